Context: an optimization exercise on an open-source flow, tuned for small area. The choices shown serve that exercise and are no tape-out recipe. RTL that was checked went through simulation tests only; none was proved equivalent to the original. Runs are listed by start time; runs that overlapped did not see each other's results, and the first one shown may already differ from the original design. The series may have gaps, and a smaller design here may also do less where the tests do not look. For runs 1 and 3, only the layout was checked, not whether the RTL still works. Power figures rest on the tool's default switching activity, not on a simulated workload.

==> design.v <==
module fetch (
    clock,
    reset,
    address,
    insn,
    insn_decode,
    pc,
    stall,
    pcIn,
    jump
);
    input wire clock;  
    input wire reset;  
    input wire[0:31] insn;  
    input wire stall;  
    input wire[0:31] pcIn;  
    input wire       jump;  
    output reg[0:31] address;  
    output wire[0:31] insn_decode;  
    output reg[0:31] pc; 
    assign insn_decode = stall ? 32'h0000_0000 : insn;
    always @(posedge clock) begin
        if (reset) begin
            pc <= 32'h8002_0000;
            address <= 32'h0000_0000;
        end
        else if (stall != 1'b1) begin
            if (jump) begin
                address <= pcIn;                
                pc <= pcIn + 4;
            end
            else begin
                address <= pc;
                pc <= pc + 4;
            end            
        end
    end
endmodule
module reg_file (
    clock,
    reset,
    rsOut,
    rtOut,
    rsIn,
    rtIn,
    rdIn,
    regWriteEnable,
    writeBackData
);
    parameter REG_WIDTH = 32;
    parameter NUM_REGS = 32;
    input wire clock;
    input wire reset;
    input wire[0:4] rdIn;
    input wire[0:31] writeBackData;
    output reg[0:31] rsOut;
    output reg[0:31] rtOut;
    input wire[0:4] rsIn;
    input wire[0:4] rtIn;
    input wire regWriteEnable;
    reg[0:REG_WIDTH-1] registers[0:NUM_REGS-1];
    integer i;
    always @(posedge clock)
    begin
        if (reset) begin
            for (i = 0; i < NUM_REGS; i = i + 1) begin
                if (i == 29)
                    registers[i] <= 32'h80022000;
                else
                    registers[i] <= i;
            end
            rsOut <= 0;
            rtOut <= 0;
        end else begin
            rsOut <= registers[rsIn];
            rtOut <= registers[rtIn];
            if (regWriteEnable) begin
                registers[rdIn] <= writeBackData;
            end        
        end
    end  
endmodule
module decode (
    clock,
    reset,
    fetch_insn,
    insn_valid,
    pc,
    rsDataOut,
    rtDataOut,
    rdIn,
    pcOut,
    irOut,
    writeBackData,
    regWriteEnable,
    control,
    rdOut,
    alu_stage_rd,
    mem_stage_rd,
    alu_stage_reg_we,
    mem_stage_reg_we,
    writeback_stage_rd,
    writeback_stage_we,
    stall,
    alu_branch_taken
);
    output wire[0:31] rsDataOut;
    output wire[0:31] rtDataOut;
    wire[0:31] insn;
    input wire[0:31] fetch_insn;
    reg[0:31] stalled_insn;
    input wire [0:31] pc;
    input wire clock;
    input wire reset;
    input wire insn_valid;
    input wire[0:4] rdIn;
    input wire[0:31] writeBackData;
    input wire regWriteEnable;
    input wire[0:4] alu_stage_rd;
    input wire[0:4] mem_stage_rd;
    input wire[0:4] writeback_stage_rd;
    input wire      alu_stage_reg_we;
    input wire      mem_stage_reg_we;
    input wire      writeback_stage_we;
    input wire      alu_branch_taken;
    wire[0:31] rsData;  
    wire[0:31] rtData;
    output reg[0:31] pcOut; 
    output reg[0:31] irOut;
    output reg[0:8-1] control;    
    output reg[0:4] rdOut;    
    output reg stall; 
    wire[0:5] opcode;
    wire[0:4] rs;
    wire[0:4] rt;
    wire[0:4] rd;
    wire[0:5] funct;
    wire    should_stall_rs; 
    wire    should_stall_rt; 
    reg_file REGISTER_FILE(
        .clock (clock),
        .reset (reset),
        .rsOut (rsData),
        .rtOut (rtData),
        .rsIn (rs),
        .rtIn (rt),
        .rdIn (rdIn),
        .regWriteEnable (regWriteEnable),
        .writeBackData (writeBackData)
    );
    assign insn = stall ? stalled_insn : fetch_insn;
    assign opcode = insn[0:5];
    assign rs = insn[6:10];
    assign rt = insn[11:15];
    assign rd = insn[16:20];
    assign funct = insn[26:31];
    assign rsDataOut = (regWriteEnable == 1 && rs == rdIn) ? writeBackData : rsData;
    assign rtDataOut = (regWriteEnable == 1 && rt == rdIn) ? writeBackData : rtData;
    assign should_stall_rs = (((alu_stage_reg_we == 1 && stall == 0) && 
                           (rs == alu_stage_rd)) || 
                           ((mem_stage_reg_we == 1) && 
                           (rs == mem_stage_rd)) ||
                           ((writeback_stage_we == 1) &&
                           (rs == writeback_stage_rd)) ||
                           ((regWriteEnable == 1) &&
                           (rs == rdIn)));
    assign should_stall_rt = (((alu_stage_reg_we == 1 && stall == 0) && 
                           (rt == alu_stage_rd)) || 
                           ((mem_stage_reg_we == 1) && 
                           (rt == mem_stage_rd)) ||
                           ((writeback_stage_we == 1) &&
                           (rt == writeback_stage_rd)) ||
                           ((regWriteEnable == 1) &&
                           (rt == rdIn)));
    reg[0:8-1] ctl;
    reg[0:4]  rd_next;
    reg[0:31] ir_next;
    reg       stall_next;
    always @(*)
    begin
        ctl = 0;
	    rd_next = rd;
        if(insn_valid && insn != 32'h0000_0000) begin            
            case(opcode)
                6'b000000: begin
                    ctl[2] = 1'b1;
    	            if(funct == 6'b001000) begin
    		            ctl[0] = 0;
    	            end else begin
    		            ctl[0] = 1;
    	            end
                end  
                6'b001001: begin  
                    ctl[0] = 1'b1;
                    ctl[1] = 1'b1;
		    rd_next = rt;
                end
                6'b001010: begin  
                    ctl[0] = 1;
                    ctl[1] = 1'b1;
		    rd_next = rt;
                end
                6'b100011: begin  
                    ctl[0] = 1;
                    ctl[1] = 1'b1;
                    ctl[5] = 1'b1;                    
                    ctl[6] = 1'b1;
		    rd_next = rt;
                end
                6'b101011: begin  
                    ctl[0] = 0;
                    ctl[4] = 1'b1;
                    ctl[1] = 1'b1;
		    rd_next = rt;
                end
                6'b001111: begin  
                    ctl[0] = 1;
                    ctl[1] = 1'b1;
		    rd_next = rt;
                end
                6'b001101: begin  
                    ctl[0] = 1'b1;
                    ctl[1] = 1'b1;
    	            ctl[7] = 1'b1;
		    rd_next = rt;
                end
                6'b000010: begin  
                    ctl[0] = 0;
    	            ctl[3] = 1'b1;
                end
                6'b000011: begin
    	            ctl[0] = 1;
    	            ctl[3] = 1'b1;
    	            ctl[7] = 1'b1;
		    rd_next = 31;
    	        end
                6'b000100: begin  
                    ctl[0] = 0;
             	    ctl[3] = 1'b1;
                end
                6'b000101: begin  
                    ctl[0] = 0;
                    ctl[3] = 1'b1;
                end
                6'b000111: begin  
                    ctl[0] = 0;
                    ctl[3] = 1'b1;
                end
                6'b000110: begin  
                    ctl[0] = 0;
                    ctl[3] = 1'b1;
                end
                6'b000001: begin  
                    ctl[3] = 1'b1;
                    ctl[0] = 0;
                end
                default:
                  ;                  
            endcase  
        end  
	    if (alu_branch_taken) begin
	        ir_next = 32'h0000_0000;
	        rd_next = 0;
	        ctl[0] = 0;
	    end else begin
	        ir_next = insn;
	    end
        stall_next = 1'b0;
        if (opcode == 6'b000000 || opcode == 6'b000100 || opcode == 6'b000101 || opcode == 6'b101011) begin
	        if (should_stall_rs || should_stall_rt) begin
		        stall_next = 1'b1;
		        ir_next = 32'h0000_0000;
		        rd_next = 0;
		        ctl[0] = 0;
                if (opcode == 6'b101011) begin
                    ctl[4] = 0;
                end
	        end
        end else if (opcode == 6'b001001 || opcode == 6'b001010 || opcode == 6'b001111 || opcode == 6'b001101) begin
            if (should_stall_rt) begin
		        stall_next = 1'b1;
		        ir_next = 32'h0000_0000;
		        rd_next = 0;
		        ctl[0] = 0;
	        end
        end else if (opcode == 6'b100011 || opcode == 6'b000111 || 
            opcode == 6'b000110 || opcode == 6'b000001) begin
            if (should_stall_rs) begin
		        stall_next = 1'b1;
		        ir_next = 32'h0000_0000;
		        rd_next = 0;
		        ctl[0] = 0;
                if (opcode == 6'b100011) begin
                    ctl[5] = 1'b0;                    
                    ctl[6] = 1'b0;
                end
	        end
        end
    end
    always @(posedge clock)
    begin
        if (reset) begin
            pcOut <= 0;
            stalled_insn <= 0;
            control <= 0;
            rdOut <= 0;
            irOut <= 0;
            stall <= 0;
        end else begin
            pcOut <= pc;
	        stalled_insn <= insn;
            control <= ctl;
            rdOut <= rd_next;
            irOut <= ir_next;
            stall <= stall_next;
        end
    end
endmodule
module alu (
    clock,
    reset,
    rsData,
    rtData,
    rtDataOut,
    control,
    control_out,
    outData,
    branchTaken,
    insn,
    insn_out,
    pc,
    rdIn,
    rdOut
);
    input wire clock;
    input wire reset;
    input wire[0:31] rsData;
    input wire[0:31] rtData;
    input wire[0:8-1] control;
    input wire[0:31] insn;
    input wire[0:31] pc;
    input wire[0:4]  rdIn;
    wire[0:5] opcode;
    wire[5:0] funct;
    wire[0:5] sa;
    wire[0:15] immediate;
    wire[0:25] insn_index;
    wire[0:17] offset;
    wire[0:4]  rt;
    output reg[0:31] outData;
    output reg branchTaken;  
    output reg[0:31] insn_out;
    output reg[0:31] rtDataOut;
    output reg[0:8-1] control_out;
    output reg[0:4] rdOut;
    assign opcode = insn[0:5];
    assign rt = insn[11:15];
    assign sa = insn[21:25];
    assign funct = insn[26:31];
    assign immediate = insn[16:31];
    assign offset = insn[16:31];
    assign insn_index = insn[6:31];
    always @(posedge clock)
    begin
        if (reset) begin
            rdOut <= 0;
        end
	else if (control[1]) begin
	    rdOut <= rt;
	end
	else if(opcode == 6'b000011) begin
	    rdOut <= 31;
	end
	else begin
	    rdOut <= rdIn;
	end
    end  
    reg[0:31] out_next;
    reg       taken_next;
    always @(*)
    begin
	    out_next = outData;
	    taken_next = 0;          
	    if (control[2]) begin
	        case(funct)
	            6'b100000:
	              out_next = rsData + rtData;
	            6'b100001:
	              out_next = $signed(rsData) + $signed(rtData);
	            6'b100010:
	              out_next = $signed(rsData) - $signed(rtData);
	            6'b100011:
	              out_next = $signed(rsData) - $signed(rtData);
	            6'b101010:  
	              if ($signed(rsData) < $signed(rtData)) begin
	                  out_next = 32'h00000001;
	              end else begin
	                  out_next = 32'h00000000;
	              end
	            6'b101011:
	              if ($unsigned(rsData) < $unsigned(rtData)) begin
	                  out_next = 32'h0000001;
	              end else begin 
	                  out_next = 32'h00000000; 
	              end
	            6'b000000: begin
	              out_next = rtData << $unsigned(sa);
		      end
	            6'b000010:
	              out_next = rtData >> sa;
	            6'b000011:
	              out_next = rtData >>> sa;
	            6'b100100:
	              out_next = rsData & rtData;
	            6'b100101:
	              out_next = rsData | rtData;
	            6'b100110:
	              out_next = rsData ^ rtData;
	            6'b100111:
	              out_next = ~(rsData | rtData);
		    6'b001000: begin
			out_next = rsData;
			taken_next = 1'b1;
		      end
		    default: ;
	        endcase  
	    end else if(control[1]) begin
	        case(opcode)
	            6'b001001:
		          out_next = $signed(rsData) + $signed(immediate);
	            6'b001010:
		          if ($signed(rsData) < $signed(immediate)) begin
		              out_next = 32'h0000001;
		          end else begin
		              out_next = 32'h0000000;
		          end
	            6'b100011:
		          out_next = $signed(offset) + rsData;
	            6'b101011:
		          out_next = $signed(offset) + rsData;
	            6'b001111:
		          out_next = immediate << 16;
	            6'b001101:
		          out_next = rsData | immediate;
		    default: ;
	        endcase  
	    end else if (control[3]) begin
            case(opcode)
	            6'b000010: begin                  
		            out_next = ((pc + 4) & 32'hfc00_0000) | (insn_index << 2); 
	                taken_next = 1'b1;
                end               
	            6'b000011: begin
			out_next = ((pc + 4) & 32'hfc00_0000) | (insn_index << 2);
			taken_next = 1'b1;
		    end
	            6'b000100:
		          if (rsData == rtData) begin
		              out_next = $signed(pc) + $signed(offset << 2);
		              taken_next = 1'b1;
		          end else begin
		              taken_next = 1'b0;
		          end
	            6'b000101:
		          if  (rsData  != rtData) begin
		              out_next = $signed(pc) + $signed(offset << 2);
		              taken_next = 1'b1;
		          end else begin
		              taken_next = 1'b0;
		          end
	            6'b000111:
		          if ($signed(rsData) > 1'b0) begin
		              out_next = $signed(pc) + $signed(offset << 2);
		              taken_next = 1'b1;
		          end else begin
		              taken_next = 1'b0;
		          end
	            6'b000110:
		          if ($signed(rsData) <= 1'b0) begin
		              out_next = $signed(pc) + $signed(offset << 2);
		          end else begin
		              taken_next = 1'b0;
		          end
	            6'b000001:
		          case(rt)
		              5'b00000:
		                if ($signed(rsData) < 1'b0) begin
			                out_next = $signed(pc) + $signed(offset << 2);
			                taken_next = 1'b1;
		                end else begin
			                taken_next = 1'b0;
		                end
		              5'b00001:
		                if ($signed(rsData) >= 1'b0) begin
			                out_next = $signed(pc) + $signed(offset << 2);
			                taken_next = 1'b1;
		                end else begin
			                taken_next = 1'b0;
		                end
		              default: ;
		          endcase  
		    default: ;
	        endcase  
	    end else begin
            out_next = 32'h0000_0000;
        end        
    end
    always @(posedge clock)
    begin
        if (reset) begin
            outData <= 0;
            branchTaken <= 0;
            insn_out <= 0;
            rtDataOut <= 0;
            control_out <= 0;
        end else begin
            outData <= out_next;
            branchTaken <= taken_next;
            insn_out <= insn;
            if (opcode == 6'b000011) begin
                rtDataOut <= (pc + 8);
            end
            else begin
                rtDataOut <= rtData;
            end
	    if (insn == 0) begin
                control_out <= 0;
	    end else begin
                control_out <= control;
	    end  
        end
    end
endmodule
module mem_stage(
    clock,
    reset,
    address,
    data_in,
    mem_rdata,
    mem_data_out,
    data_out,
    control,
    control_out,
    rdIn,
    rdOut
);
    input wire clock; 
    input wire reset;
    input wire[0:31] address;
    input wire[0:31] data_in;
    input wire[0:31] mem_rdata;
    input wire[0:8-1] control;
    input wire[0:4] rdIn;
    output reg[0:31] data_out;
    output reg[0:31] mem_data_out;
    output reg[0:8-1] control_out;
    output reg[0:4] rdOut;
    always @(posedge clock)
    begin
        if (reset) begin
            rdOut <= 0;
            mem_data_out <= 0;
            data_out <= 0;
            control_out <= 0;
        end else begin
            rdOut <= rdIn;
            mem_data_out <= mem_rdata;
            if (control[7] == 1) begin
                data_out <= data_in;
            end
            else begin
                data_out <= address;
            end
            control_out <= control;
        end
    end
endmodule
module writeback_stage(
    rdIn,
    rdDataIn,
    memDataIn,
    control,                       
    rdOut,
    regWriteEnable,
    writeBackData
);
    input wire[0:4] rdIn;
    input wire[0:31] rdDataIn;
    input wire[0:31] memDataIn;
    input wire[0:8-1] control;
    output wire[0:4] rdOut;
    output wire regWriteEnable;
    output wire[0:31] writeBackData;
    assign rdOut = rdIn;
    assign writeBackData = control[5] ? memDataIn : rdDataIn;
    assign regWriteEnable = control[0];
endmodule
module pipeline(
    clock,
    reset,
    imem_addr,
    imem_rdata,
    dmem_addr,
    dmem_wdata,
    dmem_we,
    dmem_re,
    dmem_rdata,
    program_done
);
    input wire clock;
    input wire reset;
    output wire[31:0] imem_addr;
    input wire[31:0]  imem_rdata;
    output wire[31:0] dmem_addr;
    output wire[31:0] dmem_wdata;
    output wire       dmem_we;
    output wire       dmem_re;
    input wire[31:0]  dmem_rdata;
    output reg program_done;
    wire[0:31]  fetch_address;
    wire[0:31]  fetch_data_in;
    wire[0:31]  fetch_data_out;
    wire[0:31]  fetch_pc_out;
    wire        fetch_stall; 	
    reg         decode_insn_valid;
    wire[0:31]  decode_insn_in;
    wire[0:31]  decode_rs_data;
    wire[0:31]  decode_rt_data;
    wire [0:4] 	decode_rd_out;
    wire[0:31]  decode_pc_out;
    wire[0:31]  decode_ir_out;
    wire[0:31]  decode_write_back_data;
    wire        decode_reg_write_enable;
    wire[0:8-1] decode_control;
    wire        decode_stall_out;
    wire[0:31]  alu_rt_data_out;
    wire[0:31]  alu_out_data;
    wire[0:8-1] alu_control_out;
    wire        alu_branch_taken;
    wire[0:31]  alu_insn_out;
    wire [0:31] alu_insn_in;
    wire[0:4]   alu_rd_out;
    wire[0:31]  mem_stage_mem_data_out;
    wire[0:31]  mem_stage_data_out;
    wire[0:8-1] mem_stage_control_out;
    wire[0:4]   mem_stage_rd_out;
    wire[0:4]   writeback_rd_out;
    fetch fetch0(
        .clock          (clock),
        .reset          (reset),
        .address        (fetch_address),
        .insn           (fetch_data_in),
        .insn_decode    (fetch_data_out),
        .pc             (fetch_pc_out),
        .stall          (fetch_stall),
        .pcIn           (alu_out_data),
        .jump           (alu_branch_taken)
    );
    decode decode0(
        .clock          (clock),
        .reset          (reset),
        .fetch_insn     (decode_insn_in),
        .insn_valid     (decode_insn_valid),
        .pc             (fetch_address),
        .rsDataOut      (decode_rs_data),
        .rtDataOut      (decode_rt_data),
        .rdIn           (writeback_rd_out),
        .pcOut          (decode_pc_out),
        .irOut          (decode_ir_out),
        .writeBackData  (decode_write_back_data),
        .regWriteEnable (decode_reg_write_enable),
        .control        (decode_control),
        .rdOut          (decode_rd_out),
        .alu_stage_rd   (decode_rd_out),
        .mem_stage_rd   (alu_rd_out),
        .alu_stage_reg_we   (decode_control[0]),
        .mem_stage_reg_we   (alu_control_out[0]),
        .writeback_stage_rd (mem_stage_rd_out),
        .writeback_stage_we (mem_stage_control_out[0]),
        .stall          (decode_stall_out),
        .alu_branch_taken (alu_branch_taken)
    );
    alu alu0(
        .clock          (clock),
        .reset          (reset),
        .rsData         (decode_rs_data),
        .rtData         (decode_rt_data),
        .rtDataOut      (alu_rt_data_out),
        .control        (decode_control),
        .control_out    (alu_control_out),
        .outData        (alu_out_data),
        .branchTaken    (alu_branch_taken),
        .insn           (alu_insn_in),
        .insn_out       (alu_insn_out),
        .pc             (decode_pc_out),
        .rdIn           (decode_rd_out),
        .rdOut          (alu_rd_out)
    );
    mem_stage mem_stage0(
        .clock          (clock),
        .reset          (reset),
        .address        (alu_out_data),
        .data_in        (alu_rt_data_out),
        .mem_rdata      (dmem_rdata),
        .mem_data_out   (mem_stage_mem_data_out),
        .data_out       (mem_stage_data_out),
        .control        (alu_control_out),
        .control_out    (mem_stage_control_out),
        .rdIn           (alu_rd_out),
        .rdOut          (mem_stage_rd_out)
    );
    writeback_stage writeback_stage0(
        .rdIn           (mem_stage_rd_out),
        .rdDataIn       (mem_stage_data_out),
        .memDataIn      (mem_stage_mem_data_out),
        .control        (mem_stage_control_out),
        .rdOut          (writeback_rd_out),
        .regWriteEnable (decode_reg_write_enable),
        .writeBackData  (decode_write_back_data)
    );
    assign imem_addr = fetch_address;
    assign fetch_data_in = imem_rdata;
    assign dmem_addr = alu_out_data;
    assign dmem_wdata = alu_rt_data_out;
    assign dmem_we = alu_control_out[4];
    assign dmem_re = alu_control_out[6];
    assign decode_insn_in = decode_stall_out ? decode_ir_out : fetch_data_out;
    assign alu_insn_in = (decode_stall_out || alu_branch_taken) ? 32'h0000_0000 : decode_ir_out;
    assign fetch_stall = decode_stall_out;
    always @(posedge clock) begin
        if (reset) begin
            program_done <= 1'b0;
            decode_insn_valid <= 1'b0;
        end else begin
            if (alu_insn_out[26:31] == 6'b001000 && alu_out_data == 31) begin
                program_done <= 1'b1;
            end
            if (fetch_address < 32'h8002_0000) begin
	            decode_insn_valid <= 1'b0;
            end else begin 
	            decode_insn_valid <= 1'b1;
            end
        end
    end
endmodule
==> run.sh <==
#!/bin/bash
# synth_recipe.tcl (not shown) runs the flow's synth.tcl, then flattens the netlist and writes it again
# the make line also repeats each setting of config.mk as NAME=value (left out here)
make -C /OpenROAD-flow-scripts/flow DESIGN_CONFIG=/design/flow/config.mk WORK_HOME=/design/flow/orfs CLKGATE_MAP_FILE= SYNTH_SCRIPT=/design/flow/synth_recipe.tcl finish
==> config.mk <==
export PLATFORM = sky130hd
export DESIGN_NAME = pipeline
export DESIGN_NICKNAME = pipeline
export VERILOG_FILES = /design/flow/design.v
export SDC_FILE = /design/flow/constraint.sdc
export NUM_CORES = 4
export LEC_CHECK = 0
export CAP_MARGIN = 20
export CORE_MARGIN = 2
export CORE_UTILIZATION = 40
export PLACE_DENSITY = 0.6
export SLEW_MARGIN = 20
==> constraint.sdc <==
create_clock -name core_clock -period 10.0 [get_ports {clock}]
set_input_delay 2.0000 -clock core_clock [delete_from_list [all_inputs] [get_ports {clock}]]
set_output_delay 2.0000 -clock core_clock [all_outputs]
set_load 0.01 [all_outputs]
==> results of run 1 <==
area by class of cell:
class | instances | share of cell area [%]
diodes | 14 | 0.03697
clock buffers | 230 | 4.758
clock inverters | 71 | 0.7962
inverters | 147 | 0.5823
multi-input cells | 6288 | 45.19
flip-flops and latches | 1414 | 40.71
well taps | 2805 | 3.704
repair buffers | 465 | 4.228
sequential cells by signal, indices dropped and copies added (netlist names), 6 cells and up:
signal / cells
decode0.irOut: 32
decode0.REGISTER_FILE.registers: 1024
decode0.pcOut: 32
decode0.REGISTER_FILE.rtOut: 32
decode0.REGISTER_FILE.rsOut: 32
fetch0.address: 32
mem_stage0.data_out: 32
decode0.stalled_insn: 32
decode0.control: 7
fetch0.pc: 32
alu0.outData: 32
alu0.rtDataOut: 32
mem_stage0.mem_data_out: 32
alu0.insn_out: 6
metrics by stage:
step                area [sq um]  worst slack [ns]  total power, mW  hold slack (ns)
finish                     94760            0.9821            15.15           0.4449
global route               94730             1.189            15.50           0.4733
CTS                        94700             1.446            15.09           0.4444
detailed placement         89430            0.5867            9.174           0.4303
global placement           89420            0.5951            9.175           0.4319
floorplan                  84140             2.715            8.075           0.4057
power by group:
part	internal [mW]	switching (mW)	leakage, nW	total [mW]
clock network	3.40	2.59	2.55	5.99
registers	6.46	0.145	13.5	6.61
logic	0.797	1.76	15.8	2.56
total	10.7	4.50	31.8	15.2
how the worst min path moves through the flow:
stage,from,end,cells past startpoint
after floorplan,decode0.control[4]$_SDFF_PP0_,alu0.control_out[4]$_SDFF_PP0_,1
after global placement,decode0.control[4]$_SDFF_PP0_,alu0.control_out[4]$_SDFF_PP0_,1
after detailed placement,decode0.control[4]$_SDFF_PP0_,alu0.control_out[4]$_SDFF_PP0_,1
after CTS,decode0.control[7]$_SDFF_PP0_,alu0.control_out[7]$_SDFF_PP0_,1
after global routing,decode0.control[7]$_SDFF_PP0_,alu0.control_out[7]$_SDFF_PP0_,1
final,decode0.control[7]$_SDFF_PP0_,alu0.control_out[7]$_SDFF_PP0_,1
synth_stat cells, types with 57 or more instances:
| library cell | number | area, sq um |
|---|---|---|
| edfxtp_1 | 1024 | 30750 |
| o21ai_0 | 232 | 1161 |
| nor2_1 | 1523 | 5717 |
| xnor2_1 | 135 | 1182 |
| a31oi_1 | 165 | 1032 |
| nor3_1 | 90 | 450.4 |
| buf_1 | 79 | 296.5 |
| mux2i_1 | 150 | 1501 |
| a21oi_1 | 455 | 2277 |
| o211ai_1 | 74 | 555.5 |
| nand2_1 | 910 | 3416 |
| dfxtp_1 | 390 | 7807 |
| nand2b_1 | 64 | 400.4 |
| and2_1 | 289 | 1808 |
| inv_1 | 143 | 536.8 |
| a221oi_1 | 57 | 499.2 |
| clkbuf_1 | 666 | 2500 |
| ha_1 | 206 | 2577 |
| xor2_1 | 66 | 578.1 |
| a22o_1 | 76 | 665.6 |
| nor2b_1 | 115 | 719.4 |
| nand3_1 | 104 | 520.5 |
| mux4_2 | 323 | 7274 |
| nor4_1 | 74 | 462.9 |
| a311oi_1 | 146 | 1279 |
| a211oi_1 | 393 | 2950 |
per-layer routing:
metal,vias to the layer above,routed length [um],global-route usage (%)
met5,-,262,0
met2,5135,170700,52.96
met4,36,24940,19.79
li1,31487,-,-
met3,1058,48190,9.855
met1,37365,153100,47.60
cell families after synthesis:
logic type | count (synthesis) | share of synthesized area, %
flip-flops | 1414 | 45.82
XOR/XNOR | 201 | 2.092
AND/OR/NAND/NOR | 3348 | 17.53
multiplexers | 491 | 10.70
AO/OA/AOI/OAI | 2038 | 16.53
buffers and inverters | 921 | 4.167
adder cells (fa/ha/maj) | 210 | 3.158
==> results.json, run 1 <==
{
  "rsz0062_at_grt": "false",
  "core_area_sq_um": 209400,
  "ys_ff_latch": 1414,
  "r2r_slack_ns": 2.11,
  "dieArea_sq_um": 214000,
  "power.density_nw_per_um2": 159.9,
  "cts_tree": "yes",
  "worst_ep_arrival_time_ns": 9.81,
  "reg2reg_depth": 21,
  "crit_path_frequent_cell": "buf_4",
  "synth_area_sq_um": 84140,
  "die_x_um": 462.7,
  "cp_cell_sequence": "clkdlybuf4s50_1 -> mux2i_2 -> buf_4 -> xnor2_1 -> nor4_1 -> nand2_2 -> buf_4 -> buf_4 -> a21o_1 -> buf_4 -> ha_1 -> nor4_1 -> nand4_1 -> nor3_1 -> xor2_1 -> o21ai_0 -> nor3_1 -> o21ai_1 -> nor2_1 -> nand2_1 -> a31oi_1 -> o21bai_1",
  "hold_viol": 0,
  "max_freq_mhz": 110.9,
  "fillCellCount": 19784,
  "tns_ns": 0,
  "fin_util_pct": 45.26,
  "synth.avg_cell_area_sq_um": 9.758,
  "wire_per_inst_um": 34.73,
  "relSlewSlack_pct": 13.59,
  "crit_path_start": "imem_rdata[25]",
  "finalNonFillerCells": 11434,
  "antenna_found_initial": 39,
  "cts_setup_buffers": 0,
  "overflow": 0,
  "grt_pass1_vias": 70060,
  "hp-class": "reg2reg",
  "io-pin-count": 165,
  "drv_cap": 0,
  "worstSkewPairLatency_ns": 0.88,
  "drive_gt1_share_pct": 12.06,
  "outcome": "no timing/DRC/antenna violations",
  "slowest_delay_ns": 0.92,
  "ys_types": 93,
  "multi_input_area_sq_um": 42820,
  "setup-violations-final": 0,
  "cts-root-buf": "clkbuf_16",
  "synth_edf_count": 1024,
  "worst-path-stages": 22,
  "cp-end-kind": "flip-flop",
  "io_buffers": 164,
  "die_h_um": 462.7,
  "drc": 0,
  "clk_transition_reported_paths_ns": 0.06,
  "p_leak_nw": 31.84,
  "antenna_left": 0,
  "most-common-layout-cells": "nor2_1 (1,519), edfxtp_1 (1,024), nand2_1 (893)",
  "cts_buffer_depth": 3,
  "area_growth_pct": 12.61,
  "critPathBufInv": 5,
  "cts_sinks": 1414,
  "r2r-end": "alu0.outData[16]$_SDFFE_PP0P_",
  "seq_area_sq_um": 38570,
  "post_cts_resized": 0,
  "numCtsBuffers": 163,
  "syn-instance-count": 8623,
  "finClkSkew_ns": 0.03897,
  "start_util_pct": 40.19,
  "endpoint": "alu0.outData[16]$_SDFFE_PP0P_",
  "hold_buffers": 0,
  "peakVddDrop_mv": 0.1910,
  "yosysSeqAreaShare_pct": 45.82,
  "post-place-cells": 11118,
  "worst_pin_slew_ns": 1.284,
  "first_iter_violations": 12023,
  "vias": 75081,
  "ys_warn_count": 6,
  "worstPathRequired_ns": 10.79,
  "startpoint_type": "input pin",
  "r2r_start": "decode0.stall$_SDFF_PP0_",
  "grt_first_pass_wirelength_um": 549500,
  "period_minus_slack_ns": 9.018,
  "fin_crit_sh_pct": 90.18,
  "crit_path_top_delay_cell": "nor4_1",
  "dpl.hpwl_um": 274400,
  "first_pass_iters": 9,
  "wirelength_um": 397200,
  "crit_fanout": 25,
  "grt_usage_pct": 35.89,
  "final_common_cell": "nor2_1",
  "critPathKind": "in2reg",
  "critPathTopFamily": "simple AND/OR/NAND/NOR gates",
  "place.gp.congestion": 1.075,
  "slew_viol_final": 0,
  "h-tree-depth": 4,
  "grt_max_degree": 159,
  "async_flop_share_pct": 0,
  "rows": 168,
  "routed_via_density": 6.566,
  "synth_flop_cell": "edfxtp_1",
  "nNetsFinal": 8755
}
==> run 2: changes to the inputs <==
==> design.v (replaced) <==
module pipeline(
    clock,
    reset,
    imem_addr,
    imem_rdata,
    dmem_addr,
    dmem_wdata,
    dmem_we,
    dmem_re,
    dmem_rdata,
    program_done
);
    input wire clock;
    input wire reset;
    output wire[31:0] imem_addr;
    input wire[31:0]  imem_rdata;
    output wire[31:0] dmem_addr;
    output wire[31:0] dmem_wdata;
    output wire       dmem_we;
    output wire       dmem_re;
    input wire[31:0]  dmem_rdata;
    output reg program_done;
    reg [31:0] fa;           
    reg        first;        
    reg        insn_valid;   
    reg [31:0] si;           
    reg        zap;          
    reg        stall;
    reg [31:0] pc_d;         
    reg        c_we, c_rtype, c_itype, c_jtype, c_memwe, c_memrd, c_link;
    reg [4:0]  rd_d;
    reg [31:0] regs [0:31];
    reg [31:0] rvalid;       
    reg [31:0] rs_q, rt_q;
    reg [31:0] out;
    reg        taken;
    reg [5:0]  funct_x;
    reg [31:0] rtd_x;
    reg        x_we, x_memwe, x_memrd, x_link;
    reg [4:0]  rd_x;
    reg [31:0] wb_data;
    reg        wb_we;
    reg [4:0]  wb_rd;
    assign imem_addr  = fa;
    assign dmem_addr  = out;
    assign dmem_wdata = rtd_x;
    assign dmem_we    = x_memwe;
    assign dmem_re    = x_memrd;
    wire [31:0] insn = stall ? si : imem_rdata;
    wire [5:0]  op = insn[31:26];
    wire [4:0]  rs = insn[25:21];
    wire [4:0]  rt = insn[20:16];
    wire [4:0]  rd = insn[15:11];
    wire [5:0]  fn = insn[5:0];
    wire rs_wb = wb_we && rs == wb_rd;
    wire rt_wb = wb_we && rt == wb_rd;
    wire [31:0] a = rs_wb ? wb_data : rs_q;
    wire [31:0] b = rt_wb ? wb_data : rt_q;
    wire hz_rs = (c_we && !stall && rs == rd_d) || (x_we && rs == rd_x) || rs_wb;
    wire hz_rt = (c_we && !stall && rt == rd_d) || (x_we && rt == rd_x) || rt_wb;
    wire op_r     = op == 6'b000000;
    wire op_addiu = op == 6'b001001;
    wire op_slti  = op == 6'b001010;
    wire op_lw    = op == 6'b100011;
    wire op_sw    = op == 6'b101011;
    wire op_lui   = op == 6'b001111;
    wire op_ori   = op == 6'b001101;
    wire op_j     = op == 6'b000010;
    wire op_jal   = op == 6'b000011;
    wire op_beq   = op == 6'b000100;
    wire op_bne   = op == 6'b000101;
    wire op_bgtz  = op == 6'b000111;
    wire op_blez  = op == 6'b000110;
    wire op_rimm  = op == 6'b000001;
    wire dv = insn_valid && insn != 32'h0000_0000;
    wire d_itype = op_addiu | op_slti | op_lw | op_sw | op_lui | op_ori;
    wire d_jtype = op_j | op_jal | op_beq | op_bne | op_bgtz | op_blez | op_rimm;
    wire d_we = (op_r & fn != 6'b001000) | op_addiu | op_slti | op_lw | op_lui | op_ori | op_jal;
    wire stall_next = ((op_r | op_beq | op_bne | op_sw) & (hz_rs | hz_rt)) |
                      ((op_addiu | op_slti | op_lui | op_ori) & hz_rt) |
                      ((op_lw | op_bgtz | op_blez | op_rimm) & hz_rs);
    wire kill_d = taken | stall_next;
    wire [4:0] rd_next = (dv & d_itype) ? rt : (dv & op_jal) ? 5'd31 : rd;
    always @(posedge clock) begin
        si    <= insn;
        pc_d  <= fa;
        rd_d  <= rd_next;
        if (reset) begin
            zap <= 1'b1;
            stall <= 1'b0;
            c_we <= 1'b0;
            c_rtype <= 1'b0;
            c_itype <= 1'b0;
            c_jtype <= 1'b0;
            c_memwe <= 1'b0;
            c_memrd <= 1'b0;
            c_link <= 1'b0;
        end else begin
            zap <= kill_d;
            stall <= stall_next;
            c_we <= dv & d_we & ~kill_d;
            c_rtype <= dv & op_r;
            c_itype <= dv & d_itype;
            c_jtype <= dv & d_jtype;
            c_memwe <= dv & op_sw;
            c_memrd <= dv & op_lw;
            c_link <= dv & (op_ori | op_jal);
        end
    end
    genvar gi;
    generate
        for (gi = 0; gi < 32; gi = gi + 1) begin : rf
            always @(posedge clock) begin
                if (wb_we && wb_rd == gi)
                    regs[gi] <= wb_data;
            end
        end
    endgenerate
    always @(posedge clock) begin
        if (reset)
            rvalid <= 32'h0;
        else if (wb_we)
            rvalid[wb_rd] <= 1'b1;
    end
    function [31:0] init_val;
        input [4:0] r;
        init_val = (r == 5'd29) ? 32'h8002_2000 : {27'b0, r};
    endfunction
    always @(posedge clock) begin
        rs_q <= rvalid[rs] ? regs[rs] : init_val(rs);
        rt_q <= rvalid[rt] ? regs[rt] : init_val(rt);
    end
    wire kill_x = taken | zap;               
    wire [5:0]  xop = kill_x ? 6'b0 : si[31:26];
    wire [5:0]  xfn = kill_x ? 6'b0 : si[5:0];
    wire [4:0]  xsa = kill_x ? 5'b0 : si[10:6];
    wire [4:0]  xrt = si[20:16];
    wire [15:0] imm = si[15:0];
    wire x_addiu = xop == 6'b001001;
    wire x_slti  = xop == 6'b001010;
    wire x_lwsw  = xop == 6'b100011 || xop == 6'b101011;
    wire x_lui   = xop == 6'b001111;
    wire x_ori   = xop == 6'b001101;
    wire x_j     = xop == 6'b000010 || xop == 6'b000011;
    wire x_jal   = xop == 6'b000011;
    wire x_beq   = xop == 6'b000100;
    wire x_bne   = xop == 6'b000101;
    wire x_bgtz  = xop == 6'b000111;
    wire x_blez  = xop == 6'b000110;
    wire x_bgez  = xop == 6'b000001 && xrt == 5'b00001;
    wire f_add  = xfn == 6'b100000 || xfn == 6'b100001;
    wire f_sub  = xfn == 6'b100010 || xfn == 6'b100011;
    wire f_slt  = xfn == 6'b101010;
    wire f_sltu = xfn == 6'b101011;
    wire f_sll  = xfn == 6'b000000;
    wire f_srl  = xfn == 6'b000010 || xfn == 6'b000011;
    wire f_and  = xfn == 6'b100100;
    wire f_or   = xfn == 6'b100101;
    wire f_xor  = xfn == 6'b100110;
    wire f_nor  = xfn == 6'b100111;
    wire f_jr   = xfn == 6'b001000;
    wire [31:0] simm = {{16{imm[15]}}, imm};
    wire use_pc = c_jtype | x_jal;
    wire sub = c_rtype ? (f_sub | f_slt | f_sltu) : (c_itype & x_slti);
    reg [31:0] yop;
    always @(*) begin
        if (c_rtype)
            yop = b;
        else if (c_itype)
            yop = x_lwsw ? {16'b0, imm} : simm;
        else if (x_jal)
            yop = 32'd8;
        else
            yop = {simm[29:0], 2'b00};
    end
    wire [31:0] xop_a = use_pc ? pc_d : a;
    wire [32:0] sum = {1'b0, xop_a} + {1'b0, sub ? ~yop : yop} + {32'b0, sub};
    wire lt_s = (a[31] ^ yop[31]) ? a[31] : sum[31];
    wire lt_u = ~sum[32];
    function [31:0] rev32;
        input [31:0] v;
        integer k;
        for (k = 0; k < 32; k = k + 1) rev32[k] = v[31-k];
    endfunction
    wire [31:0] sh_in  = f_sll ? rev32(b) : b;
    wire [31:0] sh_r   = sh_in >> xsa;
    wire [31:0] sh_out = f_sll ? rev32(sh_r) : sh_r;
    wire [31:0] axb = a ^ b;
    wire a_eq_b = axb == 32'h0;
    wire a_zero = a == 32'h0;
    wire [5:0]  jtop = pc_d[31:26] + {5'b0, &pc_d[25:2]};
    wire [31:0] jtarget = {jtop, 26'b0} | {si[25:0], 2'b00};
    reg [31:0] out_next;
    reg        taken_next;
    always @(*) begin
        out_next = out;
        taken_next = 1'b0;
        if (c_rtype) begin
            if (f_add | f_sub)       out_next = sum[31:0];
            else if (f_slt)          out_next = {31'b0, lt_s};
            else if (f_sltu)         out_next = {31'b0, lt_u};
            else if (f_sll | f_srl)  out_next = sh_out;
            else if (f_and)          out_next = a & b;
            else if (f_or)           out_next = a | b;
            else if (f_xor)          out_next = axb;
            else if (f_nor)          out_next = ~(a | b);
            else if (f_jr) begin
                out_next = a;
                taken_next = 1'b1;
            end
        end else if (c_itype) begin
            if (x_addiu | x_lwsw)    out_next = sum[31:0];
            else if (x_slti)         out_next = {31'b0, lt_s};
            else if (x_lui)          out_next = {imm, 16'b0};
            else if (x_ori)          out_next = a | {16'b0, imm};
        end else if (c_jtype) begin
            if (x_j) begin
                out_next = jtarget;
                taken_next = 1'b1;
            end else if ((x_beq & a_eq_b) | (x_bne & ~a_eq_b) | (x_bgtz & ~a_zero) | x_bgez) begin
                out_next = sum[31:0];
                taken_next = 1'b1;
            end else if (x_blez & a_zero) begin
                out_next = sum[31:0];
            end
        end else begin
            out_next = 32'h0;
        end
    end
    always @(posedge clock) begin
        out <= out_next;
        rtd_x <= x_jal ? sum[31:0] : b;
        rd_x <= rd_d;
        if (reset) begin
            taken <= 1'b0;
            funct_x <= 6'b0;
            x_we <= 1'b0;
            x_memwe <= 1'b0;
            x_memrd <= 1'b0;
            x_link <= 1'b0;
        end else begin
            taken <= taken_next;
            funct_x <= xfn;
            x_we <= c_we & ~kill_x;
            x_memwe <= c_memwe & ~kill_x;
            x_memrd <= c_memrd & ~kill_x;
            x_link <= c_link & ~kill_x;
        end
    end
    always @(posedge clock) begin
        wb_data <= x_memrd ? dmem_rdata : (x_link ? rtd_x : out);
        wb_rd <= rd_x;
        if (reset)
            wb_we <= 1'b0;
        else
            wb_we <= x_we;
    end
    always @(posedge clock) begin
        first <= reset;
        if (reset) begin
            fa <= 32'h0;
            insn_valid <= 1'b0;
            program_done <= 1'b0;
        end else begin
            if (!stall)
                fa <= taken ? out : first ? 32'h8002_0000 : fa + 32'd4;
            insn_valid <= fa >= 32'h8002_0000;
            if (funct_x == 6'b001000 && out == 32'd31)
                program_done <= 1'b1;
        end
    end
endmodule
==> run 2 against run 1 <==
Maximum frequency grew 9.6%. Combinational power fell by 52%. Critical path type unchanged. Synthesized cell count down 34%. Clock skew grew 0.026 ns. Register-to-register slack better by 0.54 ns. Core utilization up 1.3 points. Cell count is 29% lower. Critical endpoint is now out[30]$_DFFE_PP_. Largest cell class is now registers.
==> results.json, run 2 <==
{
  "first_pass_iters": 11,
  "fin_crit_sh_pct": 82.26,
  "relSlewSlack_pct": 12.61,
  "numCtsBuffers": 145,
  "p_leak_nw": 27.26,
  "start_util_pct": 40.12,
  "synth_commonest_cells": "edfxtp_1 (1,056), nor2_1 (443), a221oi_1 (387), clkbuf_1 (373), a22o_1 (350)",
  "ys_warn_count": 2,
  "outcome": "no timing/DRC/antenna violations",
  "dpl_worst_slack_ns": 1.282,
  "synth_flop_cell": "edfxtp_1",
  "synth_edf_count": 1056,
  "max_freq_mhz": 121.6,
  "dpl_cell_area_sq_um": 71570,
  "async_flop_share_pct": 0,
  "peakVddDrop_mv": 0.1735,
  "top_register": "regs",
  "worstSkewPairLatency_ns": 0.83,
  "routed_via_density": 7.580,
  "fin_util_pct": 46.54,
  "critPathTopFamily": "compound AO/OA/AOI/OAI gates",
  "crit_fanout": 28,
  "worst_pin_slew_ns": 1.307,
  "grt_usage_pct": 40.74,
  "antenna_found_initial": 17,
  "synth_most_common_cell": "edfxtp_1",
  "finClkSkew_ns": 0.06481,
  "ys_ff_latch": 1351,
  "overflow": 0,
  "cts_sinks": 1351,
  "die_x_um": 410.1,
  "synth.avg_cell_area_sq_um": 11.64,
  "wire_per_inst_um": 43.66,
  "h-tree-depth": 4,
  "cts_buffer_depth": 3,
  "core_area_sq_um": 164400,
  "worstPathRequired_ns": 10.52,
  "final_area_sq_um": 76530,
  "switching_share_pct": 26.27,
  "cts_setup_buffers": 0,
  "hp-class": "reg2reg",
  "reg2reg_depth": 18,
  "crit_path_top_delay_cell": "o41ai_1",
  "syn-instance-count": 5668,
  "ys_types": 89,
  "cts-root-buf": "clkbuf_16",
  "power.density_nw_per_um2": 169.5,
  "hold_viol": 0,
  "grt_first_pass_wirelength_um": 475200,
  "vias": 61576,
  "dieArea_sq_um": 168200,
  "clk_transition_reported_paths_ns": 0.06,
  "slew_viol_final": 0,
  "clkPwrFrac_pct": 43.1,
  "nNetsFinal": 5978,
  "tns_ns": 0,
  "area_growth_pct": 16.00,
  "critPathBufInv": 3,
  "rsz0062_at_grt": "false",
  "postLayoutSetupSlackWorst_ns": 1.774,
  "hold_buffers": 0,
  "yosysSeqAreaShare_pct": 57.02,
  "synth_area_leaders": "edfxtp_1 (48%), dfxtp_1 (9.0%), a221oi_1 (5.1%)",
  "synth_top_cell_by_area": "edfxtp_1",
  "most-common-layout-cells": "edfxtp_1 (1,056), a221oi_1 (387), nor2_1 (351)",
  "p_comb_share_pct": 9.5,
  "worst_ep_arrival_time_ns": 8.75,
  "wirelength_um": 354700,
  "grt_max_degree": 68,
  "final_common_cell": "edfxtp_1",
  "cts_tree": "yes",
  "cp_cell_sequence": "clkdlybuf4s50_1 -> mux2i_1 -> buf_4 -> inv_2 -> xnor2_1 -> and4_1 -> nand2_2 -> mux2i_1 -> a21oi_1 -> ha_1 -> o21ai_0 -> a21boi_0 -> o41ai_1 -> a211oi_1 -> o21ai_0 -> a41oi_1 -> a31oi_1 -> xnor2_1 -> a221o_1",
  "drv_cap": 0,
  "p_sw_mw": 3.408,
  "die_h_um": 410.1,
  "netlist.area_leader.share_pct": 48.07,
  "slowest_delay_ns": 1.00,
  "drive_gt1_share_pct": 11.91,
  "io-pin-count": 165,
  "power_frac_seq_pct": 47.4,
  "internal-power_mw": 9.567,
  "grt_pass1_vias": 56733,
  "worst-path-stages": 19,
  "setup-violations-final": 0,
  "cp-end-kind": "flip-flop",
  "synth_area_sq_um": 65970,
  "period_minus_slack_ns": 8.226,
  "io_buffers": 164,
  "antenna_left": 0,
  "post_cts_resized": 0,
  "rows": 149,
  "critPathKind": "in2reg",
  "dpl.hpwl_um": 213300,
  "largest_reg_flops": 1024,
  "startpoint_type": "input pin",
  "place.gp.congestion": 1.076,
  "min_path_cells": 0,
  "first_iter_violations": 14042,
  "drc": 0
}
==> run 2: cell count changes after synthesis, sizes merged, moves of 274 or more <==
cell	before	now
a221oi	57	387
a22o	76	350
nor2	1524	444
mux4	323	28
a211oi	393	55
nand2	911	329
clkbuf	666	373
==> run 2: per-layer routing <==
metal / up-vias / track usage (%) / routed length, um
li1: 23081 / - / -
met2: 6884 / 57.12 / 140700
met4: 25 / 30.96 / 36730
met5: - / 1.264 / 410
met1: 29475 / 48.21 / 116400
met3: 2111 / 18.90 / 60500
==> run 2: power by group through the flow <==
stage / combinational (mW) / clock, mW / sequential [mW]
final: 1.24 / 5.59 / 6.15
after global routing: 1.26 / 5.79 / 6.14
after CTS: 1.16 / 5.57 / 6.14
after detailed placement: 1.15 / 0 / 6.26
after global placement: 1.16 / 0 / 6.26
after floorplan: 0.660 / 0 / 6.19
==> run 2: path summary, 6_finish.rpt <==
check | startpoint | endpoint | slack [ns]
worst min register to register | rd_d[4]$_DFF_P_ | rd_x[4]$_DFF_P_ | 0.40
worst max-delay path | imem_rdata[23] | out[30]$_DFFE_PP_ | 1.77
worst min-delay path | rd_d[4]$_DFF_P_ | rd_x[4]$_DFF_P_ | 0.40
worst max register to register | stall$_SDFF_PP0_ | out[30]$_DFFE_PP_ | 2.65
==> run 2: cells by family (layout without fill, tap and decap cells) <==
| kind of cell | after synthesis | count (layout) | synth area share (%) |
|---|---|---|---|
| compound gates | 1927 | 1927 | 21.87 |
| flops | 1351 | 1351 | 57.02 |
| simple gates | 1348 | 1348 | 9.604 |
| buf+inv | 553 | 812 | 3.217 |
| mux | 241 | 241 | 4.379 |
| xor+xnor | 142 | 142 | 1.885 |
| fa+ha+maj | 106 | 106 | 2.022 |
| other cells | 0 | 8 | 0 |
==> run 2: cell type report <==
class	instances	area, sq um
fillers	14830	87900
flip-flops and latches	1351	37630
multi-input cells	3764	27130
clock buffers	194	3953
repair buffers	423	3643
well taps	2189	2739
clock inverters	74	965.9
inverters	121	454.2
diodes	8	20.02
==> run 2: metrics by stage <==
step | total power, mW | hold slack (ns) | std cells
after floorplan | 6.851 | 0.3748 | 5668
after global placement | 7.416 | 0.3893 | 7848
after detailed placement | 7.407 | 0.3903 | 7848
after CTS | 12.86 | 0.3883 | 8116
after global routing | 13.20 | 0.3978 | 8116
final | 12.98 | 0.3951 | 8124
==> run 2: worst register-to-register path: stages, from the launching register on <==
cell and delay (ns):
dfxtp_4 0.68, mux2i_1 0.32, buf_4 0.22, inv_2 0.10, xnor2_1 0.18, and4_1 0.51
nand2_2 0.78, mux2i_1 0.66, a21oi_1 0.15, ha_1 0.34, o21ai_0 0.12, a21boi_0 0.25
o41ai_1 1.00, a211oi_1 0.31, o21ai_0 0.29, a41oi_1 0.35, a31oi_1 0.31, xnor2_1 0.11
a221o_1 0.36
==> run 3: changes to the inputs <==
--- a/design.v
+++ b/design.v
@@ -32,3 +32,2 @@
     reg [31:0] regs [0:31];
-    reg [31:0] rvalid;       
     reg [31:0] rs_q, rt_q;
@@ -109,17 +108,2 @@
     end
-    genvar gi;
-    generate
-        for (gi = 0; gi < 32; gi = gi + 1) begin : rf
-            always @(posedge clock) begin
-                if (wb_we && wb_rd == gi)
-                    regs[gi] <= wb_data;
-            end
-        end
-    endgenerate
-    always @(posedge clock) begin
-        if (reset)
-            rvalid <= 32'h0;
-        else if (wb_we)
-            rvalid[wb_rd] <= 1'b1;
-    end
     function [31:0] init_val;
@@ -128,5 +112,15 @@
     endfunction
-    always @(posedge clock) begin
-        rs_q <= rvalid[rs] ? regs[rs] : init_val(rs);
-        rt_q <= rvalid[rt] ? regs[rt] : init_val(rt);
+    genvar gi;
+    generate
+        for (gi = 0; gi < 32; gi = gi + 1) begin : rf
+            wire [31:0] wd = reset ? init_val(gi) : wb_data;
+            always @(posedge clock) begin
+                if (reset || (wb_we && wb_rd == gi))
+                    regs[gi] <= wd;
+            end
+        end
+    endgenerate
+    always @(posedge clock) begin
+        rs_q <= regs[rs];
+        rt_q <= regs[rt];
     end
--- a/config.mk
+++ b/config.mk
@@ -9,4 +9,5 @@
 export CORE_MARGIN = 2
-export CORE_UTILIZATION = 40
-export PLACE_DENSITY = 0.6
+export CORE_UTILIZATION = 55
+export CTS_BUF_LIST = sky130_fd_sc_hd__clkbuf_4 sky130_fd_sc_hd__clkbuf_8
+export PLACE_DENSITY = 0.7
 export SLEW_MARGIN = 20
==> run 3 against run 2 <==
Cell count fell by 9.5%. Count of clock-buffer cells in the layout rose by 90. Clock skew fell by 0.015 ns. Maximum frequency rose by 0.99%. Die area fell by 28%.
==> results.json, run 3 <==
{
  "outcome": "no timing/DRC/antenna violations",
  "rsz0062_at_grt": "false",
  "die_h_um": 347.2,
  "cts-root-buf": "clkbuf_8",
  "hold_buffers": 0,
  "finClkSkew_ns": 0.05000,
  "syn-instance-count": 5500,
  "crit_path_start": "imem_rdata[17]",
  "dieArea_sq_um": 120500,
  "most-common-layout-cells": "edfxtp_1 (1,056), a221oi_1 (363), a22oi_1 (355)",
  "wire_per_inst_um": 45.66,
  "cts_sinks": 1319,
  "ys_warn_count": 2,
  "relSlewSlack_pct": 7.153,
  "grt_pass1_vias": 56184,
  "worstSkewPairLatency_ns": 1.02,
  "die_x_um": 347.2,
  "synth_top_cell_by_area": "edfxtp_1",
  "async_flop_share_pct": 0,
  "startpoint_type": "input pin",
  "setup-violations-final": 0,
  "synth_most_common_cell": "edfxtp_1",
  "top_register": "regs",
  "period_minus_slack_ns": 8.146,
  "peakVddDrop_mv": 0.1737,
  "overflow": 0,
  "synth_flop_cell": "edfxtp_1",
  "min_to": "pc_d[0]$_DFF_P_",
  "largest_reg_flops": 1024,
  "synth_commonest_cells": "edfxtp_1 (1,056), a221oi_1 (363), a22oi_1 (355), clkbuf_1 (346), nand2_1 (321)",
  "dpl.hpwl_um": 194700,
  "r2r_start": "stall$_SDFF_PP0_",
  "synth_edf_count": 1056,
  "tns_ns": 0,
  "worst_ep_arrival_time_ns": 8.86,
  "netlist.area_leader.share_pct": 48.96,
  "min-delay-start": "fa[0]$_SDFFE_PP0P_",
  "cts_buffer_depth": 3,
  "nNetsFinal": 5788,
  "p_leak_nw": 26.38,
  "hp-class": "reg2reg",
  "area_growth_pct": 13.62,
  "crit_fanout": 18,
  "min_path_cells": 0,
  "dpl_worst_slack_ns": 1.108,
  "antenna_found_initial": 24,
  "vias": 61156,
  "cts_setup_buffers": 0,
  "cts_tree": "yes",
  "clk_transition_reported_paths_ns": 0.07,
  "wirelength_um": 335900,
  "r2r-end": "out[28]$_DFFE_PP_",
  "final_common_cell": "edfxtp_1",
  "drc": 0,
  "post_cts_resized": 0,
  "start_util_pct": 55.59,
  "grt_max_degree": 80,
  "first_iter_violations": 14102,
  "io-pin-count": 165,
  "worstPathRequired_ns": 10.71,
  "synth_area_leaders": "edfxtp_1 (49%), dfxtp_1 (8.1%), a221oi_1 (4.9%)",
  "synth_area_sq_um": 64770,
  "worst_pin_slew_ns": 1.389,
  "hold_viol": 0,
  "fillCellCount": 9147,
  "synth.avg_cell_area_sq_um": 11.78,
  "yosysSeqAreaShare_pct": 57.09,
  "power.density_nw_per_um2": 183.3,
  "rows": 125,
  "antenna_left": 0,
  "final_area_sq_um": 73600,
  "postLayoutSetupSlackWorst_ns": 1.854,
  "max_freq_mhz": 122.8,
  "r2r_slack_ns": 2.62,
  "fin_crit_sh_pct": 81.46,
  "routed_via_density": 8.314,
  "reg2reg_depth": 20,
  "slew_viol_final": 0,
  "grt_first_pass_wirelength_um": 451500,
  "first_pass_iters": 12,
  "drive_gt1_share_pct": 13.53,
  "dpl_cell_area_sq_um": 68780,
  "drv_cap": 0,
  "h-tree-depth": 4,
  "io_buffers": 164,
  "cp-end-kind": "flip-flop",
  "core_area_sq_um": 116500,
  "grt_usage_pct": 54.17,
  "ys_ff_latch": 1319,
  "critPathKind": "in2reg",
  "ys_types": 96,
  "place.gp.congestion": 1.111,
  "numCtsBuffers": 205
}
[run 3: changes by cell type after synthesis, moves of 32 or more]
cell,previous run,this run
a21oi_1,255,294
a22o_1,350,305
a22oi_1,282,355
dfxtp_1,295,263
nor2_1,443,283
nor2b_1,16,58
o21ai_0,211,158
o221ai_1,53,21
o32a_1,1,64
o32ai_1,43,3
[run 3: final cells by class]
type | instances | area [sq um] | area share, %
well taps | 1524 | 1907 | 2.591
clock buffers | 284 | 3546 | 4.818
clock inverters | 102 | 1077 | 1.464
multi-input cells | 3634 | 26520 | 36.04
inverters | 112 | 420.4 | 0.5712
flip-flops and latches | 1319 | 36980 | 50.25
repair buffers | 350 | 3059 | 4.157
diodes | 31 | 77.57 | 0.1054
[run 3: power by group]
| part | internal (mW) | leakage [nW] | switching, mW |
|---|---|---|---|
| combinational | 0.579 | 10.9 | 1.26 |
| sequential | 6.17 | 13.1 | 0.328 |
| clock | 2.82 | 2.42 | 2.34 |
| total | 9.57 | 26.4 | 3.93 |
[run 3: worst max path at each step]
stage	endpoint	depth (start not counted)
after floorplan	out[0]$_DFFE_PP_	20
after global placement	out[28]$_DFFE_PP_	23
after detailed placement	out[28]$_DFFE_PP_	21
after CTS	out[28]$_DFFE_PP_	21
after global routing	out[28]$_DFFE_PP_	21
final	out[28]$_DFFE_PP_	21
[run 3: cells by family after synthesis]
family,synth area share [%]
DFF,57.09
muxes,3.927
AOI/OAI and AO/OA,22.49
and+or+nand+nor,9.380
xor gates and xnor gates,1.853
adders and majority gates,1.943
buffers and inverters,3.317
[run 3: metal layers]
layer,part of all wire [%],track usage [%],routed length [um],vias up
li1,-,-,-,22479
met1,31,61.21,103200,28630
met2,39,74.43,132200,7383
met3,17,27.70,58590,2630
met4,12,48.15,41100,34
met5,0.22,2.241,743,-
[run 3: through the flow]
stage / hold WS [ns] / instances / power [mW] / utilization [%]
final: 0.3584 / 7356 / 13.49 / 63.16
after global routing: 0.3695 / 7327 / 13.67 / 63.10
after global placement: 0.3564 / 6936 / 8.275 / 59.03
after detailed placement: 0.3582 / 6936 / 8.273 / 59.03
after CTS: 0.3549 / 7322 / 13.27 / 62.99
after floorplan: 0.3734 / 5500 / 7.376 / -
[run 3: worst max-delay path: stages]
cell and delay [ns]:
clkdlybuf4s50_1 0.59, mux2i_4 0.35, inv_1 0.18, xnor2_1 0.25
and4_1 0.61, nand2_2 0.31, buf_4 0.32, mux2i_1 0.38
a21oi_1 0.15, xnor2_1 0.17, ha_1 0.31, or4_1 0.56
o21ai_0 0.37, a21oi_1 0.25, a41oi_1 0.60, o21ai_0 0.22
a2111oi_0 0.46, o21ba_2 0.24, xnor2_1 0.09, a221oi_1 0.30
nand2_1 0.10
==> run 4: changes to the inputs <==
--- a/design.v
+++ b/design.v
@@ -28,3 +28,3 @@
     reg        stall;
-    reg [31:0] pc_d;         
+    reg        sp;           
     reg        c_we, c_rtype, c_itype, c_jtype, c_memwe, c_memrd, c_link;
@@ -35,3 +35,3 @@
     reg        taken;
-    reg [5:0]  funct_x;
+    reg        jr_x;
     reg [31:0] rtd_x;
@@ -84,3 +84,3 @@
         si    <= insn;
-        pc_d  <= fa;
+        sp    <= stall;
         rd_d  <= rd_next;
@@ -157,2 +157,3 @@
     wire use_pc = c_jtype | x_jal;
+    wire [16:0] boff = {imm[15], imm} - {16'b0, ~sp};
     wire sub = c_rtype ? (f_sub | f_slt | f_sltu) : (c_itype & x_slti);
@@ -165,7 +166,7 @@
         else if (x_jal)
-            yop = 32'd8;
+            yop = sp ? 32'd8 : 32'd4;
         else
-            yop = {simm[29:0], 2'b00};
-    end
-    wire [31:0] xop_a = use_pc ? pc_d : a;
+            yop = {{13{boff[16]}}, boff, 2'b00};
+    end
+    wire [31:0] xop_a = use_pc ? fa : a;
     wire [32:0] sum = {1'b0, xop_a} + {1'b0, sub ? ~yop : yop} + {32'b0, sub};
@@ -179,4 +180,7 @@
     wire [31:0] sh_in  = f_sll ? rev32(b) : b;
-    wire [31:0] sh_r   = sh_in >> xsa;
-    wire [31:0] sh_out = f_sll ? rev32(sh_r) : sh_r;
+    wire [31:0] sh_4 = xsa[4] ? {16'b0, sh_in[31:16]} : sh_in;
+    wire [31:0] sh_3 = xsa[3] ? {8'b0, sh_4[31:8]} : sh_4;
+    wire [31:0] sh_2 = xsa[2] ? {4'b0, sh_3[31:4]} : sh_3;
+    wire [31:0] sh_1 = xsa[1] ? {2'b0, sh_2[31:2]} : sh_2;
+    wire [31:0] sh_r = xsa[0] ? {1'b0, sh_1[31:1]} : sh_1;
     wire [31:0] axb = a ^ b;
@@ -184,41 +188,38 @@
     wire a_zero = a == 32'h0;
-    wire [5:0]  jtop = pc_d[31:26] + {5'b0, &pc_d[25:2]};
+    wire [5:0]  jtop = fa[31:26] + {5'b0, sp & (&fa[25:2])};
     wire [31:0] jtarget = {jtop, 26'b0} | {si[25:0], 2'b00};
-    reg [31:0] out_next;
-    reg        taken_next;
-    always @(*) begin
-        out_next = out;
-        taken_next = 1'b0;
-        if (c_rtype) begin
-            if (f_add | f_sub)       out_next = sum[31:0];
-            else if (f_slt)          out_next = {31'b0, lt_s};
-            else if (f_sltu)         out_next = {31'b0, lt_u};
-            else if (f_sll | f_srl)  out_next = sh_out;
-            else if (f_and)          out_next = a & b;
-            else if (f_or)           out_next = a | b;
-            else if (f_xor)          out_next = axb;
-            else if (f_nor)          out_next = ~(a | b);
-            else if (f_jr) begin
-                out_next = a;
-                taken_next = 1'b1;
-            end
-        end else if (c_itype) begin
-            if (x_addiu | x_lwsw)    out_next = sum[31:0];
-            else if (x_slti)         out_next = {31'b0, lt_s};
-            else if (x_lui)          out_next = {imm, 16'b0};
-            else if (x_ori)          out_next = a | {16'b0, imm};
-        end else if (c_jtype) begin
-            if (x_j) begin
-                out_next = jtarget;
-                taken_next = 1'b1;
-            end else if ((x_beq & a_eq_b) | (x_bne & ~a_eq_b) | (x_bgtz & ~a_zero) | x_bgez) begin
-                out_next = sum[31:0];
-                taken_next = 1'b1;
-            end else if (x_blez & a_zero) begin
-                out_next = sum[31:0];
-            end
-        end else begin
-            out_next = 32'h0;
-        end
-    end
+    wire br_go  = (x_beq & a_eq_b) | (x_bne & ~a_eq_b) | (x_bgtz & ~a_zero) | x_bgez;
+    wire s_sum  = (c_rtype & (f_add | f_sub)) | (c_itype & (x_addiu | x_lwsw)) |
+                  (c_jtype & (br_go | (x_blez & a_zero)));
+    wire s_lts  = (c_rtype & f_slt) | (c_itype & x_slti);
+    wire s_ltu  = c_rtype & f_sltu;
+    wire s_sll  = c_rtype & f_sll;
+    wire s_srl  = c_rtype & f_srl;
+    wire s_and  = c_rtype & f_and;
+    wire s_or   = c_rtype & f_or;
+    wire s_xor  = c_rtype & f_xor;
+    wire s_nor  = c_rtype & f_nor;
+    wire s_a    = c_rtype & f_jr;
+    wire s_lui  = c_itype & x_lui;
+    wire s_ori  = c_itype & x_ori;
+    wire s_jt   = c_jtype & x_j;
+    wire s_zero = ~c_rtype & ~c_itype & ~c_jtype;
+    wire s_hold = ~(s_sum | s_lts | s_ltu | s_sll | s_srl | s_and | s_or | s_xor | s_nor |
+                    s_a | s_lui | s_ori | s_jt | s_zero);
+    wire [31:0] a_or_b = a | b;
+    wire [31:0] out_next =
+        ({32{s_sum}} & sum[31:0]) |
+        {31'b0, (s_lts & lt_s) | (s_ltu & lt_u)} |
+        ({32{s_sll}} & rev32(sh_r)) |
+        ({32{s_srl}} & sh_r) |
+        ({32{s_and}} & (a & b)) |
+        ({32{s_or}}  & a_or_b) |
+        ({32{s_xor}} & axb) |
+        ({32{s_nor}} & ~a_or_b) |
+        ({32{s_a}}   & a) |
+        ({32{s_lui}} & {imm, 16'b0}) |
+        ({32{s_ori}} & (a | {16'b0, imm})) |
+        ({32{s_jt}}  & jtarget) |
+        ({32{s_hold}} & out);
+    wire taken_next = (c_rtype & f_jr) | (c_jtype & (x_j | br_go));
     always @(posedge clock) begin
@@ -229,3 +230,3 @@
             taken <= 1'b0;
-            funct_x <= 6'b0;
+            jr_x <= 1'b0;
             x_we <= 1'b0;
@@ -236,3 +237,3 @@
             taken <= taken_next;
-            funct_x <= xfn;
+            jr_x <= f_jr;
             x_we <= c_we & ~kill_x;
@@ -261,3 +262,3 @@
             insn_valid <= fa >= 32'h8002_0000;
-            if (funct_x == 6'b001000 && out == 32'd31)
+            if (jr_x && out == 32'd31)
                 program_done <= 1'b1;
--- a/config.mk
+++ b/config.mk
@@ -9,5 +9,7 @@
 export CORE_MARGIN = 2
-export CORE_UTILIZATION = 55
-export CTS_BUF_LIST = sky130_fd_sc_hd__clkbuf_4 sky130_fd_sc_hd__clkbuf_8
-export PLACE_DENSITY = 0.7
+export CORE_UTILIZATION = 45
+export CTS_BUF_LIST = sky130_fd_sc_hd__clkbuf_16
+export CTS_CLUSTER_DIAMETER = 60
+export CTS_CLUSTER_SIZE = 30
+export PLACE_DENSITY = 0.6
 export SLEW_MARGIN = 20
==> run 4 against run 3 <==
Synthesized cell count down 4.5%. Maximum frequency shrank 0.13%. Clock skew rose by 0.033 ns. Critical path depth up 2. Non-clock buffer count up 41. Wire length rose by 5.1%. Cell count down 1.7%. Worst setup slack lost 0.010 ns. Register-to-register slack lost 0.02 ns. Via count decreased by 5.4%. Clock power decreased by 12%. Sequential share of layout area rose by 0.24 points.
==> results.json, run 4 <==
{
  "numCtsBuffers": 102,
  "min-delay-start": "rd_x[3]$_DFF_P_",
  "power.total_mw": 12.57,
  "finClkSkew_ns": 0.08342,
  "netlist.area_leader.share_pct": 49.19,
  "ys_types": 87,
  "synth_area_sq_um": 62520,
  "drc": 0,
  "worst_pin_slew_ns": 1.230,
  "worstSkewPairLatency_ns": 0.83,
  "core_area_sq_um": 137700,
  "r2r_start": "stall$_SDFF_PP0_",
  "hold_buffers": 0,
  "die_h_um": 376.7,
  "synth_area_leaders": "edfxtp_1 (49%), dfxtp_1 (8.3%), a221oi_1 (5.3%)",
  "largest_reg_flops": 1024,
  "first_pass_iters": 13,
  "hold_ws_ns": 0.4010,
  "cts_sinks": 1283,
  "grt_pass1_vias": 53415,
  "finalNonFillerCells": 7233,
  "worst_ep_arrival_time_ns": 8.86,
  "wirelength_um": 352900,
  "die_x_um": 376.7,
  "seq_area_sq_um": 35940,
  "post_cts_resized": 0,
  "io-pin-count": 165,
  "max_freq_mhz": 122.6,
  "final_area_sq_um": 71180,
  "async_flop_share_pct": 0,
  "post-place-cells": 7025,
  "critPathKind": "in2reg",
  "yosysSeqAreaShare_pct": 57.48,
  "dpl_cell_area_sq_um": 67320,
  "drv_cap": 0,
  "h-tree-depth": 3,
  "antenna_found_initial": 19,
  "cp-end-kind": "flip-flop",
  "synth_commonest_cells": "edfxtp_1 (1,024), a221oi_1 (379), a22oi_1 (349), clkbuf_1 (348), a22o_1 (315)",
  "wire_per_inst_um": 48.79,
  "power.density_nw_per_um2": 176.6,
  "synth_flop_cell": "edfxtp_1",
  "grt_max_degree": 69,
  "place.gp.congestion": 1.049,
  "slew_viol_final": 0,
  "vias": 57875,
  "area_growth_pct": 13.85,
  "peakVddDrop_mv": 0.1608,
  "start_util_pct": 45.41,
  "p_leak_nw": 25.54,
  "nNetsFinal": 5505,
  "clk_transition_reported_paths_ns": 0.08,
  "ys_ff_latch": 1283,
  "overflow": 0,
  "top_register": "regs",
  "fin_crit_sh_pct": 81.56,
  "drive_gt1_share_pct": 11.87,
  "dieArea_sq_um": 141900,
  "worstPathRequired_ns": 10.70,
  "cts_buffer_depth": 3,
  "fin_util_pct": 51.71,
  "crit_fanout": 23,
  "relSlewSlack_pct": 17.90,
  "synth_edf_count": 1024,
  "startpoint_type": "input pin",
  "hp-class": "reg2reg",
  "rsz0062_at_grt": "false",
  "cts-root-buf": "clkbuf_16",
  "antenna_left": 0,
  "cts_setup_buffers": 0,
  "synth_most_common_cell": "edfxtp_1",
  "synth.avg_cell_area_sq_um": 11.90,
  "cts_tree": "yes",
  "setup-violations-final": 0,
  "io_buffers": 164,
  "outcome": "no timing/DRC/antenna violations",
  "routed_via_density": 8.002,
  "first_iter_violations": 12713,
  "dpl.hpwl_um": 206500,
  "synth_top_cell_by_area": "edfxtp_1",
  "grt_first_pass_wirelength_um": 467200,
  "postLayoutSetupSlackWorst_ns": 1.844,
  "multi_input_area_sq_um": 25470,
  "rows": 136,
  "final_common_cell": "edfxtp_1",
  "crit_path_start": "imem_rdata[25]",
  "dpl_worst_slack_ns": 1.308,
  "ys_warn_count": 2,
  "period_minus_slack_ns": 8.156,
  "hold_viol": 0,
  "most-common-layout-cells": "edfxtp_1 (1,024), a221oi_1 (379), a22oi_1 (349)",
  "fillCellCount": 11922,
  "tns_ns": 0,
  "syn-instance-count": 5255,
  "grt_usage_pct": 48.32
}
-- run 4: cell types whose count changed after synthesis, sizes merged, moves of 26 or more --
cell | previous run | this run
o22ai | 37 | 6
edfxtp | 1056 | 1024
a21oi | 295 | 242
o21ai | 167 | 129
a211oi | 73 | 24
nand3 | 146 | 120
-- run 4: final cells by class --
class / count / area share, %
tap: 1794 / 3.154
multi-input combinational: 3447 / 35.78
clock buffer: 103 / 3.621
antenna: 12 / 0.04219
inverter: 112 / 0.5906
sequential: 1283 / 50.50
timing repair buffer: 391 / 4.730
clock inverter: 91 / 1.580
-- run 4: path summary, 6_finish.rpt --
kind | slack, ns | depth (start not counted) | endpoint
worst min-delay path | 0.40 | 0 | wb_rd[3]$_DFF_P_
worst max-delay path | 1.84 | 23 | out[0]$_DFF_P_
worst max register to register | 2.60 | 20 | out[0]$_DFF_P_
worst min register to register | 0.40 | 0 | wb_rd[3]$_DFF_P_
-- run 4: critical path, cell delays in order --
cell	delay, ns
clkdlybuf4s50_1	0.57
mux2i_2	0.22
buf_4	0.30
inv_1	0.06
buf_4	0.20
xnor2_1	0.14
and4_1	0.25
nand2_2	0.38
buf_12	0.30
mux2i_1	0.88
a21oi_1	0.27
ha_1	0.46
o21a_1	0.15
o21a_1	0.19
a21oi_1	0.35
a21bo_2	0.28
a2111oi_0	0.43
nand2b_1	0.37
o21bai_1	0.12
a21oi_1	0.36
o31ai_1	0.15
a211oi_1	0.26
a211o_1	0.13
-- run 4: report_power, final --
part,total [mW],internal [mW],switching [mW]
clock network,4.53,2.13,2.40
registers,6.30,5.97,0.327
logic,1.74,0.521,1.22
-- run 4: metal layers --
layer  part of all wire, %  up-vias  GRT usage (%)  routed length, um
li1                      -    21512              -                  -
met2                    41     6360          70.12             145400
met5                 0.087        -         0.9262                307
met4                    11       22          39.20              37460
met3                    15     1900          18.14              54270
met1                    33    28081          57.11             115400
-- run 4: kinds of logic after synthesis --
group,count (synthesis),synth area share [%]
xor+xnor,118,1.653
buf+inv,525,3.260
simple gates,1183,9.250
fa+ha+maj,102,2.053
mux,243,4.141
compound gates,1801,22.16
flops,1283,57.48
==> run 5: changes to the inputs <==
--- a/design.v
+++ b/design.v
@@ -171,5 +171,34 @@
     wire [31:0] xop_a = use_pc ? fa : a;
-    wire [32:0] sum = {1'b0, xop_a} + {1'b0, sub ? ~yop : yop} + {32'b0, sub};
+    wire [32:0] sum = add33(xop_a, sub ? ~yop : yop, sub);
     wire lt_s = (a[31] ^ yop[31]) ? a[31] : sum[31];
     wire lt_u = ~sum[32];
+    function [32:0] add33;
+        input [31:0] x;
+        input [31:0] y;
+        input        ci;
+        reg [31:0] p, g, pp, gg;
+        reg [32:0] c;
+        integer i, l;
+        begin
+            p = x ^ y;
+            g = x & y;
+            gg = g;
+            pp = p;
+            gg[0] = g[0] | (p[0] & ci);
+            for (l = 0; l < 5; l = l + 1)
+                for (i = (2 << l) - 1; i < 32; i = i + (2 << l)) begin
+                    gg[i] = gg[i] | (pp[i] & gg[i - (1 << l)]);
+                    pp[i] = pp[i] & pp[i - (1 << l)];
+                end
+            for (l = 3; l >= 0; l = l - 1)
+                for (i = (3 << l) - 1; i < 32; i = i + (2 << l)) begin
+                    gg[i] = gg[i] | (pp[i] & gg[i - (1 << l)]);
+                    pp[i] = pp[i] & pp[i - (1 << l)];
+                end
+            c[0] = ci;
+            for (i = 0; i < 32; i = i + 1)
+                c[i + 1] = gg[i];
+            add33 = {c[32], p ^ c[31:0]};
+        end
+    endfunction
     function [31:0] rev32;
@@ -180,7 +209,18 @@
     wire [31:0] sh_in  = f_sll ? rev32(b) : b;
-    wire [31:0] sh_4 = xsa[4] ? {16'b0, sh_in[31:16]} : sh_in;
-    wire [31:0] sh_3 = xsa[3] ? {8'b0, sh_4[31:8]} : sh_4;
-    wire [31:0] sh_2 = xsa[2] ? {4'b0, sh_3[31:4]} : sh_3;
-    wire [31:0] sh_1 = xsa[1] ? {2'b0, sh_2[31:2]} : sh_2;
-    wire [31:0] sh_r = xsa[0] ? {1'b0, sh_1[31:1]} : sh_1;
+    wire [3:0] sd0 = 4'b1 << xsa[1:0];
+    wire [3:0] sd1 = 4'b1 << xsa[3:2];
+    wire [63:0] sh_x = {32'b0, sh_in};
+    reg  [31:0] sh_1, sh_2;
+    reg  [63:0] sh_y;
+    integer si_k;
+    always @(*) begin
+        for (si_k = 0; si_k < 32; si_k = si_k + 1)
+            sh_1[si_k] = (sd0[0] & sh_x[si_k]) | (sd0[1] & sh_x[si_k + 1]) |
+                         (sd0[2] & sh_x[si_k + 2]) | (sd0[3] & sh_x[si_k + 3]);
+        sh_y = {32'b0, sh_1};
+        for (si_k = 0; si_k < 32; si_k = si_k + 1)
+            sh_2[si_k] = (sd1[0] & sh_y[si_k]) | (sd1[1] & sh_y[si_k + 4]) |
+                         (sd1[2] & sh_y[si_k + 8]) | (sd1[3] & sh_y[si_k + 12]);
+    end
+    wire [31:0] sh_r = xsa[4] ? {16'b0, sh_2[31:16]} : sh_2;
     wire [31:0] axb = a ^ b;
==> flow/run.sh (new file) <==
#!/bin/bash
# Own layout flow: the standard synthesis and layout (standard.sh), with
# clock tree synthesis told not to add dummy loads and to cluster sinks in
# larger groups, and the port buffers made with buf_1. Each call's full
# output goes to its own log file in the work folder; ORFS keeps its
# per-step logs under orfs/logs.
set -euo pipefail
bash standard.sh synth > log_1_synth.txt 2>&1
bash standard.sh \
  "CTS_ARGS=-sink_clustering_enable -repair_clock_nets -dont_use_dummy_load -buf_list sky130_fd_sc_hd__clkbuf_8 -sink_clustering_size 18 -sink_clustering_max_diameter 50" \
  "BUFFER_PORTS_ARGS=-buffer_cell sky130_fd_sc_hd__buf_1" \
  finish > log_2_layout.txt 2>&1
==> standard.sh (new file) <==
#!/bin/bash
# synth_recipe.tcl (not shown) runs the flow's synth.tcl, then flattens the netlist and writes it again
# the make line also repeats each setting of config.mk as NAME=value (left out here)
make -C /OpenROAD-flow-scripts/flow DESIGN_CONFIG=/design/flow/config.mk WORK_HOME=/design/flow/orfs CLKGATE_MAP_FILE= SYNTH_SCRIPT=/design/flow/synth_recipe.tcl "${@:-finish}"
--- a/config.mk
+++ b/config.mk
@@ -10,5 +10,2 @@
 export CORE_UTILIZATION = 45
-export CTS_BUF_LIST = sky130_fd_sc_hd__clkbuf_16
-export CTS_CLUSTER_DIAMETER = 60
-export CTS_CLUSTER_SIZE = 30
 export PLACE_DENSITY = 0.6
removed: run.sh
==> run 5 against run 4 <==
Still clean. Worst hold slack about the same. Wire length decreased by 7.3%. Sequential power decreased by 1%. Count of clock-buffer cells in the layout increased by 30. Worst setup slack improved by 0.31 ns. Maximum frequency increased by 4.0%. Area after synthesis decreased by 1.5%. Design area decreased by 5.9%. Via count decreased by 3.4%.
==> results.json, run 5 <==
{
  "antenna_found_initial": 12,
  "max_freq_mhz": 127.5,
  "dpl_worst_slack_ns": 1.489,
  "cts_buffer_depth": 3,
  "grt_first_pass_wirelength_um": 435700,
  "numCtsBuffers": 133,
  "first_pass_iters": 9,
  "cp-end-kind": "flip-flop",
  "final_area_sq_um": 66970,
  "routed_via_density": 7.956,
  "dpl_cell_area_sq_um": 64990,
  "min-delay-start": "rd_d[4]$_DFF_P_",
  "hold_viol": 0,
  "critPathTopFamily": "compound AO/OA/AOI/OAI gates",
  "worst_ep_arrival_time_ns": 8.55,
  "io-pin-count": 165,
  "fin_util_pct": 49.38,
  "cts_sinks": 1283,
  "start_util_pct": 45.42,
  "worstPathRequired_ns": 10.71,
  "drive_gt1_share_pct": 9.771,
  "fin_crit_sh_pct": 78.42,
  "vias": 55929,
  "relSlewSlack_pct": 10.82,
  "p_leak_nw": 23.16,
  "grt_pass1_vias": 51169,
  "post-place-cells": 6885,
  "worst_pin_slew_ns": 1.335,
  "worst-path-stages": 22,
  "area_growth_pct": 8.715,
  "synth_most_common_cell": "edfxtp_1",
  "crit_fanout": 16,
  "slew_viol_final": 0,
  "grt.met1_usage_pct": 54.08,
  "finalNonFillerCells": 7030,
  "clk_transition_reported_paths_ns": 0.09,
  "first_iter_violations": 12322,
  "most-common-layout-cells": "edfxtp_1 (1,024), a221oi_1 (544), a22o_1 (449)",
  "power.density_nw_per_um2": 160.0,
  "die_x_um": 374,
  "die_h_um": 374,
  "hold_buffers": 0,
  "dieArea_sq_um": 139900,
  "final_common_cell": "edfxtp_1",
  "cts_tree": "yes",
  "ys_warn_count": 2,
  "synth_flop_cell": "edfxtp_1",
  "grt_max_degree": 71,
  "wire_per_inst_um": 46.54,
  "hp-class": "reg2reg",
  "cts_setup_buffers": 0,
  "io_buffers": 164,
  "syn-instance-count": 5164,
  "min_path_cells": 0,
  "nNetsFinal": 5424,
  "overflow": 0,
  "synth_edf_count": 1024,
  "top_usage_layer": "met2",
  "r2r_start": "taken$_SDFF_PP0_",
  "worstSkewPairLatency_ns": 0.95,
  "async_flop_share_pct": 0,
  "synth_area_sq_um": 61610,
  "antenna_left": 0,
  "rsz0062_at_grt": "false",
  "yosysSeqAreaShare_pct": 58.33,
  "cts-root-buf": "clkbuf_8",
  "crit_path_top_delay_cell": "a221oi_1",
  "power.total_mw": 10.72,
  "period_minus_slack_ns": 7.842,
  "netlist.area_leader.share_pct": 49.91,
  "largest_reg_flops": 1024,
  "synth.avg_cell_area_sq_um": 11.93,
  "post_cts_resized": 0,
  "synth_top_cell_by_area": "edfxtp_1",
  "ys_types": 79,
  "met2_usage_pct": 64.48,
  "wirelength_um": 327200,
  "critPathBufInv": 0,
  "cp_cell_sequence": "or2_2 -> o21ai_0 -> nor2_1 -> nor2_1 -> a221oi_1 -> a21oi_1 -> xnor2_1 -> ha_1 -> a2111o_1 -> o22a_1 -> and3b_1 -> o2bb2ai_1 -> a211oi_1 -> o21bai_1 -> a21oi_1 -> o21ai_0 -> a21bo_2 -> fa_1 -> xor2_1 -> a21o_1 -> a221oi_1 -> o211ai_1",
  "critPathKind": "reg2reg",
  "setup-violations-final": 0,
  "h-tree-depth": 4,
  "synth_commonest_cells": "edfxtp_1 (1,024), a221oi_1 (544), a22o_1 (449), nand2_1 (356), clkbuf_1 (348)",
  "core_area_sq_um": 135600,
  "synth_area_leaders": "edfxtp_1 (50%), dfxtp_1 (8.4%), a221oi_1 (7.7%)",
  "hold_ws_ns": 0.4015,
  "drc": 0,
  "postLayoutSetupSlackWorst_ns": 2.158,
  "tns_ns": 0,
  "finClkSkew_ns": 0.1444,
  "slowest_delay_ns": 0.93,
  "peakVddDrop_mv": 0.09943,
  "rows": 135,
  "crit_path_start": "taken$_SDFF_PP0_",
  "drv_cap": 0,
  "grt_usage_pct": 45.27,
  "outcome": "no timing/DRC/antenna violations",
  "ys_ff_latch": 1283,
  "dpl.hpwl_um": 187700,
  "met3_usage_pct": 18.54,
  "top_register": "regs",
  "reg2reg_depth": 22,
  "place.gp.congestion": 1.040,
  "startpoint_type": "flip-flop"
}
run 5: cell types whose count changed after synthesis, moves of 33 or more:
cell and change:
a22oi_1 -313, o2111ai_1 +37, mux2i_1 -97, nand2_1 +50
o22a_1 +66, inv_1 +43, a22o_1 +134, o21ai_0 +33
a221oi_1 +165, o32a_1 -63
run 5: path summary, 6_finish.rpt:
kind | end | slack (ns)
hold / removal | rd_x[4]$_DFF_P_ | 0.40
setup / recovery | out[0]$_DFF_P_ | 2.16
setup reg to reg | out[0]$_DFF_P_ | 2.16
hold reg to reg | rd_x[4]$_DFF_P_ | 0.40
run 5: metal layers:
layer  part of all wire, %  routed length (um)
met5                  0.16                 528
met4                    10               33410
met3                    16               53270
met2                    41              133100
met1                    33              107000
run 5: power by group:
group | internal, mW | switching [mW]
Combinational | 0.401 | 1.09
Sequential | 5.98 | 0.268
Clock | 1.18 | 1.81
Total | 7.56 | 3.16
run 5: cell families after synthesis:
family | synth area share [%]
adders and majority gates | 2.551
buffers and inverters | 3.406
muxes | 2.214
DFF | 58.33
and+or+nand+nor | 9.540
xor gates and xnor gates | 1.407
AOI/OAI and AO/OA | 22.55
run 5: area by class of cell:
type,instances,area [sq um]
Inverter,155,581.8
Clock buffer,133,1831
Antenna cell,9,22.52
Timing Repair Buffer,338,1949
Multi-Input combinational cell,3331,24420
Sequential cell,1283,35940
Tap cell,1781,2228
Fill cell,12141,68660
==> run 6: changes to the inputs <==
--- a/flow/run.sh
+++ b/flow/run.sh
@@ -9,3 +9,3 @@
 bash standard.sh \
-  "CTS_ARGS=-sink_clustering_enable -repair_clock_nets -dont_use_dummy_load -buf_list sky130_fd_sc_hd__clkbuf_8 -sink_clustering_size 18 -sink_clustering_max_diameter 50" \
+  "CTS_ARGS=-sink_clustering_enable -repair_clock_nets -dont_use_dummy_load -buf_list sky130_fd_sc_hd__clkbuf_16 -sink_clustering_size 30 -sink_clustering_max_diameter 60" \
   "BUFFER_PORTS_ARGS=-buffer_cell sky130_fd_sc_hd__buf_1" \
--- a/config.mk
+++ b/config.mk
@@ -7,3 +7,3 @@
 export LEC_CHECK = 0
-export CAP_MARGIN = 20
+export CAP_MARGIN = 10
 export CORE_MARGIN = 2
@@ -11,2 +11,2 @@
 export PLACE_DENSITY = 0.6
-export SLEW_MARGIN = 20
+export SLEW_MARGIN = 10
==> run 6 against run 5 <==
Register-to-register slack about the same. Still clean on timing, DRC and antenna. Critical endpoint unchanged. Non-clock buffer count decreased by 3. Critical path type unchanged. Clock power rose by 23%. Design area increased by 0.93%. Via count fell by 0.42%.
==> results.json, run 6 <==
{
  "hold_buffers": 0,
  "synth_edf_count": 1024,
  "synth_top_cell_by_area": "edfxtp_1",
  "numCtsBuffers": 103,
  "hold_ws_ns": 0.4006,
  "async_flop_share_pct": 0,
  "final_common_cell": "edfxtp_1",
  "ys_ff_latch": 1283,
  "tns_ns": 0,
  "synth_most_common_cell": "edfxtp_1",
  "routed_via_density": 7.955,
  "drc": 0,
  "ys_types": 79,
  "nNetsFinal": 5391,
  "cts_tree": "yes",
  "rsz0062_at_grt": "false",
  "peakVddDrop_mv": 0.1292,
  "synth_flop_cell": "edfxtp_1",
  "p_leak_nw": 23.45,
  "h-tree-depth": 3,
  "worst_ep_arrival_time_ns": 8.41,
  "netlist.area_leader.share_pct": 49.91,
  "most-common-layout-cells": "edfxtp_1 (1,024), a221oi_1 (544), a22o_1 (449)",
  "drv_cap": 0,
  "grt_first_pass_wirelength_um": 435200,
  "hp-class": "reg2reg",
  "first_iter_violations": 12032,
  "synth_area_sq_um": 61610,
  "io-pin-count": 165,
  "area_growth_pct": 9.726,
  "synth_commonest_cells": "edfxtp_1 (1,024), a221oi_1 (544), a22o_1 (449), nand2_1 (356), clkbuf_1 (348)",
  "synth.avg_cell_area_sq_um": 11.93,
  "vias": 55692,
  "slew_viol_final": 0,
  "worstPathRequired_ns": 10.58,
  "cts_buffer_depth": 3,
  "relSlewSlack_pct": 5.780,
  "start_util_pct": 45.42,
  "hold_viol": 0,
  "clk_transition_reported_paths_ns": 0.08,
  "outcome": "no timing/DRC/antenna violations",
  "startpoint_type": "flip-flop",
  "ys_warn_count": 2,
  "overflow": 0,
  "yosysSeqAreaShare_pct": 58.33,
  "power.density_nw_per_um2": 168.7,
  "die_x_um": 374,
  "cts_setup_buffers": 0,
  "first_pass_iters": 9,
  "grt_usage_pct": 45.10,
  "cts_sinks": 1283,
  "critPathKind": "reg2reg",
  "post_cts_resized": 0,
  "wirelength_um": 326100,
  "crit_fanout": 16,
  "syn-instance-count": 5164,
  "core_area_sq_um": 135600,
  "finClkSkew_ns": 0.1195,
  "grt_max_degree": 71,
  "die_h_um": 374,
  "antenna_left": 0,
  "rows": 135,
  "max_freq_mhz": 127.7,
  "antenna_found_initial": 14,
  "worstSkewPairLatency_ns": 0.80,
  "fin_crit_sh_pct": 78.30,
  "synth_area_leaders": "edfxtp_1 (50%), dfxtp_1 (8.4%), a221oi_1 (7.7%)",
  "setup-violations-final": 0,
  "largest_reg_flops": 1024,
  "cts-root-buf": "clkbuf_16",
  "drive_gt1_share_pct": 9.122,
  "dpl.hpwl_um": 187700,
  "grt_pass1_vias": 51078,
  "cp-end-kind": "flip-flop",
  "period_minus_slack_ns": 7.830,
  "wire_per_inst_um": 46.58,
  "dieArea_sq_um": 139900,
  "io_buffers": 164,
  "worst_pin_slew_ns": 1.410,
  "place.gp.congestion": 1.040,
  "top_register": "regs"
}
run 6: metal layers:
metal  routed length, um  up-vias  track usage, %
met2              132500     6045           64.50
li1                    -    20949               -
met4               33860       20           35.52
met3               51960     1786           18.09
met5                 325        -          0.5832
met1              107500    26892           53.85
run 6: worst max-delay path, cell delays in order, from the launching register on:
cell and delay (ns):
dfxtp_1 0.72, or2_2 0.60, o21ai_0 0.25, nor2_1 0.68
nor2_1 0.39, a221oi_1 1.01, a21oi_1 0.12, xnor2_1 0.34
ha_1 0.30, nand4_1 0.13, nor2_1 0.06, a211oi_1 0.37
o2bb2ai_1 0.21, a211oi_1 0.45, o21bai_1 0.11, a21oi_1 0.27
o21ai_0 0.23, a21bo_2 0.25, fa_1 0.43, xor2_1 0.19
a21o_1 0.17, a221oi_1 0.23, o211ai_1 0.12
run 6: worst paths after layout:
path                                        end        startpoint  slack, ns  cells after the start
worst min register to register  rd_x[4]$_DFF_P_   rd_d[4]$_DFF_P_       0.40                      0
worst max-delay path             out[0]$_DFF_P_  taken$_SDFF_PP0_       2.17                     22
worst max register to register   out[0]$_DFF_P_  taken$_SDFF_PP0_       2.17                     22
worst min-delay path            rd_x[4]$_DFF_P_   rd_d[4]$_DFF_P_       0.40                      0
run 6: final cells by class:
cell class / count / area (sq um)
Antenna cell: 13 / 32.53
Clock buffer: 103 / 2577
Fill cell: 12042 / 68040
Inverter: 155 / 581.8
Multi-Input combinational cell: 3331 / 24320
Sequential cell: 1283 / 35940
Tap cell: 1781 / 2228
Timing Repair Buffer: 335 / 1916
run 6: per-stage QoR:
stage	power, mW	area [sq um]	cells	worst slack, ns	util, %
after floorplan	6.946	61610	5164	2.356	-
after global placement	7.731	64990	6885	1.601	47.91
after detailed placement	7.724	64990	6885	1.489	47.91
after CTS	11.26	67560	6988	2.240	49.81
after global routing	11.56	67570	6989	1.802	49.82
final	11.41	67600	7001	2.170	49.84
run 6: power breakdown:
group / switching [mW] / internal, mW
clock: 1.88 / 1.80
combinational: 1.08 / 0.401
sequential: 0.269 / 5.98
total: 3.23 / 8.18
run 6: cell families (layout without fill, tap and decap cells):
group | Yosys count | in the layout | share of synthesized area [%]
AOI/OAI and AO/OA | 1769 | 1769 | 22.55
DFF | 1283 | 1283 | 58.33
and+or+nand+nor | 1220 | 1220 | 9.540
buffers and inverters | 550 | 593 | 3.406
muxes | 127 | 127 | 2.214
adders and majority gates | 116 | 116 | 2.551
xor gates and xnor gates | 99 | 99 | 1.407
other | 0 | 13 | 0
==> run 7: changes to the inputs <==
--- a/design.v
+++ b/design.v
@@ -122,5 +122,19 @@
     endgenerate
+    wire [31:0] dec_rs = 32'b1 << rs;
+    wire [31:0] dec_rt = 32'b1 << rt;
+    wire [31:0] rd_rs, rd_rt;
+    genvar bk, rk;
+    generate
+        for (bk = 0; bk < 32; bk = bk + 1) begin : rdm
+            wire [31:0] col;
+            for (rk = 0; rk < 32; rk = rk + 1) begin : c
+                assign col[rk] = regs[rk][bk];
+            end
+            rf_mux32 mrs (.sel(dec_rs), .d(col), .q(rd_rs[bk]));
+            rf_mux32 mrt (.sel(dec_rt), .d(col), .q(rd_rt[bk]));
+        end
+    endgenerate
     always @(posedge clock) begin
-        rs_q <= regs[rs];
-        rt_q <= regs[rt];
+        rs_q <= rd_rs;
+        rt_q <= rd_rt;
     end
@@ -208,19 +222,4 @@
     endfunction
-    wire [31:0] sh_in  = f_sll ? rev32(b) : b;
-    wire [3:0] sd0 = 4'b1 << xsa[1:0];
-    wire [3:0] sd1 = 4'b1 << xsa[3:2];
-    wire [63:0] sh_x = {32'b0, sh_in};
-    reg  [31:0] sh_1, sh_2;
-    reg  [63:0] sh_y;
-    integer si_k;
-    always @(*) begin
-        for (si_k = 0; si_k < 32; si_k = si_k + 1)
-            sh_1[si_k] = (sd0[0] & sh_x[si_k]) | (sd0[1] & sh_x[si_k + 1]) |
-                         (sd0[2] & sh_x[si_k + 2]) | (sd0[3] & sh_x[si_k + 3]);
-        sh_y = {32'b0, sh_1};
-        for (si_k = 0; si_k < 32; si_k = si_k + 1)
-            sh_2[si_k] = (sd1[0] & sh_y[si_k]) | (sd1[1] & sh_y[si_k + 4]) |
-                         (sd1[2] & sh_y[si_k + 8]) | (sd1[3] & sh_y[si_k + 12]);
-    end
-    wire [31:0] sh_r = xsa[4] ? {16'b0, sh_2[31:16]} : sh_2;
+    wire [31:0] sh_r;
+    shift_right SHIFTER (.left (f_sll), .sa (xsa), .d (b), .q (sh_r));
     wire [31:0] axb = a ^ b;
@@ -307 +306,36 @@
 endmodule
+module rf_mux32 (
+    input  wire [31:0] sel,
+    input  wire [31:0] d,
+    output wire        q
+);
+    assign q = |(sel & d);
+endmodule
+module shift_right (
+    input  wire        left,
+    input  wire [4:0]  sa,
+    input  wire [31:0] d,
+    output wire [31:0] q
+);
+    integer k;
+    reg [31:0] din;
+    always @(*)
+        for (k = 0; k < 32; k = k + 1)
+            din[k] = left ? d[31 - k] : d[k];
+    wire [3:0] sd0 = 4'b1 << sa[1:0];
+    wire [3:0] sd1 = 4'b1 << sa[3:2];
+    wire [63:0] sh_x = {32'b0, din};
+    reg  [31:0] sh_1, sh_2;
+    reg  [63:0] sh_y;
+    integer si_k;
+    always @(*) begin
+        for (si_k = 0; si_k < 32; si_k = si_k + 1)
+            sh_1[si_k] = (sd0[0] & sh_x[si_k]) | (sd0[1] & sh_x[si_k + 1]) |
+                         (sd0[2] & sh_x[si_k + 2]) | (sd0[3] & sh_x[si_k + 3]);
+        sh_y = {32'b0, sh_1};
+        for (si_k = 0; si_k < 32; si_k = si_k + 1)
+            sh_2[si_k] = (sd1[0] & sh_y[si_k]) | (sd1[1] & sh_y[si_k + 4]) |
+                         (sd1[2] & sh_y[si_k + 8]) | (sd1[3] & sh_y[si_k + 12]);
+    end
+    assign q = sa[4] ? {16'b0, sh_2[31:16]} : sh_2;
+endmodule
--- a/config.mk
+++ b/config.mk
@@ -12 +12,2 @@
 export SLEW_MARGIN = 10
+export SYNTH_HIERARCHICAL = 1
==> run 7 against run 6 <==
Worst hold slack improved by 0.00088 ns. Core utilization rose by 0.63 points. Largest cell class unchanged. Maximum frequency fell by 4.1%. Critical path depth did not move.
==> results.json, run 7 <==
{
  "overflow": 0,
  "grt_pass1_vias": 45745,
  "worst_ep_arrival_time_ns": 8.73,
  "synth-compound-area-share_pct": 18.96,
  "synthSimpleGateAreaFrac_pct": 9.775,
  "startpoint_type": "input pin",
  "hold_buffers": 0,
  "die_x_um": 370.5,
  "outcome": "no timing/DRC/antenna violations",
  "dpl_cell_area_sq_um": 64670,
  "drv_cap": 0,
  "r2r-end": "out[0]$_DFF_P_",
  "rows": 134,
  "critPathKind": "in2reg",
  "h-tree-depth": 3,
  "ys_ff_latch": 1283,
  "hold_ws_ns": 0.4015,
  "peakVddDrop_mv": 0.1490,
  "min_path_cells": 0,
  "dpl.hpwl_um": 173000,
  "cp-end-kind": "flip-flop",
  "dieArea_sq_um": 137300,
  "crit_fanout": 11,
  "top_register": "regs",
  "worstSkewPairLatency_ns": 0.76,
  "slew_viol_final": 0,
  "min-delay-start": "rd_x[4]$_DFF_P_",
  "ys_warn_count": 9,
  "core_area_sq_um": 133500,
  "grt_first_pass_wirelength_um": 362800,
  "final_area_sq_um": 67350,
  "crit_path_frequent_cell": "mux2i_1",
  "power.total_mw": 11.25,
  "finalNonFillerCells": 6757,
  "synthAdderAreaFrac_pct": 2.633,
  "final_common_cell": "edfxtp_1",
  "synth_area_leaders": "edfxtp_1 (51%), a22oi_1 (12%), dfxtp_1 (8.6%)",
  "worst_pin_slew_ns": 1.355,
  "io_buffers": 164,
  "area_growth_pct": 11.44,
  "synth-xor-area-share_pct": 1.536,
  "async_flop_share_pct": 0,
  "largest_reg_flops": 1024,
  "critPathBufInv": 1,
  "slowest_delay_ns": 0.72,
  "drive_gt1_share_pct": 11.95,
  "first_iter_violations": 8598,
  "dpl_worst_slack_ns": 1.325,
  "start_util_pct": 45.29,
  "setup-violations-final": 0,
  "hp-class": "reg2reg",
  "finClkSkew_ns": 0.1052,
  "cp_cell_sequence": "buf_1 -> mux2i_1 -> xnor2_1 -> nor4_4 -> nand3_2 -> mux2i_1 -> mux2i_1 -> xnor2_1 -> fa_1 -> a211oi_1 -> nor3_1 -> nor4_1 -> o31ai_1 -> nand4_1 -> a31oi_1 -> a21boi_0 -> o21ai_0 -> fa_1 -> xor2_1 -> maj3_1 -> nand2_1 -> nand3_1",
  "cts_sinks": 1283,
  "synth_top_family_by_area": "compound AO/OA/AOI/OAI gates",
  "synth_flop_cell": "edfxtp_1",
  "critPathTopFamily": "simple AND/OR/NAND/NOR gates",
  "post_cts_resized": 0,
  "io-pin-count": 165,
  "period_minus_slack_ns": 8.164,
  "ys_types": 84,
  "cts_tree": "yes",
  "die_h_um": 370.5,
  "synth_top_cell_by_area": "edfxtp_1",
  "yosysSeqAreaShare_pct": 59.46,
  "grt_usage_pct": 37.78,
  "max_freq_mhz": 122.5,
  "numCtsBuffers": 106,
  "p_leak_nw": 23.38,
  "post-place-cells": 6639,
  "relSlewSlack_pct": 9.637,
  "antenna_found_initial": 18,
  "fin_util_pct": 50.47,
  "wirelength_um": 266200,
  "synth_commonest_cells": "edfxtp_1 (1,024), a22oi_1 (980), nand4_1 (280), dfxtp_1 (259), nor2_1 (257)",
  "clk_transition_reported_paths_ns": 0.07,
  "power.density_nw_per_um2": 167.1,
  "rsz0062_at_grt": "false",
  "synth_edf_count": 1024,
  "synth_most_common_cell": "edfxtp_1",
  "most-common-layout-cells": "edfxtp_1 (1,024), a22oi_1 (980), nand4_1 (280)",
  "syn-instance-count": 4702,
  "fin_crit_sh_pct": 81.64,
  "hold_viol": 0,
  "first_pass_iters": 10,
  "postLayoutSetupSlackWorst_ns": 1.836,
  "synth.avg_cell_area_sq_um": 12.85,
  "synth_mux_area_share_pct": 5.629,
  "cts_setup_buffers": 0,
  "cts-root-buf": "clkbuf_16",
  "fillCellCount": 11577,
  "wire_per_inst_um": 39.40,
  "synth_area_sq_um": 60440,
  "min_to": "wb_rd[4]$_DFF_P_",
  "nNetsFinal": 5162,
  "place.gp.congestion": 1.010,
  "worstPathRequired_ns": 10.57,
  "cts_buffer_depth": 3,
  "vias": 48923,
  "grt_max_degree": 66,
  "r2r_slack_ns": 2.21,
  "worst-path-stages": 22,
  "routed_via_density": 7.240,
  "drc": 0,
  "crit_path_top_delay_cell": "nor4_1",
  "r2r_start": "taken$_SDFF_PP0_",
  "reg2reg_depth": 20,
  "netlist.area_leader.share_pct": 50.88,
  "antenna_left": 0,
  "tns_ns": 0
}
## run 7: changes by cell type in the layout (fill, tap and decap cells not counted), moves of 55 or more
cell / previous run / this run
a22oi_1: 36 / 980
or4_1: 7 / 71
nand4_1: 175 / 280
nand2_1: 355 / 155
a22oi_2: 0 / 64
a221oi_1: 544 / 35
o22a_1: 69 / 1
a22o_1: 449 / 2
mux2i_1: 104 / 172
nor2_1: 244 / 189
o21ai_0: 153 / 69
nand3_1: 126 / 71
## run 7: worst reg2reg max path: cells and delay by family (launching register included)
kind,cells,cell delay [ns]
compound gates,6,3.29
xor+xnor,2,0.51
fa+ha+maj,3,0.86
buf+inv,1,0.26
flops,1,0.29
simple gates,8,2.54
## run 7: kinds of logic after synthesis
family / after synthesis
simple gates: 1100
buf+inv: 293
mux: 267
fa+ha+maj: 118
flops: 1283
compound gates: 1535
xor+xnor: 106
## run 7: area by class of cell
class	count	area [sq um]	area share (%)
sequential	1283	35940	53.37
multi-input combinational	3126	24120	35.81
clock buffer	106	2653	3.938
tap	1768	2212	3.284
timing repair buffer	340	1938	2.878
inverter	123	461.7	0.6855
antenna	11	27.53	0.04087
## run 7: worst max path at each step
stage                         from              to  slack [ns]
finish              imem_rdata[20]  out[0]$_DFF_P_        1.84
global placement    imem_rdata[20]  out[0]$_DFF_P_        1.44
floorplan           imem_rdata[20]  out[0]$_DFF_P_        3.02
global route        imem_rdata[20]  out[0]$_DFF_P_        1.60
detailed placement  imem_rdata[20]  out[0]$_DFF_P_        1.32
CTS                 imem_rdata[20]  out[0]$_DFF_P_        2.02
## run 7: power breakdown
| group | internal (mW) | total (mW) | switching (mW) |
|---|---|---|---|
| clock | 1.85 | 3.67 | 1.82 |
| sequential | 5.97 | 6.19 | 0.221 |
| combinational | 0.426 | 1.38 | 0.958 |
## run 7: metal layers
layer	routed length (um)	vias up	GRT usage, %
met1	93770	24471	46.97
met5	46	-	0
met2	119200	3695	57.92
met4	23570	8	27.94
li1	-	19929	-
met3	29690	820	8.407
## run 7: per-module statistics from Yosys, one instance, submodules excluded
module,flip-flops and latches,cells,times used
shift_right,0,222,1
rf_mux32,0,21,64
pipeline,1283,3136,1
==> run 8: changes to the inputs <==
--- a/flow/run.sh
+++ b/flow/run.sh
@@ -9,3 +9,3 @@
 bash standard.sh \
-  "CTS_ARGS=-sink_clustering_enable -repair_clock_nets -dont_use_dummy_load -buf_list sky130_fd_sc_hd__clkbuf_16 -sink_clustering_size 30 -sink_clustering_max_diameter 60" \
+  "CTS_ARGS=-sink_clustering_enable -repair_clock_nets -dont_use_dummy_load -buf_list sky130_fd_sc_hd__clkbuf_8 -sink_clustering_size 16 -sink_clustering_max_diameter 50" \
   "BUFFER_PORTS_ARGS=-buffer_cell sky130_fd_sc_hd__buf_1" \
==> run 8 against run 7 <==
Area after synthesis did not move. Count of clock-buffer cells in the layout increased by 28. Core utilization is 0.59 points lower. Die area unchanged. Maximum frequency is 2.7% higher. Still clean.
==> results.json, run 8 <==
{
  "cp_cell_sequence": "buf_1 -> mux2i_1 -> xnor2_1 -> nor4_4 -> nand3_2 -> mux2i_1 -> mux2i_1 -> xnor2_1 -> fa_1 -> a211oi_1 -> nor3_1 -> nor4_1 -> o31ai_1 -> nand4_1 -> a31oi_1 -> a21boi_0 -> o21ai_0 -> fa_1 -> xor2_1 -> maj3_1 -> nand2_1 -> nand3_1",
  "syn-instance-count": 4702,
  "cts_setup_buffers": 0,
  "startpoint_type": "input pin",
  "grt_first_pass_wirelength_um": 363700,
  "setup-violations-final": 0,
  "peakVddDrop_mv": 0.1353,
  "seq_area_sq_um": 35940,
  "max_freq_mhz": 125.8,
  "fillCellCount": 11721,
  "r2r_slack_ns": 2.24,
  "async_flop_share_pct": 0,
  "cts_buffer_depth": 3,
  "routed_via_density": 7.199,
  "cts-root-buf": "clkbuf_8",
  "h-tree-depth": 4,
  "place.gp.congestion": 1.010,
  "wirelength_um": 267500,
  "synth_most_common_cell": "edfxtp_1",
  "crit_path_frequent_cell": "mux2i_1",
  "drive_gt1_share_pct": 12.43,
  "met2_usage_pct": 58.13,
  "relSlewSlack_pct": 12.28,
  "io_buffers": 164,
  "finClkSkew_ns": 0.1166,
  "grt_pass1_vias": 46062,
  "synth.avg_cell_area_sq_um": 12.85,
  "worstPathRequired_ns": 10.72,
  "ys_types": 84,
  "die_x_um": 370.5,
  "critPathKind": "in2reg",
  "cp-end-kind": "flip-flop",
  "start_util_pct": 45.29,
  "cts_tree": "yes",
  "ys_ff_latch": 1283,
  "first_iter_violations": 8474,
  "min_to": "wb_rd[4]$_DFF_P_",
  "drv_cap": 0,
  "yosysSeqAreaShare_pct": 59.46,
  "synth_top_cell_by_area": "edfxtp_1",
  "synth_commonest_cells": "edfxtp_1 (1,024), a22oi_1 (980), nand4_1 (280), dfxtp_1 (259), nor2_1 (257)",
  "tns_ns": 0,
  "rsz0062_at_grt": "false",
  "synth_area_leaders": "edfxtp_1 (51%), a22oi_1 (12%), dfxtp_1 (8.6%)",
  "p_leak_nw": 23.03,
  "synth_area_sq_um": 60440,
  "worst_pin_slew_ns": 1.316,
  "hold_buffers": 0,
  "power.density_nw_per_um2": 158.3,
  "fin_crit_sh_pct": 79.48,
  "io-pin-count": 165,
  "area_growth_pct": 10.13,
  "grt.met1_usage_pct": 46.70,
  "clk_transition_reported_paths_ns": 0.08,
  "overflow": 0,
  "r2r_start": "taken$_SDFF_PP0_",
  "netlist.area_leader.share_pct": 50.88,
  "met3_usage_pct": 9.301,
  "grt_max_degree": 66,
  "hp-class": "reg2reg",
  "period_minus_slack_ns": 7.948,
  "grt_usage_pct": 38.01,
  "worstSkewPairLatency_ns": 0.93,
  "top_usage_layer": "met2",
  "dpl.hpwl_um": 173000,
  "slew_viol_final": 0,
  "numCtsBuffers": 134,
  "reg2reg_depth": 20,
  "cts_sinks": 1283,
  "core_area_sq_um": 133500,
  "multi_input_area_sq_um": 24120,
  "drc": 0,
  "crit_path_top_delay_cell": "nor4_1",
  "crit_fanout": 11,
  "synth_edf_count": 1024,
  "finalNonFillerCells": 6793,
  "rows": 134,
  "antenna_left": 0,
  "min_path_cells": 0,
  "dieArea_sq_um": 137300,
  "critPathBufInv": 1,
  "top_register": "regs",
  "hold_viol": 0,
  "largest_reg_flops": 1024,
  "first_pass_iters": 8,
  "wire_per_inst_um": 39.37,
  "outcome": "no timing/DRC/antenna violations",
  "most-common-layout-cells": "edfxtp_1 (1,024), a22oi_1 (980), nand4_1 (280)",
  "final_common_cell": "edfxtp_1",
  "post_cts_resized": 0,
  "die_h_um": 370.5,
  "nNetsFinal": 5189,
  "min-delay-start": "rd_x[4]$_DFF_P_",
  "critPathTopFamily": "simple AND/OR/NAND/NOR gates",
  "slowest_delay_ns": 0.70,
  "post-place-cells": 6639,
  "r2r-end": "out[0]$_DFF_P_",
  "vias": 48904,
  "ys_warn_count": 9,
  "synth_flop_cell": "edfxtp_1",
  "worst_ep_arrival_time_ns": 8.67,
  "antenna_found_initial": 22
}
## run 8: cell counts after synthesis
Identical to the previous run, type by type.
## run 8: area by class of cell
cell class              instances  share of cell area, %
flip-flops and latches       1283                  54.00
multi-input cells            3126                  36.23
well taps                    1768                  3.323
repair buffers                339                  2.904
clock buffers                 134                  2.771
inverters                     123                 0.6936
diodes                         20                0.07519
## run 8: where the power goes
part | total, mW | internal, mW | switching, mW
registers | 6.19 | 5.97 | 0.220
clock network | 2.96 | 1.19 | 1.77
logic | 1.39 | 0.426 | 0.960
## run 8: kinds of logic after synthesis
family                   after synthesis  synth area share [%]
flip-flops                          1283                 59.46
XOR/XNOR                             106                 1.536
adder cells (fa/ha/maj)              118                 2.633
buffers and inverters                293                 2.006
multiplexers                         267                 5.629
AND/OR/NAND/NOR                     1100                 9.775
AO/OA/AOI/OAI                       1535                 18.96
## run 8: metal layers
layer | share of wire, % | vias to the layer above
met5 | 0.022 | -
met4 | 8.9 | 6
met3 | 12 | 820
met2 | 45 | 3737
met1 | 35 | 24387
li1 | - | 19954
## run 8: worst max path at each step
stage,endpoint,start,slack (ns),depth (start not counted)
after floorplan,out[0]$_DFF_P_,imem_rdata[20],3.02,22
after global placement,out[0]$_DFF_P_,imem_rdata[20],1.44,22
after detailed placement,out[0]$_DFF_P_,imem_rdata[20],1.32,22
after CTS,out[0]$_DFF_P_,imem_rdata[20],2.21,22
after global routing,out[0]$_DFF_P_,imem_rdata[20],1.77,23
final,out[0]$_DFF_P_,imem_rdata[20],2.05,22
## run 8: Yosys stat by module, one instance, submodules excluded
module       copies in the design  flops+latches  cell area, sq um
pipeline                        1           1283             47920
shift_right                     1              0              2426
rf_mux32                       64              0             157.7
## run 8: metrics by stage
step           worst slack (ns)  area, sq um  power [mW]  hold slack, ns  utilization (%)
2_1_floorplan             3.015        60440       6.954          0.3507                -
4_1_cts                   2.209        66510       10.48          0.4042            49.84
5_1_grt                   1.771        66520       10.79          0.4108            49.85
3_3_place_gp              1.435        64670       7.619          0.4000            48.45
6_report                  2.052        66560       10.54          0.4171            49.87
3_5_place_dp              1.325        64670       7.623          0.4056            48.45
==> run 9: changes to the inputs <==
--- a/design.v
+++ b/design.v
@@ -132,4 +132,14 @@
             end
-            rf_mux32 mrs (.sel(dec_rs), .d(col), .q(rd_rs[bk]));
-            rf_mux32 mrt (.sel(dec_rt), .d(col), .q(rd_rt[bk]));
+            wire [10:0] ts_n, tt_n;
+            wire [32:0] colx = {1'b0, col};
+            wire [32:0] dsx = {1'b0, dec_rs};
+            wire [32:0] dtx = {1'b0, dec_rt};
+            for (rk = 0; rk < 11; rk = rk + 1) begin : g
+                rf_aoi3 ms (.s0(dsx[3*rk]), .d0(colx[3*rk]), .s1(dsx[3*rk+1]), .d1(colx[3*rk+1]),
+                            .s2(dsx[3*rk+2]), .d2(colx[3*rk+2]), .q_n(ts_n[rk]));
+                rf_aoi3 mt (.s0(dtx[3*rk]), .d0(colx[3*rk]), .s1(dtx[3*rk+1]), .d1(colx[3*rk+1]),
+                            .s2(dtx[3*rk+2]), .d2(colx[3*rk+2]), .q_n(tt_n[rk]));
+            end
+            assign rd_rs[bk] = ~&ts_n;
+            assign rd_rt[bk] = ~&tt_n;
         end
@@ -306,8 +316,7 @@
 endmodule
-module rf_mux32 (
-    input  wire [31:0] sel,
-    input  wire [31:0] d,
-    output wire        q
+module rf_aoi3 (
+    input  wire s0, d0, s1, d1, s2, d2,
+    output wire q_n
 );
-    assign q = |(sel & d);
+    assign q_n = ~((s0 & d0) | (s1 & d1) | (s2 & d2));
 endmodule
@@ -319,22 +328,36 @@
 );
-    integer k;
-    reg [31:0] din;
-    always @(*)
-        for (k = 0; k < 32; k = k + 1)
-            din[k] = left ? d[31 - k] : d[k];
+    wire [31:0] din;
     wire [3:0] sd0 = 4'b1 << sa[1:0];
     wire [3:0] sd1 = 4'b1 << sa[3:2];
-    wire [63:0] sh_x = {32'b0, din};
-    reg  [31:0] sh_1, sh_2;
-    reg  [63:0] sh_y;
-    integer si_k;
-    always @(*) begin
-        for (si_k = 0; si_k < 32; si_k = si_k + 1)
-            sh_1[si_k] = (sd0[0] & sh_x[si_k]) | (sd0[1] & sh_x[si_k + 1]) |
-                         (sd0[2] & sh_x[si_k + 2]) | (sd0[3] & sh_x[si_k + 3]);
-        sh_y = {32'b0, sh_1};
-        for (si_k = 0; si_k < 32; si_k = si_k + 1)
-            sh_2[si_k] = (sd1[0] & sh_y[si_k]) | (sd1[1] & sh_y[si_k + 4]) |
-                         (sd1[2] & sh_y[si_k + 8]) | (sd1[3] & sh_y[si_k + 12]);
-    end
+    wire [31:0] sh_1, sh_2;
+    genvar k;
+    generate
+        for (k = 0; k < 32; k = k + 1) begin : st
+            assign din[k] = left ? d[31 - k] : d[k];
+            if (k + 3 < 32) begin : f1
+                wire t_n;
+                rf_aoi3 u0 (.s0(sd0[0]), .d0(din[k]), .s1(sd0[1]), .d1(din[k + 1]),
+                            .s2(sd0[2]), .d2(din[k + 2]), .q_n(t_n));
+                assign sh_1[k] = ~(t_n & ~(sd0[3] & din[k + 3]));
+            end else if (k + 2 < 32) begin : p1a
+                assign sh_1[k] = (sd0[0] & din[k]) | (sd0[1] & din[k + 1]) | (sd0[2] & din[k + 2]);
+            end else if (k + 1 < 32) begin : p1b
+                assign sh_1[k] = (sd0[0] & din[k]) | (sd0[1] & din[k + 1]);
+            end else begin : p1c
+                assign sh_1[k] = sd0[0] & din[k];
+            end
+            if (k + 12 < 32) begin : f2
+                wire t_n;
+                rf_aoi3 u0 (.s0(sd1[0]), .d0(sh_1[k]), .s1(sd1[1]), .d1(sh_1[k + 4]),
+                            .s2(sd1[2]), .d2(sh_1[k + 8]), .q_n(t_n));
+                assign sh_2[k] = ~(t_n & ~(sd1[3] & sh_1[k + 12]));
+            end else if (k + 8 < 32) begin : p2a
+                assign sh_2[k] = (sd1[0] & sh_1[k]) | (sd1[1] & sh_1[k + 4]) | (sd1[2] & sh_1[k + 8]);
+            end else if (k + 4 < 32) begin : p2b
+                assign sh_2[k] = (sd1[0] & sh_1[k]) | (sd1[1] & sh_1[k + 4]);
+            end else begin : p2c
+                assign sh_2[k] = sd1[0] & sh_1[k];
+            end
+        end
+    endgenerate
     assign q = sa[4] ? {16'b0, sh_2[31:16]} : sh_2;
==> run 9 against run 8 <==
Flip-flop and latch count stayed put. Sequential share of layout area rose by 1.6 points. First-iteration DRC count up 30%. Clock skew grew 0.023 ns. Core utilization is 0.63 points higher. Die area down 3.7%. Cell count is 3.9% lower. Area after synthesis fell by 3.7%. Highest routed layer unchanged. Maximum frequency is 1.4% higher. Via count fell by 2.5%. Still clean. Largest cell class unchanged. Critical path type unchanged. Synthesized cell count down 7.5%. Sequential power fell by 0.8%.
==> results.json, run 9 <==
{
  "fin_crit_sh_pct": 78.41,
  "netlist.area_leader.share_pct": 52.84,
  "r2r_start": "stall$_SDFF_PP0_",
  "io_buffers": 164,
  "synth_area_sq_um": 58190,
  "outcome": "no timing/DRC/antenna violations",
  "post_cts_resized": 0,
  "hold_buffers": 0,
  "dieArea_sq_um": 132200,
  "wirelength_um": 251600,
  "cts_setup_buffers": 0,
  "cp-end-kind": "flip-flop",
  "synth.avg_cell_area_sq_um": 13.37,
  "max_freq_mhz": 127.5,
  "grt_usage_pct": 36.98,
  "power.density_nw_per_um2": 161.1,
  "post-place-cells": 6392,
  "cts_sinks": 1283,
  "drive_gt1_share_pct": 11.70,
  "first_pass_iters": 13,
  "area_growth_pct": 11.09,
  "fillCellCount": 11120,
  "yosysSeqAreaShare_pct": 61.75,
  "top_register": "regs",
  "synth_edf_count": 1024,
  "relSlewSlack_pct": 15.89,
  "rsz0062_at_grt": "false",
  "grt_first_pass_wirelength_um": 344900,
  "min-delay-start": "rd_d[1]$_DFF_P_",
  "reg2reg_depth": 23,
  "synth_top_cell_by_area": "edfxtp_1",
  "min_path_cells": 0,
  "ys_warn_count": 8,
  "hold_viol": 0,
  "dpl.hpwl_um": 161000,
  "nNetsFinal": 4977,
  "async_flop_share_pct": 0,
  "worst_ep_arrival_time_ns": 8.50,
  "r2r-end": "out[0]$_DFF_P_",
  "critPathKind": "in2reg",
  "setup-violations-final": 0,
  "core_area_sq_um": 128000,
  "final_common_cell": "edfxtp_1",
  "start_util_pct": 45.46,
  "worstSkewPairLatency_ns": 0.93,
  "first_iter_violations": 11009,
  "largest_reg_flops": 1024,
  "tns_ns": 0,
  "antenna_left": 0,
  "numCtsBuffers": 130,
  "min_to": "rd_x[1]$_DFF_P_",
  "cts_tree": "yes",
  "p_leak_nw": 22.51,
  "most-common-layout-cells": "edfxtp_1 (1,024), a222oi_1 (763), nor2_1 (286)",
  "vias": 47696,
  "drv_cap": 0,
  "io-pin-count": 165,
  "cts-root-buf": "clkbuf_8",
  "cts_buffer_depth": 3,
  "fin_util_pct": 50.50,
  "hp-class": "reg2reg",
  "r2r_slack_ns": 2.42,
  "drc": 0,
  "synth_commonest_cells": "edfxtp_1 (1,024), a222oi_1 (763), nor2_1 (354), dfxtp_1 (259), nand4_1 (217)",
  "finClkSkew_ns": 0.1398,
  "synth_most_common_cell": "edfxtp_1",
  "grt_max_degree": 67,
  "power.total_mw": 10.41,
  "period_minus_slack_ns": 7.841,
  "final_area_sq_um": 64650,
  "worst_pin_slew_ns": 1.262,
  "slew_viol_final": 0,
  "overflow": 0,
  "grt_pass1_vias": 44978,
  "crit_fanout": 28,
  "wire_per_inst_um": 38.55,
  "antenna_found_initial": 13,
  "die_h_um": 363.6,
  "rows": 131,
  "crit_path_start": "imem_rdata[18]",
  "place.gp.congestion": 1.046,
  "h-tree-depth": 4,
  "clk_transition_reported_paths_ns": 0.09,
  "worstPathRequired_ns": 10.66,
  "routed_via_density": 7.306,
  "peakVddDrop_mv": 0.1269,
  "ys_types": 86,
  "dpl_cell_area_sq_um": 62840,
  "startpoint_type": "input pin",
  "ys_ff_latch": 1283,
  "synth_flop_cell": "edfxtp_1",
  "finalNonFillerCells": 6528,
  "syn-instance-count": 4351,
  "die_x_um": 363.6,
  "synth_area_leaders": "edfxtp_1 (53%), a222oi_1 (13%), dfxtp_1 (8.9%)"
}
## run 9: changes by cell type in the layout (fill, tap and decap cells not counted), moves of 28 or more
cell	before	now
conb_1	0	128
mux2i_1	172	108
a22oi_2	64	0
a222oi_1	39	763
xnor2_1	83	54
nor2_1	189	286
a22oi_1	980	71
nand2_1	155	127
or4_1	71	8
nand4_1	280	217
## run 9: modules after synthesis, one instance, submodules excluded
module / flops+latches / area, sq um / cells / times used
pipeline: 1283 / 49190 / 3388 / 1
rf_aoi3: 0 / 10.01 / 1 / 753
shift_right: 0 / 1469 / 210 / 1
## run 9: how the worst max path moves through the flow
stage                endpoint  slack [ns]
6_report       out[0]$_DFF_P_        2.16
5_1_grt        out[0]$_DFF_P_        2.02
3_3_place_gp   out[0]$_DFF_P_        1.49
4_1_cts        out[0]$_DFF_P_        2.29
2_1_floorplan  out[0]$_DFF_P_        2.66
3_5_place_dp   out[0]$_DFF_P_        1.47
## run 9: kinds of logic after synthesis
logic type	after synthesis	share of synthesized area [%]
buffers and inverters	298	2.049
XOR/XNOR	103	1.550
multiplexers	171	3.150
AO/OA/AOI/OAI	1323	19.61
AND/OR/NAND/NOR	1055	9.166
adder cells (fa/ha/maj)	117	2.718
flip-flops	1283	61.75
other	1	0.006444
## run 9: final cells by class
type	instances	area [sq um]	share of cell area, %
clock buffer	130	1789	2.768
antenna	6	15.01	0.02322
timing repair buffer	345	1978	3.060
tap	1729	2163	3.346
multi-input combinational	2897	22240	34.41
sequential	1283	35940	55.60
inverter	138	518.0	0.8013
## run 9: power by group
| part | leakage (nW) | switching, mW | total (mW) | internal, mW |
|---|---|---|---|---|
| logic | 8.91 | 0.981 | 1.39 | 0.406 |
| clock network | 0.935 | 1.73 | 2.89 | 1.16 |
| registers | 12.7 | 0.171 | 6.14 | 5.97 |
| total | 22.5 | 2.88 | 10.4 | 7.53 |
## run 9: worst max-delay path, cell delays in order
cell and delay, ns:
buf_1 0.10, mux2i_1 0.41, inv_1 0.21, xnor2_1 0.16, and2_1 0.22, nand2_1 0.26, buf_4 0.49, mux2_2 0.48
inv_1 0.10, a21oi_1 0.08, xor2_1 0.19, ha_1 0.37, a211o_1 0.29, a211oi_1 0.22, o21ai_0 0.27, a31o_2 0.37
nand2_1 0.11, a31oi_1 0.21, a211o_1 0.35, fa_1 0.43, xnor2_1 0.42, maj3_1 0.26, o21ai_0 0.07, or4_1 0.40
## run 9: metrics by stage
stage / hold WS (ns) / worst slack, ns
2_1_floorplan: 0.3319 / 2.662
3_5_place_dp: 0.3832 / 1.466
4_1_cts: 0.3863 / 2.288
5_1_grt: 0.3899 / 2.022
6_report: 0.3791 / 2.159
3_3_place_gp: 0.3817 / 1.493
## run 9: per-layer routing
| layer | global-route usage, % | share of wire (%) | vias up |
|---|---|---|---|
| met1 | 47.30 | 36 | 23642 |
| met3 | 7.089 | 12 | 663 |
| met4 | 25.61 | 7.8 | 10 |
| met5 | 0.1816 | 0.026 | - |
| met2 | 56.95 | 45 | 3820 |
| li1 | - | - | 19561 |
==> run 10: changes to the inputs <==
--- a/config.mk
+++ b/config.mk
@@ -7,3 +7,3 @@
 export LEC_CHECK = 0
-export CAP_MARGIN = 10
+export CAP_MARGIN = 0
 export CORE_MARGIN = 2
@@ -11,3 +11,3 @@
 export PLACE_DENSITY = 0.6
-export SLEW_MARGIN = 10
+export SLEW_MARGIN = 0
 export SYNTH_HIERARCHICAL = 1
==> run 10 against run 9 <==
Sequential share of layout area barely moved. Highest routed layer unchanged. Still clean. Wire length barely moved. Non-clock buffer count did not move.
==> results.json, run 10 <==
{
  "outcome": "no timing/DRC/antenna violations",
  "grt_usage_pct": 36.98,
  "routed_via_density": 7.312,
  "seq_area_sq_um": 35940,
  "synth_top_cell_by_area": "edfxtp_1",
  "cts-root-buf": "clkbuf_8",
  "max_freq_mhz": 127.4,
  "slew_viol_final": 0,
  "critPathKind": "in2reg",
  "grt_first_pass_wirelength_um": 344900,
  "ys_warn_count": 8,
  "drc": 0,
  "final_common_cell": "edfxtp_1",
  "wire_per_inst_um": 38.52,
  "core_area_sq_um": 128000,
  "area_growth_pct": 11.08,
  "r2r_slack_ns": 2.41,
  "ys_types": 86,
  "worst_pin_slew_ns": 1.327,
  "largest_reg_flops": 1024,
  "crit_path_start": "imem_rdata[18]",
  "synth.avg_cell_area_sq_um": 13.37,
  "cp-end-kind": "flip-flop",
  "syn-instance-count": 4351,
  "startpoint_type": "input pin",
  "die_h_um": 363.6,
  "grt_max_degree": 67,
  "nNetsFinal": 4977,
  "grt_pass1_vias": 44978,
  "r2r_start": "stall$_SDFF_PP0_",
  "min-delay-start": "rd_d[1]$_DFF_P_",
  "async_flop_share_pct": 0,
  "start_util_pct": 45.46,
  "drv_cap": 0,
  "fillCellCount": 11121,
  "antenna_left": 0,
  "dpl_worst_slack_ns": 1.466,
  "place.gp.congestion": 1.046,
  "postLayoutSetupSlackWorst_ns": 2.149,
  "h-tree-depth": 4,
  "peakVddDrop_mv": 0.1262,
  "finalNonFillerCells": 6528,
  "fin_util_pct": 50.50,
  "most-common-layout-cells": "edfxtp_1 (1,024), a222oi_1 (763), nor2_1 (286)",
  "hold_buffers": 0,
  "cts_buffer_depth": 3,
  "reg2reg_depth": 23,
  "rsz0062_at_grt": "false",
  "hold_viol": 0,
  "power.density_nw_per_um2": 161.1,
  "netlist.area_leader.share_pct": 52.84,
  "synth_most_common_cell": "edfxtp_1",
  "worstPathRequired_ns": 10.66,
  "io_buffers": 164,
  "dpl.hpwl_um": 161000,
  "ys_ff_latch": 1283,
  "clk_transition_reported_paths_ns": 0.09,
  "p_leak_nw": 22.51,
  "worst_ep_arrival_time_ns": 8.51,
  "r2r-end": "out[0]$_DFF_P_",
  "antenna_found_initial": 13,
  "cts_tree": "yes",
  "top_register": "regs",
  "fin_crit_sh_pct": 78.51,
  "synth_commonest_cells": "edfxtp_1 (1,024), a222oi_1 (763), nor2_1 (354), dfxtp_1 (259), nand4_1 (217)",
  "hp-class": "reg2reg",
  "numCtsBuffers": 130,
  "synth_area_sq_um": 58190,
  "yosysSeqAreaShare_pct": 61.75,
  "rows": 131,
  "die_x_um": 363.6,
  "period_minus_slack_ns": 7.851,
  "cts_setup_buffers": 0,
  "finClkSkew_ns": 0.1432,
  "final_area_sq_um": 64640,
  "vias": 47735,
  "synth_flop_cell": "edfxtp_1",
  "synth_edf_count": 1024,
  "cts_sinks": 1283,
  "endpoint": "out[0]$_DFF_P_",
  "dpl_cell_area_sq_um": 62840,
  "tns_ns": 0,
  "io-pin-count": 165,
  "post-place-cells": 6392,
  "drive_gt1_share_pct": 11.66,
  "wirelength_um": 251500,
  "synth_area_leaders": "edfxtp_1 (53%), a222oi_1 (13%), dfxtp_1 (8.9%)",
  "first_iter_violations": 11033,
  "overflow": 0,
  "multi_input_area_sq_um": 22240,
  "worstSkewPairLatency_ns": 0.93,
  "first_pass_iters": 15,
  "dieArea_sq_um": 132200,
  "setup-violations-final": 0,
  "post_cts_resized": 0,
  "crit_fanout": 28,
  "relSlewSlack_pct": 11.35
}
run 10: cell counts after synthesis:
No cell type changed its count.
run 10: worst max-delay path, cell delays in order:
cell	delay (ns)
buf_1	0.10
mux2i_1	0.42
inv_1	0.22
xnor2_1	0.16
and2_1	0.22
nand2_1	0.25
buf_4	0.49
mux2_2	0.48
inv_1	0.10
a21oi_1	0.08
xor2_1	0.19
ha_1	0.37
a211o_1	0.29
a211oi_1	0.22
o21ai_0	0.27
a31o_2	0.37
nand2_1	0.11
a31oi_1	0.21
a211o_1	0.35
fa_1	0.43
xnor2_1	0.42
maj3_1	0.26
o21ai_0	0.07
or4_1	0.40
run 10: worst min-delay path by stage:
| stage | end | slack, ns | cells after the start |
|---|---|---|---|
| after detailed placement | wb_rd[2]$_DFF_P_ | 0.38 | 0 |
| after global placement | rd_x[3]$_DFF_P_ | 0.38 | 0 |
| after floorplan | sp$_DFF_P_ | 0.33 | 0 |
| after CTS | rd_x[1]$_DFF_P_ | 0.39 | 0 |
| final | rd_x[1]$_DFF_P_ | 0.38 | 0 |
| after global routing | rd_x[1]$_DFF_P_ | 0.39 | 0 |
run 10: power by group:
part           leakage (nW)  internal, mW  switching, mW  total, mW
sequential             12.7          5.97          0.171       6.14
combinational          8.91         0.406          0.981       1.39
clock                 0.935          1.16           1.73       2.89
run 10: layout make-up:
| type | instances | share of cell area [%] |
|---|---|---|
| multi-input cells | 2897 | 34.40 |
| well taps | 1729 | 3.347 |
| diodes | 6 | 0.02323 |
| flip-flops and latches | 1283 | 55.60 |
| repair buffers | 345 | 3.060 |
| clock buffers | 130 | 2.768 |
| inverters | 138 | 0.8013 |
run 10: routing by layer:
layer	track usage, %	routed length (um)	up-vias
met5	0.1816	57	-
met4	25.61	19910	8
met3	7.089	30260	682
met2	56.95	112200	3929
met1	47.30	89070	23555
li1	-	-	19561
run 10: logic make-up (layout without fill, tap and decap cells):
family,count (synthesis),after routing,synth area share (%)
compound gates,1323,1323,19.61
xor+xnor,103,103,1.550
fa+ha+maj,117,117,2.718
buf+inv,298,613,2.049
flops,1283,1283,61.75
mux,171,171,3.150
other cells,1,134,0.006444
simple gates,1055,1055,9.166
run 10: Yosys stat by module (local to each module, per instance):
module | flip-flops and latches | cells inside | times used
shift_right | 0 | 210 | 1
pipeline | 1283 | 3388 | 1
rf_aoi3 | 0 | 1 | 753
run 10: stage by stage:
stage	power, mW	hold WS [ns]
3_3_place_gp	7.572	0.3817
6_report	10.42	0.3791
5_1_grt	10.69	0.3899
3_5_place_dp	7.578	0.3832
4_1_cts	10.37	0.3863
2_1_floorplan	6.937	0.3319
==> run 11: changes to the inputs <==
--- a/config.mk
+++ b/config.mk
@@ -9,4 +9,4 @@
 export CORE_MARGIN = 2
-export CORE_UTILIZATION = 45
-export PLACE_DENSITY = 0.6
+export CORE_UTILIZATION = 55
+export PLACE_DENSITY = 0.65
 export SLEW_MARGIN = 0
==> run 11 against run 10 <==
Sequential power about the same. Still clean on timing, DRC and antenna. Largest power group unchanged. Highest routed layer unchanged. Design area shrank 1.1%. Combinational power about the same.
==> results.json, run 11 <==
{
  "outcome": "no timing/DRC/antenna violations",
  "die_x_um": 329.3,
  "tns_ns": 0,
  "synth_top_family_by_area": "compound AO/OA/AOI/OAI gates",
  "ys_warn_count": 8,
  "io-pin-count": 165,
  "crit_path_top_delay_cell": "nor4_1",
  "hold_buffers": 0,
  "largest_reg_flops": 1024,
  "setup-violations-final": 0,
  "power.total_mw": 10.28,
  "grt_first_pass_wirelength_um": 342800,
  "hold_viol": 0,
  "ys_ff_latch": 1283,
  "synth-compound-area-share_pct": 19.61,
  "critPathKind": "in2reg",
  "syn-instance-count": 4351,
  "grt_pass1_vias": 45031,
  "core_area_sq_um": 105100,
  "drc": 0,
  "cp_cell_sequence": "buf_1 -> mux2i_1 -> xnor2_1 -> nor4_1 -> nand2_1 -> mux2_2 -> a22oi_1 -> xnor2_1 -> fa_1 -> a21o_1 -> a21oi_1 -> o21ai_0 -> a31o_2 -> nand2_1 -> a31oi_1 -> a211o_1 -> fa_1 -> xnor2_1 -> maj3_1 -> o21ai_0 -> or4_1",
  "slowest_delay_ns": 0.66,
  "yosysSeqAreaShare_pct": 61.75,
  "post-place-cells": 6034,
  "synth_area_leaders": "edfxtp_1 (53%), a222oi_1 (13%), dfxtp_1 (8.9%)",
  "critPathBufInv": 1,
  "worst_ep_arrival_time_ns": 8.84,
  "hp-class": "reg2reg",
  "ys_types": 86,
  "fin_util_pct": 60.84,
  "synth_edf_count": 1024,
  "clk_transition_reported_paths_ns": 0.08,
  "io_buffers": 164,
  "nNetsFinal": 4945,
  "relSlewSlack_pct": 12.40,
  "synth_mux_area_share_pct": 3.150,
  "p_leak_nw": 22.33,
  "routed_via_density": 7.874,
  "critPathTopFamily": "compound AO/OA/AOI/OAI gates",
  "antenna_found_initial": 6,
  "area_growth_pct": 9.899,
  "cp-end-kind": "flip-flop",
  "grt_max_degree": 81,
  "peakVddDrop_mv": 0.1454,
  "synth-xor-area-share_pct": 1.550,
  "synthSimpleGateAreaFrac_pct": 9.166,
  "final_common_cell": "edfxtp_1",
  "fin_crit_sh_pct": 81.75,
  "synth_area_sq_um": 58190,
  "crit_fanout": 8,
  "dieArea_sq_um": 108400,
  "max_freq_mhz": 122.3,
  "netlist.area_leader.share_pct": 52.84,
  "overflow": 0,
  "synth_commonest_cells": "edfxtp_1 (1,024), a222oi_1 (763), nor2_1 (354), dfxtp_1 (259), nand4_1 (217)",
  "first_iter_violations": 12429,
  "drv_cap": 0,
  "drive_gt1_share_pct": 11.09,
  "worst_pin_slew_ns": 1.311,
  "dpl.hpwl_um": 158800,
  "power.density_nw_per_um2": 160.7,
  "synthAdderAreaFrac_pct": 2.718,
  "startpoint_type": "input pin",
  "period_minus_slack_ns": 8.175,
  "cts_tree": "yes",
  "vias": 48496,
  "final_area_sq_um": 63960,
  "cts_buffer_depth": 3,
  "dpl_cell_area_sq_um": 62310,
  "crit_path_frequent_cell": "xnor2_1",
  "finalNonFillerCells": 6159,
  "cts_sinks": 1283,
  "antenna_left": 0,
  "h-tree-depth": 3,
  "synth_flop_cell": "edfxtp_1",
  "cts_setup_buffers": 0,
  "die_h_um": 329.3,
  "worstPathRequired_ns": 10.67,
  "start_util_pct": 55.36,
  "worstSkewPairLatency_ns": 0.87,
  "synth_top_cell_by_area": "edfxtp_1",
  "post_cts_resized": 0,
  "numCtsBuffers": 118,
  "place.gp.congestion": 1.052,
  "cts-root-buf": "clkbuf_8",
  "finClkSkew_ns": 0.1337,
  "grt_usage_pct": 44.92,
  "rsz0062_at_grt": "false",
  "wirelength_um": 249400,
  "hold_ws_ns": 0.4025,
  "dpl_worst_slack_ns": 1.138,
  "top_register": "regs",
  "postLayoutSetupSlackWorst_ns": 1.825,
  "r2r_slack_ns": 1.94,
  "wire_per_inst_um": 40.49,
  "slew_viol_final": 0,
  "synth.avg_cell_area_sq_um": 13.37,
  "synth_most_common_cell": "edfxtp_1",
  "rows": 119,
  "most-common-layout-cells": "edfxtp_1 (1,024), a222oi_1 (763), nor2_1 (287)",
  "first_pass_iters": 13,
  "async_flop_share_pct": 0
}
-- run 11: cell types whose count changed in the layout (fill, tap and decap cells not counted), moves of 4 or more --
cell,delta
nor2_4,+4
nor2_2,-5
buf_4,-20
clkbuf_8,-12
-- run 11: logic make-up after synthesis --
group | after synthesis
AO/OA/AOI/OAI | 1323
flip-flops | 1283
AND/OR/NAND/NOR | 1055
buffers and inverters | 298
multiplexers | 171
adder cells (fa/ha/maj) | 117
XOR/XNOR | 103
other | 1
-- run 11: final timing paths --
check | start | to | depth (start not counted)
worst max-delay path | imem_rdata[16] | out[0]$_DFF_P_ | 21
worst min-delay path | rd_x[4]$_DFF_P_ | wb_rd[4]$_DFF_P_ | 0
worst max register to register | stall$_SDFF_PP0_ | out[0]$_DFF_P_ | 24
worst min register to register | rd_x[4]$_DFF_P_ | wb_rd[4]$_DFF_P_ | 0
-- run 11: cell type report --
class / instances / area, sq um
Tap cell: 1391 / 1740
Multi-Input combinational cell: 2897 / 22290
Antenna cell: 7 / 17.52
Fill cell: 8418 / 41160
Clock buffer: 118 / 1624
Timing Repair Buffer: 325 / 1828
Inverter: 138 / 518.0
Sequential cell: 1283 / 35940
-- run 11: per-layer routing --
metal	routed length, um	GRT usage, %	vias up
met3	34450	9.617	799
met2	109600	68.82	4501
met1	81670	56.36	23663
met4	23620	33.60	8
li1	-	-	19525
met5	48	0	-
-- run 11: Yosys stat by module, one instance, submodules excluded --
module | cell area, sq um | flip-flops and latches | cells | copies in the design
shift_right | 1469 | 0 | 210 | 1
pipeline | 49190 | 1283 | 3388 | 1
rf_aoi3 | 10.01 | 0 | 1 | 753
-- run 11: worst reg2reg max path, stage by stage (launching register included) --
cell	delay, ns
dfxtp_4	0.67
buf_4	0.81
mux2i_1	0.59
inv_1	0.22
xnor2_1	0.17
and2_1	0.22
nand2_1	0.24
buf_4	0.49
mux2_2	0.48
inv_1	0.10
a21oi_1	0.08
xor2_1	0.19
ha_1	0.36
a211o_1	0.29
a211oi_1	0.21
o21ai_0	0.31
a31o_2	0.39
nand2_1	0.11
a31oi_1	0.22
a211o_1	0.36
fa_1	0.44
xnor2_1	0.30
maj3_1	0.24
o21ai_0	0.07
or4_1	0.40
-- run 11: where the power goes --
group / switching [mW] / internal, mW / total, mW
sequential: 0.186 / 5.97 / 6.15
combinational: 0.999 / 0.403 / 1.40
clock: 1.68 / 1.04 / 2.72
==> run 12: changes to the inputs <==
--- a/design.v
+++ b/design.v
@@ -133,11 +133,10 @@
             wire [10:0] ts_n, tt_n;
-            wire [32:0] colx = {1'b0, col};
-            wire [32:0] dsx = {1'b0, dec_rs};
-            wire [32:0] dtx = {1'b0, dec_rt};
-            for (rk = 0; rk < 11; rk = rk + 1) begin : g
-                rf_aoi3 ms (.s0(dsx[3*rk]), .d0(colx[3*rk]), .s1(dsx[3*rk+1]), .d1(colx[3*rk+1]),
-                            .s2(dsx[3*rk+2]), .d2(colx[3*rk+2]), .q_n(ts_n[rk]));
-                rf_aoi3 mt (.s0(dtx[3*rk]), .d0(colx[3*rk]), .s1(dtx[3*rk+1]), .d1(colx[3*rk+1]),
-                            .s2(dtx[3*rk+2]), .d2(colx[3*rk+2]), .q_n(tt_n[rk]));
+            for (rk = 0; rk < 10; rk = rk + 1) begin : g
+                rf_aoi3 ms (.s0(dec_rs[3*rk]), .d0(col[3*rk]), .s1(dec_rs[3*rk+1]), .d1(col[3*rk+1]),
+                            .s2(dec_rs[3*rk+2]), .d2(col[3*rk+2]), .q_n(ts_n[rk]));
+                rf_aoi3 mt (.s0(dec_rt[3*rk]), .d0(col[3*rk]), .s1(dec_rt[3*rk+1]), .d1(col[3*rk+1]),
+                            .s2(dec_rt[3*rk+2]), .d2(col[3*rk+2]), .q_n(tt_n[rk]));
             end
+            assign ts_n[10] = ~((dec_rs[30] & col[30]) | (dec_rs[31] & col[31]));
+            assign tt_n[10] = ~((dec_rt[30] & col[30]) | (dec_rt[31] & col[31]));
             assign rd_rs[bk] = ~&ts_n;
--- a/config.mk
+++ b/config.mk
@@ -7,7 +7,7 @@
 export LEC_CHECK = 0
-export CAP_MARGIN = 0
+export CAP_MARGIN = 10
 export CORE_MARGIN = 2
-export CORE_UTILIZATION = 55
-export PLACE_DENSITY = 0.65
-export SLEW_MARGIN = 0
+export CORE_UTILIZATION = 45
+export PLACE_DENSITY = 0.6
+export SLEW_MARGIN = 10
 export SYNTH_HIERARCHICAL = 1
==> run 12 against run 11 <==
Core utilization shrank 11 points. Power grew 1.8%. Area after synthesis increased by 0.49%. Highest routed layer unchanged. Combinational power down 3%. Critical path type unchanged. Clock power increased by 7%. Worst hold slack got worse by 0.070 ns.
==> results.json, run 12 <==
{
  "outcome": "no timing/DRC/antenna violations",
  "nNetsFinal": 4932,
  "clkPwrFrac_pct": 27.8,
  "p_comb_share_pct": 13.0,
  "routed_via_density": 7.436,
  "drc": 0,
  "synth-compound-area-share_pct": 19.19,
  "crit_fanout": 18,
  "synth_top_cell_by_area": "edfxtp_1",
  "synth_mux_area_share_pct": 3.348,
  "first_pass_iters": 13,
  "antenna_found_initial": 26,
  "met3_usage_pct": 9.796,
  "setup-violations-final": 0,
  "synth_area_leaders": "edfxtp_1 (53%), a222oi_1 (12%), dfxtp_1 (8.9%)",
  "synthSimpleGateAreaFrac_pct": 9.542,
  "dieArea_sq_um": 132900,
  "slew_viol_final": 0,
  "min_to": "wb_rd[2]$_DFF_P_",
  "p_leak_nw": 22.65,
  "netlist.area_leader.share_pct": 52.58,
  "synth_area_sq_um": 58480,
  "fin_util_pct": 49.78,
  "dpl_worst_slack_ns": 1.357,
  "most-common-layout-cells": "edfxtp_1 (1,024), a222oi_1 (721), nand2_1 (347)",
  "grt_usage_pct": 37.83,
  "ys_warn_count": 8,
  "finClkSkew_ns": 0.1237,
  "startpoint_type": "input pin",
  "critPathKind": "in2reg",
  "min_path_cells": 0,
  "relSlewSlack_pct": 2.709,
  "fillCellCount": 11371,
  "ys_ff_latch": 1283,
  "drive_gt1_share_pct": 12.07,
  "postLayoutSetupSlackWorst_ns": 2.162,
  "rsz0062_at_grt": "false",
  "cts_sinks": 1283,
  "fin_crit_sh_pct": 78.38,
  "tns_ns": 0,
  "io-pin-count": 165,
  "dpl.hpwl_um": 164400,
  "overflow": 0,
  "max_freq_mhz": 127.6,
  "crit_path_top_delay_cell": "nand2_2",
  "antenna_left": 0,
  "synth_most_common_cell": "edfxtp_1",
  "period_minus_slack_ns": 7.838,
  "numCtsBuffers": 132,
  "grt_max_degree": 70,
  "synth_top_family_by_area": "compound AO/OA/AOI/OAI gates",
  "finalNonFillerCells": 6504,
  "hp-class": "reg2reg",
  "reg2reg_depth": 22,
  "slowest_delay_ns": 0.49,
  "first_iter_violations": 11445,
  "post_cts_resized": 0,
  "cp_cell_sequence": "buf_1 -> mux2i_2 -> xnor2_1 -> nor4_4 -> nand2_2 -> mux2i_2 -> mux2i_1 -> xor2_1 -> fa_1 -> a211oi_1 -> or3_1 -> nand3_1 -> a31o_2 -> a211oi_1 -> a21oi_1 -> a21boi_0 -> o21ai_0 -> fa_1 -> xnor2_1 -> maj3_1 -> o21ai_0 -> or3_1",
  "synth_edf_count": 1024,
  "rows": 132,
  "hold_buffers": 0,
  "largest_reg_flops": 1024,
  "ys_types": 87,
  "grt_first_pass_wirelength_um": 352200,
  "core_area_sq_um": 129300,
  "die_h_um": 364.5,
  "cts_buffer_depth": 3,
  "worst_pin_slew_ns": 1.459,
  "vias": 48363,
  "drv_cap": 0,
  "power_frac_seq_pct": 59.2,
  "synth_commonest_cells": "edfxtp_1 (1,024), a222oi_1 (721), nand2_1 (347), nor2_1 (263), dfxtp_1 (259)",
  "area_growth_pct": 10.07,
  "grt.met1_usage_pct": 45.18,
  "place.gp.congestion": 1.066,
  "power.density_nw_per_um2": 162.6,
  "worstPathRequired_ns": 10.74,
  "async_flop_share_pct": 0,
  "io_buffers": 164,
  "peakVddDrop_mv": 0.1315,
  "synthAdderAreaFrac_pct": 2.704,
  "cp-end-kind": "flip-flop",
  "die_x_um": 364.5,
  "start_util_pct": 45.22,
  "top_usage_layer": "met2",
  "p_sw_mw": 2.932,
  "cts_setup_buffers": 0,
  "internal-power_mw": 7.538,
  "top_register": "regs",
  "syn-instance-count": 4457,
  "switching_share_pct": 28.00,
  "synth.avg_cell_area_sq_um": 13.12,
  "yosysSeqAreaShare_pct": 61.44,
  "wirelength_um": 258900,
  "hold_ws_ns": 0.3325,
  "synth_flop_cell": "edfxtp_1",
  "synth-xor-area-share_pct": 1.528,
  "h-tree-depth": 4,
  "worst_ep_arrival_time_ns": 8.58,
  "post-place-cells": 6357,
  "seq_area_sq_um": 35940,
  "clk_transition_reported_paths_ns": 0.09,
  "grt_pass1_vias": 44643,
  "wire_per_inst_um": 39.80,
  "r2r_start": "taken$_SDFF_PP0_",
  "hold_viol": 0,
  "r2r-end": "out[0]$_DFF_P_",
  "final_common_cell": "edfxtp_1",
  "r2r_slack_ns": 2.30,
  "cts_tree": "yes",
  "multi_input_area_sq_um": 21950,
  "worstSkewPairLatency_ns": 0.94,
  "min-delay-start": "rd_x[2]$_DFF_P_",
  "cts-root-buf": "clkbuf_8",
  "met2_usage_pct": 58.79
}
==> run 12: per-module statistics from Yosys (local to each module, per instance) <==
| module | cells inside | flip-flops and latches |
|---|---|---|
| pipeline | 3558 | 1283 |
| shift_right | 210 | 0 |
| rf_aoi3 | 1 | 0 |
==> run 12: worst max path at each step <==
| stage | from | end | cells past startpoint |
|---|---|---|---|
| 2_1_floorplan | imem_rdata[16] | out[0]$_DFF_P_ | 23 |
| 3_3_place_gp | imem_rdata[16] | out[0]$_DFF_P_ | 23 |
| 3_5_place_dp | imem_rdata[16] | out[0]$_DFF_P_ | 22 |
| 4_1_cts | imem_rdata[16] | out[0]$_DFF_P_ | 22 |
| 5_1_grt | imem_rdata[16] | out[0]$_DFF_P_ | 23 |
| 6_report | imem_rdata[16] | out[0]$_DFF_P_ | 22 |
==> run 12: cell families (layout without fill, tap and decap cells) <==
group	Yosys count	in the layout
compound gates	1321	1321
xor+xnor	102	102
fa+ha+maj	117	117
buf+inv	320	611
flops	1283	1283
mux	177	177
other cells	0	14
simple gates	1137	1137
==> run 12: through the flow <==
| step | power [mW] | cell area (sq um) |
|---|---|---|
| after global routing | 10.73 | 64340 |
| final | 10.47 | 64370 |
| after CTS | 10.42 | 64320 |
| after detailed placement | 7.592 | 62500 |
| after floorplan | 6.923 | 58480 |
| after global placement | 7.592 | 62500 |
==> run 12: critical path, delay by kind of cell <==
family,cells,cell delay [ns]
buffers and inverters,1,0.11
XOR/XNOR,3,0.69
AO/OA/AOI/OAI,7,1.90
multiplexers,3,1.04
adder cells (fa/ha/maj),3,1.17
AND/OR/NAND/NOR,5,1.64
==> run 12: final cells by class <==
cell class                      count  area share (%)
Sequential cell                  1283           55.84
Timing Repair Buffer              334           2.954
Clock buffer                      132           2.822
Inverter                          145          0.8455
Multi-Input combinational cell   2854           34.10
Antenna cell                       14         0.05442
Tap cell                         1742           3.386
==> run 12: per-layer routing <==
metal  part of all wire, %  vias to the layer above
li1                      -                    19521
met1                    33                    23905
met2                    45                     4077
met3                    13                      844
met4                   9.1                       16
met5                 0.040                        -
==> run 12: power by group through the flow <==
stage	combinational [mW]	sequential (mW)	clock [mW]
2_1_floorplan	0.741	6.18	0
3_3_place_gp	1.31	6.28	0
4_1_cts	1.31	6.17	2.94
6_report	1.36	6.19	2.91
5_1_grt	1.41	6.20	3.12
3_5_place_dp	1.30	6.29	0
==> run 13: changes to the inputs <==
==> flow/run.sh (replaced) <==
#!/bin/bash
# Own layout flow: the standard synthesis and layout (standard.sh), with
# clock tree synthesis told not to add dummy loads and to cluster sinks in
# larger groups, the port buffers made with buf_1, and the resizer kept from
# buffers larger than buf_2 after synthesis (flow/dont_use.txt: the
# platform's don't-use list plus those). Each call's full output goes to its
# own log file in the work folder; ORFS keeps its per-step logs under
# orfs/logs.
set -euo pipefail
bash standard.sh synth > log_1_synth.txt 2>&1
bash standard.sh \
  "CTS_ARGS=-sink_clustering_enable -repair_clock_nets -dont_use_dummy_load -buf_list sky130_fd_sc_hd__clkbuf_4 -sink_clustering_size 8 -sink_clustering_max_diameter 50" \
  "BUFFER_PORTS_ARGS=-buffer_cell sky130_fd_sc_hd__buf_1" \
  "DONT_USE_CELLS=$(cat flow/dont_use.txt)" \
  finish > log_2_layout.txt 2>&1
==> flow/dont_use.txt (new file) <==
sky130_fd_sc_hd__probe_p_8 sky130_fd_sc_hd__probec_p_8 sky130_fd_sc_hd__lpflow_bleeder_1 sky130_fd_sc_hd__lpflow_clkbufkapwr_1 sky130_fd_sc_hd__lpflow_clkbufkapwr_16 sky130_fd_sc_hd__lpflow_clkbufkapwr_2 sky130_fd_sc_hd__lpflow_clkbufkapwr_4 sky130_fd_sc_hd__lpflow_clkbufkapwr_8 sky130_fd_sc_hd__lpflow_clkinvkapwr_1 sky130_fd_sc_hd__lpflow_clkinvkapwr_16 sky130_fd_sc_hd__lpflow_clkinvkapwr_2 sky130_fd_sc_hd__lpflow_clkinvkapwr_4 sky130_fd_sc_hd__lpflow_clkinvkapwr_8 sky130_fd_sc_hd__lpflow_decapkapwr_12 sky130_fd_sc_hd__lpflow_decapkapwr_3 sky130_fd_sc_hd__lpflow_decapkapwr_4 sky130_fd_sc_hd__lpflow_decapkapwr_6 sky130_fd_sc_hd__lpflow_decapkapwr_8 sky130_fd_sc_hd__lpflow_inputiso0n_1 sky130_fd_sc_hd__lpflow_inputiso0p_1 sky130_fd_sc_hd__lpflow_inputiso1n_1 sky130_fd_sc_hd__lpflow_inputiso1p_1 sky130_fd_sc_hd__lpflow_inputisolatch_1 sky130_fd_sc_hd__lpflow_isobufsrc_1 sky130_fd_sc_hd__lpflow_isobufsrc_16 sky130_fd_sc_hd__lpflow_isobufsrc_2 sky130_fd_sc_hd__lpflow_isobufsrc_4 sky130_fd_sc_hd__lpflow_isobufsrc_8 sky130_fd_sc_hd__lpflow_isobufsrckapwr_16 sky130_fd_sc_hd__lpflow_lsbuf_lh_hl_isowell_tap_1 sky130_fd_sc_hd__lpflow_lsbuf_lh_hl_isowell_tap_2 sky130_fd_sc_hd__lpflow_lsbuf_lh_hl_isowell_tap_4 sky130_fd_sc_hd__lpflow_lsbuf_lh_isowell_4 sky130_fd_sc_hd__lpflow_lsbuf_lh_isowell_tap_1 sky130_fd_sc_hd__lpflow_lsbuf_lh_isowell_tap_2 sky130_fd_sc_hd__lpflow_lsbuf_lh_isowell_tap_4 sky130_fd_sc_hd__buf_4 sky130_fd_sc_hd__buf_6 sky130_fd_sc_hd__buf_8 sky130_fd_sc_hd__buf_12 sky130_fd_sc_hd__buf_16 sky130_fd_sc_hd__bufbuf_8 sky130_fd_sc_hd__bufbuf_16 sky130_fd_sc_hd__bufinv_8 sky130_fd_sc_hd__bufinv_16
--- a/config.mk
+++ b/config.mk
@@ -9,4 +9,4 @@
 export CORE_MARGIN = 2
-export CORE_UTILIZATION = 45
-export PLACE_DENSITY = 0.6
+export CORE_UTILIZATION = 55
+export PLACE_DENSITY = 0.65
 export SLEW_MARGIN = 10
==> run 13 against run 12 <==
Still clean on timing, DRC and antenna. Cell count is 4.3% lower. Combinational power hardly changed. Synthesized cell count stayed put. Die area is 18% lower. First-iteration DRC count is 7.5% higher. Critical endpoint unchanged. Largest cell class unchanged. Largest power group unchanged.
==> results.json, run 13 <==
{
  "cts-root-buf": "clkbuf_4",
  "hold_viol": 0,
  "rows": 119,
  "min_to": "rd_x[2]$_DFF_P_",
  "wirelength_um": 256000,
  "dpl_worst_slack_ns": 1.343,
  "numCtsBuffers": 185,
  "hold_ws_ns": 0.4063,
  "ys_ff_latch": 1283,
  "vias": 49344,
  "rsz0062_at_grt": "false",
  "die_h_um": 330.1,
  "area_growth_pct": 7.659,
  "synth_most_common_cell": "edfxtp_1",
  "routed_via_density": 7.924,
  "grt_usage_pct": 46.04,
  "min_path_cells": 0,
  "yosysSeqAreaShare_pct": 61.44,
  "max_freq_mhz": 124.2,
  "synth_flop_cell": "edfxtp_1",
  "postLayoutSetupSlackWorst_ns": 1.948,
  "drv_cap": 0,
  "post_cts_resized": 0,
  "overflow": 0,
  "synth_top_cell_by_area": "edfxtp_1",
  "synth_edf_count": 1024,
  "synth_area_sq_um": 58480,
  "first_pass_iters": 30,
  "period_minus_slack_ns": 8.052,
  "startpoint_type": "flip-flop",
  "io-pin-count": 165,
  "slew_viol_final": 0,
  "die_x_um": 330.1,
  "finClkSkew_ns": 0.1093,
  "reg2reg_depth": 21,
  "antenna_found_initial": 20,
  "cts_tree": "yes",
  "ys_warn_count": 8,
  "drc": 0,
  "first_iter_violations": 12309,
  "final_area_sq_um": 62960,
  "worst_pin_slew_ns": 1.430,
  "crit_fanout": 31,
  "wire_per_inst_um": 41.10,
  "synth_commonest_cells": "edfxtp_1 (1,024), a222oi_1 (721), nand2_1 (347), nor2_1 (263), dfxtp_1 (259)",
  "antenna_left": 0,
  "power.total_mw": 10.15,
  "fin_util_pct": 59.73,
  "final_common_cell": "edfxtp_1",
  "grt_first_pass_wirelength_um": 350500,
  "drive_gt1_share_pct": 10.39,
  "r2r_slack_ns": 1.95,
  "cts_setup_buffers": 0,
  "finalNonFillerCells": 6227,
  "min-delay-start": "rd_d[2]$_DFF_P_",
  "async_flop_share_pct": 0,
  "place.gp.congestion": 1.123,
  "most-common-layout-cells": "edfxtp_1 (1,024), a222oi_1 (721), nand2_1 (347)",
  "io_buffers": 164,
  "ys_types": 87,
  "h-tree-depth": 4,
  "power.density_nw_per_um2": 161.2,
  "hp-class": "reg2reg",
  "worstSkewPairLatency_ns": 1.12,
  "fin_crit_sh_pct": 80.52,
  "start_util_pct": 55.48,
  "synth_area_leaders": "edfxtp_1 (53%), a222oi_1 (12%), dfxtp_1 (8.9%)",
  "fillCellCount": 8456,
  "netlist.area_leader.share_pct": 52.58,
  "grt_pass1_vias": 45920,
  "worstPathRequired_ns": 10.97,
  "nNetsFinal": 4995,
  "r2r-end": "out[0]$_DFF_P_",
  "grt_max_degree": 65,
  "dpl_cell_area_sq_um": 61500,
  "top_register": "regs",
  "cts_buffer_depth": 3,
  "outcome": "no timing/DRC/antenna violations",
  "largest_reg_flops": 1024,
  "setup-violations-final": 0,
  "critPathKind": "reg2reg",
  "post-place-cells": 6016,
  "peakVddDrop_mv": 0.1177,
  "synth.avg_cell_area_sq_um": 13.12,
  "clk_transition_reported_paths_ns": 0.09,
  "cts_sinks": 1283,
  "tns_ns": 0,
  "hold_buffers": 0,
  "core_area_sq_um": 105400,
  "dpl.hpwl_um": 174100,
  "p_leak_nw": 22.07,
  "dieArea_sq_um": 109000,
  "cp-end-kind": "flip-flop",
  "worst_ep_arrival_time_ns": 9.03,
  "relSlewSlack_pct": 4.634,
  "syn-instance-count": 4457,
  "r2r_start": "stall$_SDFF_PP0_"
}
[run 13: cell count changes in the layout (fill, tap and decap cells not counted), sizes merged]
cell    change
buf         +9
clkbuf     +54
diode      +11
[run 13: kinds of logic (layout without fill, tap and decap cells)]
| group | count (synthesis) | in the layout | share of synthesized area (%) |
|---|---|---|---|
| muxes | 177 | 177 | 3.348 |
| xor gates and xnor gates | 102 | 102 | 1.528 |
| other | 0 | 25 | 0 |
| buffers and inverters | 320 | 674 | 2.242 |
| and+or+nand+nor | 1137 | 1137 | 9.542 |
| adders and majority gates | 117 | 117 | 2.704 |
| DFF | 1283 | 1283 | 61.44 |
| AOI/OAI and AO/OA | 1321 | 1321 | 19.19 |
[run 13: area by class of cell]
cell class              count  area [sq um]  area share [%]
inverters                 145         544.3          0.8645
well taps                1391          1740           2.764
repair buffers            344          1361           2.162
multi-input cells        2854         21920           34.82
clock buffers             185          1389           2.206
diodes                     25         62.56         0.09936
flip-flops and latches   1283         35940           57.09
[run 13: modules after synthesis (local to each module, per instance)]
module       times used  cells  cell area [sq um]  flip-flops and latches
rf_aoi3             689      1              10.01                       0
pipeline              1   3558              50120                    1283
shift_right           1    210               1469                       0
[run 13: power by group]
part           total (mW)  leakage [nW]  switching (mW)  internal (mW)
Combinational        1.37          8.55           0.983          0.382
Clock                2.58         0.851            1.73          0.844
Sequential           6.21          12.7           0.237           5.97
[run 13: worst max-delay path: stages, from the launching register on]
cell and delay, ns:
dfxtp_4 0.74, buf_2 0.56, mux2i_2 0.50, xnor2_1 0.18, nor4_4 0.49, nand2_2 0.60
mux2i_1 0.51, a21oi_1 0.14, fa_1 0.47, a211oi_1 0.40, or3_1 0.22, nand3_1 0.21
a31o_2 0.33, a211oi_1 0.43, a21oi_1 0.24, a21boi_0 0.29, o21ai_0 0.17, fa_1 0.46
xnor2_1 0.30, maj3_1 0.23, o21ai_0 0.07, or3_1 0.37
[run 13: routing by layer]
layer | track usage, % | wire length, um | vias to the layer above
met5 | 0 | 69 | -
met4 | 37.30 | 25350 | 10
met3 | 14.30 | 35040 | 1010
met2 | 70.08 | 113200 | 4567
met1 | 53.98 | 82250 | 23990
li1 | - | - | 19767
[run 13: worst max-delay path by stage]
stage | cells past startpoint | start | end
floorplan | 23 | imem_rdata[16] | out[0]$_DFF_P_
global placement | 24 | imem_rdata[16] | out[0]$_DFF_P_
detailed placement | 24 | imem_rdata[16] | out[0]$_DFF_P_
CTS | 21 | stall$_SDFF_PP0_ | out[0]$_DFF_P_
global route | 21 | stall$_SDFF_PP0_ | out[0]$_DFF_P_
finish | 21 | stall$_SDFF_PP0_ | out[0]$_DFF_P_
==> run 14: changes to the inputs <==
==> flow/run.sh (replaced) <==
#!/bin/bash
# Own layout flow: the standard synthesis and layout (standard.sh), with
# clock tree synthesis told not to add dummy loads and to cluster sinks in
# larger groups, and the port buffers made with buf_1. Each call's full
# output goes to its own log file in the work folder; ORFS keeps its
# per-step logs under orfs/logs.
set -euo pipefail
bash standard.sh synth > log_1_synth.txt 2>&1
bash standard.sh \
  "CTS_ARGS=-sink_clustering_enable -repair_clock_nets -dont_use_dummy_load -buf_list sky130_fd_sc_hd__clkbuf_4 -sink_clustering_size 8 -sink_clustering_max_diameter 50" \
  "BUFFER_PORTS_ARGS=-buffer_cell sky130_fd_sc_hd__buf_1" \
  finish > log_2_layout.txt 2>&1
removed: flow/dont_use.txt
==> run 14 against run 13 <==
Critical endpoint unchanged. Synthesized cell count unchanged. First-iteration DRC count decreased by 2.3%. Flip-flop and latch count unchanged. Sequential power barely moved. Clock power is essentially flat. Combinational power barely moved. Area after synthesis did not move. Worst setup slack improved by 0.25 ns. Power shrank 0.14%. Sequential share of layout area is 0.43 points lower.
==> results.json, run 14 <==
{
  "outcome": "no timing/DRC/antenna violations",
  "io_buffers": 164,
  "grt_pass1_vias": 45197,
  "yosysSeqAreaShare_pct": 61.44,
  "most-common-layout-cells": "edfxtp_1 (1,024), a222oi_1 (721), nand2_1 (347)",
  "cts_setup_buffers": 0,
  "post_cts_resized": 0,
  "hold_ws_ns": 0.4009,
  "switching_share_pct": 28.88,
  "post-place-cells": 5997,
  "power_frac_seq_pct": 61.2,
  "nNetsFinal": 4978,
  "ys_warn_count": 8,
  "fin_crit_sh_pct": 78.05,
  "numCtsBuffers": 186,
  "netlist.area_leader.share_pct": 52.58,
  "peakVddDrop_mv": 0.1242,
  "synth_edf_count": 1024,
  "r2r_slack_ns": 2.19,
  "routed_via_density": 7.892,
  "io-pin-count": 165,
  "dieArea_sq_um": 109000,
  "die_h_um": 330.1,
  "synth_area_sq_um": 58480,
  "hold_viol": 0,
  "worst_ep_arrival_time_ns": 8.80,
  "ys_types": 87,
  "cts_buffer_depth": 3,
  "wire_per_inst_um": 40.80,
  "start_util_pct": 55.48,
  "crit_fanout": 72,
  "synth-xor-area-share_pct": 1.528,
  "min_path_cells": 0,
  "syn-instance-count": 4457,
  "cts_sinks": 1283,
  "finalNonFillerCells": 6208,
  "cts_tree": "yes",
  "synth_mux_area_share_pct": 3.348,
  "seq_area_sq_um": 35940,
  "top_register": "regs",
  "p_leak_nw": 22.52,
  "largest_reg_flops": 1024,
  "first_iter_violations": 12030,
  "synth_top_family_by_area": "compound AO/OA/AOI/OAI gates",
  "drc": 0,
  "async_flop_share_pct": 0,
  "clk_transition_reported_paths_ns": 0.09,
  "cp-end-kind": "flip-flop",
  "multi_input_area_sq_um": 21920,
  "place.gp.congestion": 1.073,
  "tns_ns": 0,
  "worst_pin_slew_ns": 1.372,
  "synthSimpleGateAreaFrac_pct": 9.542,
  "final_common_cell": "edfxtp_1",
  "crit_path_start": "stall$_SDFF_PP0_",
  "worstPathRequired_ns": 11.00,
  "setup-violations-final": 0,
  "ys_ff_latch": 1283,
  "synth_area_leaders": "edfxtp_1 (53%), a222oi_1 (12%), dfxtp_1 (8.9%)",
  "grt_max_degree": 73,
  "finClkSkew_ns": 0.1478,
  "r2r_start": "stall$_SDFF_PP0_",
  "power.density_nw_per_um2": 159.7,
  "synthAdderAreaFrac_pct": 2.704,
  "vias": 48994,
  "synth-compound-area-share_pct": 19.19,
  "grt_usage_pct": 45.45,
  "p_comb_share_pct": 13.5,
  "grt_first_pass_wirelength_um": 345200,
  "overflow": 0,
  "rows": 119,
  "clkPwrFrac_pct": 25.3,
  "synth_top_cell_by_area": "edfxtp_1",
  "die_x_um": 330.1,
  "rsz0062_at_grt": "false",
  "internal-power_mw": 7.207,
  "hp-class": "reg2reg",
  "first_pass_iters": 28,
  "period_minus_slack_ns": 7.805,
  "worstSkewPairLatency_ns": 1.17,
  "max_freq_mhz": 128.1,
  "p_sw_mw": 2.927,
  "dpl.hpwl_um": 160200,
  "synth_commonest_cells": "edfxtp_1 (1,024), a222oi_1 (721), nand2_1 (347), nor2_1 (263), dfxtp_1 (259)",
  "slew_viol_final": 0,
  "critPathKind": "reg2reg",
  "antenna_found_initial": 39,
  "core_area_sq_um": 105400,
  "r2r-end": "out[0]$_DFF_P_",
  "synth.avg_cell_area_sq_um": 13.12,
  "drv_cap": 0,
  "area_growth_pct": 8.472,
  "wirelength_um": 253300,
  "relSlewSlack_pct": 8.236,
  "h-tree-depth": 4,
  "antenna_left": 0,
  "fillCellCount": 8546,
  "endpoint": "out[0]$_DFF_P_",
  "startpoint_type": "flip-flop",
  "drive_gt1_share_pct": 12.83,
  "synth_flop_cell": "edfxtp_1",
  "hold_buffers": 0,
  "reg2reg_depth": 24,
  "cts-root-buf": "clkbuf_4",
  "synth_most_common_cell": "edfxtp_1",
  "power.total_mw": 10.13
}
[run 14: power groups by stage]
stage / combinational, mW / clock [mW] / sequential, mW
2_1_floorplan: 0.741 / 0 / 6.18
3_3_place_gp: 1.30 / 0 / 6.29
3_5_place_dp: 1.29 / 0 / 6.30
4_1_cts: 1.30 / 2.56 / 6.18
5_1_grt: 1.41 / 2.77 / 6.21
6_report: 1.37 / 2.56 / 6.21
[run 14: layout make-up]
class | instances | share of cell area [%]
clock buffer | 186 | 2.201
tap | 1391 | 2.744
inverter | 145 | 0.8580
timing repair buffer | 326 | 2.899
multi-input combinational | 2854 | 34.55
sequential | 1283 | 56.66
antenna | 23 | 0.09073
[run 14: cell families (layout without fill, tap and decap cells)]
logic type | count (synthesis) | after routing
compound gates | 1321 | 1321
flops | 1283 | 1283
simple gates | 1137 | 1137
buf+inv | 320 | 657
mux | 177 | 177
fa+ha+maj | 117 | 117
xor+xnor | 102 | 102
other cells | 0 | 23
[run 14: how the worst min path moves through the flow]
| stage | slack [ns] | from | endpoint |
|---|---|---|---|
| final | 0.40 | rd_x[2]$_DFF_P_ | wb_rd[2]$_DFF_P_ |
| after CTS | 0.40 | rd_x[2]$_DFF_P_ | wb_rd[2]$_DFF_P_ |
| after global routing | 0.41 | rd_x[0]$_DFF_P_ | wb_rd[0]$_DFF_P_ |
| after floorplan | 0.35 | stall$_SDFF_PP0_ | sp$_DFF_P_ |
| after detailed placement | 0.38 | rd_x[2]$_DFF_P_ | wb_rd[2]$_DFF_P_ |
| after global placement | 0.39 | rd_d[2]$_DFF_P_ | rd_x[2]$_DFF_P_ |
[run 14: through the flow]
stage	utilization [%]	instance area, sq um	setup slack, ns
final	60.18	63440	2.195
after global routing	60.14	63400	1.719
after CTS	60.10	63350	2.339
after detailed placement	58.77	61960	1.361
after global placement	58.77	61960	1.512
after floorplan	-	58480	2.722
[run 14: per-module statistics from Yosys (local to each module, per instance)]
module	times used	flops+latches	area, sq um	cells
pipeline	1	1283	50120	3558
rf_aoi3	689	0	10.01	1
shift_right	1	0	1469	210
[run 14: worst max-delay path, cell delays in order (launching register included)]
cell and delay (ns):
dfxtp_4 0.82, buf_4 0.74, mux2i_2 0.52, inv_2 0.14, nand3_1 0.11, nand2_1 0.14, nand2_2 0.48, buf_4 0.47
mux2_2 0.42, inv_1 0.10, a21oi_1 0.10, ha_1 0.31, nand4_1 0.12, nor2_1 0.06, a211o_1 0.26, a31o_2 0.26
a211oi_1 0.49, a21oi_1 0.24, a21boi_0 0.33, o21ai_0 0.17, fa_1 0.45, xnor2_1 0.28, maj3_1 0.23, o21ai_0 0.07
or3_1 0.37
[run 14: layer usage]
metal	vias to the layer above	wire length, um	global-route usage, %	part of all wire (%)
met1	23806	80930	53.19	32
met5	-	119	0	0.047
li1	19700	-	-	-
met4	22	25080	36.30	9.9
met3	995	34610	13.42	14
met2	4471	112600	70.05	44
==> run 15: changes to the inputs <==
==> flow/run.sh (replaced) <==
#!/bin/bash
# Own layout flow: the standard synthesis (standard.sh synth), then
# the standard layout (standard.sh finish) with these changes:
#  - clock tree synthesis adds no dummy loads and builds the tree from
#    clkbuf_4 cells driving up to 8 flip-flops each;
#  - the port buffers are buf_1 cells;
#  - after synthesis the resizer may not use logic cells or buffers of
#    drive strength 4 or more (flow/dont_use.txt: the platform's don't-use
#    list plus those), so it buffers high fanout nets with small cells.
# Each call's full output goes to its own log file in the work folder;
# ORFS keeps its per-step logs under orfs/logs.
set -euo pipefail
bash standard.sh synth > log_1_synth.txt 2>&1
bash standard.sh \
  "CTS_ARGS=-sink_clustering_enable -repair_clock_nets -dont_use_dummy_load -buf_list sky130_fd_sc_hd__clkbuf_4 -sink_clustering_size 8 -sink_clustering_max_diameter 50" \
  "BUFFER_PORTS_ARGS=-buffer_cell sky130_fd_sc_hd__buf_1" \
  "DONT_USE_CELLS=$(cat flow/dont_use.txt)" \
  finish > log_2_layout.txt 2>&1
==> flow/dont_use.txt (new file) <==
sky130_fd_sc_hd__probe_p_8 sky130_fd_sc_hd__probec_p_8 sky130_fd_sc_hd__lpflow_bleeder_1 sky130_fd_sc_hd__lpflow_clkbufkapwr_1 sky130_fd_sc_hd__lpflow_clkbufkapwr_16 sky130_fd_sc_hd__lpflow_clkbufkapwr_2 sky130_fd_sc_hd__lpflow_clkbufkapwr_4 sky130_fd_sc_hd__lpflow_clkbufkapwr_8 sky130_fd_sc_hd__lpflow_clkinvkapwr_1 sky130_fd_sc_hd__lpflow_clkinvkapwr_16 sky130_fd_sc_hd__lpflow_clkinvkapwr_2 sky130_fd_sc_hd__lpflow_clkinvkapwr_4 sky130_fd_sc_hd__lpflow_clkinvkapwr_8 sky130_fd_sc_hd__lpflow_decapkapwr_12 sky130_fd_sc_hd__lpflow_decapkapwr_3 sky130_fd_sc_hd__lpflow_decapkapwr_4 sky130_fd_sc_hd__lpflow_decapkapwr_6 sky130_fd_sc_hd__lpflow_decapkapwr_8 sky130_fd_sc_hd__lpflow_inputiso0n_1 sky130_fd_sc_hd__lpflow_inputiso0p_1 sky130_fd_sc_hd__lpflow_inputiso1n_1 sky130_fd_sc_hd__lpflow_inputiso1p_1 sky130_fd_sc_hd__lpflow_inputisolatch_1 sky130_fd_sc_hd__lpflow_isobufsrc_1 sky130_fd_sc_hd__lpflow_isobufsrc_16 sky130_fd_sc_hd__lpflow_isobufsrc_2 sky130_fd_sc_hd__lpflow_isobufsrc_4 sky130_fd_sc_hd__lpflow_isobufsrc_8 sky130_fd_sc_hd__lpflow_isobufsrckapwr_16 sky130_fd_sc_hd__lpflow_lsbuf_lh_hl_isowell_tap_1 sky130_fd_sc_hd__lpflow_lsbuf_lh_hl_isowell_tap_2 sky130_fd_sc_hd__lpflow_lsbuf_lh_hl_isowell_tap_4 sky130_fd_sc_hd__lpflow_lsbuf_lh_isowell_4 sky130_fd_sc_hd__lpflow_lsbuf_lh_isowell_tap_1 sky130_fd_sc_hd__lpflow_lsbuf_lh_isowell_tap_2 sky130_fd_sc_hd__lpflow_lsbuf_lh_isowell_tap_4 sky130_fd_sc_hd__a2111o_4 sky130_fd_sc_hd__a2111oi_4 sky130_fd_sc_hd__a211o_4 sky130_fd_sc_hd__a211oi_4 sky130_fd_sc_hd__a21bo_4 sky130_fd_sc_hd__a21boi_4 sky130_fd_sc_hd__a21o_4 sky130_fd_sc_hd__a21oi_4 sky130_fd_sc_hd__a221o_4 sky130_fd_sc_hd__a221oi_4 sky130_fd_sc_hd__a22o_4 sky130_fd_sc_hd__a22oi_4 sky130_fd_sc_hd__a2bb2o_4 sky130_fd_sc_hd__a2bb2oi_4 sky130_fd_sc_hd__a311o_4 sky130_fd_sc_hd__a311oi_4 sky130_fd_sc_hd__a31o_4 sky130_fd_sc_hd__a31oi_4 sky130_fd_sc_hd__a32o_4 sky130_fd_sc_hd__a32oi_4 sky130_fd_sc_hd__a41o_4 sky130_fd_sc_hd__a41oi_4 sky130_fd_sc_hd__and2_4 sky130_fd_sc_hd__and2b_4 sky130_fd_sc_hd__and3_4 sky130_fd_sc_hd__and3b_4 sky130_fd_sc_hd__and4_4 sky130_fd_sc_hd__and4b_4 sky130_fd_sc_hd__and4bb_4 sky130_fd_sc_hd__buf_12 sky130_fd_sc_hd__buf_16 sky130_fd_sc_hd__buf_4 sky130_fd_sc_hd__buf_6 sky130_fd_sc_hd__buf_8 sky130_fd_sc_hd__bufbuf_16 sky130_fd_sc_hd__bufbuf_8 sky130_fd_sc_hd__bufinv_16 sky130_fd_sc_hd__bufinv_8 sky130_fd_sc_hd__fa_4 sky130_fd_sc_hd__ha_4 sky130_fd_sc_hd__inv_12 sky130_fd_sc_hd__inv_16 sky130_fd_sc_hd__inv_4 sky130_fd_sc_hd__inv_6 sky130_fd_sc_hd__inv_8 sky130_fd_sc_hd__maj3_4 sky130_fd_sc_hd__mux2_4 sky130_fd_sc_hd__mux2_8 sky130_fd_sc_hd__mux2i_4 sky130_fd_sc_hd__mux4_4 sky130_fd_sc_hd__nand2_4 sky130_fd_sc_hd__nand2_8 sky130_fd_sc_hd__nand2b_4 sky130_fd_sc_hd__nand3_4 sky130_fd_sc_hd__nand3b_4 sky130_fd_sc_hd__nand4_4 sky130_fd_sc_hd__nand4b_4 sky130_fd_sc_hd__nand4bb_4 sky130_fd_sc_hd__nor2_4 sky130_fd_sc_hd__nor2_8 sky130_fd_sc_hd__nor2b_4 sky130_fd_sc_hd__nor3_4 sky130_fd_sc_hd__nor3b_4 sky130_fd_sc_hd__nor4_4 sky130_fd_sc_hd__nor4b_4 sky130_fd_sc_hd__nor4bb_4 sky130_fd_sc_hd__o2111a_4 sky130_fd_sc_hd__o2111ai_4 sky130_fd_sc_hd__o211a_4 sky130_fd_sc_hd__o211ai_4 sky130_fd_sc_hd__o21a_4 sky130_fd_sc_hd__o21ai_4 sky130_fd_sc_hd__o21ba_4 sky130_fd_sc_hd__o21bai_4 sky130_fd_sc_hd__o221a_4 sky130_fd_sc_hd__o221ai_4 sky130_fd_sc_hd__o22a_4 sky130_fd_sc_hd__o22ai_4 sky130_fd_sc_hd__o2bb2a_4 sky130_fd_sc_hd__o2bb2ai_4 sky130_fd_sc_hd__o311a_4 sky130_fd_sc_hd__o311ai_4 sky130_fd_sc_hd__o31a_4 sky130_fd_sc_hd__o31ai_4 sky130_fd_sc_hd__o32a_4 sky130_fd_sc_hd__o32ai_4 sky130_fd_sc_hd__o41a_4 sky130_fd_sc_hd__o41ai_4 sky130_fd_sc_hd__or2_4 sky130_fd_sc_hd__or2b_4 sky130_fd_sc_hd__or3_4 sky130_fd_sc_hd__or3b_4 sky130_fd_sc_hd__or4_4 sky130_fd_sc_hd__or4b_4 sky130_fd_sc_hd__or4bb_4 sky130_fd_sc_hd__xnor2_4 sky130_fd_sc_hd__xnor3_4 sky130_fd_sc_hd__xor2_4 sky130_fd_sc_hd__xor3_4
--- a/config.mk
+++ b/config.mk
@@ -9,4 +9,4 @@
 export CORE_MARGIN = 2
-export CORE_UTILIZATION = 55
-export PLACE_DENSITY = 0.65
+export CORE_UTILIZATION = 45
+export PLACE_DENSITY = 0.6
 export SLEW_MARGIN = 10
==> run 15 against run 14 <==
Highest routed layer unchanged. Critical endpoint unchanged. Still clean on timing, DRC and antenna. First-iteration DRC count is 9.9% lower. Count of clock-buffer cells in the layout did not move. Area after synthesis is the same. Non-clock buffer count rose by 57. Worst setup slack improved by 0.10 ns. Maximum frequency increased by 1.3%. Wire length up 2.4%. Power is 0.18% higher. Critical path type is now in2reg.
==> results.json, run 15 <==
{
  "hold_ws_ns": 0.4055,
  "clk_transition_reported_paths_ns": 0.09,
  "ys_types": 87,
  "drv_cap": 0,
  "worstSkewPairLatency_ns": 1.25,
  "overflow": 0,
  "h-tree-depth": 4,
  "max_freq_mhz": 129.8,
  "hold_buffers": 0,
  "crit_path_top_delay_cell": "fa_1",
  "wirelength_um": 259300,
  "grt_max_degree": 52,
  "synth.avg_cell_area_sq_um": 13.12,
  "ys_ff_latch": 1283,
  "worst_pin_slew_ns": 1.410,
  "antenna_left": 0,
  "power.total_mw": 10.15,
  "synth_edf_count": 1024,
  "finalNonFillerCells": 6613,
  "worst_ep_arrival_time_ns": 8.76,
  "grt_pass1_vias": 45736,
  "first_pass_iters": 13,
  "vias": 48574,
  "fin_crit_sh_pct": 77.03,
  "die_x_um": 364.5,
  "slew_viol_final": 0,
  "critPathBufInv": 1,
  "finClkSkew_ns": 0.1299,
  "cts-root-buf": "clkbuf_4",
  "routed_via_density": 7.345,
  "setup-violations-final": 0,
  "synth_top_cell_by_area": "edfxtp_1",
  "area_growth_pct": 8.190,
  "outcome": "no timing/DRC/antenna violations",
  "startpoint_type": "input pin",
  "r2r-end": "out[0]$_DFF_P_",
  "async_flop_share_pct": 0,
  "crit_path_start": "imem_rdata[19]",
  "worst-path-stages": 22,
  "post-place-cells": 6406,
  "relSlewSlack_pct": 5.712,
  "cts_tree": "yes",
  "antenna_found_initial": 26,
  "wire_per_inst_um": 39.21,
  "grt_usage_pct": 38.11,
  "power.density_nw_per_um2": 160.5,
  "place.gp.congestion": 1.027,
  "hp-class": "reg2reg",
  "drc": 0,
  "critPathKind": "in2reg",
  "largest_reg_flops": 1024,
  "io-pin-count": 165,
  "top_register": "regs",
  "yosysSeqAreaShare_pct": 61.44,
  "worstPathRequired_ns": 11.06,
  "syn-instance-count": 4457,
  "synth_most_common_cell": "edfxtp_1",
  "synth_flop_cell": "edfxtp_1",
  "synth_area_sq_um": 58480,
  "p_leak_nw": 22.29,
  "ys_warn_count": 8,
  "drive_gt1_share_pct": 11.54,
  "cp_cell_sequence": "buf_1 -> mux2i_2 -> xnor2_1 -> nor4_4 -> nand2_2 -> mux2i_2 -> mux2i_1 -> xor2_1 -> fa_1 -> a211oi_1 -> or3_1 -> nand3_1 -> a31o_2 -> a211oi_1 -> a21oi_1 -> a21boi_0 -> o21ai_0 -> fa_1 -> xnor2_1 -> maj3_1 -> o21ai_0 -> or3_1",
  "synth_area_leaders": "edfxtp_1 (53%), a222oi_1 (12%), dfxtp_1 (8.9%)",
  "cts_setup_buffers": 0,
  "critPathTopFamily": "compound AO/OA/AOI/OAI gates",
  "crit_fanout": 15,
  "hold_viol": 0,
  "cts_buffer_depth": 3,
  "r2r_slack_ns": 2.38,
  "netlist.area_leader.share_pct": 52.58,
  "cp-end-kind": "flip-flop",
  "dpl.hpwl_um": 179400,
  "synth_commonest_cells": "edfxtp_1 (1,024), a222oi_1 (721), nand2_1 (347), nor2_1 (263), dfxtp_1 (259)",
  "rows": 132,
  "post_cts_resized": 0,
  "period_minus_slack_ns": 7.703,
  "die_h_um": 364.5,
  "tns_ns": 0,
  "peakVddDrop_mv": 0.1261,
  "rsz0062_at_grt": "false",
  "core_area_sq_um": 129300,
  "io_buffers": 164,
  "fin_util_pct": 48.93,
  "r2r_start": "c_rtype$_SDFF_PP0_",
  "slowest_delay_ns": 0.52,
  "start_util_pct": 45.22,
  "reg2reg_depth": 19,
  "most-common-layout-cells": "edfxtp_1 (1,024), a222oi_1 (721), nand2_1 (347)",
  "cts_sinks": 1283,
  "grt_first_pass_wirelength_um": 354600,
  "first_iter_violations": 10835,
  "nNetsFinal": 5035,
  "final_common_cell": "edfxtp_1",
  "dieArea_sq_um": 132900,
  "endpoint": "out[0]$_DFF_P_",
  "numCtsBuffers": 186
}
==> run 15: cell counts after synthesis <==
Identical to the previous run, type by type.
==> run 15: worst min path at each step <==
| stage | start | endpoint | slack [ns] | depth (start not counted) |
|---|---|---|---|---|
| 6_report | rd_x[2]$_DFF_P_ | wb_rd[2]$_DFF_P_ | 0.41 | 0 |
| 5_1_grt | rd_x[2]$_DFF_P_ | wb_rd[2]$_DFF_P_ | 0.41 | 0 |
| 4_1_cts | rd_x[2]$_DFF_P_ | wb_rd[2]$_DFF_P_ | 0.40 | 0 |
| 3_5_place_dp | rd_x[2]$_DFF_P_ | wb_rd[2]$_DFF_P_ | 0.39 | 0 |
| 3_3_place_gp | rd_x[0]$_DFF_P_ | wb_rd[0]$_DFF_P_ | 0.39 | 0 |
| 2_1_floorplan | stall$_SDFF_PP0_ | sp$_DFF_P_ | 0.35 | 0 |
==> run 15: metrics by stage <==
stage          setup WS, ns  cell area, sq um
2_1_floorplan         2.722             58480
3_3_place_gp          1.333             61810
3_5_place_dp          1.239             61810
4_1_cts               2.469             63210
5_1_grt               1.932             63250
6_report              2.297             63270
==> run 15: Yosys stat by module (local to each module, per instance) <==
module / cells inside / area [sq um] / copies in the design / flip-flops and latches
pipeline: 3558 / 50120 / 1 / 1283
shift_right: 210 / 1469 / 1 / 0
rf_aoi3: 1 / 10.01 / 689 / 0
==> run 15: metal layers <==
layer	global-route usage [%]	share of wire, %	vias up
met4	30.08	9.2	14
met2	59.59	45	3972
met5	0	0.035	-
met1	45.41	34	23976
met3	8.886	12	798
li1	-	-	19814
==> run 15: report_power, final <==
group          total, mW  internal [mW]  switching [mW]
logic               1.35          0.381           0.968
clock network       2.61          0.848            1.76
registers           6.20           5.97           0.229
==> run 15: layout make-up <==
type,instances,area (sq um)
multi-input combinational,2854,21580
fill,11505,66050
inverter,145,544.3
clock buffer,186,1396
tap,1742,2180
antenna,20,50.05
sequential,1283,35940
timing repair buffer,383,1578
==> run 15: kinds of logic after synthesis <==
| kind of cell | Yosys count | synth area share (%) |
|---|---|---|
| fa+ha+maj | 117 | 2.704 |
| simple gates | 1137 | 9.542 |
| mux | 177 | 3.348 |
| xor+xnor | 102 | 1.528 |
| buf+inv | 320 | 2.242 |
| flops | 1283 | 61.44 |
| compound gates | 1321 | 19.19 |
==> run 16: changes to the inputs <==
--- a/config.mk
+++ b/config.mk
@@ -9,4 +9,4 @@
 export CORE_MARGIN = 2
-export CORE_UTILIZATION = 45
-export PLACE_DENSITY = 0.6
+export CORE_UTILIZATION = 55
+export PLACE_DENSITY = 0.65
 export SLEW_MARGIN = 10
==> run 16 against run 15 <==
Non-clock buffer count is 18 lower. Critical path depth stayed put. Still clean. Register-to-register slack better by 0.15 ns. Design area is 0.84% lower. Power decreased by 0.62%. Clock power shrank 3%. First-iteration DRC count rose by 15%. Sequential share of layout area up 0.48 points. Wire length down 1.8%. Combinational power barely moved. Flip-flop and latch count is the same. Worst hold slack worse by 0.042 ns.
==> results.json, run 16 <==
{
  "grt_first_pass_wirelength_um": 346800,
  "cts_tree": "yes",
  "drive_gt1_share_pct": 11.30,
  "most-common-layout-cells": "edfxtp_1 (1,024), a222oi_1 (721), nand2_1 (347)",
  "async_flop_share_pct": 0,
  "synth_mux_area_share_pct": 3.348,
  "place.gp.congestion": 1.095,
  "start_util_pct": 55.48,
  "antenna_left": 0,
  "relSlewSlack_pct": 11.16,
  "reg2reg_depth": 21,
  "rsz0062_at_grt": "false",
  "syn-instance-count": 4457,
  "slew_viol_final": 0,
  "dieArea_sq_um": 109000,
  "hold_viol": 0,
  "h-tree-depth": 4,
  "crit_path_start": "imem_rdata[16]",
  "synth-xor-area-share_pct": 1.528,
  "routed_via_density": 7.897,
  "r2r_start": "stall$_SDFF_PP0_",
  "synth.avg_cell_area_sq_um": 13.12,
  "p_leak_nw": 22.25,
  "endpoint": "out[0]$_DFF_P_",
  "period_minus_slack_ns": 7.781,
  "worstSkewPairLatency_ns": 1.18,
  "internal-power_mw": 7.181,
  "vias": 49335,
  "final_area_sq_um": 62740,
  "nNetsFinal": 5014,
  "fin_crit_sh_pct": 77.81,
  "outcome": "no timing/DRC/antenna violations",
  "fillCellCount": 8554,
  "rows": 119,
  "synth_most_common_cell": "edfxtp_1",
  "peakVddDrop_mv": 0.1049,
  "p_comb_share_pct": 13.3,
  "cp_cell_sequence": "buf_1 -> mux2i_2 -> xnor2_1 -> nor4_4 -> nand2_2 -> buf_2 -> mux2i_1 -> buf_1 -> inv_1 -> mux2i_1 -> inv_1 -> a222oi_1 -> inv_1 -> a31o_2 -> a222oi_1 -> a21boi_0 -> a21oi_1 -> a221o_1 -> a2111oi_0 -> buf_1 -> o21ai_0 -> or3_1",
  "r2r_slack_ns": 2.53,
  "finClkSkew_ns": 0.1395,
  "synth_top_family_by_area": "compound AO/OA/AOI/OAI gates",
  "first_pass_iters": 30,
  "worst_pin_slew_ns": 1.329,
  "hold_buffers": 0,
  "synth_commonest_cells": "edfxtp_1 (1,024), a222oi_1 (721), nand2_1 (347), nor2_1 (263), dfxtp_1 (259)",
  "numCtsBuffers": 183,
  "startpoint_type": "input pin",
  "cts_sinks": 1283,
  "synth_top_cell_by_area": "edfxtp_1",
  "worst_ep_arrival_time_ns": 8.70,
  "top_register": "regs",
  "ys_types": 87,
  "io-pin-count": 165,
  "synth_area_sq_um": 58480,
  "worst-path-stages": 22,
  "drv_cap": 0,
  "clk_transition_reported_paths_ns": 0.10,
  "synth-compound-area-share_pct": 19.19,
  "synth_edf_count": 1024,
  "cts-root-buf": "clkbuf_4",
  "grt_usage_pct": 45.72,
  "cts_setup_buffers": 0,
  "drc": 0,
  "setup-violations-final": 0,
  "critPathKind": "in2reg",
  "crit_path_top_delay_cell": "nand2_2",
  "power_frac_seq_pct": 61.6,
  "synth_area_leaders": "edfxtp_1 (53%), a222oi_1 (12%), dfxtp_1 (8.9%)",
  "tns_ns": 0,
  "switching_share_pct": 28.82,
  "yosysSeqAreaShare_pct": 61.44,
  "critPathBufInv": 7,
  "antenna_found_initial": 25,
  "crit_fanout": 22,
  "worstPathRequired_ns": 10.92,
  "cp-end-kind": "flip-flop",
  "synthSimpleGateAreaFrac_pct": 9.542,
  "power.density_nw_per_um2": 160.8,
  "slowest_delay_ns": 0.56,
  "synth_flop_cell": "edfxtp_1",
  "netlist.area_leader.share_pct": 52.58,
  "die_h_um": 330.1,
  "final_common_cell": "edfxtp_1",
  "p_sw_mw": 2.907,
  "largest_reg_flops": 1024,
  "grt_pass1_vias": 45084,
  "clkPwrFrac_pct": 25.2,
  "dpl.hpwl_um": 170000,
  "wire_per_inst_um": 40.77,
  "hp-class": "reg2reg",
  "core_area_sq_um": 105400,
  "dpl_cell_area_sq_um": 61270,
  "io_buffers": 164,
  "post_cts_resized": 0,
  "cts_buffer_depth": 3,
  "die_x_um": 330.1,
  "grt_max_degree": 66,
  "first_iter_violations": 12415,
  "area_growth_pct": 7.278,
  "overflow": 0,
  "max_freq_mhz": 128.5,
  "r2r-end": "out[0]$_DFF_P_",
  "ys_ff_latch": 1283,
  "power.total_mw": 10.09,
  "wirelength_um": 254700,
  "critPathTopFamily": "compound AO/OA/AOI/OAI gates",
  "synthAdderAreaFrac_pct": 2.704,
  "ys_warn_count": 8
}
-- run 16: worst reg2reg max path, cell delays in order (launching register included) --
cell,delay (ns)
dfxtp_4,0.63
mux2i_2,0.59
xnor2_1,0.19
nor4_4,0.39
nand2_2,0.56
buf_2,0.50
mux2i_1,0.19
buf_1,0.29
inv_1,0.18
mux2i_1,0.53
inv_1,0.17
a222oi_1,0.35
inv_1,0.07
a31o_2,0.25
a222oi_1,0.20
a21boi_0,0.41
a21oi_1,0.28
a221o_1,0.40
a2111oi_0,0.39
buf_1,0.25
o21ai_0,0.12
or3_1,0.37
-- run 16: power groups by stage --
stage	sequential (mW)	clock (mW)	combinational, mW
2_1_floorplan	6.18	0	0.741
3_5_place_dp	6.30	0	1.26
5_1_grt	6.21	2.75	1.38
3_3_place_gp	6.30	0	1.27
4_1_cts	6.18	2.54	1.27
6_report	6.21	2.54	1.34
-- run 16: area by class of cell --
type / count / area (sq um) / share of cell area [%]
flip-flops and latches: 1283 / 35940 / 57.29
multi-input cells: 2854 / 21560 / 34.37
well taps: 1391 / 1740 / 2.774
repair buffers: 365 / 1510 / 2.407
clock buffers: 183 / 1374 / 2.190
inverters: 145 / 544.3 / 0.8675
diodes: 26 / 65.06 / 0.1037
-- run 16: how the worst min path moves through the flow --
stage,start,endpoint,slack (ns),depth (start not counted)
floorplan,stall$_SDFF_PP0_,sp$_DFF_P_,0.35,0
global placement,rd_x[0]$_DFF_P_,wb_rd[0]$_DFF_P_,0.39,0
detailed placement,rd_x[2]$_DFF_P_,wb_rd[2]$_DFF_P_,0.39,0
CTS,rd_d[0]$_DFF_P_,rd_x[0]$_DFF_P_,0.38,0
global route,rd_d[0]$_DFF_P_,rd_x[0]$_DFF_P_,0.39,0
finish,rd_d[0]$_DFF_P_,rd_x[0]$_DFF_P_,0.36,0
-- run 16: per-layer routing --
metal | GRT usage (%) | part of all wire [%] | vias up
met5 | 0 | 0.038 | -
met4 | 36.61 | 9.7 | 14
met3 | 13.39 | 14 | 1015
met2 | 69.51 | 44 | 4623
met1 | 54.40 | 32 | 23884
li1 | - | - | 19799
-- run 16: cell families after synthesis --
kind of cell               count (synthesis)
adders and majority gates                117
and+or+nand+nor                         1137
xor gates and xnor gates                 102
buffers and inverters                    320
AOI/OAI and AO/OA                       1321
muxes                                    177
DFF                                     1283
-- run 16: per-stage QoR --
stage | cells | hold slack, ns | utilization (%) | setup slack [ns]
6_report | 6247 | 0.3631 | 59.52 | 2.219
5_1_grt | 6226 | 0.3941 | 59.47 | 1.744
4_1_cts | 6219 | 0.3805 | 59.43 | 2.353
3_5_place_dp | 6036 | 0.3891 | 58.12 | 1.287
3_3_place_gp | 6036 | 0.3877 | 58.12 | 1.388
2_1_floorplan | 4457 | 0.3507 | - | 2.722
-- run 16: modules after synthesis (local to each module, per instance) --
module       cells inside  flip-flops and latches  area [sq um]  times used
rf_aoi3                 1                       0         10.01         689
shift_right           210                       0          1469           1
pipeline             3558                    1283         50120           1
==> run 17: changes to the inputs <==
--- a/flow/run.sh
+++ b/flow/run.sh
@@ -4,3 +4,3 @@
 #  - clock tree synthesis adds no dummy loads and builds the tree from
-#    clkbuf_4 cells driving up to 8 flip-flops each;
+#    clkbuf_4 cells driving up to 9 flip-flops each;
 #  - the port buffers are buf_1 cells;
@@ -14,3 +14,3 @@
 bash standard.sh \
-  "CTS_ARGS=-sink_clustering_enable -repair_clock_nets -dont_use_dummy_load -buf_list sky130_fd_sc_hd__clkbuf_4 -sink_clustering_size 8 -sink_clustering_max_diameter 50" \
+  "CTS_ARGS=-sink_clustering_enable -repair_clock_nets -dont_use_dummy_load -buf_list sky130_fd_sc_hd__clkbuf_4 -sink_clustering_size 9 -sink_clustering_max_diameter 50" \
   "BUFFER_PORTS_ARGS=-buffer_cell sky130_fd_sc_hd__buf_1" \
--- a/config.mk
+++ b/config.mk
@@ -9,4 +9,4 @@
 export CORE_MARGIN = 2
-export CORE_UTILIZATION = 55
-export PLACE_DENSITY = 0.65
+export CORE_UTILIZATION = 45
+export PLACE_DENSITY = 0.6
 export SLEW_MARGIN = 10
==> run 17 against run 16 <==
Still clean on timing, DRC and antenna. Critical endpoint unchanged. Power fell by 0.16%. Count of clock-buffer cells in the layout fell by 12. Cell count rose by 5.5%. Worst hold slack improved by 0.042 ns. Register-to-register slack got worse by 0.09 ns. Global-route usage fell by 7.7 points. Die area rose by 22%. Highest routed layer unchanged. Maximum frequency rose by 1.7%. Clock skew fell by 0.0033 ns. Sequential power barely moved.
==> results.json, run 17 <==
{
  "antenna_found_initial": 23,
  "peakVddDrop_mv": 0.1293,
  "p_sw_mw": 2.943,
  "synth_area_sq_um": 58480,
  "overflow": 0,
  "ys_types": 87,
  "numCtsBuffers": 171,
  "cts_tree": "yes",
  "final_common_cell": "edfxtp_1",
  "worst_pin_slew_ns": 1.384,
  "crit_fanout": 15,
  "cts_buffer_depth": 3,
  "grt_pass1_vias": 45668,
  "fillCellCount": 11518,
  "synth_flop_cell": "edfxtp_1",
  "most-common-layout-cells": "edfxtp_1 (1,024), a222oi_1 (721), nand2_1 (347)",
  "fin_crit_sh_pct": 76.52,
  "drive_gt1_share_pct": 11.27,
  "crit_path_top_delay_cell": "fa_1",
  "rsz0062_at_grt": "false",
  "start_util_pct": 45.22,
  "setup-violations-final": 0,
  "finClkSkew_ns": 0.1362,
  "dpl.hpwl_um": 179400,
  "cts_setup_buffers": 0,
  "worst_ep_arrival_time_ns": 8.74,
  "vias": 48753,
  "internal-power_mw": 7.130,
  "antenna_left": 0,
  "io_buffers": 164,
  "slowest_delay_ns": 0.52,
  "switching_share_pct": 29.22,
  "max_freq_mhz": 130.7,
  "area_growth_pct": 7.976,
  "synth_most_common_cell": "edfxtp_1",
  "clkPwrFrac_pct": 25.1,
  "postLayoutSetupSlackWorst_ns": 2.348,
  "multi_input_area_sq_um": 21580,
  "h-tree-depth": 4,
  "cp-end-kind": "flip-flop",
  "synth_commonest_cells": "edfxtp_1 (1,024), a222oi_1 (721), nand2_1 (347), nor2_1 (263), dfxtp_1 (259)",
  "nNetsFinal": 5020,
  "yosysSeqAreaShare_pct": 61.44,
  "synth_area_leaders": "edfxtp_1 (53%), a222oi_1 (12%), dfxtp_1 (8.9%)",
  "routed_via_density": 7.395,
  "startpoint_type": "input pin",
  "core_area_sq_um": 129300,
  "hold_buffers": 0,
  "dpl_worst_slack_ns": 1.239,
  "rows": 132,
  "synth.avg_cell_area_sq_um": 13.12,
  "top_register": "regs",
  "first_iter_violations": 10884,
  "die_h_um": 364.5,
  "worstPathRequired_ns": 11.09,
  "syn-instance-count": 4457,
  "relSlewSlack_pct": 7.440,
  "worstSkewPairLatency_ns": 1.28,
  "power.total_mw": 10.07,
  "post_cts_resized": 0,
  "largest_reg_flops": 1024,
  "synth_top_cell_by_area": "edfxtp_1",
  "grt_usage_pct": 38.06,
  "outcome": "no timing/DRC/antenna violations",
  "period_minus_slack_ns": 7.652,
  "die_x_um": 364.5,
  "grt_max_degree": 52,
  "wire_per_inst_um": 39.33,
  "drv_cap": 0,
  "cts-root-buf": "clkbuf_4",
  "p_comb_share_pct": 13.4,
  "synth_edf_count": 1024,
  "seq_area_sq_um": 35940,
  "tns_ns": 0,
  "dieArea_sq_um": 132900,
  "cp_cell_sequence": "buf_1 -> mux2i_2 -> xnor2_1 -> nor4_4 -> nand2_2 -> mux2i_2 -> mux2i_1 -> xor2_1 -> fa_1 -> a211oi_1 -> or3_1 -> nand3_1 -> a31o_2 -> a211oi_1 -> a21oi_1 -> a21boi_0 -> o21ai_0 -> fa_1 -> xnor2_1 -> maj3_1 -> o21ai_0 -> or3_1",
  "async_flop_share_pct": 0,
  "grt_first_pass_wirelength_um": 354000,
  "power.density_nw_per_um2": 159.5,
  "critPathKind": "in2reg",
  "drc": 0,
  "slew_viol_final": 0,
  "netlist.area_leader.share_pct": 52.58,
  "hold_viol": 0,
  "place.gp.congestion": 1.027,
  "hp-class": "reg2reg",
  "cts_sinks": 1283,
  "first_pass_iters": 11,
  "io-pin-count": 165,
  "ys_ff_latch": 1283,
  "wirelength_um": 259300,
  "power_frac_seq_pct": 61.5,
  "hold_ws_ns": 0.4054,
  "clk_transition_reported_paths_ns": 0.10,
  "p_leak_nw": 22.22,
  "ys_warn_count": 8
}
-- run 17: final cells by class --
class	count	share of cell area (%)
Sequential cell	1283	56.92
Multi-Input combinational cell	2854	34.18
Tap cell	1742	3.452
Timing Repair Buffer	383	2.499
Clock buffer	171	2.033
Inverter	145	0.8619
Antenna cell	15	0.05944
-- run 17: kinds of logic after synthesis --
group	Yosys count	share of synthesized area [%]
compound gates	1321	19.19
flops	1283	61.44
simple gates	1137	9.542
buf+inv	320	2.242
mux	177	3.348
fa+ha+maj	117	2.704
xor+xnor	102	1.528
-- run 17: power groups by stage --
stage          logic, mW  registers [mW]  clock network (mW)
2_1_floorplan      0.741            6.18                   0
3_3_place_gp        1.30            6.29                   0
3_5_place_dp        1.30            6.30                   0
4_1_cts             1.30            6.17                2.55
5_1_grt             1.40            6.21                2.76
6_report            1.35            6.20                2.53
-- run 17: final timing paths --
path,cells past startpoint,endpoint,from,slack (ns)
worst max-delay path,22,out[0]$_DFF_P_,imem_rdata[19],2.35
worst min-delay path,0,wb_rd[2]$_DFF_P_,rd_x[2]$_DFF_P_,0.41
worst max register to register,20,out[0]$_DFF_P_,taken$_SDFF_PP0_,2.44
worst min register to register,0,wb_rd[2]$_DFF_P_,rd_x[2]$_DFF_P_,0.41
-- run 17: worst max-delay path, delay by kind of cell --
family / cells / cell delay (ns)
simple gates: 5 / 1.63
xor+xnor: 3 / 0.69
buf+inv: 1 / 0.16
compound gates: 7 / 2.02
mux: 3 / 1.01
fa+ha+maj: 3 / 1.22
-- run 17: stage by stage --
step                      util, %  instance area (sq um)  cells
after floorplan                 -                  58480   4457
after global placement      47.79                  61810   6406
after detailed placement    47.80                  61810   6406
after CTS                   48.79                  63090   6577
after global routing        48.82                  63130   6587
final                       48.83                  63150   6593
-- run 17: Yosys stat by module (local to each module, per instance) --
module	cell area (sq um)	cells inside	copies in the design
pipeline	50120	3558	1
shift_right	1469	210	1
rf_aoi3	10.01	1	689
-- run 17: layer usage --
metal | wire length (um) | up-vias | part of all wire (%) | global-route usage [%]
met5 | 163 | - | 0.063 | 0
met4 | 24670 | 18 | 9.5 | 30.42
met3 | 30400 | 858 | 12 | 8.857
met2 | 116400 | 3990 | 45 | 59.45
met1 | 87660 | 24108 | 34 | 45.25
li1 | - | 19779 | - | -

[what the ideal ports hide]
The flow's constraints put no driver on any port. The routed layouts listed below were extracted and timed again, unchanged, in two steps.
Step 1 (the two cells are an assumption about what drives the block):
set clk [get_ports {clock}]
set_driving_cell -lib_cell sky130_fd_sc_hd__clkbuf_16 $clk
set_driving_cell -lib_cell sky130_fd_sc_hd__buf_2 [delete_from_list [all_inputs] $clk]
Step 2 times the ports against the registers' clock, not the clock port: input delays grow and output delays shrink by t, the midpoint of the rising clock arrivals with the driver on.
a / b / c = ideal / step 1 / step 2; a / b = the first two.
run | t (ns) | setup slack, ns | worst hold slack (ns) | slew at the worst register clock pin (ns)
run 1 | 0.951 | 0.982 / 1.045 / 0.094 | 0.445 / 0.445 / 0.445 | 0.07 / 0.07
run 2 | 0.884 | 1.774 / 1.831 / 0.947 | 0.395 / 0.395 / 0.395 | 0.07 / 0.07
run 3 | 1.067 | 1.854 / 1.899 / 0.832 | 0.358 / 0.358 / 0.358 | 0.08 / 0.08
run 4 | 0.865 | 1.844 / 1.873 / 1.008 | 0.401 / 0.401 / 0.401 | 0.12 / 0.12
run 5 | 0.949 | 2.158 / 2.158 / 1.445 | 0.401 / 0.401 / 0.401 | 0.12 / 0.12
run 6 | 0.820 | 2.170 / 2.170 / 1.417 | 0.401 / 0.401 / 0.401 | 0.09 / 0.09
run 7 | 0.791 | 1.836 / 1.885 / 1.094 | 0.402 / 0.402 / 0.402 | 0.10 / 0.10
run 8 | 0.962 | 2.052 / 2.103 / 1.142 | 0.417 / 0.417 / 0.417 | 0.11 / 0.11
run 9 | 0.921 | 2.159 / 2.189 / 1.268 | 0.379 / 0.379 / 0.379 | 0.10 / 0.10
run 10 | 0.920 | 2.149 / 2.178 / 1.258 | 0.379 / 0.379 / 0.379 | 0.11 / 0.11
run 11 | 0.876 | 1.825 / 1.874 / 0.998 | 0.402 / 0.402 / 0.402 | 0.11 / 0.11
run 12 | 0.945 | 2.162 / 2.169 / 1.224 | 0.332 / 0.332 / 0.332 | 0.10 / 0.10
run 13 | 1.159 | 1.948 / 1.948 / 1.061 | 0.406 / 0.406 / 0.406 | 0.11 / 0.11
run 14 | 1.183 | 2.195 / 2.195 / 1.228 | 0.401 / 0.401 / 0.401 | 0.10 / 0.10
run 15 | 1.248 | 2.297 / 2.343 / 1.095 | 0.405 / 0.405 / 0.405 | 0.10 / 0.10
run 16 | 1.179 | 2.219 / 2.264 / 1.085 | 0.363 / 0.363 / 0.363 | 0.11 / 0.11
run 17 | 1.262 | 2.348 / 2.391 / 1.129 | 0.405 / 0.405 / 0.405 | 0.12 / 0.12
After both steps every run listed still meets setup and hold. For run 17, which loses most, drivers alone change the setup slack by +0.043 ns; drivers and shift together by -1.219 ns.
